Context: an optimization exercise on an open-source flow, tuned for small area. The choices shown serve that exercise and are no tape-out recipe.
RTL that was checked went through simulation tests only; none was proved equivalent to the original.
Order is by start time. A run may have started before the one above it ended, and the first run may already hold edits.
Some runs may be left out. An edit can pass the tests and still lose a function that they never use.
Function not checked in runs 4 and 5: the RTL went through the layout flow alone.

## design/flow/config.mk

```make
export PLATFORM = sky130hd
export DESIGN_NAME = fir_filter
export DESIGN_NICKNAME = fir_filter
export VERILOG_FILES = /design/flow/design.v
export SDC_FILE = /design/flow/constraint.sdc
export NUM_CORES = 8
export LEC_CHECK = 0
export CAP_MARGIN = 35
export CORE_MARGIN = 2
export CORE_UTILIZATION = 40
export SLEW_MARGIN = 35
```

## design/flow/constraint.sdc

```tcl
create_clock -name core_clock -period 10.0 [get_ports {fir_clk}]
set_input_delay 2.0000 -clock core_clock [delete_from_list [all_inputs] [get_ports {fir_clk}]]
set_output_delay 2.0000 -clock core_clock [all_outputs]
set_load 0.01 [all_outputs]
```

## design/flow/design.v

```verilog
`timescale 1ns / 1ps
module fir_filter #(
    parameter INPUT_WIDTH = 30,
    parameter INPUT_FRACTION_BITS = INPUT_WIDTH - 3,  
    parameter TAPS_WIDTH = 16,  
    parameter TAPS_FRACTIONAL_BITS = TAPS_WIDTH - 0,
    parameter TAPS_COUNT = 40,  
    parameter ADDITIONAL_MULTIPLIER_BITS = 5,
    parameter ADDITIONAL_ADDER_BITS = 5
) (
    input fir_clk,
    input rst_active_low,
    input signed [INPUT_WIDTH-1:0] data_in,
    output signed [INPUT_WIDTH+TAPS_WIDTH+$clog2(TAPS_COUNT)+ADDITIONAL_MULTIPLIER_BITS+ADDITIONAL_ADDER_BITS-1:0] data_out
);
reg signed [INPUT_WIDTH-1:0] initial_delay;
localparam MULTIPLIER_WIDTH = INPUT_WIDTH+TAPS_WIDTH+ADDITIONAL_MULTIPLIER_BITS;
reg signed [MULTIPLIER_WIDTH-1:0] multiplier_delay [0:TAPS_COUNT-1];
localparam ADDER_WIDTH = MULTIPLIER_WIDTH+$clog2(TAPS_COUNT)+ADDITIONAL_ADDER_BITS;
reg signed [ADDER_WIDTH-1:0] adder_delay [0:TAPS_COUNT-2];
reg signed [TAPS_WIDTH-1:0] coefficient_values [0:TAPS_COUNT-1];
integer idx;
initial begin
    $readmemh("fir_values.mem", coefficient_values);
end
always @(posedge fir_clk) begin
initial_delay <= data_in;
for (idx = 0; idx < TAPS_COUNT; idx = idx + 1) begin
    multiplier_delay[idx] <= $signed(initial_delay) * $signed(coefficient_values[idx]);  
end
adder_delay[0] <= {{(ADDER_WIDTH-MULTIPLIER_WIDTH){multiplier_delay[0][MULTIPLIER_WIDTH-1]}}, multiplier_delay[0]} + {{(ADDER_WIDTH-MULTIPLIER_WIDTH){multiplier_delay[1][MULTIPLIER_WIDTH-1]}}, multiplier_delay[1]};
	for (idx = 1; idx < TAPS_COUNT - 1; idx = idx + 1) begin
		adder_delay[idx] <= $signed(adder_delay[idx-1]) + $signed({{(ADDER_WIDTH-MULTIPLIER_WIDTH){multiplier_delay[idx+1][MULTIPLIER_WIDTH-1]}}, multiplier_delay[idx+1]});
	end
end
assign data_out = adder_delay[TAPS_COUNT-2];
endmodule
```

## design/flow/fir_values.mem

```
00F7
010A
0141
019B
0215
02AE
035F
0426
04FD
05DE
06C3
07A7
0883
0953
0A10
0AB5
0B3F
0BAA
0BF2
0C17
0C17
0BF2
0BAA
0B3F
0AB5
0A10
0953
0883
07A7
06C3
05DE
04FD
0426
035F
02AE
0215
019B
0141
010A
00F7
```

## design/flow/run.sh

```bash
#!/bin/bash
# synth_recipe.tcl (not shown) runs the flow's synth.tcl, then flattens the netlist and writes it again
# the make line also repeats each setting of config.mk as NAME=value (left out here)
make -C /OpenROAD-flow-scripts/flow DESIGN_CONFIG=/design/flow/config.mk WORK_HOME=/design/flow/orfs CLKGATE_MAP_FILE= SYNTH_SCRIPT=/design/flow/synth_recipe.tcl finish
```

==> summary.md, run 1 <==
| Metric | Value |
|---|---|
| Post-Synth Simple-Gate Area | `0.1087` |
| Mapped Cells | `34387` |
| Main synth FF type | `dfxtp_1` |
| Worst min path class | `reg -> reg` |
| CTS clock-pin slew for the worst setup and hold paths | `0.08 ns` |
| R2r startpoint | `initial_delay[12]` |
| CTS tree | `yes` |
| Slew Limit Fails | `0` |
| Xor-xnor portion of the synthesized cell area | `0.08526` |
| Fmax | `114.5 MHz` |
| Hold path start | `adder_delay[19][0]` |
| Design Area, Final | `0.3343 mm^2` |
| RSZ-0062 raised after global routing | `false` |
| Syn avg cell area | `about 9 um^2` |
| Area leader, netlist | `dfxtp_1` |
| Netlist cell types | `about 110` |
| Final period util | `0.8730` |
| Yosys warns | `3` |
| Hold Path End | `adder_delay[20][0]` |
| Critical path cell sequence | `buf_4, ha_1, fa_1, inv_1, fa_1, fa_1, inv_1, fa_1, inv_1, fa_1, inv_1, ha_1, a2111o_1, a31oi_1, nor3b_1, buf_4, o31ai_1, a31o_2, o21ai_0, a221oi_1, o21ai_1, buf_4, nand2_1, mux2i_1` |
| Top-count cell post-synth | `ha_1` |
| Routed WL | `1518000 um` |
| Post-CTS Repair Setup Buffers | `0` |
| Crit Path Class | `reg -> reg` |
| Root Driver | `clkbuf_16` |
| DP HPWL | `about 1300000 um` |
| Final setup fails | `0` |
| CP Launch Type | `flip-flop` |
| Post-synth ARST share | `0` |
| Port Buf Inserts | `92` |
| Die area | `between 0.7 and 0.8 mm^2` |
| Critical Path AT | `9.71 ns` |
| Largest fanout on the critical path | `18` |
| Final ANT Viol Nets | `0` |
| Number of global-route vias before repair | `259752` |
| Slew headroom | `0.2151` |
| Area grow syn2layout | `10.21%` |
| Post-Syn Area | `0.3033 mm^2` |
| Largest net degree at the start of global routing | `58` |
| Gr usage total | `0.3837` |
| Hold buffer count at CTS | `0` |
| Most instantiated cells after synthesis | `ha_1, inv_1, a21oi_1, dfxtp_1, fa_1` |
| H-tree Lvls | `5` |
| Gr ovfl total | `0` |
| Sequential-to-total area share from yosys stat | `0.2151` |
| GR peak layer | `met2` |
| Final Hold Fails | `0` |
| Most used cell, CP | `fa_1` |
| Largest buffer count on any clock path | `4` |
| Mux cell area share after synthesis | `0.0007094` |
| Synth top area share | `0.2151` |
| Synth Net Count | `just over 40000` |
| Die W | `874.8 um` |
| Initial Util | `0.4017` |
| Status | `finished clean` |
| Share of cells above drive strength 1 | `0.04892` |
| GR Util met2 | `0.5774` |
| Post-route setup TNS | `0 ns` |
| CP max stage cell | `dfxtp_2` |
| Met1 Use GR | `0.5052` |
| Die H | `874.8 um` |
| Post-CTS sizing | `0` |
| Number of flops mapped to enable cells by yosys | `0` |
| Critical Path End Type | `flip-flop` |
| Data required, critical path | `roughly 11 ns` |
| DR DRC count | `0` |
| DRT Pass-1 Iters | `6` |
| Num CTS Buffers | `403` |
| Worst Reg-to-Reg Cells | `24` |
| Top cells by area, synth | `dfxtp_1, ha_1, fa_1, xnor2_1, a21oi_1` |
| Cell family with most CP delay | `adder cells` |
| GR met3 Demand/Resource | `0.1010` |
| First-pass GRT wire length | `between 2000000 and 2500000 um` |
| Worst-skew pair later-pin latency | `1.13 ns` |
| Core area | `0.7552 mm^2` |
| Slew at the pin closest to its max-slew limit | `1.169 ns` |
| Compound-Gate Fraction of Synth Area | `0.2054` |
| Via/cell ratio | `between 5 and 6` |
| Initial antenna violation count | `around 270` |
| Wire per inst | `33.53 um` |
| R2R setup slack | `1.27 ns` |
| Largest stage delay on the critical path | `0.78 ns` |
| Clock skew | `0.06915 ns` |
| Top Ports | `94` |
| Post-DP Area | `0.3184 mm^2` |
| Worst r2r dst | `multiplier_delay[9][43]` |
| Max Cap Viol | `0` |
| Largest family of logic cells by synthesized area | `adder cells` |
| Gpl congestion | `approximately 1.1` |
| Seq cells post-synth | `3260` |
| CP Buf/Inv Count | `7` |
| Min-Delay Path Depth | `0` |
| Post-synthesis adder-cell area fraction | `0.3241` |
| Site row count | `319` |
| Drt initial violations | `26973` |
| Fin crit period | `8.730 ns` |
| Fill count | `between 70000 and 80000` |
| Nets@finish | `a little over 40000` |
| Clock sinks | `3260` |
| Via count | `266803` |
metal layers:
metal | vias up | wire [um]
li1 | 120348 | -
met1 | 132488 | 640400
met2 | 11563 | 638900
met3 | 2300 | 142300
met4 | 104 | 95640
met5 | - | 647
registers in the layout, indices dropped and copies added, names as in the netlist:
register,count
initial_delay,30
adder_delay,2389
multiplier_delay,841
cell usage in the layout, fill, tap and decap left out, types with 315 or more instances in the layout:
master / Yosys / layout
ha_1: 4577 / 4566
inv_1: 3977 / 3973
a21oi_1: 3273 / 3270
dfxtp_1: 3260 / 3204
fa_1: 2050 / 2047
nand2_1: 1951 / 1951
a21o_1: 1947 / 1947
xnor2_1: 1915 / 1842
o21ai_0: 1679 / 1661
nor2_1: 1659 / 1658
xor2_1: 1038 / 1012
nand4_1: 666 / 666
o21bai_1: 558 / 557
nand3_1: 546 / 546
buf_4: 1 / 467
clkbuf_16: 0 / 407
diode_2: 0 / 373
nor3_1: 371 / 367
nor2b_1: 360 / 359
a31oi_1: 360 / 359
o21a_1: 339 / 339
nand2b_1: 316 / 315
final cells by class:
class                           count  area [um^2]  share of cell area
Multi-Input combinational cell  26225       221100              0.6613
Sequential cell                  3260        65360              0.1955
Inverter                         3978        14940             0.04468
Tap cell                        10111        12650             0.03784
Clock buffer                      485        10880             0.03254
Timing Repair Buffer              571         4549             0.01361
Clock inverter                    269         3915             0.01171
Antenna cell                      373        933.4            0.002792
per-stage QoR:
stage / util / setup slack, ns / hold slack [ns] / std cells
floorplan: - / 0.7821 / 0.3096 / 34387
global placement: 0.4206 / 1.543 / 0.3138 / 44132
detailed placement: 0.4216 / 1.560 / 0.3132 / 44141
CTS: 0.4412 / 1.489 / 0.3265 / 44895
global route: 0.4421 / 1.227 / 0.3418 / 45084
finish: 0.4427 / 1.270 / 0.3252 / 45272
worst reg2reg max path, cell delays in order, from the launching register on:
cell	delay [ns]
dfxtp_2	0.78
buf_4	0.65
ha_1	0.58
fa_1	0.65
inv_1	0.07
fa_1	0.48
fa_1	0.54
inv_1	0.05
fa_1	0.49
inv_1	0.06
fa_1	0.49
inv_1	0.05
ha_1	0.40
a2111o_1	0.40
a31oi_1	0.24
nor3b_1	0.11
buf_4	0.19
o31ai_1	0.41
a31o_2	0.36
o21ai_0	0.27
a221oi_1	0.58
o21ai_1	0.15
buf_4	0.24
nand2_1	0.17
mux2i_1	0.20
how the worst max path moves through the flow:
stage | from | end | cells after the start
floorplan | initial_delay[29] | multiplier_delay[9][43] | 20
global placement | initial_delay[12] | multiplier_delay[9][45] | 24
detailed placement | initial_delay[12] | multiplier_delay[9][43] | 24
CTS | initial_delay[12] | multiplier_delay[9][43] | 24
global route | initial_delay[12] | multiplier_delay[9][43] | 24
finish | initial_delay[12] | multiplier_delay[9][43] | 24
logic make-up (layout without fill, tap and decap cells):
| kind of cell | after synthesis | count (layout) |
|---|---|---|
| and+or+nand+nor | 6826 | 6826 |
| muxes | 21 | 21 |
| other | 0 | 373 |
| buffers and inverters | 4902 | 5303 |
| DFF | 3260 | 3260 |
| AOI/OAI and AO/OA | 9798 | 9798 |
| xor gates and xnor gates | 2953 | 2953 |
| adders and majority gates | 6627 | 6627 |
Power of run 1 is not shown: default switching activity piles up to over one toggle a cycle in this logic, so the estimate is an artifact.
## Run 2: large edit since run 1, in outline
design/flow/design.v: 37 -> 4247 lines; modules unchanged: 0
  fir_filter: edited, 36 -> 4239 lines, shown in part
  fir_fa: new, 4 lines
  fir_ha: new, 4 lines
  code outside the modules changed too, not shown
==> module fir_filter, changes in run 2, first 66 of 4269 lines <==
@@ -1,36 +1,4239 @@
-module fir_filter #(
-    parameter INPUT_WIDTH = 30,
-    parameter INPUT_FRACTION_BITS = INPUT_WIDTH - 3,  
-    parameter TAPS_WIDTH = 16,  
-    parameter TAPS_FRACTIONAL_BITS = TAPS_WIDTH - 0,
-    parameter TAPS_COUNT = 40,  
-    parameter ADDITIONAL_MULTIPLIER_BITS = 5,
-    parameter ADDITIONAL_ADDER_BITS = 5
-) (
+module fir_filter (
     input fir_clk,
     input rst_active_low,
-    input signed [INPUT_WIDTH-1:0] data_in,
-    output signed [INPUT_WIDTH+TAPS_WIDTH+$clog2(TAPS_COUNT)+ADDITIONAL_MULTIPLIER_BITS+ADDITIONAL_ADDER_BITS-1:0] data_out
+    input signed [29:0] data_in,
+    output signed [61:0] data_out
 );
-reg signed [INPUT_WIDTH-1:0] initial_delay;
-localparam MULTIPLIER_WIDTH = INPUT_WIDTH+TAPS_WIDTH+ADDITIONAL_MULTIPLIER_BITS;
-reg signed [MULTIPLIER_WIDTH-1:0] multiplier_delay [0:TAPS_COUNT-1];
-localparam ADDER_WIDTH = MULTIPLIER_WIDTH+$clog2(TAPS_COUNT)+ADDITIONAL_ADDER_BITS;
-reg signed [ADDER_WIDTH-1:0] adder_delay [0:TAPS_COUNT-2];
-reg signed [TAPS_WIDTH-1:0] coefficient_values [0:TAPS_COUNT-1];
-integer idx;
-initial begin
-    $readmemh("fir_values.mem", coefficient_values);
-end
+reg [29:0] X0;
+reg [29:0] X1;
+reg [29:0] X2;
+reg [29:0] X3;
+reg [29:0] X4;
+reg [29:0] X5;
+reg [29:0] X6;
+reg [29:0] X7;
+reg [29:0] X8;
+reg [29:0] X9;
+reg [29:0] X10;
+reg [29:0] X11;
+reg [29:0] X12;
+reg [29:0] X13;
+reg [29:0] X14;
+reg [29:0] X15;
+reg [29:0] X16;
+reg [29:0] X17;
+reg [29:0] X18;
+reg [29:0] X19;
+reg [29:0] X20;
+reg [29:0] X21;
+reg [29:0] X22;
+reg [29:0] X23;
+reg [29:0] X24;
+reg [29:0] X25;
+reg [29:0] X26;
+reg [29:0] X27;
+reg [29:0] X28;
+reg [29:0] X29;
+reg [29:0] X30;
+reg [29:0] X31;
+reg [29:0] X32;
+reg [29:0] X33;
+reg [29:0] X34;
+reg [29:0] X35;
+reg [29:0] X36;
+reg [29:0] X37;
==> module fir_fa as of run 2 <==
module fir_fa (input a, input b, input c, output s, output co);
assign s = a ^ b ^ c;
assign co = (a & b) | (a & c) | (b & c);
endmodule
==> module fir_ha as of run 2 <==
module fir_ha (input a, input b, output s, output co);
assign s = a ^ b;
assign co = a & b;
endmodule
removed: design/flow/fir_values.mem
--- a/design/flow/config.mk
+++ b/design/flow/config.mk
@@ -9,3 +9,4 @@
 export CORE_MARGIN = 2
 export CORE_UTILIZATION = 40
 export SLEW_MARGIN = 35
+export SYNTH_HIERARCHICAL = 1
==> summary.md, run 2 <==
| Metric | Value |
|---|---|
| Status | `finished clean` |
| Via count | `38436` |
| Gpl congestion | `0.9524` |
| Main synth FF type | `dfxtp_1` |
| Drt initial violations | `3110` |
| Syn avg cell area | `17.40 um^2` |
| Post-CTS Repair Setup Buffers | `0` |
| CP max stage cell | `fa_1` |
| Post-synth ARST share | `0` |
| Fill count | `18790` |
| Gr ovfl total | `0` |
| First-pass GRT wire length | `between 300000 and 400000 um` |
| CP Launch Type | `flip-flop` |
| Hold Path End | `n4936_d2` |
| CTS tree | `yes` |
| Area grow syn2layout | `11.70%` |
| Initial antenna violation count | `4` |
| Clock skew | `0.05272 ns` |
| Die W | `469.3 um` |
| Number of flops mapped to enable cells by yosys | `0` |
| Hold buffer count at CTS | `0` |
| Top Ports | `94` |
| Largest buffer count on any clock path | `3` |
| Synth Net Count | `7657` |
| Gr usage total | `0.2519` |
| Core area | `~0.21 mm^2` |
| Slew headroom | `0.4370` |
| R2R setup slack | `1.19 ns` |
| Register area | `0.03261 mm^2` |
| Site row count | `170` |
| Die area | `0.2202 mm^2` |
| Final setup fails | `0` |
| H-tree Lvls | `4` |
| Slew at the pin closest to its max-slew limit | `0.8434 ns` |
| Share of cells above drive strength 1 | `0.05398` |
| Top cells by area, synth | `fa_1, dfxtp_1, ha_1, inv_1, buf_4` |
| Min-Delay Path Depth | `0` |
| Slew Limit Fails | `0` |
| Critical Path AT | `9.53 ns` |
| Area leader, netlist | `fa_1` |
| Most frequent cells in the layout | `fa_1, dfxtp_1, inv_1` |
| Clock sinks | `1629` |
| Worst r2r dst | `n6312_d1` |
| Most common cell after layout, fill and taps aside | `fa_1` |
| Final Hold Fails | `0` |
| R2r startpoint | `X0[10]` |
| Fin crit period | `8.807 ns` |
| Largest fanout on the critical path | `3` |
| Die H | `469.3 um` |
| Most instantiated cells after synthesis | `fa_1, dfxtp_1, inv_1, ha_1, buf_4` |
| Nets@finish | `7875` |
| Synth top area share | `0.5535` |
| Largest net degree at the start of global routing | `18` |
| Seq cells post-synth | `1629` |
| Worst Reg-to-Reg Cells | `17` |
| Sequential-to-total area share from yosys stat | `0.3766` |
| Top-count cell post-synth | `fa_1` |
| Port Buf Inserts | `92` |
| Post-CTS sizing | `0` |
| Root Driver | `clkbuf_16` |
| DR DRC count | `0` |
| DP HPWL | `241100 um` |
| Post-route setup TNS | `0 ns` |
| Fmax | `~110 MHz` |
| Worst-skew pair later-pin latency | `roughly 0.85 ns` |
| Final period util | `0.8807` |
| Most used cell, CP | `fa_1` |
| Wire per inst | `32.59 um` |
| Worst min path class | `reg -> reg` |
| Data required, critical path | `10.72 ns` |
| Routed WL | `266400 um` |
| Crit path from | `X0[10]` |
| Post-Syn Area | `0.08659 mm^2` |
| Max Cap Viol | `0` |
| Final ANT Viol Nets | `0` |
| Yosys warns | `7` |
| Netlist cell types | `8` |
| Num CTS Buffers | `between 150 and 200` |
| CTS clock-pin slew for the worst setup and hold paths | `0.07 ns` |
| Crit Path Class | `reg -> reg` |
| Critical Path End Type | `flip-flop` |
| Initial Util | `0.4031` |
| Multi-input logic area | `~0.051 mm^2` |
| Hold path start | `n4936_d1` |
| Largest stage delay on the critical path | `slightly below 0.8 ns` |
| RSZ-0062 raised after global routing | `false` |
| Number of global-route vias before repair | `45622` |
| Mapped Cells | `4977` |
| Via/cell ratio | `about 4.7` |
| Critical path cell sequence | `fa_1, fa_1, fa_1, fa_1, fa_1, fa_1, fa_1, fa_1, fa_1, fa_1, fa_1, fa_1, fa_1, fa_1, fa_1, fa_1, fa_1` |
| DRT Pass-1 Iters | `7` |
[run 2: cell types whose count changed in the layout (fill, tap and decap cells not counted), sizes merged, moves of 1739 or more]
cell   delta
xnor2  -1912
inv    -3365
nand2  -1951
a21o   -1947
ha     -4323
a21oi  -3278
o21ai  -1739
[run 2: how the worst max path moves through the flow]
stage / endpoint / slack, ns / depth (start not counted)
floorplan: n6312_d1 / 2.08 / 17
finish: n6312_d1 / 1.19 / 17
detailed placement: n6312_d1 / 1.19 / 17
global placement: n6312_d1 / 1.25 / 17
CTS: n6312_d1 / 1.19 / 17
global route: n6312_d1 / 1.07 / 17
[run 2: cell families after synthesis]
kind of cell / synth area share
buffers and inverters: 0.03203
xor gates and xnor gates: 0.001170
DFF: 0.3766
adders and majority gates: 0.5902
[run 2: per-module statistics from Yosys, one instance, submodules excluded]
module	cell area, um^2	cells
fir_fa	20.02	1
fir_ha	12.51	1
fir_filter	36930	2444
[run 2: per-layer routing]
layer | global-route usage | vias up | wire length, um
met1 | 0.3607 | 21829 | 118500
met3 | 0.03840 | 282 | 12820
met5 | 0 | - | 0
li1 | - | 15202 | -
met2 | 0.4027 | 1123 | 127700
met4 | 0.06796 | 0 | 7436
[run 2: stage by stage]
step                utilization  hold slack (ns)  instances  worst slack, ns  cell area, um^2
floorplan                     -           0.3096       4977            2.085            86590
global placement         0.4222           0.3100       7859            1.245            90700
detailed placement       0.4222           0.3121       7859            1.194            90700
CTS                      0.4502           0.3203       8173            1.188            96720
global route             0.4502           0.3252       8173            1.065            96720
finish                   0.4502           0.3213       8175            1.193            96720
[run 2: final cells by class]
type / count / share of cell area
clock inverters: 80 / 0.01144
clock buffers: 234 / 0.05076
multi-input cells: 2658 / 0.5294
well taps: 2838 / 0.03671
diodes: 2 / 0.00005174
inverters: 641 / 0.02488
flip-flops and latches: 1629 / 0.3372
repair buffers: 93 / 0.009598
[run 2: worst max-delay path, delay by kind of cell, from the launching register on]
| kind | cells | cell delay, ns |
|---|---|---|
| flops | 1 | 0.41 |
| fa+ha+maj | 17 | 8.25 |
Power of run 2 is left out for the same reason.
==> inputs of run 3 (changes only) <==
--- a/design/flow/config.mk
+++ b/design/flow/config.mk
@@ -7,6 +7,8 @@
 export LEC_CHECK = 0
 export CAP_MARGIN = 35
 export CORE_MARGIN = 2
-export CORE_UTILIZATION = 40
+export CORE_UTILIZATION = 60
+export CTS_BUF_LIST = sky130_fd_sc_hd__clkbuf_8
+export CTS_CLUSTER_SIZE = 20
 export SLEW_MARGIN = 35
 export SYNTH_HIERARCHICAL = 1
==> summary.md, run 3 <==
| Metric | Value |
|---|---|
| Final Hold Fails | `0` |
| Num CTS Buffers | `between 200 and 300` |
| Number of flops mapped to enable cells by yosys | `0` |
| Worst Reg-to-Reg Cells | `17` |
| Top Ports | `94` |
| Syn avg cell area | `17.40 um^2` |
| Mapped Cells | `between 4000 and 5000` |
| Worst r2r dst | `n6310_d1` |
| Clock sinks | `1629` |
| Nets@finish | `7989` |
| Drt initial violations | `3699` |
| R2R setup slack | `1.19 ns` |
| Synth Net Count | `around 7700` |
| Via count | `39976` |
| CP Launch Type | `flip-flop` |
| Via/cell ratio | `about 5.4` |
| Initial Util | `0.6035` |
| Fill count | `10163` |
| First-pass GRT wire length | `358600 um` |
| CP Buf/Inv Count | `0` |
| CTS clock-pin slew for the worst setup and hold paths | `0.06 ns` |
| Area leader, netlist | `fa_1` |
| Max Cap Viol | `0` |
| Netlist cell types | `8` |
| Post-Syn Area | `0.08659 mm^2` |
| CP max stage cell | `fa_1` |
| Sequential-to-total area share from yosys stat | `0.3766` |
| Final period util | `0.8806` |
| RSZ-0062 raised after global routing | `false` |
| Most instantiated cells after synthesis | `fa_1, dfxtp_1, inv_1, ha_1, buf_4` |
| Status | `finished clean` |
| Share of cells above drive strength 1 | `0.07295` |
| Post-route setup TNS | `0 ns` |
| Largest stage delay on the critical path | `0.88 ns` |
| Area grow syn2layout | `9.657%` |
| DP Cell Count | `around 6900` |
| Final std cells w/o fill | `7402` |
| Hold path start | `n4155_d1` |
| Top-count cell post-synth | `fa_1` |
| Post-synth ARST share | `0` |
| DR DRC count | `0` |
| Yosys warns | `7` |
| Fin crit period | `8.806 ns` |
| Most frequent cells in the layout | `fa_1, dfxtp_1, inv_1` |
| Data required, critical path | `10.82 ns` |
| Critical Path AT | `9.63 ns` |
| Port Buf Inserts | `~90` |
| R2r startpoint | `X21[14]` |
| Top cells by area, synth | `fa_1, dfxtp_1, ha_1, inv_1, buf_4` |
| Crit Path Class | `reg -> reg` |
| Final setup fails | `0` |
| Most common cell after layout, fill and taps aside | `fa_1` |
| Design Area, Final | `0.09495 mm^2` |
| Largest fanout on the critical path | `3` |
| Slew headroom | `0.4000` |
| Util after Layout | `0.6618` |
| Wire per inst | `~34 um` |
| DP HPWL | `227600 um` |
| Gr ovfl total | `0` |
| Gr usage total | `0.3661` |
| Die H | `~380 um` |
| Post-CTS Repair Setup Buffers | `0` |
| Routed WL | `around 250000 um` |
| Number of global-route vias before repair | `46989` |
| Largest buffer count on any clock path | `4` |
| Final ANT Viol Nets | `0` |
| Core area | `0.1435 mm^2` |
| Main synth FF type | `dfxtp_1` |
| Post-DP Area | `0.08955 mm^2` |
| Seq cells post-synth | `between 1500 and 2000` |
| Gpl congestion | `0.9984` |
| DRT Pass-1 Iters | `7` |
| Crit path from | `X21[14]` |
| Post-CTS sizing | `0` |
| Worst-skew pair later-pin latency | `1.02 ns` |
| Cell family with most CP delay | `adder cells` |
| Most used cell, CP | `fa_1` |
| Critical path cell sequence | `fa_1, fa_1, fa_1, fa_1, fa_1, fa_1, fa_1, fa_1, fa_1, fa_1, fa_1, fa_1, fa_1, fa_1, fa_1, fa_1, fa_1` |
| H-tree Lvls | `5` |
| Worst min path class | `reg -> reg` |
| Root Driver | `clkbuf_8` |
| Initial antenna violation count | `16` |
| Largest net degree at the start of global routing | `18` |
| Die area | `0.1474 mm^2` |
| CTS tree | `yes` |
| Levels on crit path | `17` |
| Synth top area share | `0.5535` |
| End point of the critical path | `n6310_d1` |
| Critical Path End Type | `flip-flop` |
| Slew Limit Fails | `0` |
| Clock skew | `0.09588 ns` |
| Hold buffer count at CTS | `0` |
| Slew at the pin closest to its max-slew limit | `between 0.8 and 0.9 ns` |
| Fmax | `113.6 MHz` |
| Die W | `between 300 and 400 um` |
| Site row count | `approximately 140` |
## run 3: cell counts after synthesis
Identical to the previous run, type by type.
## run 3: how the worst min path moves through the flow
stage                     depth (start not counted)       end
after detailed placement                          0    X1[26]
after CTS                                         0   X10[23]
final                                             0  n4155_d2
after floorplan                                   0    X1[24]
after global routing                              0   X10[19]
after global placement                            0    X1[24]
## run 3: cells by family (layout without fill, tap and decap cells)
group / Yosys count / after routing / share of synthesized area
buf+inv: 690 / 1210 / 0.03203
fa+ha+maj: 2648 / 2648 / 0.5902
flops: 1629 / 1629 / 0.3766
other cells: 0 / 2 / 0
xor+xnor: 10 / 10 / 0.001170
## run 3: per-stage QoR
| step | hold slack, ns | worst slack [ns] |
|---|---|---|
| after detailed placement | 0.3121 | 1.256 |
| after floorplan | 0.3096 | 2.085 |
| after CTS | 0.3175 | 1.020 |
| after global routing | 0.3238 | 1.061 |
| after global placement | 0.3119 | 1.322 |
| final | 0.3135 | 1.194 |
## run 3: final cells by class
class                           count  area (um^2)  area share
Antenna cell                        2        5.005  0.00005271
Clock buffer                      340         4679     0.04928
Clock inverter                    133        705.7    0.007432
Inverter                          641         2406     0.02534
Multi-Input combinational cell   2658        51210      0.5394
Sequential cell                  1629        32610      0.3434
Tap cell                         1903         2381     0.02508
Timing Repair Buffer               96        950.9     0.01001
## run 3: modules after synthesis (local to each module, per instance)
module / times used / flops+latches / cells inside / cell area (um^2)
fir_filter: 1 / 1629 / 2444 / 36930
fir_fa: 2394 / 0 / 1 / 20.02
fir_ha: 139 / 0 / 1 / 12.51
## run 3: metal layers
layer	GRT usage	vias up	share of wire
li1	-	15452	-
met1	0.5454	22280	0.43
met2	0.5425	1799	0.45
met3	0.08309	437	0.083
met4	0.1232	8	0.038
met5	0	-	0.00021
Power of run 3 is left out for the same reason.
--- run 4: outline of the changes from run 3 ---
design/flow/design.v: 4247 -> 3710 lines; modules unchanged: 2
  fir_filter: edited, 4239 -> 3702 lines, shown in part
==> module fir_filter as of run 4, first 90 of 3702 lines <==
module fir_filter (
    input fir_clk,
    input rst_active_low,
    input signed [29:0] data_in,
    output signed [61:0] data_out
);
reg [29:0] X0;
reg [29:0] X1;
reg [29:0] X2;
reg [29:0] X3;
reg [29:0] X4;
reg [29:0] X5;
reg [29:0] X6;
reg [29:0] X7;
reg [29:0] X8;
reg [29:0] X9;
reg [29:0] X10;
reg [29:0] X11;
reg [29:0] X12;
reg [29:0] X13;
reg [29:0] X14;
reg [29:0] X15;
reg [29:0] X16;
reg [29:0] X17;
reg [29:0] X18;
reg [29:0] X19;
reg [29:0] X20;
reg [29:0] X21;
reg [29:0] X22;
reg [29:0] X23;
reg [29:0] X24;
reg [29:0] X25;
reg [29:0] X26;
reg [29:0] X27;
reg [29:0] X28;
reg [29:0] X29;
reg [29:0] X30;
reg [29:0] X31;
reg [29:0] X32;
reg [29:0] X33;
reg [29:0] X34;
reg [29:0] X35;
reg [29:0] X36;
reg [29:0] X37;
reg [29:0] X38;
always @(posedge fir_clk) begin
    X0 <= {~data_in[29], data_in[28:0]};
    X1 <= X0;
    X2 <= X1;
    X3 <= X2;
    X4 <= X3;
    X5 <= X4;
    X6 <= X5;
    X7 <= X6;
    X8 <= X7;
    X9 <= X8;
    X10 <= X9;
    X11 <= X10;
    X12 <= X11;
    X13 <= X12;
    X14 <= X13;
    X15 <= X14;
    X16 <= X15;
    X17 <= X16;
    X18 <= X17;
    X19 <= X18;
    X20 <= X19;
    X21 <= X20;
    X22 <= X21;
    X23 <= X22;
    X24 <= X23;
    X25 <= X24;
    X26 <= X25;
    X27 <= X26;
    X28 <= X27;
    X29 <= X28;
    X30 <= X29;
    X31 <= X30;
    X32 <= X31;
    X33 <= X32;
    X34 <= X33;
    X35 <= X34;
    X36 <= X35;
    X37 <= X36;
    X38 <= X37;
end
wire n60, n61, n62, n63, n64, n65, n66, n67, n68, n69, n70, n71, n72, n73, n74, n75;
wire n76, n77, n78, n79, n80, n81, n82, n83, n84, n85, n86, n87, n88, n89, n90, n91;
wire n92, n93, n94, n95, n96, n97, n98, n99, n100, n101, n102, n103, n104, n105, n106, n107;
wire n108, n109, n110, n111, n112, n113, n114, n115, n116, n117, n118, n119, n180, n181, n182, n183;
--- a/design/flow/config.mk
+++ b/design/flow/config.mk
@@ -8,7 +8,8 @@
 export CAP_MARGIN = 35
 export CORE_MARGIN = 2
 export CORE_UTILIZATION = 60
-export CTS_BUF_LIST = sky130_fd_sc_hd__clkbuf_8
-export CTS_CLUSTER_SIZE = 20
+export CTS_BUF_LIST = sky130_fd_sc_hd__clkbuf_16
+export CTS_CLUSTER_DIAMETER = 60
+export CTS_CLUSTER_SIZE = 30
 export SLEW_MARGIN = 35
 export SYNTH_HIERARCHICAL = 1
==> summary.md, run 4 <==
| Metric | Value |
|---|---|
| Area leader, netlist | `fa_1` |
| Mapped Cells | `between 4000 and 5000` |
| Largest fanout on the critical path | `17` |
| Cell family with most CP delay | `adder cells` |
| Clock skew | `0.04500 ns` |
| Most instantiated cells after synthesis | `fa_1, dfxtp_1, inv_1, ha_1, buf_4` |
| Hold WS | `approximately 0.3 ns` |
| DR DRC count | `0` |
| Most used cell, CP | `fa_1` |
| Num CTS Buffers | `119` |
| DRT Pass-1 Iters | `7` |
| Final Hold Fails | `0` |
| Status | `finished clean` |
| Worst-skew pair later-pin latency | `0.78 ns` |
| H-tree Lvls | `3` |
| CP Buf/Inv Count | `1` |
| Post-CTS sizing | `0` |
| Synth top area share | `0.5068` |
| Core area | `0.1296 mm^2` |
| Critical Path End Type | `output pin` |
| Crit Path Class | `reg -> out` |
| Largest buffer count on any clock path | `3` |
| Hold buffer count at CTS | `0` |
| Port Buf Inserts | `92` |
| Routed WL | `approximately 180000 um` |
| Slew headroom | `0.6492` |
| Initial Util | `0.6051` |
| Site row count | `132` |
| Share of cells above drive strength 1 | `0.04432` |
| Area grow syn2layout | `8.970%` |
| Syn avg cell area | `between 15 and 20 um^2` |
| Root Driver | `clkbuf_16` |
| ANT cells | `0` |
| Gr usage total | `0.2973` |
| Number of flops mapped to enable cells by yosys | `0` |
| Largest net degree at the start of global routing | `31` |
| Top cells by area, synth | `fa_1, dfxtp_1, ha_1, inv_1, buf_4` |
| Die W | `365.6 um` |
| First-pass GRT wire length | `271300 um` |
| Most frequent cells in the layout | `fa_1, dfxtp_1, inv_1` |
| Sequential-to-total area share from yosys stat | `0.4341` |
| Critical path cell sequence | `fa_1, fa_1, fa_1, fa_1, fa_1, fa_1, fa_1, fa_1, fa_1, fa_1, ha_1, xnor2_1, xnor3_1, clkdlybuf4s50_1` |
| Drt initial violations | `2266` |
| Die area | `roughly 0.13 mm^2` |
| Worst min path class | `reg -> reg` |
| CP max stage cell | `clkdlybuf4s50_1` |
| DP HPWL | `around 160000 um` |
| Yosys warns | `7` |
| Nets@finish | `6795` |
| Final setup fails | `0` |
| Initial antenna violation count | `4` |
| Fmax | `111.6 MHz` |
| Fin crit period | `8.957 ns` |
| Wire per inst | `roughly 28 um` |
| Via count | `32354` |
| CP Launch Type | `flip-flop` |
| Post-Syn Area | `0.07845 mm^2` |
| Seq cells post-synth | `1701` |
| Main synth FF type | `dfxtp_1` |
| Top Ports | `94` |
| Post-CTS Repair Setup Buffers | `0` |
| RSZ-0062 raised after global routing | `false` |
| Synth Net Count | `roughly 6600` |
| Most common cell after layout, fill and taps aside | `fa_1` |
| Via/cell ratio | `5.010` |
| Top-count cell post-synth | `fa_1` |
| Slew Limit Fails | `0` |
| Die H | `365.6 um` |
| CTS clock-pin slew for the worst setup and hold paths | `0.09 ns` |
| Gpl congestion | `0.8924` |
| Netlist cell types | `9` |
| Post-route setup TNS | `0 ns` |
| Number of global-route vias before repair | `a little under 40000` |
| Critical Path AT | `roughly 7.0 ns` |
| Clock sinks | `roughly 1700` |
| Max Cap Viol | `0` |
| Data required, critical path | `around 8.0 ns` |
| Final ANT Viol Nets | `0` |
| CTS tree | `yes` |
| Post-synth ARST share | `0` |
| Slew at the pin closest to its max-slew limit | `0.5245 ns` |
| Largest stage delay on the critical path | `0.63 ns` |
| Final period util | `0.8957` |
| Gr ovfl total | `0` |
[run 4: cell types whose count changed after synthesis, sizes merged]
cell | previous run | this run
xor3 | 0 | 1
xnor2 | 3 | 5
buf | 49 | 56
xor2 | 6 | 4
fa | 2394 | 1986
dfxtp | 1629 | 1701
ha | 254 | 165
inv | 641 | 535
xnor3 | 1 | 2
[run 4: cells by family after synthesis]
family | synth area share
xor gates and xnor gates | 0.001882
adders and majority gates | 0.5331
buffers and inverters | 0.03096
DFF | 0.4341
[run 4: Yosys stat by module, one instance, submodules excluded]
module | times used | flip-flops and latches | cell area, um^2
fir_fa | 1986 | 0 | 20.02
fir_ha | 112 | 0 | 12.51
fir_filter | 1 | 1701 | 37290
[run 4: worst register-to-register path, delay by kind of cell, from the launching register on]
family,cells,cell delay [ns]
fa+ha+maj,17,7.99
flops,1,0.33
[run 4: final timing paths]
kind / from / endpoint / slack [ns] / cells past startpoint
worst max-delay path: n4606_d1 / data_out[54] / 1.04 / 14
worst min-delay path: n5403_d1 / n5403_d2 / 0.30 / 0
worst max register to register: n1884_d1 / n5861_d1 / 1.57 / 17
worst min register to register: n5403_d1 / n5403_d2 / 0.30 / 0
[run 4: area by class of cell]
type,count,area [um^2]
clock buffer,123,3078
clock inverter,102,1279
tap,1742,2180
inverter,535,2008
fill,9180,44160
timing repair buffer,92,920.9
sequential,1701,34050
multi-input combinational,2163,41970
[run 4: through the flow]
step | cells | area [um^2] | setup WS, ns | util
2_1_floorplan | 4455 | 78450 | 2.243 | -
3_3_place_gp | 6233 | 81130 | 1.564 | 0.6258
3_5_place_dp | 6233 | 81130 | 1.575 | 0.6258
4_1_cts | 6458 | 85490 | 0.9256 | 0.6594
5_1_grt | 6458 | 85490 | 0.7416 | 0.6594
6_report | 6458 | 85490 | 1.043 | 0.6594
[run 4: routing by layer]
| layer | share of wire | GRT usage |
|---|---|---|
| met1 | 0.47 | 0.4681 |
| met2 | 0.46 | 0.4515 |
| met3 | 0.052 | 0.04844 |
| met4 | 0.016 | 0.04841 |
| met5 | 0.000071 | 0 |
Power of run 4 is left out for the same reason.
==> inputs of run 5 (changes only) <==
--- a/design/flow/config.mk
+++ b/design/flow/config.mk
@@ -9,7 +9,7 @@
 export CORE_MARGIN = 2
 export CORE_UTILIZATION = 60
 export CTS_BUF_LIST = sky130_fd_sc_hd__clkbuf_16
-export CTS_CLUSTER_DIAMETER = 60
-export CTS_CLUSTER_SIZE = 30
+export CTS_CLUSTER_DIAMETER = 50
+export CTS_CLUSTER_SIZE = 24
 export SLEW_MARGIN = 35
 export SYNTH_HIERARCHICAL = 1
==> summary.md, run 5 <==
| Metric | Value |
|---|---|
| Status | `finished clean` |
| Largest family of logic cells by synthesized area | `adder cells` |
| Sequential-to-total area share from yosys stat | `0.4341` |
| DP HPWL | `around 160000 um` |
| Critical Path AT | `6.97 ns` |
| Most used cell, CP | `fa_1` |
| Via count | `32698` |
| Synth top area share | `0.5068` |
| Fill count | `9123` |
| Post-CTS Repair Setup Buffers | `0` |
| Gr usage total | `0.2999` |
| Hold buffer count at CTS | `0` |
| Clock sinks | `between 1500 and 2000` |
| Post-Syn Area | `a little under 0.08 mm^2` |
| Main synth FF type | `dfxtp_1` |
| Most instantiated cells after synthesis | `fa_1, dfxtp_1, inv_1, ha_1, buf_4` |
| Netlist cell types | `9` |
| CP Buf/Inv Count | `1` |
| Final setup fails | `0` |
| Largest net degree at the start of global routing | `25` |
| Post-route setup TNS | `0 ns` |
| Top Ports | `94` |
| Area leader, netlist | `fa_1` |
| Largest buffer count on any clock path | `3` |
| Initial Util | `0.6051` |
| Area grow syn2layout | `10.32%` |
| Cell family with most CP delay | `adder cells` |
| Levels on crit path | `14` |
| Worst Reg-to-Reg Cells | `17` |
| Final Hold Fails | `0` |
| Final ANT Viol Nets | `0` |
| Syn avg cell area | `~18 um^2` |
| Gpl congestion | `0.8924` |
| Largest fanout on the critical path | `17` |
| Post-synthesis adder-cell area fraction | `0.5331` |
| Fmax | `111.5 MHz` |
| Clock skew | `approximately 0.045 ns` |
| Site row count | `132` |
| CTS clock-pin slew for the worst setup and hold paths | `0.07 ns` |
| H-tree Lvls | `4` |
| Share of cells above drive strength 1 | `0.05498` |
| Slew headroom | `0.6765` |
| Mapped Cells | `~4500` |
| Via/cell ratio | `5.025` |
| Die area | `about 0.13 mm^2` |
| Port Buf Inserts | `92` |
| Critical path cell sequence | `fa_1, fa_1, fa_1, fa_1, fa_1, fa_1, fa_1, fa_1, fa_1, fa_1, ha_1, xnor2_1, xnor3_1, clkdlybuf4s50_1` |
| Top-count cell post-synth | `fa_1` |
| Min-Delay Path Depth | `0` |
| Root Driver | `clkbuf_16` |
| Routed WL | `184600 um` |
| CTS tree | `yes` |
| Number of flops mapped to enable cells by yosys | `0` |
| Post-synth ARST share | `0` |
| DRT Pass-1 Iters | `7` |
| Worst-skew pair later-pin latency | `0.80 ns` |
| Nets@finish | `6823` |
| Most common cell after layout, fill and taps aside | `fa_1` |
| Fin crit period | `8.968 ns` |
| Synth Net Count | `6638` |
| Largest stage delay on the critical path | `0.63 ns` |
| Most frequent cells in the layout | `fa_1, dfxtp_1, inv_1` |
| Post-Synth Simple-Gate Area | `0` |
| First-pass GRT wire length | `between 200000 and 300000 um` |
| Seq cells post-synth | `1701` |
| DR DRC count | `0` |
| Die W | `365.6 um` |
| Wire per inst | `28.37 um` |
| Mux cell area share after synthesis | `0` |
| Initial antenna violation count | `2` |
| Slew Limit Fails | `0` |
| Slew at the pin closest to its max-slew limit | `0.4836 ns` |
| Post-CTS sizing | `0` |
| RSZ-0062 raised after global routing | `false` |
| Compound-Gate Fraction of Synth Area | `0` |
| Data required, critical path | `8.00 ns` |
| Die H | `365.6 um` |
| Core area | `~0.13 mm^2` |
| Hold WS | `0.3023 ns` |
| ANT cells | `0` |
| Worst min path class | `reg -> reg` |
| Max Cap Viol | `0` |
| Crit Path Class | `reg -> out` |
| Yosys warns | `7` |
| CP max stage cell | `clkdlybuf4s50_1` |
| Gr ovfl total | `0` |
| Num CTS Buffers | `147` |
| Critical Path End Type | `output pin` |
| Xor-xnor portion of the synthesized cell area | `0.001882` |
| Final period util | `0.8968` |
| Drt initial violations | `2264` |
| CP Launch Type | `flip-flop` |
| Number of global-route vias before repair | `39078` |
| Top cells by area, synth | `fa_1, dfxtp_1, ha_1, inv_1, buf_4` |
## run 5: cell counts after synthesis
No cell type changed its count.
## run 5: per-stage QoR
step	utilization	area [um^2]	cells	worst slack [ns]
global placement	0.6258	81130	6233	1.564
global route	0.6676	86550	6507	0.7171
CTS	0.6676	86550	6507	0.9111
detailed placement	0.6258	81130	6233	1.575
finish	0.6676	86550	6507	1.032
floorplan	-	78450	4455	2.243
## run 5: layout make-up
| class | instances | area, um^2 | area share |
|---|---|---|---|
| Clock buffer | 153 | 3829 | 0.04424 |
| Clock inverter | 121 | 1590 | 0.01837 |
| Inverter | 535 | 2008 | 0.02320 |
| Multi-Input combinational cell | 2163 | 41970 | 0.4849 |
| Sequential cell | 1701 | 34050 | 0.3934 |
| Tap cell | 1742 | 2180 | 0.02518 |
| Timing Repair Buffer | 92 | 920.9 | 0.01064 |
## run 5: cell families (layout without fill, tap and decap cells)
kind of cell	count (synthesis)	count (layout)
adder cells (fa/ha/maj)	2151	2151
flip-flops	1701	1701
buffers and inverters	591	901
XOR/XNOR	12	12
## run 5: path summary, 6_finish.rpt
path | startpoint | slack [ns] | to
worst max-delay path | n4606_d1 | 1.03 | data_out[54]
worst min-delay path | n5403_d1 | 0.30 | n5403_d2
worst max register to register | n1884_d1 | 1.56 | n5861_d1
worst min register to register | n5403_d1 | 0.30 | n5403_d2
## run 5: routing by layer
metal	GRT usage	wire length (um)	part of all wire
met5	0	0	0
met4	0.05374	2893	0.016
met3	0.05190	10190	0.055
met2	0.4539	85330	0.46
met1	0.4693	86170	0.47
## run 5: Yosys stat by module, one instance, submodules excluded
module,cell area (um^2),flops+latches
fir_fa,20.02,0
fir_ha,12.51,0
fir_filter,37290,1701
Power of run 5 is left out for the same reason.
## Run 6: large edit since run 5, in outline
design/flow/design.v: 3710 -> 3440 lines; modules unchanged: 2
  fir_filter: edited, 3702 -> 3432 lines, shown in part
==> module fir_filter as of run 6, first 90 of 3432 lines <==
module fir_filter (
    input fir_clk,
    input rst_active_low,
    input signed [29:0] data_in,
    output signed [61:0] data_out
);
reg [29:0] X0;
reg [29:0] X1;
reg [29:0] X2;
reg [29:0] X3;
reg [29:0] X4;
reg [29:0] X5;
reg [29:0] X6;
reg [29:0] X7;
reg [29:0] X8;
reg [29:0] X9;
reg [29:0] X10;
reg [29:0] X11;
reg [29:0] X12;
reg [29:0] X13;
reg [29:0] X14;
reg [29:0] X15;
reg [29:0] X16;
reg [29:0] X17;
reg [29:0] X18;
reg [29:0] X19;
reg [29:0] X20;
reg [29:0] X21;
reg [29:0] X22;
reg [29:0] X23;
reg [29:0] X24;
reg [29:0] X25;
reg [29:0] X26;
reg [29:0] X27;
reg [29:0] X28;
reg [29:0] X29;
reg [29:0] X30;
reg [29:0] X31;
reg [29:0] X32;
reg [29:0] X33;
reg [29:0] X34;
reg [29:0] X35;
reg [29:0] X36;
reg [29:0] X37;
reg [29:0] X38;
always @(posedge fir_clk) begin
    X0 <= {~data_in[29], data_in[28:0]};
    X1 <= X0;
    X2 <= X1;
    X3 <= X2;
    X4 <= X3;
    X5 <= X4;
    X6 <= X5;
    X7 <= X6;
    X8 <= X7;
    X9 <= X8;
    X10 <= X9;
    X11 <= X10;
    X12 <= X11;
    X13 <= X12;
    X14 <= X13;
    X15 <= X14;
    X16 <= X15;
    X17 <= X16;
    X18 <= X17;
    X19 <= X18;
    X20 <= X19;
    X21 <= X20;
    X22 <= X21;
    X23 <= X22;
    X24 <= X23;
    X25 <= X24;
    X26 <= X25;
    X27 <= X26;
    X28 <= X27;
    X29 <= X28;
    X30 <= X29;
    X31 <= X30;
    X32 <= X31;
    X33 <= X32;
    X34 <= X33;
    X35 <= X34;
    X36 <= X35;
    X37 <= X36;
    X38 <= X37;
end
wire n60, n61, n62, n63, n64, n65, n66, n67, n68, n69, n70, n71, n72, n73, n74, n75;
wire n76, n77, n78, n79, n80, n81, n82, n83, n84, n85, n86, n87, n88, n89, n90, n91;
wire n92, n93, n94, n95, n96, n97, n98, n99, n100, n101, n102, n103, n104, n105, n106, n107;
wire n108, n109, n110, n111, n112, n113, n114, n115, n116, n117, n118, n119, n180, n181, n182, n183;
--- a/design/flow/config.mk
+++ b/design/flow/config.mk
@@ -9,7 +9,7 @@
 export CORE_MARGIN = 2
 export CORE_UTILIZATION = 60
 export CTS_BUF_LIST = sky130_fd_sc_hd__clkbuf_16
-export CTS_CLUSTER_DIAMETER = 50
-export CTS_CLUSTER_SIZE = 24
+export CTS_CLUSTER_DIAMETER = 60
+export CTS_CLUSTER_SIZE = 30
 export SLEW_MARGIN = 35
 export SYNTH_HIERARCHICAL = 1
==> summary.md, run 6 <==
| Metric | Value |
|---|---|
| Status | `finished clean` |
| Routed WL | `174300 um` |
| RSZ-0062 raised after global routing | `false` |
| Top cells by area, synth | `fa_1, dfxtp_1, ha_1, inv_1, buf_4` |
| Post-Synth Simple-Gate Area | `0` |
| Gr ovfl total | `0` |
| Critical Path End Type | `flip-flop` |
| Via/cell ratio | `between 5 and 6` |
| Top-count cell post-synth | `fa_1` |
| Final ANT Viol Nets | `0` |
| Post-CTS sizing | `0` |
| Site row count | `~130` |
| Area leader, netlist | `fa_1` |
| Main synth FF type | `dfxtp_1` |
| Worst min path class | `reg -> reg` |
| GR peak layer | `met2` |
| Yosys warns | `7` |
| Largest fanout on the critical path | `2` |
| Syn avg cell area | `between 15 and 20 um^2` |
| Largest stage delay on the critical path | `0.73 ns` |
| DR DRC count | `0` |
| CP Launch Type | `flip-flop` |
| Seq cells post-synth | `1575` |
| Mux cell area share after synthesis | `0` |
| Largest net degree at the start of global routing | `31` |
| Number of global-route vias before repair | `36542` |
| CP max stage cell | `fa_1` |
| Number of flops mapped to enable cells by yosys | `0` |
| Largest buffer count on any clock path | `3` |
| Post-synthesis adder-cell area fraction | `0.5480` |
| Synth top area share | `0.5269` |
| Final period util | `0.9253` |
| Final Hold Fails | `0` |
| Drt initial violations | `2155` |
| Worst Reg-to-Reg Cells | `18` |
| Post-route setup TNS | `0 ns` |
| DRT Pass-1 Iters | `5` |
| GR met3 Demand/Resource | `0.06742` |
| Die area | `0.1270 mm^2` |
| GR Util met2 | `0.4630` |
| H-tree Lvls | `3` |
| Root Driver | `clkbuf_16` |
| Nets@finish | `~6400` |
| Post-synth ARST share | `0` |
| Initial antenna violation count | `2` |
| Most instantiated cells after synthesis | `fa_1, dfxtp_1, inv_1, ha_1, buf_4` |
| Largest family of logic cells by synthesized area | `adder cells` |
| Worst-skew pair later-pin latency | `0.77 ns` |
| Mapped Cells | `4137` |
| Hold buffer count at CTS | `0` |
| Critical Path AT | `9.89 ns` |
| Synth Net Count | `around 6300` |
| Xor-xnor portion of the synthesized cell area | `0.002319` |
| Slew at the pin closest to its max-slew limit | `around 0.59 ns` |
| Core area | `0.1235 mm^2` |
| Post-Syn Area | `0.07447 mm^2` |
| Fmax | `108.1 MHz` |
| Data required, critical path | `10.64 ns` |
| Sequential-to-total area share from yosys stat | `0.4234` |
| Area grow syn2layout | `9.481%` |
| Via count | `30433` |
| Final setup fails | `0` |
| Most frequent cells in the layout | `fa_1, dfxtp_1, inv_1` |
| Port Buf Inserts | `92` |
| Most used cell, CP | `fa_1` |
| Clock sinks | `1575` |
| Fin crit period | `9.253 ns` |
| Crit Path Class | `reg -> reg` |
| Max Cap Viol | `0` |
| CTS clock-pin slew for the worst setup and hold paths | `roughly 0.10 ns` |
| Fill count | `just under 9000` |
| Post-CTS Repair Setup Buffers | `0` |
| Compound-Gate Fraction of Synth Area | `0` |
| Netlist cell types | `8` |
| Initial Util | `0.6031` |
| Critical path cell sequence | `fa_1, fa_1, fa_1, fa_1, fa_1, fa_1, fa_1, fa_1, fa_1, fa_1, fa_1, fa_1, fa_1, fa_1, fa_1, fa_1, fa_1, fa_1` |
| Clock skew | `0.03643 ns` |
| CTS tree | `yes` |
| Most common cell after layout, fill and taps aside | `fa_1` |
| Wire per inst | `roughly 29 um` |
| Num CTS Buffers | `approximately 120` |
| Share of cells above drive strength 1 | `0.04962` |
| Gpl congestion | `0.8814` |
| Min-Delay Path Depth | `0` |
| Slew Limit Fails | `0` |
| Die W | `356.3 um` |
| Gr usage total | `0.2965` |
| Die H | `356.3 um` |
| Met1 Use GR | `0.4311` |
| Slew headroom | `0.6050` |
| DP HPWL | `156600 um` |
| Top Ports | `94` |
| First-pass GRT wire length | `256900 um` |
run 6: cell count changes in the layout (fill, tap and decap cells not counted), moves of 5 or more:
| cell | change |
|---|---|
| clkinv_16 | +11 |
| inv_6 | -6 |
| dfxtp_1 | -126 |
| inv_1 | -135 |
| fa_1 | -26 |
| bufinv_16 | -5 |
| ha_1 | -39 |
| inv_12 | -8 |
| clkbuf_16 | -33 |
| clkinv_4 | -5 |
run 6: routing by layer:
layer | vias to the layer above | share of wire
met5 | - | 0
met4 | 0 | 0.028
met3 | 203 | 0.063
met2 | 878 | 0.47
met1 | 16735 | 0.43
li1 | 12617 | -
run 6: final timing paths:
kind | startpoint | to | slack [ns]
max | X12[19] | n3220_d1 | 0.75
min | n5381_d1 | n5381_d2 | 0.32
max reg2reg | X12[19] | n3220_d1 | 0.75
min reg2reg | n5381_d1 | n5381_d2 | 0.32
run 6: kinds of logic (layout without fill, tap and decap cells):
logic type | count (synthesis) | count (layout)
flip-flops | 1575 | 1575
other | 0 | 1
buffers and inverters | 461 | 717
XOR/XNOR | 15 | 15
adder cells (fa/ha/maj) | 2086 | 2086
run 6: stage by stage:
| stage | cells | setup WS, ns | cell area [um^2] | hold slack (ns) | utilization |
|---|---|---|---|---|---|
| after global placement | 5807 | 0.7715 | 77000 | 0.3110 | 0.6236 |
| after CTS | 6030 | 0.7010 | 81520 | 0.3183 | 0.6602 |
| after detailed placement | 5807 | 0.7444 | 77000 | 0.3121 | 0.6236 |
| final | 6031 | 0.7473 | 81530 | 0.3198 | 0.6603 |
| after floorplan | 4137 | 1.551 | 74470 | 0.3096 | - |
| after global routing | 6030 | 0.5172 | 81530 | 0.3208 | 0.6603 |
run 6: critical path: cells and delay by family (launching register included):
kind / cells / cell delay [ns]
flops: 1 / 0.34
fa+ha+maj: 18 / 8.79
run 6: layout make-up:
cell class	instances	area (um^2)	area share
multi-input combinational	2101	40990	0.5028
sequential	1575	31530	0.3867
clock buffer	120	3003	0.03683
tap	1637	2048	0.02512
clock inverter	103	1521	0.01866
inverter	401	1505	0.01846
timing repair buffer	93	928.4	0.01139
antenna	1	2.502	0.00003069
run 6: per-module statistics from Yosys (local to each module, per instance):
module,cells,flops+latches,copies in the design
fir_fa,1,0,1960
fir_filter,2080,1575,1
fir_ha,1,0,97
Power of run 6 is left out for the same reason.
==> inputs of run 7 (changes only) <==
--- a/design/flow/config.mk
+++ b/design/flow/config.mk
@@ -7,9 +7,9 @@
 export LEC_CHECK = 0
 export CAP_MARGIN = 35
 export CORE_MARGIN = 2
-export CORE_UTILIZATION = 60
+export CORE_UTILIZATION = 75
 export CTS_BUF_LIST = sky130_fd_sc_hd__clkbuf_16
 export CTS_CLUSTER_DIAMETER = 60
-export CTS_CLUSTER_SIZE = 30
+export CTS_CLUSTER_SIZE = 40
 export SLEW_MARGIN = 35
 export SYNTH_HIERARCHICAL = 1
==> summary.md, run 7 <==
| Metric | Value |
|---|---|
| Status | `finished clean` |
| Most used cell, CP | `fa_1` |
| Wire per inst | `35.82 um` |
| Slew headroom | `0.5739` |
| Fill count | `4353` |
| Post-synth ARST share | `0` |
| Largest stage delay on the critical path | `0.64 ns` |
| Worst slack at placement | `0.7392 ns` |
| Routed WL | `just over 200000 um` |
| Post-CTS sizing | `0` |
| Slew at the pin closest to its max-slew limit | `around 0.64 ns` |
| Worst min path class | `reg -> reg` |
| Largest buffer count on any clock path | `3` |
| Number of flops mapped to enable cells by yosys | `0` |
| Largest fanout on the critical path | `2` |
| Most instantiated cells after synthesis | `fa_1, dfxtp_1, inv_1, ha_1, buf_4` |
| Site row count | `115` |
| Via/cell ratio | `roughly 6.0` |
| Final Hold Fails | `0` |
| Crit Path Class | `reg -> reg` |
| Top-count cell post-synth | `fa_1` |
| Top cells by area, synth | `fa_1, dfxtp_1, ha_1, inv_1, buf_4` |
| Clock skew | `0.06025 ns` |
| DR DRC count | `0` |
| Root Driver | `clkbuf_16` |
| Met3 Wirelength | `18880 um` |
| Max Cap Viol | `0` |
| Synth Net Count | `6255` |
| Syn avg cell area | `~18 um^2` |
| Top Ports | `94` |
| Initial antenna violation count | `1` |
| Largest net degree at the start of global routing | `35` |
| Post-route setup TNS | `0 ns` |
| Worst-skew pair later-pin latency | `approximately 0.76 ns` |
| Hold buffer count at CTS | `0` |
| Via count | `34151` |
| Die area | `slightly above 0.1 mm^2` |
| DRT met1 WL | `just over 70000 um` |
| Yosys warns | `7` |
| Slew Limit Fails | `0` |
| First-pass GRT wire length | `~300000 um` |
| Fin crit period | `roughly 9.5 ns` |
| Most common cell after layout, fill and taps aside | `fa_1` |
| Seq cells post-synth | `1575` |
| Netlist cell types | `8` |
| Critical Path End Type | `flip-flop` |
| Hold WS | `0.3207 ns` |
| RSZ-0062 raised after global routing | `false` |
| DRT Pass-1 Iters | `5` |
| Gr ovfl total | `0` |
| Sequential-to-total area share from yosys stat | `0.4234` |
| Number of global-route vias before repair | `42145` |
| Drt initial violations | `about 3500` |
| Port Buf Inserts | `92` |
| Area grow syn2layout | `8.550%` |
| Fmax | `105.2 MHz` |
| Post-Syn Area | `0.07447 mm^2` |
| Critical path cell sequence | `fa_1, fa_1, fa_1, fa_1, fa_1, fa_1, fa_1, fa_1, fa_1, fa_1, fa_1, fa_1, inv_1, fa_1, fa_1, fa_1, fa_1, inv_1, fa_1, inv_1` |
| H-tree Lvls | `3` |
| Core area | `0.09842 mm^2` |
| Mapped Cells | `about 4100` |
| Die H | `319.1 um` |
| DP HPWL | `between 150000 and 200000 um` |
| Top sig layer | `met4` |
| Nets@finish | `6394` |
| Gpl congestion | `between 0.9 and 1` |
| Most frequent cells in the layout | `fa_1, dfxtp_1, inv_1` |
| Post-CTS Repair Setup Buffers | `0` |
| Gr usage total | `0.4288` |
| Initial Util | `0.7567` |
| CP Launch Type | `flip-flop` |
| CTS clock-pin slew for the worst setup and hold paths | `0.12 ns` |
| Main synth FF type | `dfxtp_1` |
| Met2 WL post-DR | `98140 um` |
| ANT cells | `0` |
| Num CTS Buffers | `105` |
| Util after Layout | `0.8214` |
| Synth top area share | `0.5269` |
| Final ANT Viol Nets | `0` |
| Critical Path AT | `10.13 ns` |
| CTS tree | `yes` |
| Share of cells above drive strength 1 | `0.04534` |
| Area leader, netlist | `fa_1` |
| Final period util | `0.9504` |
| Data required, critical path | `10.63 ns` |
| Die W | `between 300 and 400 um` |
| CP max stage cell | `fa_1` |
| Final setup margin | `0.4960 ns` |
| Final setup fails | `0` |
| Clock sinks | `1575` |
-- run 7: cell types whose count changed in the layout (fill, tap and decap cells not counted), moves of 2 or more --
cell / before / now
clkbuf_16: 120 / 106
inv_12: 5 / 14
clkinv_16: 12 / 19
bufinv_16: 7 / 2
clkinv_1: 4 / 0
inv_1: 404 / 402
inv_16: 7 / 18
inv_8: 14 / 5
clkinv_2: 10 / 3
clkinv_8: 19 / 10
-- run 7: worst paths after layout --
kind | cells after the start | startpoint | slack, ns | endpoint
min reg2reg | 0 | X20[25] | 0.32 | X21[25]
max reg2reg | 20 | n1774_d1 | 0.50 | n5654_d1
min | 0 | X20[25] | 0.32 | X21[25]
max | 20 | n1774_d1 | 0.50 | n5654_d1
-- run 7: kinds of logic (layout without fill, tap and decap cells) --
| logic type | after synthesis | after routing | share of synthesized area |
|---|---|---|---|
| adders and majority gates | 2086 | 2086 | 0.5480 |
| DFF | 1575 | 1575 | 0.4234 |
| buffers and inverters | 461 | 691 | 0.02626 |
| xor gates and xnor gates | 15 | 15 | 0.002319 |
-- run 7: area by class of cell --
| cell class | instances | area (um^2) | area share |
|---|---|---|---|
| clock inverters | 92 | 1627 | 0.02012 |
| multi-input cells | 2101 | 40990 | 0.5071 |
| clock buffers | 106 | 2653 | 0.03281 |
| well taps | 1287 | 1610 | 0.01992 |
| flip-flops and latches | 1575 | 31530 | 0.3900 |
| inverters | 401 | 1505 | 0.01862 |
| repair buffers | 92 | 920.9 | 0.01139 |
-- run 7: per-layer routing --
| layer | up-vias | global-route usage |
|---|---|---|
| met2 | 2204 | 0.6752 |
| met4 | 0 | 0.2397 |
| met1 | 18702 | 0.5589 |
| met5 | - | 0 |
| met3 | 678 | 0.1088 |
| li1 | 12567 | - |
-- run 7: worst max-delay path, delay by kind of cell (launching register included) --
kind	cells	cell delay, ns
adder cells (fa/ha/maj)	17	8.76
flip-flops	1	0.40
buffers and inverters	3	0.23
-- run 7: stage by stage --
step                cell area, um^2  cells
CTS                           80830   5654
finish                        80840   5654
floorplan                     74470   4137
detailed placement            76550   5456
global placement              76550   5456
global route                  80840   5654
-- run 7: per-module statistics from Yosys, one instance, submodules excluded --
module      copies in the design  cells  area, um^2
fir_filter                     1   2080       34020
fir_ha                        97      1       12.51
fir_fa                      1960      1       20.02
Power of run 7 is left out for the same reason.
==> inputs of run 8 (changes only) <==
==> design/flow/flow/run.sh (new file) <==
#!/bin/bash
set -e
export CTS_ARGS="-sink_clustering_enable -repair_clock_nets -dont_use_dummy_load -sink_clustering_size 30 -sink_clustering_max_diameter 60 -buf_list sky130_fd_sc_hd__clkbuf_16"
bash standard.sh > standard_flow.log 2>&1
==> design/flow/standard.sh (new file) <==
#!/bin/bash
# synth_recipe.tcl (not shown) runs the flow's synth.tcl, then flattens the netlist and writes it again
# the make line also repeats each setting of config.mk as NAME=value (left out here)
make -C /OpenROAD-flow-scripts/flow DESIGN_CONFIG=/design/flow/config.mk WORK_HOME=/design/flow/orfs CLKGATE_MAP_FILE= SYNTH_SCRIPT=/design/flow/synth_recipe.tcl "${@:-finish}"
--- a/design/flow/config.mk
+++ b/design/flow/config.mk
@@ -7,9 +7,9 @@
 export LEC_CHECK = 0
 export CAP_MARGIN = 35
 export CORE_MARGIN = 2
-export CORE_UTILIZATION = 75
+export CORE_UTILIZATION = 60
 export CTS_BUF_LIST = sky130_fd_sc_hd__clkbuf_16
 export CTS_CLUSTER_DIAMETER = 60
-export CTS_CLUSTER_SIZE = 40
+export CTS_CLUSTER_SIZE = 30
 export SLEW_MARGIN = 35
 export SYNTH_HIERARCHICAL = 1
removed: design/flow/run.sh
==> summary.md, run 8 <==
| Metric | Value |
|---|---|
| Syn avg cell area | `about 18 um^2` |
| CP max stage cell | `fa_1` |
| Netlist cell types | `8` |
| Crit path from | `X5[19]` |
| Largest net degree at the start of global routing | `31` |
| Site row count | `129` |
| Crit Path Class | `reg -> reg` |
| Via/cell ratio | `5.089` |
| Root Driver | `clkbuf_16` |
| Nets@finish | `6409` |
| Largest buffer count on any clock path | `3` |
| Largest fanout on the critical path | `2` |
| Worst min path class | `reg -> reg` |
| Clock sinks | `1575` |
| Share of cells above drive strength 1 | `0.02821` |
| DRT Pass-1 Iters | `5` |
| Top cells by area, synth | `fa_1, dfxtp_1, ha_1, inv_1, buf_4` |
| Final period util | `0.9287` |
| Gr usage total | `0.2961` |
| Mapped Cells | `about 4100` |
| First-pass GRT wire length | `256100 um` |
| Post-CTS sizing | `0` |
| Final setup fails | `0` |
| Hold WS | `0.2806 ns` |
| Final Hold Fails | `0` |
| Post-synth ARST share | `0` |
| CTS clock-pin slew for the worst setup and hold paths | `about 0.10 ns` |
| R2r startpoint | `X5[19]` |
| Met3 Wirelength | `11360 um` |
| Most common cell after layout, fill and taps aside | `fa_1` |
| CP Launch Type | `flip-flop` |
| Drt initial violations | `2207` |
| Met2 WL post-DR | `81860 um` |
| Top Ports | `94` |
| Initial antenna violation count | `4` |
| Routed WL | `174000 um` |
| Critical path cell sequence | `fa_1, fa_1, fa_1, fa_1, fa_1, fa_1, fa_1, fa_1, fa_1, fa_1, fa_1, fa_1, fa_1, fa_1, fa_1, fa_1, fa_1, fa_1` |
| Critical Path AT | `9.88 ns` |
| Most frequent cells in the layout | `fa_1, dfxtp_1, inv_1` |
| Most used cell, CP | `fa_1` |
| Die W | `356.3 um` |
| Gr ovfl total | `0` |
| Main synth FF type | `dfxtp_1` |
| Post-CTS Repair Setup Buffers | `0` |
| CTS tree | `yes` |
| Slew headroom | `0.5405` |
| Fmax | `107.7 MHz` |
| Max Cap Viol | `0` |
| Slew Limit Fails | `0` |
| Area leader, netlist | `fa_1` |
| Clock skew | `0.09334 ns` |
| Synth Net Count | `between 6000 and 7000` |
| Synth top area share | `0.5269` |
| Number of flops mapped to enable cells by yosys | `0` |
| Core area | `around 0.12 mm^2` |
| Wire per inst | `29.37 um` |
| Most instantiated cells after synthesis | `fa_1, dfxtp_1, inv_1, ha_1, buf_4` |
| Top sig layer | `met4` |
| Fin crit period | `9.287 ns` |
| Number of global-route vias before repair | `36515` |
| DRT met1 WL | `75150 um` |
| Port Buf Inserts | `92` |
| Area grow syn2layout | `7.401%` |
| Gpl congestion | `0.8814` |
| Top-count cell post-synth | `fa_1` |
| Largest stage delay on the critical path | `0.76 ns` |
| ANT cells | `0` |
| Sequential-to-total area share from yosys stat | `0.4234` |
| Worst-skew pair later-pin latency | `0.75 ns` |
| DR DRC count | `0` |
| Hold path start | `n5219_d1` |
| Slew at the pin closest to its max-slew limit | `0.6869 ns` |
| Seq cells post-synth | `1575` |
| Data required, critical path | `10.60 ns` |
| Initial Util | `0.6031` |
| RSZ-0062 raised after global routing | `false` |
| Status | `finished clean` |
| Die area | `about 0.13 mm^2` |
| Final ANT Viol Nets | `0` |
| Via count | `around 30000` |
| H-tree Lvls | `3` |
| Hold buffer count at CTS | `0` |
| Post-route setup TNS | `0 ns` |
| Yosys warns | `7` |
| Num CTS Buffers | `119` |
| Critical Path End Type | `flip-flop` |
| Post-Syn Area | `between 0.07 and 0.08 mm^2` |
| DP HPWL | `roughly 160000 um` |
| Die H | `approximately 360 um` |
run 8: cell counts after synthesis:
Identical to the previous run, type by type.
run 8: final timing paths:
check,cells after the start,slack (ns),endpoint
worst min-delay path,0,0.28,n5219_d2
worst max-delay path,18,0.71,n3220_d1
worst max register to register,18,0.71,n3220_d1
worst min register to register,0,0.28,n5219_d2
run 8: cell families after synthesis:
family     after synthesis  synth area share
xor+xnor                15          0.002319
buf+inv                461           0.02626
flops                 1575            0.4234
fa+ha+maj             2086            0.5480
run 8: routing by layer:
layer / global-route usage / up-vias
met5: 0 / -
met4: 0.08329 / 0
met3: 0.06783 / 231
met2: 0.4583 / 892
met1: 0.4298 / 16546
li1: - / 12489
run 8: worst max-delay path: cells and delay by family (launching register included):
family / cells / cell delay [ns]
adders and majority gates: 18 / 8.79
DFF: 1 / 0.33
run 8: final cells by class:
type                    count  area (um^2)
flip-flops and latches   1575        31530
multi-input cells        2101        40990
inverters                 401         1505
fillers                  8880        43490
clock buffers             119         2978
repair buffers             93        928.4
well taps                1637         2048
run 8: through the flow:
stage	utilization	cell area, um^2	instances	setup WS (ns)
after floorplan	-	74470	4137	1.551
after detailed placement	0.6236	77000	5807	0.7444
after global routing	0.6478	79980	5926	0.4857
final	0.6478	79980	5926	0.7125
after global placement	0.6236	77000	5807	0.7715
after CTS	0.6477	79980	5926	0.6984
run 8: Yosys stat by module, one instance, submodules excluded:
module | area, um^2 | flip-flops and latches
fir_ha | 12.51 | 0
fir_filter | 34020 | 1575
fir_fa | 20.02 | 0
Power of run 8 is left out for the same reason.
==> inputs of run 9 (changes only) <==
==> design/flow/flow/run.sh (replaced) <==
#!/bin/bash
set -e
export CTS_ARGS="-sink_clustering_enable -repair_clock_nets -dont_use_dummy_load -sink_clustering_size 30 -sink_clustering_max_diameter 60 -buf_list sky130_fd_sc_hd__clkbuf_16"
export BUFFER_PORTS_ARGS="-buffer_cell sky130_fd_sc_hd__buf_1"
bash standard.sh > standard_flow.log 2>&1
==> summary.md, run 9 <==
| Metric | Value |
|---|---|
| Clock skew | `0.1138 ns` |
| Largest stage delay on the critical path | `0.72 ns` |
| Area grow syn2layout | `6.662%` |
| Final ANT Viol Nets | `0` |
| Wire per inst | `between 20 and 30 um` |
| Slew at the pin closest to its max-slew limit | `0.6971 ns` |
| Die area | `0.1270 mm^2` |
| Most instantiated cells after synthesis | `fa_1, dfxtp_1, inv_1, ha_1, buf_4` |
| CTS clock-pin slew for the worst setup and hold paths | `~0.080 ns` |
| Top-count cell post-synth | `fa_1` |
| Top cells by area, synth | `fa_1, dfxtp_1, ha_1, inv_1, buf_4` |
| Synth Net Count | `6255` |
| Number of global-route vias before repair | `about 36000` |
| Area leader, netlist | `fa_1` |
| R2R setup slack | `0.68 ns` |
| Final setup fails | `0` |
| Critical Path AT | `9.91 ns` |
| Post-synth ARST share | `0` |
| CP max stage cell | `fa_1` |
| DR DRC count | `0` |
| Fmax | `107.3 MHz` |
| Hold WS | `about 0.30 ns` |
| Drt initial violations | `2162` |
| Post-CTS sizing | `0` |
| Number of flops mapped to enable cells by yosys | `0` |
| Post-CTS Repair Setup Buffers | `0` |
| Fill count | `8866` |
| Mapped Cells | `4137` |
| Initial antenna violation count | `2` |
| Nets@finish | `6410` |
| Slew headroom | `0.5337` |
| Core area | `0.1235 mm^2` |
| Hold buffer count at CTS | `0` |
| DRT Pass-1 Iters | `5` |
| Cell family with most CP delay | `adder cells` |
| Largest net degree at the start of global routing | `30` |
| Most common cell after layout, fill and taps aside | `fa_1` |
| Max Cap Viol | `0` |
| Num CTS Buffers | `120` |
| Worst min path class | `reg -> reg` |
| Seq cells post-synth | `1575` |
| Largest fanout on the critical path | `2` |
| Main synth FF type | `dfxtp_1` |
| Gr usage total | `0.2976` |
| Die H | `around 360 um` |
| Clock sinks | `1575` |
| Via count | `between 30000 and 40000` |
| CP Buf/Inv Count | `0` |
| Multi-input logic area | `0.04099 mm^2` |
| Final period util | `0.9316` |
| Status | `finished clean` |
| Sequential-to-total area share from yosys stat | `0.4234` |
| Yosys warns | `7` |
| Root Driver | `clkbuf_16` |
| Syn avg cell area | `18.00 um^2` |
| Site row count | `129` |
| Gr ovfl total | `0` |
| Critical path cell sequence | `fa_1, fa_1, fa_1, fa_1, fa_1, fa_1, fa_1, fa_1, fa_1, fa_1, fa_1, fa_1, fa_1, fa_1, fa_1, fa_1, fa_1, fa_1` |
| RSZ-0062 raised after global routing | `false` |
| Slew Limit Fails | `0` |
| Largest buffer count on any clock path | `3` |
| Most frequent cells in the layout | `fa_1, dfxtp_1, inv_1` |
| Crit Path Class | `reg -> reg` |
| First-pass GRT wire length | `between 200000 and 300000 um` |
| Gpl congestion | `0.8828` |
| Worst-skew pair later-pin latency | `around 0.77 ns` |
| ANT cells | `0` |
| Share of cells above drive strength 1 | `0.02844` |
| Netlist cell types | `8` |
| Routed WL | `around 180000 um` |
| Register area | `0.03153 mm^2` |
| Post-route setup TNS | `0 ns` |
| Critical Path End Type | `flip-flop` |
| Synth top area share | `0.5269` |
| Top Ports | `94` |
| Initial Util | `0.6031` |
| CP Launch Type | `flip-flop` |
| Port Buf Inserts | `92` |
| Most used cell, CP | `fa_1` |
| CTS tree | `yes` |
| Die W | `356.3 um` |
| Fin crit period | `9.316 ns` |
| Data required, critical path | `10.59 ns` |
| Via/cell ratio | `5.082` |
| Post-Syn Area | `0.07447 mm^2` |
| Final Hold Fails | `0` |
| DP HPWL | `roughly 160000 um` |
| H-tree Lvls | `3` |
## run 9: cell counts after synthesis
Identical to the previous run, type by type.
## run 9: cell type report
cell class	instances	share of cell area
Timing Repair Buffer	93	0.004442
Tap cell	1637	0.02579
Inverter	401	0.01895
Multi-Input combinational cell	2101	0.5161
Sequential cell	1575	0.3969
Clock buffer	120	0.03780
## run 9: Yosys stat by module, one instance, submodules excluded
module / cells / times used
fir_fa: 1 / 1960
fir_filter: 2080 / 1
fir_ha: 1 / 97
## run 9: metrics by stage
step                cells  area, um^2    util  worst slack [ns]
floorplan            4137       74470       -             1.551
global placement     5807       76420  0.6189            0.7373
detailed placement   5807       76420  0.6189            0.7655
CTS                  5927       79430  0.6433            0.6842
global route         5927       79430  0.6433            0.4593
finish               5927       79430  0.6433            0.6839
## run 9: cell families after synthesis
| logic type | after synthesis | synth area share |
|---|---|---|
| xor+xnor | 15 | 0.002319 |
| fa+ha+maj | 2086 | 0.5480 |
| buf+inv | 461 | 0.02626 |
| flops | 1575 | 0.4234 |
## run 9: worst reg2reg max path: stages, from the launching register on
cell and delay, ns:
dfxtp_1 0.33, fa_1 0.45, fa_1 0.55, fa_1 0.72, fa_1 0.51, fa_1 0.43
fa_1 0.47, fa_1 0.46, fa_1 0.47, fa_1 0.47, fa_1 0.45, fa_1 0.50
fa_1 0.47, fa_1 0.44, fa_1 0.51, fa_1 0.60, fa_1 0.47, fa_1 0.42
fa_1 0.45
## run 9: worst paths after layout
kind	start	to	depth (start not counted)
max	X12[19]	n3220_d1	18
min	X34[26]	X35[26]	0
max reg2reg	X12[19]	n3220_d1	18
min reg2reg	X34[26]	X35[26]	0
## run 9: layer usage
metal  track usage  vias up  share of wire
met5             0        -              0
met4       0.05038        0          0.017
met3       0.05202      168          0.052
met2        0.4747      750           0.49
met1        0.4450    16714           0.45
li1              -    12487              -
Power of run 9 is left out for the same reason.
==> inputs of run 10 (changes only) <==
==> design/flow/flow/run.sh (replaced) <==
#!/bin/bash
set -e
export CTS_ARGS="-sink_clustering_enable -repair_clock_nets -dont_use_dummy_load -sink_clustering_size 40 -sink_clustering_max_diameter 70 -buf_list sky130_fd_sc_hd__clkbuf_16"
export BUFFER_PORTS_ARGS="-buffer_cell sky130_fd_sc_hd__buf_1"
bash standard.sh > standard_flow.log 2>&1
==> summary.md, run 10 <==
| Metric | Value |
|---|---|
| Largest net degree at the start of global routing | `36` |
| RSZ-0062 raised after global routing | `false` |
| Post-CTS sizing | `0` |
| Post-synth ARST share | `0` |
| Core area | `0.1235 mm^2` |
| Initial Util | `0.6031` |
| Die area | `0.1270 mm^2` |
| DR DRC count | `0` |
| Top-count cell post-synth | `fa_1` |
| Port Buf Inserts | `92` |
| Critical Path AT | `roughly 9.9 ns` |
| CTS tree | `yes` |
| Crit Path Class | `reg -> reg` |
| Xor-xnor portion of the synthesized cell area | `0.002319` |
| Slew at the pin closest to its max-slew limit | `around 0.67 ns` |
| Main synth FF type | `dfxtp_1` |
| Wire per inst | `29.56 um` |
| Most frequent cells in the layout | `fa_1, dfxtp_1, inv_1` |
| Die H | `356.3 um` |
| Register area | `0.03153 mm^2` |
| H-tree Lvls | `3` |
| Mux cell area share after synthesis | `0` |
| Hold path start | `X9[27]` |
| CTS clock-pin slew for the worst setup and hold paths | `0.12 ns` |
| Min-Delay Path Depth | `0` |
| Slew headroom | `0.5524` |
| Status | `finished with violations` |
| DRT Pass-1 Iters | `4` |
| Site row count | `approximately 130` |
| Share of cells above drive strength 1 | `0.02297` |
| Netlist cell types | `8` |
| Post-Syn Area | `0.07447 mm^2` |
| Mapped Cells | `approximately 4100` |
| Sequential-to-total area share from yosys stat | `0.4234` |
| R2r startpoint | `X12[19]` |
| Post-Synth Simple-Gate Area | `0` |
| Area grow syn2layout | `5.875%` |
| Top cells by area, synth | `fa_1, dfxtp_1, ha_1, inv_1, buf_4` |
| First-pass GRT wire length | `between 200000 and 300000 um` |
| Yosys warns | `7` |
| Most common cell after layout, fill and taps aside | `fa_1` |
| Post-route setup TNS | `0 ns` |
| Routed WL | `174700 um` |
| Multi-input logic area | `between 0.04 and 0.05 mm^2` |
| Largest fanout on the critical path | `2` |
| Die W | `356.3 um` |
| Largest family of logic cells by synthesized area | `adder cells` |
| Fin crit period | `9.319 ns` |
| R2R setup slack | `between 0.6 and 0.7 ns` |
| Gr usage total | `0.2962` |
| Area leader, netlist | `fa_1` |
| Worst r2r dst | `n3220_d1` |
| Seq cells post-synth | `about 1600` |
| Gpl congestion | `0.8828` |
| Top Ports | `between 90 and 100` |
| Synth Net Count | `about 6300` |
| Initial antenna violation count | `2` |
| Clock skew | `about 0.12 ns` |
| Critical Path End Type | `flip-flop` |
| Post-synthesis adder-cell area fraction | `0.5480` |
| Max Cap Viol | `0` |
| Root Driver | `clkbuf_16` |
| Fmax | `107.3 MHz` |
| Final period util | `0.9319` |
| Via count | `between 20000 and 30000` |
| Syn avg cell area | `18.00 um^2` |
| Final setup fails | `0` |
| Synth top area share | `0.5269` |
| Hold buffer count at CTS | `0` |
| Fill count | `~8900` |
| Post-DP Area | `0.07642 mm^2` |
| Data required, critical path | `~11 ns` |
| Via/cell ratio | `5.043` |
| Final ANT Viol Nets | `1` |
| Worst Reg-to-Reg Cells | `18` |
| Number of global-route vias before repair | `36039` |
| Post-CTS Repair Setup Buffers | `0` |
| Drt initial violations | `2236` |
| Worst-skew pair later-pin latency | `between 0.7 and 0.8 ns` |
| Design Area, Final | `0.07885 mm^2` |
| Gr ovfl total | `0` |
| CP Launch Type | `flip-flop` |
| Nets@finish | `6386` |
| Hold Path End | `X10[27]` |
| Worst min path class | `reg -> reg` |
| Slew Limit Fails | `0` |
| DP HPWL | `157600 um` |
| Most instantiated cells after synthesis | `fa_1, dfxtp_1, inv_1, ha_1, buf_4` |
| Largest buffer count on any clock path | `3` |
| Violated checks | `antenna rules` |
| Final Hold Fails | `0` |
| Num CTS Buffers | `96` |
| Clock sinks | `1575` |
| Compound-Gate Fraction of Synth Area | `0` |
| Number of flops mapped to enable cells by yosys | `0` |
run 10: cell types whose count changed in the layout (fill, tap and decap cells not counted):
cell / change
clkbuf_16: -24
diode_2: +6
run 10: how the worst max path moves through the flow:
stage / startpoint / end / slack [ns] / cells after the start
after global routing: X12[19] / n3220_d1 / 0.44 / 18
after global placement: X12[19] / n3220_d1 / 0.74 / 18
after detailed placement: n1774_d1 / n4517_d1 / 0.77 / 18
after CTS: X12[19] / n3220_d1 / 0.66 / 18
final: X12[19] / n3220_d1 / 0.68 / 18
after floorplan: X15[19] / n3220_d1 / 1.55 / 19
run 10: routing by layer:
layer,share of wire,up-vias,track usage
met5,0,-,0
met4,0.025,0,0.06650
met3,0.061,202,0.07038
met2,0.48,784,0.4654
met1,0.44,16379,0.4290
li1,-,12435,-
run 10: final cells by class:
type,count,area share
multi-input combinational,2101,0.5199
inverter,401,0.01909
sequential,1575,0.3999
antenna,6,0.0001904
timing repair buffer,93,0.004475
clock buffer,96,0.03047
tap,1637,0.02598
run 10: cell families after synthesis:
| logic type | after synthesis |
|---|---|
| flops | 1575 |
| fa+ha+maj | 2086 |
| xor+xnor | 15 |
| buf+inv | 461 |
run 10: metrics by stage:
| stage | hold slack, ns | worst slack (ns) | utilization | std cells |
|---|---|---|---|---|
| after floorplan | 0.3096 | 1.551 | - | 4137 |
| after global placement | 0.3114 | 0.7373 | 0.6189 | 5807 |
| after detailed placement | 0.3121 | 0.7655 | 0.6189 | 5807 |
| after CTS | 0.3003 | 0.6611 | 0.6384 | 5903 |
| after global routing | 0.3059 | 0.4395 | 0.6385 | 5903 |
| final | 0.2980 | 0.6811 | 0.6386 | 5909 |
run 10: worst max-delay path, cell delays in order (launching register included):
cell     delay, ns
dfxtp_1       0.34
fa_1          0.58
fa_1          0.68
fa_1          0.52
fa_1          0.42
fa_1          0.45
fa_1          0.47
fa_1          0.46
fa_1          0.46
fa_1          0.46
fa_1          0.45
fa_1          0.49
fa_1          0.46
fa_1          0.45
fa_1          0.50
fa_1          0.60
fa_1          0.46
fa_1          0.42
fa_1          0.45
run 10: modules after synthesis (local to each module, per instance):
module / cells inside / times used / flops+latches
fir_filter: 2080 / 1 / 1575
fir_fa: 1 / 1960 / 0
fir_ha: 1 / 97 / 0
Power of run 10 is left out for the same reason.
==> inputs of run 11 (changes only) <==
==> design/flow/flow/run.sh (replaced) <==
#!/bin/bash
set -e
export CTS_ARGS="-sink_clustering_enable -repair_clock_nets -dont_use_dummy_load -sink_clustering_size 30 -sink_clustering_max_diameter 90 -buf_list sky130_fd_sc_hd__clkbuf_16"
export BUFFER_PORTS_ARGS="-buffer_cell sky130_fd_sc_hd__buf_1"
bash standard.sh > standard_flow.log 2>&1
==> summary.md, run 11 <==
| Metric | Value |
|---|---|
| Status | `finished clean` |
| Die W | `356.3 um` |
| Clock sinks | `1575` |
| Critical Path End Type | `flip-flop` |
| Hold buffer count at CTS | `0` |
| Core area | `0.1235 mm^2` |
| Mapped Cells | `4137` |
| Top Ports | `94` |
| Seq cells post-synth | `between 1500 and 2000` |
| Synth Net Count | `6255` |
| Most frequent cells in the layout | `fa_1, dfxtp_1, inv_1` |
| Register area | `~0.032 mm^2` |
| First-pass GRT wire length | `256400 um` |
| DP HPWL | `157600 um` |
| Worst min path class | `reg -> reg` |
| Final Hold Fails | `0` |
| Via/cell ratio | `5.071` |
| Worst r2r dst | `n3220_d1` |
| Gpl congestion | `0.8828` |
| DR DRC count | `0` |
| Fill count | `9002` |
| Post-synth ARST share | `0` |
| Fmax | `107.6 MHz` |
| CTS clock-pin slew for the worst setup and hold paths | `0.11 ns` |
| Netlist cell types | `8` |
| Worst Reg-to-Reg Cells | `18` |
| Gr ovfl total | `0` |
| Final ANT Viol Nets | `0` |
| Initial Util | `0.6031` |
| DRT Pass-1 Iters | `5` |
| CP Launch Type | `flip-flop` |
| Largest net degree at the start of global routing | `31` |
| Site row count | `around 130` |
| Fin crit period | `9.292 ns` |
| Largest fanout on the critical path | `2` |
| Routed WL | `174100 um` |
| Sequential-to-total area share from yosys stat | `0.4234` |
| Nets@finish | `6359` |
| Yosys warns | `7` |
| Largest buffer count on any clock path | `3` |
| Port Buf Inserts | `92` |
| Initial antenna violation count | `3` |
| Worst-skew pair later-pin latency | `0.69 ns` |
| Hold Path End | `n5102_d2` |
| Num CTS Buffers | `69` |
| Crit Path Class | `reg -> reg` |
| Slew headroom | `0.5284` |
| Die H | `356.3 um` |
| Top-count cell post-synth | `fa_1` |
| Most instantiated cells after synthesis | `fa_1, dfxtp_1, inv_1, ha_1, buf_4` |
| Gr usage total | `0.2950` |
| Area grow syn2layout | `4.951%` |
| Most common cell after layout, fill and taps aside | `fa_1` |
| Slew at the pin closest to its max-slew limit | `0.7051 ns` |
| Slew Limit Fails | `0` |
| Min-Delay Path Depth | `0` |
| Clock skew | `0.08119 ns` |
| Synth top area share | `0.5269` |
| Via count | `29800` |
| Root Driver | `clkbuf_16` |
| Wire per inst | `29.62 um` |
| Critical Path AT | `9.84 ns` |
| H-tree Lvls | `3` |
| Post-route setup TNS | `0 ns` |
| CTS tree | `yes` |
| Drt initial violations | `2454` |
| Hold path start | `n5102_d1` |
| Final std cells w/o fill | `between 5000 and 6000` |
| R2R setup slack | `0.71 ns` |
| RSZ-0062 raised after global routing | `false` |
| Die area | `0.1270 mm^2` |
| Final period util | `0.9292` |
| Post-CTS Repair Setup Buffers | `0` |
| Number of global-route vias before repair | `35699` |
| Final setup fails | `0` |
| Post-CTS sizing | `0` |
| Syn avg cell area | `18.00 um^2` |
| Post-Syn Area | `0.07447 mm^2` |
| R2r startpoint | `X12[19]` |
| Top cells by area, synth | `fa_1, dfxtp_1, ha_1, inv_1, buf_4` |
| Number of flops mapped to enable cells by yosys | `0` |
| Main synth FF type | `dfxtp_1` |
| DP Cell Count | `a little under 6000` |
| Share of cells above drive strength 1 | `0.01675` |
| Multi-input logic area | `0.04099 mm^2` |
| Max Cap Viol | `0` |
| Area leader, netlist | `fa_1` |
| Data required, critical path | `10.55 ns` |
## run 11: cell families after synthesis
kind of cell,synth area share
buffers and inverters,0.02626
xor gates and xnor gates,0.002319
DFF,0.4234
adders and majority gates,0.5480
## run 11: layer usage
layer,track usage,part of all wire
met3,0.04409,0.047
met1,0.4451,0.45
met4,0.05105,0.018
met5,0,0
met2,0.4715,0.49
## run 11: worst max-delay path, stage by stage (launching register included)
cell and delay (ns):
dfxtp_1 0.34, fa_1 0.45, fa_1 0.54, fa_1 0.72
fa_1 0.51, fa_1 0.44, fa_1 0.47, fa_1 0.46
fa_1 0.46, fa_1 0.46, fa_1 0.45, fa_1 0.49
fa_1 0.51, fa_1 0.62, fa_1 0.50, fa_1 0.43
fa_1 0.42, fa_1 0.42, fa_1 0.45
## run 11: worst max-delay path by stage
stage | slack (ns) | end | from
after floorplan | 1.55 | n3220_d1 | X15[19]
after global placement | 0.74 | n3220_d1 | X12[19]
after detailed placement | 0.77 | n4517_d1 | n1774_d1
after CTS | 0.71 | n3220_d1 | X12[19]
after global routing | 0.51 | n3220_d1 | X12[19]
final | 0.71 | n3220_d1 | X12[19]
## run 11: stage by stage
stage,worst slack [ns],area [um^2],util,hold slack [ns]
finish,0.7082,78160,0.6330,0.3108
CTS,0.7067,78150,0.6329,0.3026
global placement,0.7373,76420,0.6189,0.3114
global route,0.5067,78160,0.6330,0.2996
floorplan,1.551,74470,-,0.3096
detailed placement,0.7655,76420,0.6189,0.3121
## run 11: area by class of cell
class,instances,area share
Antenna cell,1,0.00003202
Inverter,401,0.01926
Tap cell,1637,0.02621
Timing Repair Buffer,93,0.004514
Multi-Input combinational cell,2101,0.5245
Clock buffer,69,0.02209
Sequential cell,1575,0.4034
## run 11: modules after synthesis, one instance, submodules excluded
| module | copies in the design | area, um^2 | flops+latches | cells |
|---|---|---|---|---|
| fir_filter | 1 | 34020 | 1575 | 2080 |
| fir_fa | 1960 | 20.02 | 0 | 1 |
| fir_ha | 97 | 12.51 | 0 | 1 |
Power of run 11 is left out for the same reason.
==> inputs of run 12 (changes only) <==
==> design/flow/flow/run.sh (replaced) <==
#!/bin/bash
set -e
export CTS_ARGS="-sink_clustering_enable -repair_clock_nets -dont_use_dummy_load -sink_clustering_size 30 -sink_clustering_max_diameter 70 -buf_list sky130_fd_sc_hd__clkbuf_16"
export BUFFER_PORTS_ARGS="-buffer_cell sky130_fd_sc_hd__buf_1"
bash standard.sh > standard_flow.log 2>&1
--- a/design/flow/config.mk
+++ b/design/flow/config.mk
@@ -7,7 +7,7 @@
 export LEC_CHECK = 0
 export CAP_MARGIN = 35
 export CORE_MARGIN = 2
-export CORE_UTILIZATION = 60
+export CORE_UTILIZATION = 70
 export CTS_BUF_LIST = sky130_fd_sc_hd__clkbuf_16
 export CTS_CLUSTER_DIAMETER = 60
 export CTS_CLUSTER_SIZE = 30
==> summary.md, run 12 <==
| Metric | Value |
|---|---|
| R2r startpoint | `n1774_d1` |
| Area grow syn2layout | `5.012%` |
| Multi-input logic area | `0.04099 mm^2` |
| Slew headroom | `0.6209` |
| Post-synth ARST share | `0` |
| Compound-Gate Fraction of Synth Area | `0` |
| Largest buffer count on any clock path | `3` |
| Gr usage total | `0.3421` |
| Clock skew | `0.09107 ns` |
| Final Hold Fails | `0` |
| Core area | `about 0.11 mm^2` |
| Via count | `30791` |
| Top Ports | `94` |
| Syn avg cell area | `18.00 um^2` |
| Final ANT Viol Nets | `0` |
| Num CTS Buffers | `83` |
| Final period util | `0.9328` |
| Worst Reg-to-Reg Cells | `19` |
| Site row count | `119` |
| Wire per inst | `30.41 um` |
| CTS clock-pin slew for the worst setup and hold paths | `between 0.1 and 0.15 ns` |
| Worst-skew pair later-pin latency | `between 0.7 and 0.8 ns` |
| Crit path from | `n1774_d1` |
| Root Driver | `clkbuf_16` |
| End point of the critical path | `n4823_d1` |
| CTS tree | `yes` |
| Slew at the pin closest to its max-slew limit | `0.5667 ns` |
| Share of cells above drive strength 1 | `0.01999` |
| Slew Limit Fails | `0` |
| Number of flops mapped to enable cells by yosys | `0` |
| Critical Path AT | `9.86 ns` |
| GR met3 Demand/Resource | `0.06954` |
| DR DRC count | `0` |
| Mux cell area share after synthesis | `0` |
| Max Cap Viol | `0` |
| Yosys warns | `7` |
| Mapped Cells | `roughly 4100` |
| Port Buf Inserts | `92` |
| Hold buffer count at CTS | `0` |
| Data required, critical path | `~11 ns` |
| Die area | `0.1090 mm^2` |
| Synth Net Count | `6255` |
| Met1 Use GR | `0.5044` |
| Initial Util | `0.7065` |
| Via/cell ratio | `approximately 5.5` |
| Post-Syn Area | `0.07447 mm^2` |
| Hold WS | `a little over 0.3 ns` |
| Register area | `around 0.032 mm^2` |
| Seq cells post-synth | `1575` |
| DRT Pass-1 Iters | `26` |
| Post-CTS sizing | `0` |
| Largest net degree at the start of global routing | `31` |
| RSZ-0062 raised after global routing | `false` |
| Synth top area share | `0.5269` |
| Clock sinks | `between 1500 and 2000` |
| CP Launch Type | `flip-flop` |
| Die H | `330.2 um` |
| Critical Path End Type | `flip-flop` |
| Fin crit period | `9.328 ns` |
| Main synth FF type | `dfxtp_1` |
| Area leader, netlist | `fa_1` |
| Die W | `330.2 um` |
| Sequential-to-total area share from yosys stat | `0.4234` |
| First-pass GRT wire length | `254000 um` |
| Most instantiated cells after synthesis | `fa_1, dfxtp_1, inv_1, ha_1, buf_4` |
| Drt initial violations | `2342` |
| Post-synthesis adder-cell area fraction | `0.5480` |
| Netlist cell types | `8` |
| Worst r2r dst | `n4823_d1` |
| GR Util met2 | `0.5352` |
| Nets@finish | `between 6000 and 7000` |
| Post-route setup TNS | `0 ns` |
| R2R setup slack | `0.67 ns` |
| Crit Path Class | `reg -> reg` |
| Fmax | `107.2 MHz` |
| DP HPWL | `around 150000 um` |
| Initial antenna violation count | `1` |
| Final setup fails | `0` |
| Most common cell after layout, fill and taps aside | `fa_1` |
| Status | `finished clean` |
| Largest fanout on the critical path | `2` |
| Post-CTS Repair Setup Buffers | `0` |
| Top-count cell post-synth | `fa_1` |
| Routed WL | `171700 um` |
| Gr ovfl total | `0` |
| Number of global-route vias before repair | `about 37000` |
| Fill count | `6387` |
| Top cells by area, synth | `fa_1, dfxtp_1, ha_1, inv_1, buf_4` |
| H-tree Lvls | `3` |
| Largest family of logic cells by synthesized area | `adder cells` |
| Most frequent cells in the layout | `fa_1, dfxtp_1, inv_1` |
| GR peak layer | `met2` |
| Worst min path class | `reg -> reg` |
| Xor-xnor portion of the synthesized cell area | `0.002319` |
| Gpl congestion | `0.9181` |
| Post-Synth Simple-Gate Area | `0` |
==> run 12: logic make-up after synthesis <==
family / count (synthesis)
adder cells (fa/ha/maj): 2086
flip-flops: 1575
XOR/XNOR: 15
buffers and inverters: 461
==> run 12: worst min-delay path by stage <==
stage	start	slack [ns]	to	depth (start not counted)
after floorplan	X0[14]	0.31	X1[14]	0
after global placement	X0[20]	0.31	X1[20]	0
after detailed placement	X0[23]	0.31	X1[23]	0
after CTS	X0[5]	0.30	X1[5]	0
after global routing	X3[5]	0.31	X4[5]	0
final	X3[5]	0.30	X4[5]	0
==> run 12: critical path, cell delays in order (launching register included) <==
cell,delay [ns]
dfxtp_1,0.38
fa_1,0.52
fa_1,0.43
fa_1,0.50
fa_1,0.46
fa_1,0.45
fa_1,0.47
fa_1,0.46
fa_1,0.47
fa_1,0.46
fa_1,0.45
fa_1,0.47
fa_1,0.47
fa_1,0.59
inv_1,0.10
fa_1,0.65
fa_1,0.47
fa_1,0.49
fa_1,0.41
fa_1,0.44
==> run 12: layout make-up <==
class	count	share of cell area
clock buffers	83	0.02656
diodes	2	0.00006400
repair buffers	93	0.004512
multi-input cells	2101	0.5242
inverters	401	0.01925
well taps	1391	0.02225
flip-flops and latches	1575	0.4032
==> run 12: per-stage QoR <==
step / area, um^2 / setup WS (ns) / cells / utilization
after global routing: 78200 / 0.5141 / 5644 / 0.7418
after floorplan: 74470 / 1.551 / 4137 / -
final: 78210 / 0.6716 / 5646 / 0.7419
after detailed placement: 76120 / 0.8247 / 5561 / 0.7220
after global placement: 76120 / 0.7970 / 5561 / 0.7220
after CTS: 78190 / 0.7121 / 5644 / 0.7418
==> run 12: metal layers <==
layer / part of all wire / vias up
li1: - / 12422
met1: 0.42 / 17035
met2: 0.48 / 1107
met3: 0.070 / 227
met4: 0.032 / 0
met5: 0 / -
==> run 12: modules after synthesis (local to each module, per instance) <==
| module | flip-flops and latches | area (um^2) | cells |
|---|---|---|---|
| fir_filter | 1575 | 34020 | 2080 |
| fir_ha | 0 | 12.51 | 1 |
| fir_fa | 0 | 20.02 | 1 |
Power of run 12 is left out for the same reason.
==> inputs of run 13 (changes only) <==
==> design/flow/flow/run.sh (replaced) <==
#!/bin/bash
set -e
export CTS_ARGS="-sink_clustering_enable -repair_clock_nets -dont_use_dummy_load -sink_clustering_size 35 -sink_clustering_max_diameter 75 -buf_list sky130_fd_sc_hd__clkbuf_16"
export BUFFER_PORTS_ARGS="-buffer_cell sky130_fd_sc_hd__buf_1"
bash standard.sh > standard_flow.log 2>&1
--- a/design/flow/config.mk
+++ b/design/flow/config.mk
@@ -7,7 +7,7 @@
 export LEC_CHECK = 0
 export CAP_MARGIN = 35
 export CORE_MARGIN = 2
-export CORE_UTILIZATION = 70
+export CORE_UTILIZATION = 65
 export CTS_BUF_LIST = sky130_fd_sc_hd__clkbuf_16
 export CTS_CLUSTER_DIAMETER = 60
 export CTS_CLUSTER_SIZE = 30
==> summary.md, run 13 <==
| Metric | Value |
|---|---|
| Status | `finished clean` |
| Most common cell after layout, fill and taps aside | `fa_1` |
| Main synth FF type | `dfxtp_1` |
| Synth Net Count | `6255` |
| Final ANT Viol Nets | `0` |
| Gr ovfl total | `0` |
| Slew headroom | `0.5758` |
| Initial antenna violation count | `5` |
| Post-route setup TNS | `0 ns` |
| Slew Limit Fails | `0` |
| Wire per inst | `between 20 and 30 um` |
| Crit path from | `X12[19]` |
| Num CTS Buffers | `76` |
| Sequential-to-total area share from yosys stat | `0.4234` |
| Core area | `0.1140 mm^2` |
| Area grow syn2layout | `4.973%` |
| Initial Util | `0.6531` |
| Yosys warns | `7` |
| Largest net degree at the start of global routing | `36` |
| DR DRC count | `0` |
| Max Cap Viol | `0` |
| Final setup margin | `0.6352 ns` |
| Top cells by area, synth | `fa_1, dfxtp_1, ha_1, inv_1, buf_4` |
| Via/cell ratio | `5.243` |
| ANT cells | `0` |
| Syn avg cell area | `18.00 um^2` |
| End point of the critical path | `n3220_d1` |
| CP Launch Type | `flip-flop` |
| Fin crit period | `between 9 and 10 ns` |
| Port Buf Inserts | `92` |
| Clock sinks | `~1600` |
| DRT Pass-1 Iters | `5` |
| First-pass GRT wire length | `254500 um` |
| Die H | `342.5 um` |
| Site row count | `124` |
| Slew at the pin closest to its max-slew limit | `0.6341 ns` |
| Fill count | `approximately 7800` |
| Final period util | `0.9365` |
| Post-CTS Repair Setup Buffers | `0` |
| Netlist cell types | `8` |
| Via count | `30191` |
| Drt initial violations | `2463` |
| R2R setup slack | `0.64 ns` |
| Hold buffer count at CTS | `0` |
| Most instantiated cells after synthesis | `fa_1, dfxtp_1, inv_1, ha_1, buf_4` |
| Final Hold Fails | `0` |
| Top Ports | `94` |
| H-tree Lvls | `3` |
| Worst min path class | `reg -> reg` |
| Root Driver | `clkbuf_16` |
| Synth top area share | `0.5269` |
| Crit Path Class | `reg -> reg` |
| Final setup fails | `0` |
| Gpl congestion | `approximately 0.9` |
| Post-Syn Area | `around 0.074 mm^2` |
| RSZ-0062 raised after global routing | `false` |
| Worst slack at placement | `0.7170 ns` |
| Nets@finish | `about 6400` |
| Worst r2r dst | `n3220_d1` |
| Top-count cell post-synth | `fa_1` |
| Critical Path End Type | `flip-flop` |
| Post-CTS sizing | `0` |
| Number of flops mapped to enable cells by yosys | `0` |
| Routed WL | `172100 um` |
| Data required, critical path | `about 11 ns` |
| DP HPWL | `about 150000 um` |
| Worst Reg-to-Reg Cells | `18` |
| Die area | `0.1173 mm^2` |
| Clock skew | `0.1066 ns` |
| Area leader, netlist | `fa_1` |
| Die W | `342.5 um` |
| Critical Path AT | `9.93 ns` |
| Share of cells above drive strength 1 | `0.01837` |
| Mapped Cells | `4137` |
| CTS clock-pin slew for the worst setup and hold paths | `0.11 ns` |
| Fmax | `106.8 MHz` |
| Most frequent cells in the layout | `fa_1, dfxtp_1, inv_1` |
| Number of global-route vias before repair | `36109` |
| Seq cells post-synth | `1575` |
| Gr usage total | `0.3175` |
| Post-synth ARST share | `0` |
| R2r startpoint | `X12[19]` |
| Largest buffer count on any clock path | `3` |
| CTS tree | `yes` |
| Largest fanout on the critical path | `2` |
| Worst-skew pair later-pin latency | `0.70 ns` |
## run 13: worst min path at each step
stage	from	cells past startpoint	to	slack (ns)
5_1_grt	n4867_d2	0	n4867_d3	0.30
6_report	n4867_d2	0	n4867_d3	0.30
3_5_place_dp	X0[15]	0	X1[15]	0.31
4_1_cts	n4867_d2	0	n4867_d3	0.30
2_1_floorplan	X0[14]	0	X1[14]	0.31
3_3_place_gp	X0[20]	0	X1[20]	0.31
## run 13: critical path, stage by stage, from the launching register on
cell	delay [ns]
dfxtp_1	0.35
fa_1	0.47
fa_1	0.53
fa_1	0.77
fa_1	0.51
fa_1	0.43
fa_1	0.46
fa_1	0.46
fa_1	0.46
fa_1	0.46
fa_1	0.45
fa_1	0.49
fa_1	0.46
fa_1	0.46
fa_1	0.50
fa_1	0.58
fa_1	0.47
fa_1	0.42
fa_1	0.48
## run 13: area by class of cell
| class | count | area, um^2 | area share |
|---|---|---|---|
| Multi-Input combinational cell | 2101 | 40990 | 0.5244 |
| Sequential cell | 1575 | 31530 | 0.4033 |
| Clock buffer | 76 | 1902 | 0.02433 |
| Tap cell | 1512 | 1892 | 0.02420 |
| Inverter | 401 | 1505 | 0.01925 |
| Timing Repair Buffer | 93 | 352.8 | 0.004513 |
## run 13: per-module statistics from Yosys, one instance, submodules excluded
| module | area [um^2] | cells | flops+latches |
|---|---|---|---|
| fir_filter | 34020 | 2080 | 1575 |
| fir_fa | 20.02 | 1 | 0 |
| fir_ha | 12.51 | 1 | 0 |
## run 13: per-layer routing
layer / share of wire / vias up / track usage / wire, um
met3: 0.053 / 155 / 0.04217 / 9060
met2: 0.49 / 899 / 0.5040 / 83650
li1: - / 12385 / - / -
met5: 0 / - / 0 / 0
met4: 0.019 / 0 / 0.06040 / 3342
met1: 0.44 / 16752 / 0.4868 / 76100
## run 13: logic make-up after synthesis
group                    count (synthesis)  synth area share
flip-flops                            1575            0.4234
buffers and inverters                  461           0.02626
XOR/XNOR                                15          0.002319
adder cells (fa/ha/maj)               2086            0.5480
## run 13: metrics by stage
| stage | instance area, um^2 | utilization | cells | hold WS (ns) |
|---|---|---|---|---|
| final | 78180 | 0.6856 | 5758 | 0.2956 |
| after CTS | 78170 | 0.6855 | 5758 | 0.2988 |
| after global placement | 76270 | 0.6688 | 5682 | 0.3106 |
| after floorplan | 74470 | - | 4137 | 0.3096 |
| after global routing | 78180 | 0.6856 | 5758 | 0.2964 |
| after detailed placement | 76270 | 0.6688 | 5682 | 0.3121 |
Power of run 13 is left out for the same reason.
==> inputs of run 14 (changes only) <==
==> design/flow/flow/run.sh (replaced) <==
#!/bin/bash
set -e
export CTS_ARGS="-sink_clustering_enable -repair_clock_nets -dont_use_dummy_load -sink_clustering_size 30 -sink_clustering_max_diameter 80 -buf_list sky130_fd_sc_hd__clkbuf_16"
export BUFFER_PORTS_ARGS="-buffer_cell sky130_fd_sc_hd__buf_1"
bash standard.sh > standard_flow.log 2>&1
--- a/design/flow/config.mk
+++ b/design/flow/config.mk
@@ -7,7 +7,7 @@
 export LEC_CHECK = 0
 export CAP_MARGIN = 35
 export CORE_MARGIN = 2
-export CORE_UTILIZATION = 65
+export CORE_UTILIZATION = 60
 export CTS_BUF_LIST = sky130_fd_sc_hd__clkbuf_16
 export CTS_CLUSTER_DIAMETER = 60
 export CTS_CLUSTER_SIZE = 30
==> summary.md, run 14 <==
| Metric | Value |
|---|---|
| Worst-skew pair later-pin latency | `0.73 ns` |
| Root Driver | `clkbuf_16` |
| CTS tree | `yes` |
| Top cells by area, synth | `fa_1, dfxtp_1, ha_1, inv_1, buf_4` |
| Final period util | `0.9301` |
| Final setup fails | `0` |
| DRT Pass-1 Iters | `5` |
| Sequential-to-total area share from yosys stat | `0.4234` |
| Nets@finish | `6370` |
| DP HPWL | `roughly 160000 um` |
| Clock skew | `0.1071 ns` |
| Max Cap Viol | `0` |
| Post-Syn Area | `around 0.074 mm^2` |
| Hold WS | `0.3119 ns` |
| Hold buffer count at CTS | `0` |
| Crit Path Class | `reg -> reg` |
| Gr usage total | `0.2960` |
| Most used cell, CP | `fa_1` |
| CP Launch Type | `flip-flop` |
| Synth top area share | `0.5269` |
| Via/cell ratio | `5.083` |
| CTS clock-pin slew for the worst setup and hold paths | `roughly 0.1 ns` |
| Clock sinks | `1575` |
| Slew headroom | `0.5412` |
| Share of cells above drive strength 1 | `0.01929` |
| CP max stage cell | `fa_1` |
| Netlist cell types | `8` |
| Number of flops mapped to enable cells by yosys | `0` |
| H-tree Lvls | `3` |
| Fill count | `8938` |
| Slew at the pin closest to its max-slew limit | `0.6858 ns` |
| Most frequent cells in the layout | `fa_1, dfxtp_1, inv_1` |
| Site row count | `129` |
| Worst min path class | `reg -> reg` |
| Most common cell after layout, fill and taps aside | `fa_1` |
| Wire per inst | `between 20 and 30 um` |
| Critical Path AT | `9.85 ns` |
| Largest stage delay on the critical path | `0.67 ns` |
| Num CTS Buffers | `80` |
| Largest buffer count on any clock path | `3` |
| Routed WL | `174300 um` |
| RSZ-0062 raised after global routing | `false` |
| Top-count cell post-synth | `fa_1` |
| Worst slack at placement | `approximately 0.77 ns` |
| Final setup margin | `0.6989 ns` |
| Number of global-route vias before repair | `35885` |
| Main synth FF type | `dfxtp_1` |
| Mapped Cells | `4137` |
| Final ANT Viol Nets | `0` |
| Gr ovfl total | `0` |
| CP Buf/Inv Count | `0` |
| Gpl congestion | `between 0.8 and 0.9` |
| Initial antenna violation count | `3` |
| Critical Path End Type | `flip-flop` |
| Largest fanout on the critical path | `2` |
| Fmax | `around 110 MHz` |
| First-pass GRT wire length | `256700 um` |
| Cell family with most CP delay | `adder cells` |
| Yosys warns | `7` |
| Die H | `between 300 and 400 um` |
| Top Ports | `94` |
| Core area | `0.1235 mm^2` |
| Post-synth ARST share | `0` |
| Fin crit period | `around 9.3 ns` |
| Synth Net Count | `6255` |
| Post-CTS Repair Setup Buffers | `0` |
| Port Buf Inserts | `a little over 90` |
| Critical path cell sequence | `fa_1, fa_1, fa_1, fa_1, fa_1, fa_1, fa_1, fa_1, fa_1, fa_1, fa_1, fa_1, fa_1, fa_1, fa_1, fa_1, fa_1, fa_1` |
| Seq cells post-synth | `1575` |
| Largest net degree at the start of global routing | `31` |
| Post-CTS sizing | `0` |
| Drt initial violations | `2109` |
| Die W | `~360 um` |
| Area grow syn2layout | `5.321%` |
| DR DRC count | `0` |
| Slew Limit Fails | `0` |
| Via count | `approximately 30000` |
| Final Hold Fails | `0` |
| Most instantiated cells after synthesis | `fa_1, dfxtp_1, inv_1, ha_1, buf_4` |
| Syn avg cell area | `18.00 um^2` |
| Data required, critical path | `10.55 ns` |
| Post-route setup TNS | `0 ns` |
| Initial Util | `0.6031` |
| Die area | `0.1270 mm^2` |
| Area leader, netlist | `fa_1` |
| Status | `finished clean` |
[run 14: path summary, 6_finish.rpt]
kind,start,depth (start not counted),slack [ns],endpoint
hold / removal,X37[18],0,0.31,X38[18]
setup reg to reg,X12[19],18,0.70,n3220_d1
setup / recovery,X12[19],18,0.70,n3220_d1
hold reg to reg,X37[18],0,0.31,X38[18]
[run 14: modules after synthesis, one instance, submodules excluded]
module | copies in the design | cell area [um^2]
fir_fa | 1960 | 20.02
fir_filter | 1 | 34020
fir_ha | 97 | 12.51
[run 14: layer usage]
layer | vias up | global-route usage | wire [um]
met5 | - | 0 | 0
met4 | 0 | 0.05080 | 3209
met3 | 147 | 0.04844 | 8538
met2 | 748 | 0.4717 | 84390
met1 | 16628 | 0.4449 | 78150
li1 | 12405 | - | -
[run 14: layout make-up]
type                    instances  area, um^2  area share
multi-input cells            2101       40990      0.5227
flip-flops and latches       1575       31530      0.4020
inverters                     401        1505     0.01919
repair buffers                 93       352.8    0.004498
clock buffers                  80        2002     0.02552
diodes                          1       2.502  0.00003190
well taps                    1637        2048     0.02611
[run 14: per-stage QoR]
step           cells    util  instance area (um^2)
6_report        5888  0.6352                 78440
5_1_grt         5887  0.6352                 78430
4_1_cts         5887  0.6352                 78430
3_5_place_dp    5807  0.6189                 76420
3_3_place_gp    5807  0.6189                 76420
2_1_floorplan   4137       -                 74470
[run 14: logic make-up after synthesis]
group                      synth area share
adders and majority gates            0.5480
xor gates and xnor gates           0.002319
buffers and inverters               0.02626
DFF                                  0.4234
Power of run 14 is left out for the same reason.
==> run 15: too many edits to list; what changed since run 14 <==
design/flow/design.v: 3440 -> 3261 lines; modules unchanged: 2
  fir_filter: edited, 3432 -> 3253 lines, shown in part
==> module fir_filter as of run 15, first 90 of 3253 lines <==
module fir_filter (
    input fir_clk,
    input rst_active_low,
    input signed [29:0] data_in,
    output signed [61:0] data_out
);
reg [29:0] X0;
reg [29:0] X1;
reg [29:0] X2;
reg [29:0] X3;
reg [29:0] X4;
reg [29:0] X5;
reg [29:0] X6;
reg [29:0] X7;
reg [29:0] X8;
reg [29:0] X9;
reg [29:0] X10;
reg [29:0] X11;
reg [29:0] X12;
reg [29:0] X13;
reg [29:0] X14;
reg [29:0] X15;
reg [29:0] X16;
reg [29:0] X17;
reg [29:0] X18;
reg [29:0] X19;
reg [29:0] X20;
reg [29:0] X21;
reg [29:0] X22;
reg [29:0] X23;
reg [29:0] X24;
reg [29:0] X25;
reg [29:0] X26;
reg [29:0] X27;
reg [29:0] X28;
reg [29:0] X29;
reg [29:0] X30;
reg [29:0] X31;
reg [29:0] X32;
reg [29:0] X33;
reg [29:0] X34;
reg [29:0] X35;
reg [29:0] X36;
reg [29:0] X37;
reg [29:0] X38;
always @(posedge fir_clk) begin
    X0 <= {~data_in[29], data_in[28:0]};
    X1 <= X0;
    X2 <= X1;
    X3 <= X2;
    X4 <= X3;
    X5 <= X4;
    X6 <= X5;
    X7 <= X6;
    X8 <= X7;
    X9 <= X8;
    X10 <= X9;
    X11 <= X10;
    X12 <= X11;
    X13 <= X12;
    X14 <= X13;
    X15 <= X14;
    X16 <= X15;
    X17 <= X16;
    X18 <= X17;
    X19 <= X18;
    X20 <= X19;
    X21 <= X20;
    X22 <= X21;
    X23 <= X22;
    X24 <= X23;
    X25 <= X24;
    X26 <= X25;
    X27 <= X26;
    X28 <= X27;
    X29 <= X28;
    X30 <= X29;
    X31 <= X30;
    X32 <= X31;
    X33 <= X32;
    X34 <= X33;
    X35 <= X34;
    X36 <= X35;
    X37 <= X36;
    X38 <= X37;
end
wire n60, n61, n62, n63, n64, n65, n66, n67, n68, n69, n70, n71, n72, n73, n74, n75;
wire n76, n77, n78, n79, n80, n81, n82, n83, n84, n85, n86, n87, n88, n89, n90, n91;
wire n92, n93, n94, n95, n96, n97, n98, n99, n100, n101, n102, n103, n104, n105, n106, n107;
wire n108, n109, n110, n111, n112, n113, n114, n115, n116, n117, n118, n119, n180, n181, n182, n183;
==> design/flow/flow/run.sh (replaced) <==
#!/bin/bash
set -e
export CTS_ARGS="-sink_clustering_enable -repair_clock_nets -dont_use_dummy_load -sink_clustering_size 30 -sink_clustering_max_diameter 65 -buf_list sky130_fd_sc_hd__clkbuf_16"
export BUFFER_PORTS_ARGS="-buffer_cell sky130_fd_sc_hd__buf_1"
bash standard.sh > standard_flow.log 2>&1
--- a/design/flow/config.mk
+++ b/design/flow/config.mk
@@ -7,7 +7,7 @@
 export LEC_CHECK = 0
 export CAP_MARGIN = 35
 export CORE_MARGIN = 2
-export CORE_UTILIZATION = 60
+export CORE_UTILIZATION = 65
 export CTS_BUF_LIST = sky130_fd_sc_hd__clkbuf_16
 export CTS_CLUSTER_DIAMETER = 60
 export CTS_CLUSTER_SIZE = 30
==> summary.md, run 15 <==
| Metric | Value |
|---|---|
| Status | `finished clean` |
| Clock sinks | `1521` |
| Wire per inst | `about 32 um` |
| Routed WL | `179200 um` |
| Gr ovfl total | `0` |
| Initial Util | `0.6531` |
| Hold Path End | `n4765_d2` |
| Synth Net Count | `~6100` |
| CTS tree | `yes` |
| Port Buf Inserts | `between 90 and 100` |
| Final setup fails | `0` |
| Gpl congestion | `0.9576` |
| Final period util | `0.9525` |
| Share of cells above drive strength 1 | `0.02338` |
| Worst min path class | `reg -> reg` |
| Crit Path Class | `reg -> reg` |
| H-tree Lvls | `3` |
| Data required, critical path | `10.56 ns` |
| Largest fanout on the critical path | `3` |
| Top Ports | `94` |
| Slew headroom | `0.5799` |
| R2R setup slack | `between 0.4 and 0.5 ns` |
| Top-count cell post-synth | `fa_1` |
| Largest buffer count on any clock path | `3` |
| Via count | `30351` |
| Yosys warns | `7` |
| Clock skew | `0.09330 ns` |
| Gr usage total | `0.3355` |
| Seq cells post-synth | `1521` |
| Most common cell after layout, fill and taps aside | `fa_1` |
| Number of global-route vias before repair | `36881` |
| Hold buffer count at CTS | `0` |
| Post-CTS Repair Setup Buffers | `0` |
| Post-CTS sizing | `0` |
| RSZ-0062 raised after global routing | `false` |
| Fin crit period | `9.525 ns` |
| Via/cell ratio | `5.372` |
| First-pass GRT wire length | `263800 um` |
| Slew at the pin closest to its max-slew limit | `0.6295 ns` |
| Most instantiated cells after synthesis | `fa_1, dfxtp_1, inv_1, ha_1, buf_4` |
| Num CTS Buffers | `94` |
| Post-Syn Area | `0.07317 mm^2` |
| Largest net degree at the start of global routing | `31` |
| Initial antenna violation count | `1` |
| Core area | `0.1120 mm^2` |
| Number of flops mapped to enable cells by yosys | `0` |
| Final ANT Viol Nets | `0` |
| Main synth FF type | `dfxtp_1` |
| Netlist cell types | `10` |
| CP Launch Type | `flip-flop` |
| Site row count | `123` |
| Nets@finish | `between 6000 and 7000` |
| DR DRC count | `0` |
| Sequential-to-total area share from yosys stat | `0.4162` |
| Critical Path AT | `10.09 ns` |
| Die W | `339.5 um` |
| Root Driver | `clkbuf_16` |
| Die area | `0.1153 mm^2` |
| Area grow syn2layout | `5.674%` |
| Fmax | `105.0 MHz` |
| Syn avg cell area | `about 18 um^2` |
| Mapped Cells | `roughly 4000` |
| Worst r2r dst | `n3819_d1` |
| R2r startpoint | `X26[16]` |
| Post-route setup TNS | `0 ns` |
| CTS clock-pin slew for the worst setup and hold paths | `0.10 ns` |
| Most frequent cells in the layout | `fa_1, dfxtp_1, inv_1` |
| Slew Limit Fails | `0` |
| Critical Path End Type | `flip-flop` |
| Top cells by area, synth | `fa_1, dfxtp_1, inv_1, ha_1, buf_4` |
| Final Hold Fails | `0` |
| Worst-skew pair later-pin latency | `approximately 0.73 ns` |
| Synth top area share | `0.5434` |
| Die H | `339.5 um` |
| Area leader, netlist | `fa_1` |
| Post-synth ARST share | `0` |
| Max Cap Viol | `0` |
| Min-Delay Path Depth | `0` |
| Drt initial violations | `2287` |
| DP HPWL | `162000 um` |
| DRT Pass-1 Iters | `5` |
| Worst Reg-to-Reg Cells | `18` |
| Hold path start | `n4765_d1` |
==> run 15: cell count changes in the layout (fill, tap and decap cells not counted), sizes merged, moves of 2 or more <==
cell	before	now
dfxtp	1575	1521
ha	126	82
inv	401	359
fa	1960	1986
clkbuf	80	94
xnor2	3	6
xnor3	3	1
xor2	9	7
==> run 15: worst max-delay path, stage by stage (launching register included) <==
cell and delay [ns]:
dfxtp_1 0.42, fa_1 0.54, fa_1 0.51, fa_1 0.46, fa_1 0.45, fa_1 0.54, fa_1 0.73, fa_1 0.54
fa_1 0.46, fa_1 0.47, fa_1 0.47, fa_1 0.45, fa_1 0.48, fa_1 0.46, fa_1 0.47, fa_1 0.46
fa_1 0.59, fa_1 0.45, fa_1 0.46
==> run 15: Yosys stat by module (local to each module, per instance) <==
| module | cell area [um^2] | cells | flops+latches |
|---|---|---|---|
| fir_fa | 20.02 | 1 | 0 |
| fir_filter | 32700 | 1977 | 1521 |
| fir_ha | 12.51 | 1 | 0 |
==> run 15: per-stage QoR <==
stage / hold WS, ns / utilization / worst slack, ns / cell area, um^2 / cells
after floorplan: 0.3096 / - / 1.395 / 73170 / 4020
after global placement: 0.3103 / 0.6690 / 0.5499 / 74950 / 5554
after detailed placement: 0.3121 / 0.6690 / 0.5177 / 74950 / 5554
after CTS: 0.2704 / 0.6900 / 0.4771 / 77310 / 5648
after global routing: 0.2616 / 0.6901 / 0.2464 / 77310 / 5648
final: 0.2696 / 0.6901 / 0.4754 / 77320 / 5650
==> run 15: final cells by class <==
type / instances / area [um^2]
diodes: 2 / 5.005
clock buffers: 94 / 2352
fillers: 7583 / 34720
inverters: 359 / 1348
multi-input cells: 2082 / 40940
flip-flops and latches: 1521 / 30450
well taps: 1500 / 1877
repair buffers: 92 / 345.3
==> run 15: cell families after synthesis <==
| group | Yosys count | share of synthesized area |
|---|---|---|
| adders and majority gates | 2068 | 0.5574 |
| DFF | 1521 | 0.4162 |
| buffers and inverters | 417 | 0.02437 |
| xor gates and xnor gates | 14 | 0.002069 |
==> run 15: worst max path at each step <==
| stage | from | end | cells past startpoint |
|---|---|---|---|
| finish | X26[16] | n3819_d1 | 18 |
| floorplan | X26[16] | n4573_d1 | 18 |
| CTS | X26[16] | n3819_d1 | 18 |
| global placement | X26[16] | n3819_d1 | 18 |
| global route | X26[16] | n3819_d1 | 18 |
| detailed placement | X26[16] | n3819_d1 | 18 |
==> run 15: per-layer routing <==
metal,up-vias,track usage,part of all wire
li1,12104,-,-
met4,0,0.07375,0.025
met3,222,0.06334,0.064
met1,17024,0.5088,0.44
met2,1001,0.5209,0.47
met5,-,0,0
Power of run 15 is left out for the same reason.
==> inputs of run 16 (changes only) <==
==> design/flow/flow/run.sh (replaced) <==
#!/bin/bash
set -e
export CTS_ARGS="-sink_clustering_enable -repair_clock_nets -dont_use_dummy_load -sink_clustering_size 25 -sink_clustering_max_diameter 75 -buf_list sky130_fd_sc_hd__clkbuf_16"
export BUFFER_PORTS_ARGS="-buffer_cell sky130_fd_sc_hd__buf_1"
bash standard.sh > standard_flow.log 2>&1
==> summary.md, run 16 <==
| Metric | Value |
|---|---|
| Status | `finished clean` |
| Post-Syn Area | `0.07317 mm^2` |
| Main synth FF type | `dfxtp_1` |
| Syn avg cell area | `18.20 um^2` |
| CTS clock-pin slew for the worst setup and hold paths | `0.09 ns` |
| Register area | `0.03045 mm^2` |
| Critical Path AT | `10.12 ns` |
| Most frequent cells in the layout | `fa_1, dfxtp_1, inv_1` |
| Site row count | `123` |
| Clock sinks | `1521` |
| Mapped Cells | `4020` |
| DRT Pass-1 Iters | `5` |
| Slew headroom | `0.5941` |
| Crit path from | `X26[16]` |
| Mux cell area share after synthesis | `0` |
| Largest net degree at the start of global routing | `26` |
| Post-DP Area | `0.07495 mm^2` |
| Initial Util | `0.6531` |
| Top cells by area, synth | `fa_1, dfxtp_1, inv_1, ha_1, buf_4` |
| Most common cell after layout, fill and taps aside | `fa_1` |
| Via count | `30174` |
| H-tree Lvls | `3` |
| Data required, critical path | `10.54 ns` |
| Num CTS Buffers | `80` |
| Crit Path Class | `reg -> reg` |
| Top-count cell post-synth | `fa_1` |
| Critical Path End Type | `flip-flop` |
| Initial antenna violation count | `2` |
| Clock skew | `0.08313 ns` |
| Seq cells post-synth | `1521` |
| Final setup fails | `0` |
| Slew Limit Fails | `0` |
| Final ANT Viol Nets | `0` |
| Most instantiated cells after synthesis | `fa_1, dfxtp_1, inv_1, ha_1, buf_4` |
| Number of global-route vias before repair | `approximately 37000` |
| Number of flops mapped to enable cells by yosys | `0` |
| Post-CTS Repair Setup Buffers | `0` |
| Synth top area share | `0.5434` |
| Gr ovfl total | `0` |
| Hold path start | `X12[17]` |
| Die H | `339.5 um` |
| Fin crit period | `9.577 ns` |
| Wire per inst | `about 32 um` |
| Post-route setup TNS | `0 ns` |
| Max Cap Viol | `0` |
| Top Ports | `94` |
| DR DRC count | `0` |
| Via/cell ratio | `5.355` |
| Fmax | `104.4 MHz` |
| RSZ-0062 raised after global routing | `false` |
| Post-synthesis adder-cell area fraction | `0.5574` |
| Die W | `339.5 um` |
| Post-synth ARST share | `0` |
| R2r startpoint | `X26[16]` |
| Largest fanout on the critical path | `3` |
| Fill count | `7616` |
| Final period util | `0.9577` |
| Post-Synth Simple-Gate Area | `0` |
| Drt initial violations | `2318` |
| Yosys warns | `7` |
| Gr usage total | `0.3343` |
| Worst min path class | `reg -> reg` |
| Netlist cell types | `10` |
| Multi-input logic area | `0.04094 mm^2` |
| Largest family of logic cells by synthesized area | `adder cells` |
| CP Launch Type | `flip-flop` |
| Port Buf Inserts | `92` |
| Largest buffer count on any clock path | `3` |
| Root Driver | `clkbuf_16` |
| Final Hold Fails | `0` |
| Slew at the pin closest to its max-slew limit | `0.6082 ns` |
| Area grow syn2layout | `5.192%` |
| Die area | `0.1153 mm^2` |
| DP HPWL | `162000 um` |
| Core area | `between 0.1 and 0.15 mm^2` |
| Sequential-to-total area share from yosys stat | `0.4162` |
| Hold buffer count at CTS | `0` |
| Share of cells above drive strength 1 | `0.02008` |
| CTS tree | `yes` |
| Design Area, Final | `0.07697 mm^2` |
| Post-CTS sizing | `0` |
| Nets@finish | `6236` |
| Routed WL | `~180000 um` |
| Xor-xnor portion of the synthesized cell area | `0.002069` |
| Synth Net Count | `6120` |
| Gpl congestion | `0.9576` |
| Compound-Gate Fraction of Synth Area | `0` |
| First-pass GRT wire length | `262700 um` |
| Area leader, netlist | `fa_1` |
| Worst-skew pair later-pin latency | `0.72 ns` |
==> run 16: changes by cell type in the layout (fill, tap and decap cells not counted) <==
cell,delta
clkbuf_16,-14
diode_2,-1
==> run 16: per-module statistics from Yosys, one instance, submodules excluded <==
| module | cell area, um^2 | flops+latches | copies in the design | cells inside |
|---|---|---|---|---|
| fir_fa | 20.02 | 0 | 1986 | 1 |
| fir_filter | 32700 | 1521 | 1 | 1977 |
| fir_ha | 12.51 | 0 | 57 | 1 |
==> run 16: area by class of cell <==
class                      instances  share of cell area
timing repair buffer              92            0.004487
tap                             1500             0.02438
antenna                            1          0.00003251
inverter                         359             0.01751
clock buffer                      80             0.02601
multi-input combinational       2082              0.5320
sequential                      1521              0.3956
==> run 16: path summary, 6_finish.rpt <==
kind	slack, ns	end	cells after the start
setup / recovery	0.42	n3819_d1	18
hold / removal	0.29	X13[17]	0
setup reg to reg	0.42	n3819_d1	18
hold reg to reg	0.29	X13[17]	0
==> run 16: cells by family (layout without fill, tap and decap cells) <==
family,count (synthesis),count (layout)
buffers and inverters,417,531
xor gates and xnor gates,14,14
DFF,1521,1521
adders and majority gates,2068,2068
other,0,1
==> run 16: worst max-delay path, cell delays in order (launching register included) <==
cell and delay, ns:
dfxtp_1 0.43, fa_1 0.55, fa_1 0.50, fa_1 0.46, fa_1 0.45, fa_1 0.54
fa_1 0.73, fa_1 0.54, fa_1 0.46, fa_1 0.46, fa_1 0.47, fa_1 0.45
fa_1 0.49, fa_1 0.46, fa_1 0.47, fa_1 0.46, fa_1 0.59, fa_1 0.45
fa_1 0.45
==> run 16: per-stage QoR <==
stage               hold WS [ns]  setup slack, ns    util  std cells
finish                    0.2907           0.4229  0.6870       5635
global route              0.2944           0.2150  0.6869       5634
CTS                       0.2863           0.4420  0.6869       5634
detailed placement        0.3121           0.5177  0.6690       5554
global placement          0.3103           0.5499  0.6690       5554
floorplan                 0.3096            1.395       -       4020
==> run 16: per-layer routing <==
metal  wire [um]  up-vias  global-route usage  share of wire
met5           0        -                   0              0
met4        4918        0             0.08223          0.028
met3       11110      212             0.05740          0.062
met2       84220      957              0.5173           0.47
met1       78180    16944              0.5087           0.44
li1            -    12061                   -              -
Power of run 16 is left out for the same reason.
==> inputs of run 17 (changes only) <==
==> design/flow/flow/run.sh (replaced) <==
#!/bin/bash
# The standard layout (standard.sh), with two changes:
#  - clock tree: no dummy load cells (they only balance capacitance), clusters
#    of at most 25 flip-flops within 75 um, each driven by a clkbuf_16;
#  - port buffers: buf_1 instead of the default (each port still gets one).
set -e
export CTS_ARGS="-sink_clustering_enable -repair_clock_nets -dont_use_dummy_load -sink_clustering_size 25 -sink_clustering_max_diameter 75 -buf_list sky130_fd_sc_hd__clkbuf_16"
export BUFFER_PORTS_ARGS="-buffer_cell sky130_fd_sc_hd__buf_1"
bash standard.sh > standard_flow.log 2>&1
==> summary.md, run 17 <==
| Metric | Value |
|---|---|
| Clock skew | `0.08313 ns` |
| Fin crit period | `9.577 ns` |
| Gr ovfl total | `0` |
| Largest buffer count on any clock path | `3` |
| Worst min path class | `reg -> reg` |
| Via count | `30174` |
| Min-Delay Path Depth | `0` |
| Post-DP Area | `0.07495 mm^2` |
| Top cells by area, synth | `fa_1, dfxtp_1, inv_1, ha_1, buf_4` |
| CP Launch Type | `flip-flop` |
| CP max stage cell | `fa_1` |
| R2R setup slack | `roughly 0.42 ns` |
| Most used cell, CP | `fa_1` |
| Final ANT Viol Nets | `0` |
| Die H | `about 340 um` |
| Initial Util | `0.6531` |
| Fmax | `104.4 MHz` |
| Core area | `0.1120 mm^2` |
| Hold buffer count at CTS | `0` |
| Clock sinks | `1521` |
| DR DRC count | `0` |
| Largest fanout on the critical path | `3` |
| Share of cells above drive strength 1 | `0.02008` |
| Slew Limit Fails | `0` |
| Final setup fails | `0` |
| Status | `finished clean` |
| Synth Net Count | `6120` |
| Drt initial violations | `2318` |
| Nets@finish | `6236` |
| Routed WL | `178400 um` |
| Sequential-to-total area share from yosys stat | `0.4162` |
| Data required, critical path | `between 10 and 15 ns` |
| Number of global-route vias before repair | `around 37000` |
| Critical path cell sequence | `fa_1, fa_1, fa_1, fa_1, fa_1, fa_1, fa_1, fa_1, fa_1, fa_1, fa_1, fa_1, fa_1, fa_1, fa_1, fa_1, fa_1, fa_1` |
| Design Area, Final | `0.07697 mm^2` |
| Most instantiated cells after synthesis | `fa_1, dfxtp_1, inv_1, ha_1, buf_4` |
| Cell family with most CP delay | `adder cells` |
| Gpl congestion | `~0.96` |
| H-tree Lvls | `3` |
| Port Buf Inserts | `92` |
| Slew headroom | `0.5941` |
| CTS tree | `yes` |
| Die W | `339.5 um` |
| Worst-skew pair later-pin latency | `0.72 ns` |
| DP HPWL | `162000 um` |
| Critical Path End Type | `flip-flop` |
| DRT Pass-1 Iters | `5` |
| Multi-input logic area | `0.04094 mm^2` |
| Top-count cell post-synth | `fa_1` |
| First-pass GRT wire length | `262700 um` |
| Slew at the pin closest to its max-slew limit | `~0.6 ns` |
| Site row count | `123` |
| Post-CTS sizing | `0` |
| Post-CTS Repair Setup Buffers | `0` |
| CP Buf/Inv Count | `0` |
| Synth top area share | `0.5434` |
| CTS clock-pin slew for the worst setup and hold paths | `0.09 ns` |
| Gr usage total | `0.3343` |
| Area grow syn2layout | `5.192%` |
| Post-Syn Area | `about 0.073 mm^2` |
| Most frequent cells in the layout | `fa_1, dfxtp_1, inv_1` |
| Netlist cell types | `10` |
| Mapped Cells | `between 4000 and 5000` |
| Hold WS | `around 0.29 ns` |
| Worst Reg-to-Reg Cells | `18` |
| Levels on crit path | `18` |
| Crit Path Class | `reg -> reg` |
| Syn avg cell area | `18.20 um^2` |
| Wire per inst | `31.66 um` |
| Post-synth ARST share | `0` |
| Via/cell ratio | `5.355` |
| Top Ports | `94` |
| Most common cell after layout, fill and taps aside | `fa_1` |
| Seq cells post-synth | `1521` |
| Largest stage delay on the critical path | `0.73 ns` |
| Yosys warns | `7` |
| Post-route setup TNS | `0 ns` |
| Final period util | `0.9577` |
| Num CTS Buffers | `80` |
| Register area | `0.03045 mm^2` |
| Max Cap Viol | `0` |
| Largest net degree at the start of global routing | `26` |
| Die area | `0.1153 mm^2` |
| Main synth FF type | `dfxtp_1` |
| RSZ-0062 raised after global routing | `false` |
| Area leader, netlist | `fa_1` |
| Fill count | `7616` |
| Critical Path AT | `10.12 ns` |
| Final Hold Fails | `0` |
| Root Driver | `clkbuf_16` |
| Initial antenna violation count | `2` |
| Number of flops mapped to enable cells by yosys | `0` |
run 17: cell counts in the layout (fill, tap and decap cells not counted):
No cell type changed its count.
run 17: cell type report:
type / count / share of cell area
inverter: 359 / 0.01751
multi-input combinational: 2082 / 0.5320
sequential: 1521 / 0.3956
timing repair buffer: 92 / 0.004487
tap: 1500 / 0.02438
antenna: 1 / 0.00003251
clock buffer: 80 / 0.02601
run 17: path summary, 6_finish.rpt:
check,startpoint,end
setup / recovery,X26[16],n3819_d1
hold / removal,X12[17],X13[17]
setup reg to reg,X26[16],n3819_d1
hold reg to reg,X12[17],X13[17]
run 17: kinds of logic after synthesis:
group      count (synthesis)  share of synthesized area
xor+xnor                  14                   0.002069
buf+inv                  417                    0.02437
flops                   1521                     0.4162
fa+ha+maj               2068                     0.5574
run 17: metrics by stage:
step | setup slack, ns | std cells | util
floorplan | 1.395 | 4020 | -
global placement | 0.5499 | 5554 | 0.6690
detailed placement | 0.5177 | 5554 | 0.6690
CTS | 0.4420 | 5634 | 0.6869
global route | 0.2150 | 5634 | 0.6869
finish | 0.4229 | 5635 | 0.6870
run 17: Yosys stat by module, one instance, submodules excluded:
module | cells | area (um^2) | times used
fir_fa | 1 | 20.02 | 1986
fir_filter | 1977 | 32700 | 1
fir_ha | 1 | 12.51 | 57
run 17: routing by layer:
metal / vias to the layer above / global-route usage / wire [um]
met5: - / 0 / 0
met4: 0 / 0.08223 / 4918
met3: 212 / 0.05740 / 11110
met2: 957 / 0.5173 / 84220
met1: 16944 / 0.5087 / 78180
li1: 12061 / - / -
Power of run 17 is left out for the same reason.
==> inputs of run 18 (changes only) <==
==> design/flow/flow/run.sh (replaced) <==
#!/bin/bash
# The standard layout (standard.sh), with two changes:
#  - clock tree: no dummy load cells (they only balance capacitance), clusters
#    of at most 25 flip-flops within 75 um, each driven by a clkbuf_16;
#  - port buffers: buf_1 instead of the default (each port still gets one).
set -e
export CTS_ARGS="-sink_clustering_enable -repair_clock_nets -dont_use_dummy_load -sink_clustering_size 28 -sink_clustering_max_diameter 70 -buf_list sky130_fd_sc_hd__clkbuf_16"
export BUFFER_PORTS_ARGS="-buffer_cell sky130_fd_sc_hd__buf_1"
bash standard.sh > standard_flow.log 2>&1
--- a/design/flow/config.mk
+++ b/design/flow/config.mk
@@ -7,7 +7,7 @@
 export LEC_CHECK = 0
 export CAP_MARGIN = 35
 export CORE_MARGIN = 2
-export CORE_UTILIZATION = 65
+export CORE_UTILIZATION = 70
 export CTS_BUF_LIST = sky130_fd_sc_hd__clkbuf_16
 export CTS_CLUSTER_DIAMETER = 60
 export CTS_CLUSTER_SIZE = 30
==> summary.md, run 18 <==
| Metric | Value |
|---|---|
| Status | `finished clean` |
| Num CTS Buffers | `80` |
| Die H | `327.3 um` |
| Final Hold Fails | `0` |
| Number of global-route vias before repair | `about 37000` |
| Mapped Cells | `about 4000` |
| Slew at the pin closest to its max-slew limit | `0.6523 ns` |
| Most instantiated cells after synthesis | `fa_1, dfxtp_1, inv_1, ha_1, buf_4` |
| DR DRC count | `0` |
| Data required, critical path | `10.54 ns` |
| RSZ-0062 raised after global routing | `false` |
| H-tree Lvls | `3` |
| Largest buffer count on any clock path | `3` |
| Initial antenna violation count | `3` |
| Largest net degree at the start of global routing | `29` |
| Post-Syn Area | `~0.073 mm^2` |
| Top-count cell post-synth | `fa_1` |
| Area grow syn2layout | `4.983%` |
| Nets@finish | `approximately 6200` |
| CTS tree | `yes` |
| Synth top area share | `0.5434` |
| Sequential-to-total area share from yosys stat | `0.4162` |
| Die area | `0.1071 mm^2` |
| Largest fanout on the critical path | `3` |
| Post-synth ARST share | `0` |
| Fmax | `103.9 MHz` |
| Post-CTS sizing | `0` |
| Post-CTS Repair Setup Buffers | `0` |
| Clock sinks | `1521` |
| Area leader, netlist | `fa_1` |
| Slew headroom | `0.5646` |
| Fin crit period | `between 9 and 10 ns` |
| Seq cells post-synth | `1521` |
| Gr ovfl total | `0` |
| Gr usage total | `0.3680` |
| DRT Pass-1 Iters | `5` |
| DP HPWL | `158700 um` |
| Via/cell ratio | `roughly 5.7` |
| Critical Path AT | `10.16 ns` |
| Post-route setup TNS | `0 ns` |
| First-pass GRT wire length | `approximately 270000 um` |
| Syn avg cell area | `18.20 um^2` |
| CTS clock-pin slew for the worst setup and hold paths | `0.10 ns` |
| CP Launch Type | `flip-flop` |
| Wire per inst | `33.07 um` |
| Worst-skew pair later-pin latency | `0.74 ns` |
| Site row count | `roughly 120` |
| Share of cells above drive strength 1 | `0.02008` |
| Synth Net Count | `6120` |
| Root Driver | `clkbuf_16` |
| Via count | `approximately 31000` |
| Core area | `0.1036 mm^2` |
| Crit Path Class | `reg -> reg` |
| Top cells by area, synth | `fa_1, dfxtp_1, inv_1, ha_1, buf_4` |
| Drt initial violations | `2775` |
| Port Buf Inserts | `approximately 90` |
| Routed WL | `182400 um` |
| Slew Limit Fails | `0` |
| Yosys warns | `7` |
| Final period util | `0.9624` |
| Top Ports | `94` |
| Main synth FF type | `dfxtp_1` |
| Die W | `327.3 um` |
| Most frequent cells in the layout | `fa_1, dfxtp_1, inv_1` |
| ANT cells | `0` |
| Netlist cell types | `10` |
| Initial Util | `0.7059` |
| Gpl congestion | `0.9691` |
| Number of flops mapped to enable cells by yosys | `0` |
| Max Cap Viol | `0` |
| Fill count | `6039` |
| Final ANT Viol Nets | `0` |
| Hold buffer count at CTS | `0` |
| Most common cell after layout, fill and taps aside | `fa_1` |
| Final setup fails | `0` |
| Critical Path End Type | `flip-flop` |
| Worst min path class | `reg -> reg` |
| Clock skew | `0.1071 ns` |
==> run 18: cell count changes in the layout (fill, tap and decap cells not counted) <==
cell     previous run  this run
diode_2             1         0
==> run 18: worst paths after layout <==
check        slack [ns]  depth (start not counted)  endpoint  startpoint
max                0.38                         18  n3819_d1     X26[16]
min                0.31                          0  n4895_d2    n4895_d1
max reg2reg        0.38                         18  n3819_d1     X26[16]
min reg2reg        0.31                          0  n4895_d2    n4895_d1
==> run 18: cell families after synthesis <==
group                      share of synthesized area
adders and majority gates                     0.5574
xor gates and xnor gates                    0.002069
DFF                                           0.4162
buffers and inverters                        0.02437
==> run 18: final cells by class <==
type | count | area (um^2) | share of cell area
repair buffers | 92 | 345.3 | 0.004496
flip-flops and latches | 1521 | 30450 | 0.3964
inverters | 359 | 1348 | 0.01754
well taps | 1380 | 1727 | 0.02248
clock buffers | 80 | 2002 | 0.02606
multi-input cells | 2082 | 40940 | 0.5330
==> run 18: routing by layer <==
layer	global-route usage	up-vias	wire length [um]	share of wire
li1	-	12031	-	-
met1	0.5415	17592	74640	0.41
met2	0.5660	1320	86320	0.47
met3	0.08914	280	15380	0.084
met4	0.1041	6	5976	0.033
met5	0	-	46	0.00025
==> run 18: stage by stage <==
step	std cells	utilization	hold WS [ns]	worst slack, ns	area (um^2)
global placement	5434	0.7217	0.3098	0.5531	74800
floorplan	4020	-	0.3096	1.395	73170
global route	5514	0.7411	0.3162	0.2674	76810
detailed placement	5434	0.7217	0.3121	0.5228	74800
CTS	5514	0.7411	0.3061	0.4334	76810
finish	5514	0.7411	0.3122	0.3760	76810
==> run 18: modules after synthesis (local to each module, per instance) <==
module      times used  cells  flops+latches  cell area (um^2)
fir_fa            1986      1              0             20.02
fir_ha              57      1              0             12.51
fir_filter           1   1977           1521             32700
==> run 18: worst max-delay path: stages (launching register included) <==
cell     delay (ns)
dfxtp_1        0.36
fa_1           0.47
fa_1           0.59
fa_1           0.53
fa_1           0.46
fa_1           0.54
fa_1           0.73
fa_1           0.55
fa_1           0.45
fa_1           0.48
fa_1           0.46
fa_1           0.46
fa_1           0.49
fa_1           0.44
fa_1           0.47
fa_1           0.45
fa_1           0.59
fa_1           0.45
fa_1           0.46
Power of run 18 is left out for the same reason.
==> run 19: too many edits to list; what changed since run 18 <==
design/flow/design.v: 3261 -> 3200 lines; modules unchanged: 2
  fir_filter: edited, 3253 -> 3192 lines, shown in part
==> module fir_filter as of run 19, first 91 of 3192 lines <==
module fir_filter (
    input fir_clk,
    input rst_active_low,
    input signed [29:0] data_in,
    output signed [61:0] data_out
);
reg [29:0] X0;
reg [29:0] X1;
reg [29:0] X2;
reg [29:0] X3;
reg [29:0] X4;
reg [29:0] X5;
reg [29:0] X6;
reg [29:0] X7;
reg [29:0] X8;
reg [29:0] X9;
reg [29:0] X10;
reg [29:0] X11;
reg [29:0] X12;
reg [29:0] X13;
reg [29:0] X14;
reg [29:0] X15;
reg [29:0] X16;
reg [29:0] X17;
reg [29:0] X18;
reg [29:0] X19;
reg [29:0] X20;
reg [29:0] X21;
reg [29:0] X22;
reg [29:0] X23;
reg [29:0] X24;
reg [29:0] X25;
reg [29:0] X26;
reg [29:0] X27;
reg [29:0] X28;
reg [29:0] X29;
reg [29:0] X30;
reg [29:0] X31;
reg [29:0] X32;
reg [29:0] X33;
reg [29:0] X34;
reg [29:0] X35;
reg [29:0] X36;
reg [29:0] X37;
reg [29:0] X38;
reg [29:0] X39;
always @(posedge fir_clk) begin
    X0 <= {~data_in[29], data_in[28:0]};
    X1 <= X0;
    X2 <= X1;
    X3 <= X2;
    X4 <= X3;
    X5 <= X4;
    X6 <= X5;
    X7 <= X6;
    X8 <= X7;
    X9 <= X8;
    X10 <= X9;
    X11 <= X10;
    X12 <= X11;
    X13 <= X12;
    X14 <= X13;
    X15 <= X14;
    X16 <= X15;
    X17 <= X16;
    X18 <= X17;
    X19 <= X18;
    X20 <= X19;
    X21 <= X20;
    X22 <= X21;
    X23 <= X22;
    X24 <= X23;
    X25 <= X24;
    X26 <= X25;
    X27 <= X26;
    X28 <= X27;
    X29 <= X28;
    X30 <= X29;
    X31 <= X30;
    X32 <= X31;
    X33 <= X32;
    X34 <= X33;
    X35 <= X34;
    X36 <= X35;
    X37 <= X36;
    X38 <= X37;
    X39 <= X38;
end
wire n60, n61, n62, n63, n64, n65, n66, n67, n68, n69, n70, n71, n72, n73, n74, n75;
wire n76, n77, n78, n79, n80, n81, n82, n83, n84, n85, n86, n87, n88, n89, n90, n91;
wire n92, n93, n94, n95, n96, n97, n98, n99, n100, n101, n102, n103, n104, n105, n106, n107;
==> design/flow/flow/run.sh (replaced) <==
#!/bin/bash
# The standard layout (standard.sh), with two changes:
#  - clock tree: no dummy load cells (they only balance capacitance), clusters
#    of at most 25 flip-flops within 75 um, each driven by a clkbuf_16;
#  - port buffers: buf_1 instead of the default (each port still gets one).
set -e
export CTS_ARGS="-sink_clustering_enable -repair_clock_nets -dont_use_dummy_load -sink_clustering_size 25 -sink_clustering_max_diameter 75 -buf_list sky130_fd_sc_hd__clkbuf_16"
export BUFFER_PORTS_ARGS="-buffer_cell sky130_fd_sc_hd__buf_1"
bash standard.sh > standard_flow.log 2>&1
--- a/design/flow/config.mk
+++ b/design/flow/config.mk
@@ -7,7 +7,7 @@
 export LEC_CHECK = 0
 export CAP_MARGIN = 35
 export CORE_MARGIN = 2
-export CORE_UTILIZATION = 70
+export CORE_UTILIZATION = 65
 export CTS_BUF_LIST = sky130_fd_sc_hd__clkbuf_16
 export CTS_CLUSTER_DIAMETER = 60
 export CTS_CLUSTER_SIZE = 30
==> summary.md, run 19 <==
| Metric | Value |
|---|---|
| Critical path cell sequence | `fa_1, fa_1, fa_1, fa_1, fa_1, fa_1, inv_1, fa_1, fa_1, fa_1, fa_1, fa_1, fa_1, fa_1, fa_1, fa_1, fa_1, fa_1` |
| Via count | `30202` |
| Fin crit period | `9.303 ns` |
| Post-CTS Repair Setup Buffers | `0` |
| Most instantiated cells after synthesis | `fa_1, dfxtp_1, inv_1, ha_1, buf_4` |
| Initial Util | `0.6547` |
| Site row count | `122` |
| Initial antenna violation count | `0` |
| Most common cell after layout, fill and taps aside | `fa_1` |
| Cell family with most CP delay | `adder cells` |
| Slew at the pin closest to its max-slew limit | `0.5565 ns` |
| Post-Syn Area | `0.07236 mm^2` |
| Routed WL | `~170000 um` |
| Worst r2r dst | `n5261_d1` |
| Area leader, netlist | `fa_1` |
| Clock skew | `0.1101 ns` |
| Min-Delay Path Depth | `0` |
| Multi-input logic area | `0.04066 mm^2` |
| Synth Net Count | `6065` |
| Hold path start | `X24[8]` |
| Largest stage delay on the critical path | `0.70 ns` |
| Gpl congestion | `1.002` |
| Top-count cell post-synth | `fa_1` |
| Mapped Cells | `about 4000` |
| Status | `finished clean` |
| CP Buf/Inv Count | `1` |
| Largest net degree at the start of global routing | `26` |
| Final Hold Fails | `0` |
| Via/cell ratio | `5.414` |
| Final setup fails | `0` |
| Max Cap Viol | `0` |
| CTS clock-pin slew for the worst setup and hold paths | `about 0.10 ns` |
| Root Driver | `clkbuf_16` |
| Crit path from | `X13[11]` |
| Worst min path class | `reg -> reg` |
| Die W | `337.6 um` |
| Syn avg cell area | `18.18 um^2` |
| Largest buffer count on any clock path | `3` |
| Worst-skew pair later-pin latency | `0.71 ns` |
| CP max stage cell | `fa_1` |
| Fill count | `7278` |
| Seq cells post-synth | `1494` |
| ANT cells | `0` |
| Die area | `between 0.1 and 0.15 mm^2` |
| Yosys warns | `7` |
| Main synth FF type | `dfxtp_1` |
| Nets@finish | `6178` |
| R2r startpoint | `X13[11]` |
| Clock sinks | `1494` |
| CTS tree | `yes` |
| Drt initial violations | `1917` |
| Post-synth ARST share | `0` |
| R2R setup slack | `0.70 ns` |
| Top Ports | `94` |
| RSZ-0062 raised after global routing | `false` |
| Share of cells above drive strength 1 | `0.01932` |
| Synth top area share | `0.5467` |
| Die H | `between 300 and 400 um` |
| Critical Path AT | `9.84 ns` |
| Core area | `0.1105 mm^2` |
| Register area | `0.02991 mm^2` |
| Largest fanout on the critical path | `2` |
| Slew headroom | `0.6272` |
| H-tree Lvls | `3` |
| Netlist cell types | `8` |
| Area grow syn2layout | `5.146%` |
| Worst Reg-to-Reg Cells | `18` |
| DRT Pass-1 Iters | `5` |
| Number of global-route vias before repair | `38339` |
| Wire per inst | `31.26 um` |
| Post-CTS sizing | `0` |
| Most used cell, CP | `fa_1` |
| Top cells by area, synth | `fa_1, dfxtp_1, inv_1, ha_1, buf_4` |
| Port Buf Inserts | `92` |
| Post-route setup TNS | `0 ns` |
| Critical Path End Type | `flip-flop` |
| Number of flops mapped to enable cells by yosys | `0` |
| Data required, critical path | `between 10 and 15 ns` |
| Sequential-to-total area share from yosys stat | `0.4134` |
| Gr usage total | `0.3322` |
| DR DRC count | `0` |
| Slew Limit Fails | `0` |
| Crit Path Class | `reg -> reg` |
| First-pass GRT wire length | `257900 um` |
| Num CTS Buffers | `78` |
| Hold Path End | `X25[8]` |
| Gr ovfl total | `0` |
| Most frequent cells in the layout | `fa_1, dfxtp_1, inv_1` |
| DP HPWL | `155800 um` |
| Fmax | `107.5 MHz` |
| Final ANT Viol Nets | `0` |
| CP Launch Type | `flip-flop` |
| Final period util | `0.9303` |
| Hold buffer count at CTS | `0` |
run 19: cell types whose count changed in the layout (fill, tap and decap cells not counted):
cell / delta
dfxtp_1: -27
fa_1: -10
ha_1: -4
clkbuf_16: -2
xor2_2: -2
inv_1: +1
xnor2_1: +1
xor2_1: -1
run 19: metal layers:
metal / vias to the layer above / GRT usage / routed length, um
met5: - / 0 / 0
met4: 0 / 0.09097 / 5437
met3: 242 / 0.08684 / 13500
met2: 974 / 0.5374 / 86180
met1: 17079 / 0.4558 / 69250
li1: 11907 / - / -
run 19: cell type report:
cell class | instances | share of cell area
clock buffers | 78 | 0.02566
flip-flops and latches | 1494 | 0.3931
well taps | 1488 | 0.02447
multi-input cells | 2066 | 0.5344
inverters | 360 | 0.01776
repair buffers | 92 | 0.004539
run 19: per-module statistics from Yosys (local to each module, per instance):
module	flip-flops and latches	cell area (um^2)
fir_ha	0	12.51
fir_filter	1494	32050
fir_fa	0	20.02
run 19: worst max path at each step:
| stage | cells past startpoint | end |
|---|---|---|
| finish | 18 | n5261_d1 |
| global route | 18 | data_out[48] |
| CTS | 18 | data_out[45] |
| detailed placement | 18 | n5086_d1 |
| global placement | 18 | n5059_d1 |
| floorplan | 18 | data_out[45] |
run 19: cells by family after synthesis:
| group | after synthesis | synth area share |
|---|---|---|
| adder cells (fa/ha/maj) | 2054 | 0.5602 |
| flip-flops | 1494 | 0.4134 |
| XOR/XNOR | 12 | 0.001643 |
| buffers and inverters | 419 | 0.02480 |
run 19: worst register-to-register path, stage by stage (launching register included):
cell and delay, ns:
dfxtp_1 0.34, fa_1 0.53, fa_1 0.46, fa_1 0.44
fa_1 0.46, fa_1 0.47, fa_1 0.52, inv_1 0.06
fa_1 0.46, fa_1 0.70, fa_1 0.55, fa_1 0.49
fa_1 0.66, fa_1 0.49, fa_1 0.41, fa_1 0.50
fa_1 0.54, fa_1 0.65, fa_1 0.45
run 19: stage by stage:
step | hold WS [ns] | instance area, um^2 | util | setup slack, ns | std cells
5_1_grt | 0.3163 | 76080 | 0.6884 | 0.4738 | 5578
3_3_place_gp | 0.3106 | 74120 | 0.6707 | 0.7829 | 5500
3_5_place_dp | 0.3121 | 74120 | 0.6707 | 0.7195 | 5500
6_report | 0.2961 | 76080 | 0.6884 | 0.6967 | 5578
4_1_cts | 0.2947 | 76070 | 0.6883 | 0.4369 | 5578
2_1_floorplan | 0.3096 | 72360 | - | 1.496 | 3979
Power of run 19 is left out for the same reason.
==> inputs of run 20 (changes only) <==
==> design/flow/flow/run.sh (replaced) <==
#!/bin/bash
# The standard layout (standard.sh), with two changes:
#  - clock tree: no dummy load cells (they only balance capacitance), clusters
#    of at most 25 flip-flops within 75 um, each driven by a clkbuf_16;
#  - port buffers: buf_1 instead of the default (each port still gets one).
set -e
export CTS_ARGS="-sink_clustering_enable -repair_clock_nets -dont_use_dummy_load -sink_clustering_size 20 -sink_clustering_max_diameter 60 -buf_list sky130_fd_sc_hd__clkbuf_8"
export BUFFER_PORTS_ARGS="-buffer_cell sky130_fd_sc_hd__buf_1"
bash standard.sh > standard_flow.log 2>&1
==> summary.md, run 20 <==
| Metric | Value |
|---|---|
| Status | `finished clean` |
| Worst slack at placement | `0.7195 ns` |
| Top Ports | `94` |
| Largest buffer count on any clock path | `3` |
| Seq cells post-synth | `1494` |
| Wire per inst | `between 30 and 40 um` |
| Final setup fails | `0` |
| Via count | `30295` |
| Area leader, netlist | `fa_1` |
| Post-CTS Repair Setup Buffers | `0` |
| Hold buffer count at CTS | `0` |
| Worst min path class | `reg -> reg` |
| Largest stage delay on the critical path | `around 0.50 ns` |
| Critical path cell sequence | `inv_1, fa_1, ha_1, fa_1, ha_1, fa_1, fa_1, fa_1, fa_1, fa_1, fa_1, ha_1, fa_1, ha_1, ha_1, xor2_1, xnor2_2, buf_1` |
| Top cells by area, synth | `fa_1, dfxtp_1, inv_1, ha_1, buf_4` |
| Register area | `0.02991 mm^2` |
| Drt initial violations | `about 2000` |
| Gr usage total | `0.3303` |
| Number of flops mapped to enable cells by yosys | `0` |
| Util after Layout | `0.6838` |
| CP max stage cell | `fa_1` |
| Fin crit period | `roughly 9.4 ns` |
| CTS tree | `yes` |
| Slew headroom | `0.6235` |
| Mapped Cells | `around 4000` |
| Critical Path End Type | `output pin` |
| Via/cell ratio | `roughly 5.4` |
| Sequential-to-total area share from yosys stat | `0.4134` |
| Site row count | `~120` |
| Netlist cell types | `8` |
| Final setup margin | `0.6147 ns` |
| Most common cell after layout, fill and taps aside | `fa_1` |
| Die W | `337.6 um` |
| CTS clock-pin slew for the worst setup and hold paths | `0.09 ns` |
| Gpl congestion | `between 1 and 1.5` |
| CP Buf/Inv Count | `2` |
| Most instantiated cells after synthesis | `fa_1, dfxtp_1, inv_1, ha_1, buf_4` |
| Critical Path AT | `7.39 ns` |
| Yosys warns | `7` |
| Initial antenna violation count | `2` |
| H-tree Lvls | `3` |
| Core area | `around 0.11 mm^2` |
| Final ANT Viol Nets | `0` |
| Slew at the pin closest to its max-slew limit | `0.5620 ns` |
| Fill count | `7344` |
| GR peak layer | `met2` |
| GR met3 Demand/Resource | `0.08868` |
| Worst-skew pair later-pin latency | `0.82 ns` |
| Share of cells above drive strength 1 | `0.02551` |
| Max Cap Viol | `0` |
| Clock skew | `0.1182 ns` |
| First-pass GRT wire length | `256700 um` |
| Final Hold Fails | `0` |
| Syn avg cell area | `18.18 um^2` |
| DR DRC count | `0` |
| DRT Pass-1 Iters | `7` |
| Nets@finish | `between 6000 and 7000` |
| Cell family with most CP delay | `adder cells` |
| Hold WS | `0.2453 ns` |
| GR Util met2 | `0.5318` |
| RSZ-0062 raised after global routing | `false` |
| Final period util | `0.9385` |
| Slew Limit Fails | `0` |
| Post-CTS sizing | `0` |
| Synth Net Count | `6065` |
| Top-count cell post-synth | `fa_1` |
| Initial Util | `0.6547` |
| DP HPWL | `155800 um` |
| Post-Syn Area | `0.07236 mm^2` |
| Post-synth ARST share | `0` |
| Port Buf Inserts | `92` |
| CP Launch Type | `flip-flop` |
| Die area | `0.1140 mm^2` |
| Crit Path Class | `reg -> out` |
| Largest net degree at the start of global routing | `21` |
| Clock sinks | `1494` |
| Most frequent cells in the layout | `fa_1, dfxtp_1, inv_1` |
| Met1 Use GR | `0.4535` |
| Area grow syn2layout | `4.444%` |
| Number of global-route vias before repair | `38443` |
| Largest fanout on the critical path | `17` |
| Root Driver | `clkbuf_8` |
| Fmax | `106.6 MHz` |
| Routed WL | `173500 um` |
| Data required, critical path | `about 8 ns` |
| Num CTS Buffers | `104` |
| Die H | `337.6 um` |
| Most used cell, CP | `fa_1` |
| Gr ovfl total | `0` |
| Post-route setup TNS | `0 ns` |
| Multi-input logic area | `0.04066 mm^2` |
| Synth top area share | `0.5467` |
| Main synth FF type | `dfxtp_1` |
[run 20: final timing paths]
path | slack, ns | depth (start not counted) | start | to
worst max-delay path | 0.61 | 18 | n2942_d1 | data_out[54]
worst min register to register | 0.25 | 0 | n5004_d1 | n5004_d2
worst min-delay path | 0.25 | 0 | n5004_d1 | n5004_d2
worst max register to register | 0.70 | 18 | X13[11] | n5086_d1
[run 20: routing by layer]
metal / routed length (um) / share of wire
met5: 0 / 0
met3: 13540 / 0.078
met2: 85410 / 0.49
met1: 69080 / 0.40
met4: 5492 / 0.032
[run 20: modules after synthesis, one instance, submodules excluded]
module | area (um^2) | flip-flops and latches
fir_fa | 20.02 | 0
fir_filter | 32050 | 1494
fir_ha | 12.51 | 0
[run 20: metrics by stage]
stage	std cells	area, um^2
floorplan	3979	72360
finish	5609	75570
global route	5608	75570
CTS	5604	75550
detailed placement	5500	74120
global placement	5500	74120
[run 20: worst reg2reg max path, stage by stage (launching register included)]
cell,delay [ns]
dfxtp_1,0.35
fa_1,0.53
fa_1,0.46
fa_1,0.45
fa_1,0.46
fa_1,0.46
fa_1,0.51
inv_1,0.06
fa_1,0.46
fa_1,0.71
fa_1,0.55
fa_1,0.49
fa_1,0.67
fa_1,0.48
fa_1,0.41
fa_1,0.50
fa_1,0.54
fa_1,0.64
fa_1,0.45
[run 20: final cells by class]
type / instances / area share
diodes: 5 / 0.0001656
clock buffers: 104 / 0.01894
inverters: 360 / 0.01788
multi-input cells: 2066 / 0.5380
flip-flops and latches: 1494 / 0.3958
well taps: 1488 / 0.02464
repair buffers: 92 / 0.004570
[run 20: cells by family after synthesis]
logic type,synth area share
adders and majority gates,0.5602
xor gates and xnor gates,0.001643
DFF,0.4134
buffers and inverters,0.02480
Power of run 20 is left out for the same reason.
==> inputs of run 21 (changes only) <==
==> design/flow/flow/run.sh (replaced) <==
#!/bin/bash
# The standard layout (standard.sh), with two changes:
#  - clock tree: no dummy load cells (they only balance capacitance), clusters
#    of at most 25 flip-flops within 75 um, each driven by a clkbuf_16;
#  - port buffers: buf_1 instead of the default (each port still gets one).
set -e
export CTS_ARGS="-sink_clustering_enable -repair_clock_nets -dont_use_dummy_load -sink_clustering_size 16 -sink_clustering_max_diameter 50 -buf_list sky130_fd_sc_hd__clkbuf_8"
export BUFFER_PORTS_ARGS="-buffer_cell sky130_fd_sc_hd__buf_1"
bash standard.sh > standard_flow.log 2>&1
==> summary.md, run 21 <==
| Metric | Value |
|---|---|
| Min-Delay Path Depth | `0` |
| Top-count cell post-synth | `fa_1` |
| Post-route setup TNS | `0 ns` |
| DR DRC count | `0` |
| Post-Syn Area | `between 0.07 and 0.08 mm^2` |
| Die area | `0.1140 mm^2` |
| Via/cell ratio | `between 5 and 6` |
| Initial Util | `0.6547` |
| Number of flops mapped to enable cells by yosys | `0` |
| Wire per inst | `~30 um` |
| Worst-skew pair later-pin latency | `0.86 ns` |
| DP HPWL | `roughly 160000 um` |
| R2r startpoint | `X13[11]` |
| Syn avg cell area | `about 18 um^2` |
| Initial antenna violation count | `1` |
| Die H | `337.6 um` |
| Worst slack at placement | `just over 0.7 ns` |
| Max Cap Viol | `0` |
| Most used cell, CP | `fa_1` |
| Slew Limit Fails | `0` |
| Clock sinks | `1494` |
| Via count | `30367` |
| GR Util met2 | `0.5328` |
| Final Hold Fails | `0` |
| Crit path from | `n2942_d1` |
| Slew at the pin closest to its max-slew limit | `roughly 0.56 ns` |
| Final ANT Viol Nets | `0` |
| Worst r2r dst | `n5086_d1` |
| First-pass GRT wire length | `257600 um` |
| Util after Layout | `0.6881` |
| Data required, critical path | `8.00 ns` |
| Critical Path End Type | `output pin` |
| Post-CTS sizing | `0` |
| H-tree Lvls | `4` |
| Fin crit period | `9.385 ns` |
| Design Area, Final | `0.07605 mm^2` |
| Synth top area share | `0.5467` |
| Hold path start | `X19[4]` |
| Yosys warns | `7` |
| Post-CTS Repair Setup Buffers | `0` |
| Most frequent cells in the layout | `fa_1, dfxtp_1, inv_1` |
| GR met3 Demand/Resource | `0.09298` |
| Top cells by area, synth | `fa_1, dfxtp_1, inv_1, ha_1, buf_4` |
| Final setup fails | `0` |
| Port Buf Inserts | `92` |
| CTS clock-pin slew for the worst setup and hold paths | `0.09 ns` |
| Gr usage total | `0.3325` |
| Most common cell after layout, fill and taps aside | `fa_1` |
| Area grow syn2layout | `5.106%` |
| Die W | `roughly 340 um` |
| DRT Pass-1 Iters | `5` |
| CP max stage cell | `fa_1` |
| Largest stage delay on the critical path | `0.51 ns` |
| Synth Net Count | `6065` |
| Gpl congestion | `1.002` |
| Critical path cell sequence | `inv_1, fa_1, fa_1, ha_1, fa_1, fa_1, ha_1, fa_1, fa_1, fa_1, fa_1, ha_1, fa_1, ha_1, ha_1, xor2_1, xnor2_2, buf_1` |
| Gr ovfl total | `0` |
| Most instantiated cells after synthesis | `fa_1, dfxtp_1, inv_1, ha_1, buf_4` |
| Num CTS Buffers | `139` |
| Largest net degree at the start of global routing | `18` |
| CTS tree | `yes` |
| RSZ-0062 raised after global routing | `false` |
| Post-DP Area | `0.07412 mm^2` |
| Netlist cell types | `8` |
| CP Launch Type | `flip-flop` |
| Sequential-to-total area share from yosys stat | `0.4134` |
| Worst min path class | `reg -> reg` |
| Hold Path End | `X20[4]` |
| Crit Path Class | `reg -> out` |
| Routed WL | `174100 um` |
| Largest buffer count on any clock path | `3` |
| Worst Reg-to-Reg Cells | `18` |
| Hold buffer count at CTS | `0` |
| Site row count | `122` |
| Mapped Cells | `3979` |
| Final period util | `0.9385` |
| Largest fanout on the critical path | `17` |
| GR peak layer | `met2` |
| Critical Path AT | `7.38 ns` |
| Fmax | `106.6 MHz` |
| Post-synth ARST share | `0` |
| Share of cells above drive strength 1 | `0.03373` |
| Final setup margin | `0.6152 ns` |
| Drt initial violations | `1865` |
| Number of global-route vias before repair | `38729` |
| Core area | `0.1105 mm^2` |
| Nets@finish | `6239` |
| Root Driver | `clkbuf_8` |
| Main synth FF type | `dfxtp_1` |
| R2R setup slack | `around 0.65 ns` |
| Seq cells post-synth | `1494` |
| Top Ports | `between 90 and 100` |
| Slew headroom | `0.6233` |
| Status | `finished clean` |
| Met1 Use GR | `0.4539` |
| Clock skew | `roughly 0.11 ns` |
| Area leader, netlist | `fa_1` |
==> run 21: cell counts after synthesis <==
Identical to the previous run, type by type.
==> run 21: logic make-up (layout without fill, tap and decap cells) <==
kind of cell | after synthesis | in the layout | share of synthesized area
adders and majority gates | 2054 | 2054 | 0.5602
other | 0 | 4 | 0
buffers and inverters | 419 | 591 | 0.02480
DFF | 1494 | 1494 | 0.4134
xor gates and xnor gates | 12 | 12 | 0.001643
==> run 21: metal layers <==
| layer | vias up | wire (um) | part of all wire |
|---|---|---|---|
| met5 | - | 0 | 0 |
| met4 | 0 | 5614 | 0.032 |
| met3 | 296 | 13670 | 0.078 |
| met2 | 1000 | 85280 | 0.49 |
| met1 | 17049 | 69590 | 0.40 |
| li1 | 12022 | - | - |
==> run 21: worst max path at each step <==
stage,to,slack [ns],cells past startpoint
final,data_out[45],0.62,18
after floorplan,data_out[45],1.50,18
after CTS,data_out[45],0.27,18
after global routing,data_out[48],0.32,18
after detailed placement,n5086_d1,0.72,18
after global placement,n5059_d1,0.78,18
==> run 21: through the flow <==
stage,instances,hold slack (ns)
6_report,5643,0.2668
5_1_grt,5640,0.2779
4_1_cts,5639,0.2674
3_5_place_dp,5500,0.3121
3_3_place_gp,5500,0.3106
2_1_floorplan,3979,0.3096
==> run 21: cell type report <==
type,count,area [um^2]
diodes,4,10.01
clock buffers,139,1913
fillers,7290,34470
inverters,360,1351
multi-input cells,2066,40660
flip-flops and latches,1494,29910
well taps,1488,1862
repair buffers,92,345.3
==> run 21: critical path, delay by kind of cell (launching register included) <==
kind / cells / cell delay [ns]
xor+xnor: 2 / 0.66
buf+inv: 2 / 0.30
flops: 1 / 0.36
fa+ha+maj: 14 / 5.28
==> run 21: modules after synthesis (local to each module, per instance) <==
module	cells	copies in the design	area, um^2
fir_fa	1	1976	20.02
fir_ha	1	60	12.51
fir_filter	1943	1	32050
Power of run 21 is left out for the same reason.
==> inputs of run 22 (changes only) <==
==> design/flow/flow/run.sh (replaced) <==
#!/bin/bash
# The standard layout (standard.sh), with two changes:
#  - clock tree: no dummy load cells (they only balance capacitance), clusters
#    of at most 25 flip-flops within 75 um, each driven by a clkbuf_16;
#  - port buffers: buf_1 instead of the default (each port still gets one).
set -e
export CTS_ARGS="-sink_clustering_enable -repair_clock_nets -dont_use_dummy_load -sink_clustering_size 18 -sink_clustering_max_diameter 55 -buf_list sky130_fd_sc_hd__clkbuf_8"
export BUFFER_PORTS_ARGS="-buffer_cell sky130_fd_sc_hd__buf_1"
bash standard.sh > standard_flow.log 2>&1
==> summary.md, run 22 <==
| Metric | Value |
|---|---|
| Status | `finished clean` |
| Die H | `around 340 um` |
| Largest fanout on the critical path | `17` |
| Share of cells above drive strength 1 | `0.02905` |
| Yosys warns | `7` |
| Final ANT Viol Nets | `0` |
| Slew headroom | `0.6263` |
| Largest buffer count on any clock path | `3` |
| Synth Net Count | `between 6000 and 7000` |
| Clock sinks | `1494` |
| Data required, critical path | `8.00 ns` |
| Clock skew | `0.1125 ns` |
| Mapped Cells | `roughly 4000` |
| Final setup margin | `about 0.61 ns` |
| DRT Pass-1 Iters | `5` |
| Hold buffer count at CTS | `0` |
| CTS clock-pin slew for the worst setup and hold paths | `0.08 ns` |
| Site row count | `122` |
| Syn avg cell area | `18.18 um^2` |
| Root Driver | `clkbuf_8` |
| Routed WL | `174200 um` |
| R2r startpoint | `X13[11]` |
| Top Ports | `94` |
| Post-CTS sizing | `0` |
| DR DRC count | `0` |
| Synth top area share | `0.5467` |
| Final setup fails | `0` |
| Top-count cell post-synth | `fa_1` |
| Num CTS Buffers | `about 120` |
| Critical Path AT | `7.39 ns` |
| H-tree Lvls | `3` |
| Final Hold Fails | `0` |
| Final period util | `0.9392` |
| Most common cell after layout, fill and taps aside | `fa_1` |
| Gpl congestion | `1.002` |
| Critical Path End Type | `output pin` |
| Post-CTS Repair Setup Buffers | `0` |
| Most instantiated cells after synthesis | `fa_1, dfxtp_1, inv_1, ha_1, buf_4` |
| Register area | `0.02991 mm^2` |
| Worst-skew pair later-pin latency | `0.85 ns` |
| Hold path start | `n5004_d1` |
| Min-Delay Path Depth | `0` |
| Worst Reg-to-Reg Cells | `18` |
| Area leader, netlist | `fa_1` |
| Max Cap Viol | `0` |
| Worst r2r dst | `n5086_d1` |
| Gr usage total | `0.3313` |
| Number of global-route vias before repair | `38611` |
| Fill count | `7343` |
| Post-synth ARST share | `0` |
| CP Launch Type | `flip-flop` |
| Die area | `around 0.11 mm^2` |
| Port Buf Inserts | `between 90 and 100` |
| Post-route setup TNS | `0 ns` |
| Largest net degree at the start of global routing | `19` |
| Slew at the pin closest to its max-slew limit | `0.5578 ns` |
| Worst min path class | `reg -> reg` |
| DP HPWL | `155800 um` |
| Via count | `30312` |
| Worst slack at placement | `0.7195 ns` |
| Hold Path End | `n5004_d2` |
| Sequential-to-total area share from yosys stat | `0.4134` |
| Nets@finish | `about 6200` |
| R2R setup slack | `~0.71 ns` |
| Die W | `337.6 um` |
| Post-Syn Area | `0.07236 mm^2` |
| Netlist cell types | `8` |
| RSZ-0062 raised after global routing | `false` |
| CTS tree | `yes` |
| Number of flops mapped to enable cells by yosys | `0` |
| Slew Limit Fails | `0` |
| Via/cell ratio | `between 5 and 6` |
| First-pass GRT wire length | `257400 um` |
| Seq cells post-synth | `1494` |
| Multi-input logic area | `0.04066 mm^2` |
| Initial Util | `0.6547` |
| Fmax | `106.5 MHz` |
| Main synth FF type | `dfxtp_1` |
| Most frequent cells in the layout | `fa_1, dfxtp_1, inv_1` |
| Drt initial violations | `1856` |
| Top cells by area, synth | `fa_1, dfxtp_1, inv_1, ha_1, buf_4` |
| Fin crit period | `9.392 ns` |
| Gr ovfl total | `0` |
| Initial antenna violation count | `2` |
| Wire per inst | `30.98 um` |
| Crit Path Class | `reg -> out` |
| Core area | `0.1105 mm^2` |
| Area grow syn2layout | `4.719%` |
==> run 22: final cells by class <==
type,count,share of cell area
inverters,360,0.01783
repair buffers,92,0.004558
diodes,2,0.00006605
flip-flops and latches,1494,0.3947
well taps,1488,0.02457
multi-input cells,2066,0.5366
clock buffers,119,0.02162
==> run 22: worst max-delay path: stages, from the launching register on <==
cell     delay (ns)
dfxtp_1        0.37
inv_1          0.08
fa_1           0.48
ha_1           0.38
fa_1           0.50
ha_1           0.38
fa_1           0.43
fa_1           0.49
fa_1           0.41
fa_1           0.39
fa_1           0.39
fa_1           0.40
ha_1           0.23
fa_1           0.38
ha_1           0.22
ha_1           0.21
xor2_1         0.17
xnor2_2        0.49
buf_1          0.22
==> run 22: worst max-delay path by stage <==
stage	from	endpoint	cells after the start
final	n2942_d1	data_out[45]	18
after CTS	n2942_d1	data_out[45]	18
after global routing	n2942_d1	data_out[48]	18
after global placement	X13[11]	n5059_d1	18
after floorplan	n2942_d1	data_out[45]	18
after detailed placement	X26[11]	n5086_d1	18
==> run 22: logic make-up (layout without fill, tap and decap cells) <==
family,count (synthesis),in the layout,share of synthesized area
buffers and inverters,419,571,0.02480
other,0,2,0
XOR/XNOR,12,12,0.001643
flip-flops,1494,1494,0.4134
adder cells (fa/ha/maj),2054,2054,0.5602
==> run 22: layer usage <==
layer,vias to the layer above,share of wire,GRT usage
met5,-,0,0
li1,11981,-,-
met3,288,0.079,0.09269
met4,0,0.033,0.09409
met2,983,0.49,0.5322
met1,17060,0.40,0.4522
==> run 22: per-stage QoR <==
| step | area, um^2 | util | hold WS (ns) | std cells |
|---|---|---|---|---|
| floorplan | 72360 | - | 0.3096 | 3979 |
| global placement | 74120 | 0.6707 | 0.3106 | 5500 |
| detailed placement | 74120 | 0.6707 | 0.3121 | 5500 |
| CTS | 75760 | 0.6855 | 0.2535 | 5619 |
| global route | 75770 | 0.6856 | 0.2640 | 5621 |
| finish | 75770 | 0.6856 | 0.2679 | 5621 |
==> run 22: Yosys stat by module, one instance, submodules excluded <==
| module | flip-flops and latches | cells inside |
|---|---|---|
| fir_fa | 0 | 1 |
| fir_filter | 1494 | 1943 |
| fir_ha | 0 | 1 |
Power of run 22 is left out for the same reason.
==> inputs of run 23 (changes only) <==
==> design/flow/flow/run.sh (replaced) <==
#!/bin/bash
# The standard layout (standard.sh), with two changes:
#  - clock tree: no dummy load cells (they only balance capacitance), clusters
#    of at most 18 flip-flops within 55 um, each driven by a clkbuf_8
#    (CTS_ARGS replaces the CTS_* settings in config.mk);
#  - port buffers: buf_1 instead of the default (each port still gets one).
set -e
export CTS_ARGS="-sink_clustering_enable -repair_clock_nets -dont_use_dummy_load -sink_clustering_size 18 -sink_clustering_max_diameter 55 -buf_list sky130_fd_sc_hd__clkbuf_8"
export BUFFER_PORTS_ARGS="-buffer_cell sky130_fd_sc_hd__buf_1"
bash standard.sh > standard_flow.log 2>&1
==> summary.md, run 23 <==
| Metric | Value |
|---|---|
| Status | `finished clean` |
| Post-DP Area | `0.07412 mm^2` |
| Data required, critical path | `8.00 ns` |
| Largest family of logic cells by synthesized area | `adder cells` |
| Seq cells post-synth | `approximately 1500` |
| Crit Path Class | `reg -> out` |
| Syn avg cell area | `18.18 um^2` |
| Largest fanout on the critical path | `17` |
| Final setup fails | `0` |
| Post-synth ARST share | `0` |
| Gr ovfl total | `0` |
| Wire per inst | `30.98 um` |
| Number of flops mapped to enable cells by yosys | `0` |
| Post-Synth Simple-Gate Area | `0` |
| Slew at the pin closest to its max-slew limit | `0.5578 ns` |
| Max Cap Viol | `0` |
| Xor-xnor portion of the synthesized cell area | `0.001643` |
| Number of global-route vias before repair | `38611` |
| Die area | `approximately 0.11 mm^2` |
| Routed WL | `174200 um` |
| Most instantiated cells after synthesis | `fa_1, dfxtp_1, inv_1, ha_1, buf_4` |
| Nets@finish | `6219` |
| Post-synthesis adder-cell area fraction | `0.5602` |
| Die W | `337.6 um` |
| Largest net degree at the start of global routing | `19` |
| Fin crit period | `9.392 ns` |
| DP HPWL | `between 150000 and 200000 um` |
| Post-route setup TNS | `0 ns` |
| Gpl congestion | `around 1.0` |
| Via/cell ratio | `5.393` |
| Main synth FF type | `dfxtp_1` |
| Top-count cell post-synth | `fa_1` |
| Sequential-to-total area share from yosys stat | `0.4134` |
| Top cells by area, synth | `fa_1, dfxtp_1, inv_1, ha_1, buf_4` |
| Clock sinks | `1494` |
| Fill count | `approximately 7300` |
| Slew Limit Fails | `0` |
| Worst-skew pair later-pin latency | `between 0.8 and 0.9 ns` |
| Area grow syn2layout | `4.719%` |
| Post-Syn Area | `0.07236 mm^2` |
| Critical Path End Type | `output pin` |
| Area leader, netlist | `fa_1` |
| Design Area, Final | `0.07577 mm^2` |
| Critical Path AT | `7.39 ns` |
| CP Launch Type | `flip-flop` |
| Largest buffer count on any clock path | `3` |
| Final period util | `0.9392` |
| Final ANT Viol Nets | `0` |
| Fmax | `between 100 and 150 MHz` |
| Synth Net Count | `6065` |
| Mapped Cells | `3979` |
| Initial antenna violation count | `2` |
| DRT Pass-1 Iters | `5` |
| First-pass GRT wire length | `257400 um` |
| Slew headroom | `0.6263` |
| Mux cell area share after synthesis | `0` |
| Most frequent cells in the layout | `fa_1, dfxtp_1, inv_1` |
| Die H | `337.6 um` |
| CTS tree | `yes` |
| Final Hold Fails | `0` |
| Worst min path class | `reg -> reg` |
| Share of cells above drive strength 1 | `0.02905` |
| Top Ports | `94` |
| Core area | `0.1105 mm^2` |
| Num CTS Buffers | `119` |
| CTS clock-pin slew for the worst setup and hold paths | `0.08 ns` |
| Site row count | `122` |
| Most common cell after layout, fill and taps aside | `fa_1` |
| Post-CTS sizing | `0` |
| Hold buffer count at CTS | `0` |
| RSZ-0062 raised after global routing | `false` |
| Netlist cell types | `8` |
| DR DRC count | `0` |
| Gr usage total | `0.3313` |
| Port Buf Inserts | `92` |
| Initial Util | `0.6547` |
| Synth top area share | `0.5467` |
| Via count | `about 30000` |
| Root Driver | `clkbuf_8` |
| Clock skew | `0.1125 ns` |
| Yosys warns | `7` |
| Drt initial violations | `1856` |
| Compound-Gate Fraction of Synth Area | `0` |
| Post-CTS Repair Setup Buffers | `0` |
| H-tree Lvls | `3` |
==> run 23: cell counts after synthesis <==
Identical to the previous run, type by type.
==> run 23: path summary, 6_finish.rpt <==
check	end	slack, ns	cells past startpoint	startpoint
min	n5004_d2	0.27	0	n5004_d1
max reg2reg	n5086_d1	0.71	18	X13[11]
max	data_out[45]	0.61	18	n2942_d1
min reg2reg	n5004_d2	0.27	0	n5004_d1
==> run 23: per-layer routing <==
metal,global-route usage,wire length (um),share of wire
met1,0.4522,69310,0.40
met2,0.5322,85330,0.49
met3,0.09269,13760,0.079
met4,0.09409,5756,0.033
met5,0,0,0
==> run 23: kinds of logic (layout without fill, tap and decap cells) <==
family | Yosys count | after routing
xor+xnor | 12 | 12
buf+inv | 419 | 571
fa+ha+maj | 2054 | 2054
other cells | 0 | 2
flops | 1494 | 1494
==> run 23: area by class of cell <==
cell class / instances / area, um^2 / share of cell area
Timing Repair Buffer: 92 / 345.3 / 0.004558
Multi-Input combinational cell: 2066 / 40660 / 0.5366
Sequential cell: 1494 / 29910 / 0.3947
Clock buffer: 119 / 1638 / 0.02162
Antenna cell: 2 / 5.005 / 0.00006605
Inverter: 360 / 1351 / 0.01783
Tap cell: 1488 / 1862 / 0.02457
==> run 23: worst max-delay path, stage by stage (launching register included) <==
cell	delay (ns)
dfxtp_1	0.37
inv_1	0.08
fa_1	0.48
ha_1	0.38
fa_1	0.50
ha_1	0.38
fa_1	0.43
fa_1	0.49
fa_1	0.41
fa_1	0.39
fa_1	0.39
fa_1	0.40
ha_1	0.23
fa_1	0.38
ha_1	0.22
ha_1	0.21
xor2_1	0.17
xnor2_2	0.49
buf_1	0.22
==> run 23: Yosys stat by module, one instance, submodules excluded <==
module      flops+latches  area (um^2)  cells inside  copies in the design
fir_fa                  0        20.02             1                  1976
fir_filter           1494        32050          1943                     1
fir_ha                  0        12.51             1                    60
==> run 23: per-stage QoR <==
stage / util / instances / worst slack, ns / hold slack, ns
floorplan: - / 3979 / 1.496 / 0.3096
global placement: 0.6707 / 5500 / 0.7829 / 0.3106
detailed placement: 0.6707 / 5500 / 0.7195 / 0.3121
CTS: 0.6855 / 5619 / 0.2578 / 0.2535
global route: 0.6856 / 5621 / 0.2953 / 0.2640
finish: 0.6856 / 5621 / 0.6078 / 0.2679
Power of run 23 is left out for the same reason.

[port drivers added, routing unchanged]
The results above use ideal ports. As a check the final layouts listed here were re-extracted and re-timed, cells and wires unchanged.
Step 1 (the two cells are an assumption about what drives the block):
set clk [get_ports {fir_clk}]
set_driving_cell -lib_cell sky130_fd_sc_hd__clkbuf_16 $clk
set_driving_cell -lib_cell sky130_fd_sc_hd__buf_2 [delete_from_list [all_inputs] $clk]
Step 2 also shifts input and output timing later by t, the mid clock arrival at the registers, as if the neighbouring blocks saw the same clock.
a / b / c = ideal / step 1 / step 2; a / b = the first two.
| run | shift t [ns] | setup slack, ns | latest minus earliest clock arrival (ns) | pins driven straight from the clock port |
|---|---|---|---|---|
| run 1 | 1.249 | 1.270 / 1.270 / 1.270 | 0.080 / 0.080 | 1 |
| run 2 | 0.920 | 1.193 / 1.193 / 1.193 | 0.055 / 0.055 | 1 |
| run 3 | 1.038 | 1.194 / 1.194 / 1.194 | 0.103 / 0.103 | 1 |
| run 4 | 0.832 | 1.043 / 0.971 / 1.574 | 0.049 / 0.049 | 1 |
| run 5 | 0.855 | 1.032 / 0.951 / 1.557 | 0.045 / 0.045 | 1 |
| run 6 | 0.821 | 0.747 / 0.747 / 0.747 | 0.039 / 0.040 | 1 |
| run 7 | 0.806 | 0.496 / 0.496 / 0.496 | 0.070 / 0.071 | 1 |
| run 8 | 0.779 | 0.713 / 0.713 / 0.713 | 0.094 / 0.094 | 1 |
| run 9 | 0.781 | 0.684 / 0.684 / 0.684 | 0.114 / 0.115 | 1 |
| run 10 | 0.758 | 0.681 / 0.681 / 0.681 | 0.126 / 0.125 | 1 |
| run 11 | 0.738 | 0.708 / 0.708 / 0.708 | 0.087 / 0.087 | 1 |
| run 12 | 0.750 | 0.672 / 0.672 / 0.672 | 0.094 / 0.095 | 1 |
| run 13 | 0.722 | 0.635 / 0.635 / 0.635 | 0.120 / 0.121 | 1 |
| run 14 | 0.749 | 0.699 / 0.699 / 0.699 | 0.108 / 0.108 | 1 |
| run 15 | 0.764 | 0.475 / 0.475 / 0.475 | 0.093 / 0.093 | 1 |
| run 16 | 0.758 | 0.423 / 0.423 / 0.423 | 0.087 / 0.087 | 1 |
| run 17 | 0.758 | 0.423 / 0.423 / 0.423 | 0.087 / 0.087 | 1 |
| run 18 | 0.752 | 0.376 / 0.376 / 0.376 | 0.120 / 0.120 | 1 |
| run 19 | 0.729 | 0.697 / 0.686 / 0.697 | 0.112 / 0.111 | 1 |
| run 20 | 0.829 | 0.615 / 0.548 / 0.696 | 0.127 / 0.127 | 1 |
| run 21 | 0.877 | 0.615 / 0.548 / 0.649 | 0.109 / 0.109 | 1 |
| run 22 | 0.858 | 0.608 / 0.540 / 0.708 | 0.116 / 0.116 | 1 |
| run 23 | 0.858 | 0.608 / 0.540 / 0.708 | 0.116 / 0.116 | 1 |
